From an optimization exercise on the open Yosys and OpenROAD flow, aimed at small area; shortcuts taken in it are not production practice.
Where RTL was checked, it was by simulation tests only, not by an equivalence proof against the original.
Order is by start time. A run may have started before the one above it ended, and the first run may already hold edits.
Some runs may be left out. An edit can pass the tests and still lose a function that they never use.
For runs 1, 10 and 11, only the layout was checked, not whether the RTL still works.
The clock cells of runs 8 to 21 come from the design's own scripts or RTL, not from TritonCTS.
The clock input has no modelled driver; a real chip could not lean on it and would need a root buffer or a full tree.
Power is estimated from default activity; no workload was simulated.

==> design.v <==
module Reloj200Hz
(
input clk,
input rst,
output reg salida,
output tick
);
parameter SIZE = 25;
parameter duty = 25'd6;
reg [SIZE-1:0] count;
assign tick = (count == duty) & ~salida;
always@ (posedge clk) begin
	if (rst) begin
		salida <= 0;
		count <= 0;
	end
	else if(count == duty) begin
		count <= 0;
		salida <= ~salida;
	end
	else begin
		count <= count + 1;
	end
end
endmodule
module Reloj50Hz
(
input clk,
input rst,
output reg salida,
output tick
);
parameter SIZE = 25;
parameter duty = 25'd25;
reg [SIZE-1:0] count;
assign tick = (count == duty) & ~salida;
always@ (posedge clk) begin
	if (rst) begin
		salida <= 0;
		count <= 0;
	end
	else if(count == duty) begin
		count <= 0;
		salida <= ~salida;
	end
	else begin
		count <= count + 1;
	end
end
endmodule
module Reloj5Hz
(
input clk,
input rst,
output reg salida,
output tick
);
parameter SIZE = 25;
parameter duty = 25'd250;
reg [SIZE-1:0] count;
assign tick = (count == duty) & ~salida;
always@ (posedge clk) begin
	if (rst) begin
		salida <= 0;
		count <= 0;
	end
	else if(count == duty) begin
		count <= 0;
		salida <= ~salida;
	end
	else begin
		count <= count + 1;
	end
end
endmodule
module DIG_D_FF_1bit
#(
    parameter Default = 0
)
(
   input D,
   input C,
   input en,
   input rst,
   output Q,
   output \~Q
);
    reg state;
    assign Q = state;
    assign \~Q = ~state;
    always @ (posedge C) begin
        if (rst)
            state <= Default;
        else if (en)
            state <= D;
    end
endmodule
module Prototipo_UWU (
  input X,
  input R,
  input en,
  input rst,
  output S0,
  output S1,
  output S2,
  output S3
);
  wire s4;
  wire s5;
  wire s6;
  wire s7;
  assign s4 = ((~ X & s5) | (X & ~ s5 & s7) | (s5 & ~ s7));
  assign s6 = ((~ X & s7) | (X & ~ s7));
  assign S0 = (X & ~ s5 & ~ s7);
  assign S1 = (X & ~ s5 & s7);
  assign S2 = (X & s5 & ~ s7);
  assign S3 = (X & s5 & s7);
  DIG_D_FF_1bit #(
    .Default(0)
  )
  DIG_D_FF_1bit_i0 (
    .D( s4 ),
    .C( R ),
    .en( en ),
    .rst( rst ),
    .Q( s5 )
  );
  DIG_D_FF_1bit #(
    .Default(0)
  )
  DIG_D_FF_1bit_i1 (
    .D( s6 ),
    .C( R ),
    .en( en ),
    .rst( rst ),
    .Q( s7 )
  );
endmodule
module ContadorTiempo
( 
input clk,
input en,
input rst,
input setTime,
input [SIZE-1:0] setSeg,
input [SIZE-1:0] setMin, 
output reg [SIZE-1:0] countSeg,
output reg [SIZE-1:0] countMin,
input clk2,
output [3:0] SalidaMotor,
input sensor
);
parameter SIZE = 6;
reg control ;
reg [2:0] estados;
reg [9:0] count;
Prototipo_UWU protounu(control,clk2,en,rst,SalidaMotor[0],SalidaMotor[1],SalidaMotor[2],SalidaMotor[3]);
always@ (posedge clk) begin
	if (rst) begin
		control <= 0;
		count <= 412;
		countSeg <= 0;
		countMin <= 0;
		estados <= 1;
	end
	else if (en)
	case(estados)
	0: 
	begin	
			count<=count+1;
			if(setTime==1'b1)begin
				estados<=2;
				count<=0;
			end
			else begin
			if(countSeg==0 && countMin==0)begin
				count<=0;
				estados<=1;
			end 
			else begin
				if(countSeg==0 & count==50)begin
					count<=0;
					countSeg<=6'd59;
					countMin<=countMin-1;
				end
				else begin
					if(count==50)begin
					countSeg<=countSeg-1;
					count<=0;
					end
				end
		end 
		end
	end
	1: begin	
			if(sensor==1)begin
			control<=0;
			count<=count;
			end
			else begin 
			count<=count+1;
			control<=1;
			if (count==512)begin
				control<=0;
				count<=0;
				countSeg<=setSeg;
				countMin<=setMin;
				estados<=0;
			end
			end
		end
	2:begin
			if(setTime==1'b0)begin
				estados<=0;
			end
			countSeg<=setSeg;
			countMin<=setMin;
	  end
	endcase
end
endmodule
module pulsadores (
    input clk,
    input en,
    input rst,
    input sw1,
    input sw2,
    input sw3,
    input setTime,
    output reg [5:0] setSeg,
    output reg [5:0] setMin,
    output reg op
  );
always@(posedge clk)	
begin
	if (rst) begin
		setSeg <= 6'd30;
		setMin <= 0;
		op <= 0;
	end
	else if (en) begin
	if (sw3==1'b1)begin
		op<=~op;
	end
	if (setTime==1)begin
		if(op==0)begin
			if(sw1==1'b1)begin
				if(setSeg==6'd59)begin
					setSeg<=0;
				end
				else begin
					setSeg<=setSeg+1;
				end
			end 
			else begin
			if(sw2==1'b1)begin
				if(setSeg==6'd0)begin
					setSeg<=6'd59;
				end
				else begin
					setSeg<=setSeg-1;
				end
				end
			end
		end begin
		if(op==1)begin
			if(sw1==1'b1)begin
				if(setMin==6'd59)begin
					setMin<=0;
				end
				else begin
					setMin<=setMin+1;
				end
			end 
			else begin
			if(sw2==1'b1)begin
				if(setMin==6'd0)begin
					setMin<=6'd59;
				end
				else begin
					setMin<=setMin-1;
				end
				end
			end
			end
		end
	end
	end
	end
endmodule
module pulsador (
    input clk,
    input en,
    input rst,
    input sw,
    output reg salida
  );
reg[2:0] count;
always@(posedge clk)
begin 
	if (rst) begin
		count <= 0;
		salida <= 0;
	end
	else if (en) begin
		if(sw==1'b1)begin
			count<=count+1;
		end
		else begin
			count<=0;
		end
		if(count==3'd5)begin
			salida<=~salida;
			count<=0;
		end
	end
end
endmodule
module blink (
	input clk,
	input en,
	input rst,
	input setTime,
    input [5:0] Segundos,
	input [5:0] Minutos,
	input [5:0] SegundosPulsa,
	input [5:0] MinutosPulsa,
	output reg [5:0] SalidaSelectorMin,
	output reg [5:0] SalidaSelectorSeg
  );
always@(posedge clk)
begin 
	if (rst) begin
		SalidaSelectorMin <= 0;
		SalidaSelectorSeg <= 0;
	end
	else if (en) begin
		if(setTime==1'b1)begin
			SalidaSelectorMin<=MinutosPulsa;
			SalidaSelectorSeg<=SegundosPulsa;
		end
		else begin
			SalidaSelectorMin<=Minutos;
			SalidaSelectorSeg<=Segundos;
		end
	end
end
endmodule
module selector (
input clk,
input en,
input rst,
input [5:0] Segundos,
input [5:0] Minutos,
output reg [5:0] SalidaSelector,
output reg SenalDecontrol,
output reg Led1,
output reg Led2,
output reg Led3,
output reg Led4,
output reg punto
);
reg [2:0] count;
always@ (posedge clk) begin
	if (rst) begin
		SalidaSelector <= 0;
		SenalDecontrol <= 0;
		punto <= 1;
		Led1 <= 0;
		Led2 <= 0;
		Led3 <= 0;
		Led4 <= 0;
		count <= 0;
	end
	else if (en)
	case (count)
	0:
	begin
		SalidaSelector <= Segundos;
		SenalDecontrol<=1;
		punto<=1;
		Led4 <=0;
		Led1 <=1;
		count <=1;
	end
	1:
	begin
		SenalDecontrol<=0;
		Led1 <=0;
		Led2 <=1;
		count <=2;
	end
	2:
	begin
		SalidaSelector <= Minutos;
		SenalDecontrol<=0;
		Led2 <=0;
		Led3 <=1;
		count <=3;
	end
	3:
	begin
		SenalDecontrol<=1;
		punto<=0;
		Led3 <=0;
		Led4 <=1;
		count <=0;
	end
	endcase
end
endmodule
module BinarioBCD (
  input S5,
  input S4,
  input S3,
  input S2,
  input S1,
  input S0,
  output D3,
  output D2,
  output D1,
  output D0,
  output U3,
  output U2,
  output U1,
  output U0
);
  wire s6;
  wire s7;
  wire s8;
  wire s9;
  wire s10;
  assign D3 = 1'b0;
  assign D2 = ((S3 & S5) | (S4 & S5));
  assign s6 = ~ S5;
  assign s8 = ~ S4;
  assign s7 = ~ S3;
  assign s9 = ~ S2;
  assign s10 = ~ S1;
  assign D1 = ((S2 & S4 & s6) | (S3 & S4 & s6) | (s7 & s8 & S5));
  assign D0 = ((S1 & s9 & s7 & S4) | (S1 & S2 & S3 & S4) | (S1 & S3 & s8 & s6) | (S2 & S3 & s8 & s6) | (s9 & s7 & S4 & s6) | (S2 & s7 & S5) | (s7 & s8 & S5) | (S3 & S4 & S5));
  assign U3 = ((s10 & s9 & S3 & s8 & s6) | (S1 & s9 & s7 & S4 & s6) | (S1 & S2 & s7 & s8 & S5) | (s10 & s9 & s7 & S4 & S5) | (s10 & S2 & S3 & S4) | (S1 & S3 & S4 & S5));
  assign U2 = ((S1 & s9 & s7 & s8 & S5) | (S1 & S2 & S3 & s8) | (s10 & s9 & S3 & S4) | (s10 & s9 & S4 & s6) | (s10 & S2 & s8 & S5) | (S1 & S2 & S4 & S5) | (S2 & s7 & s8 & s6) | (s9 & S3 & S4 & s6));
  assign U1 = ((s10 & S2 & S3 & s8 & s6) | (s10 & s9 & s7 & S4 & s6) | (S1 & s9 & S3 & S4 & s6) | (S1 & S2 & s7 & s6) | (s10 & S2 & s7 & S5) | (S1 & s7 & s8 & s6) | (s10 & s7 & s8 & S5) | (S1 & S3 & s8 & S5) | (s10 & S3 & S4 & S5));
  assign U0 = S0;
endmodule
module mux8a4 (
  input A0,
  input A1,
  input A2,
  input A3,
  input B0,
  input B1,
  input B2,
  input B3,
  input control,
  output A,
  output B,
  output C,
  output D
);
assign A=((A3 & ~(control))|(B3 & control));
assign B=((A2 & ~(control))|(B2 & control));
assign C=((A1 & ~(control))|(B1 & control));
assign D=((A0 & ~(control))|(B0 & control));
endmodule
module bcd7seg (
  input A,
  input B,
  input C,
  input D,
  output Y,
  output X,
  output W,
  output V,
  output U,
  output T,
  output S,
  output N
);
  wire s0;
  wire s1;
  wire s2;
  assign s0 = ~ B;
  assign s2 = ~ C;
  assign s1 = ~ D;
  assign Y = ~(A | (s0 & s1) | (B & D) | C);
  assign X = ~(s0 | (s2 & s1) | (C & D));
  assign W = ~(B | s2 | D);
  assign V = ~(A | (s0 & s1) | (s0 & C) | (B & s2 & D) | (C & s1));
  assign U = ~((s0 & s1) | (C & s1));
  assign T = ~(A | (B & s2) | (B & s1) | (s2 & s1));
  assign S = ~(A | (s0 & C) | (B & s2) | (C & s1));
  assign N= 1;
endmodule
module top 
( 
    input  clk, 
    input rst,
    input sw1,
    input sw2,
    input sw3,
    input sensor,
    output [6:0] salidaSieteSeg,
    output [4:0] Leds,
    output [3:0] SalidaMotor
  );
parameter SIZE=6;
wire [3:0] Led;
wire [SIZE-1:0] salidaSeg;
wire [SIZE-1:0] salidaMin;
wire [SIZE-1:0] setSeg;
wire [SIZE-1:0] setMin;
wire [SIZE-1:0] salidaSelec;
wire [SIZE-1:0] salidaSegBlink;
wire [SIZE-1:0] salidaMinBlink;
wire op;
wire control;
wire setTime;
wire NewReloj200;
wire NewReloj50; 
wire NewReloj5; 
wire tick200;
wire tick50;
wire tick5;
wire [3:0] Decenas;
wire [3:0] Unidades;
wire [3:0] SalidaMux;
wire punto7seg;
Reloj200Hz clk200z(clk,rst,NewReloj200,tick200);
Reloj5Hz clk5z(clk,rst,NewReloj5,tick5); 
Reloj50Hz clk50z(clk,rst,NewReloj50,tick50);
pulsadores pulsa(clk,tick5,rst,~sw1,~sw2,~sw3,setTime,setSeg,setMin,op);
pulsador set(clk,tick5,rst,~sw3,setTime);
ContadorTiempo   contauwu(clk,tick50,rst,setTime,setSeg,setMin,salidaSeg,salidaMin,clk,SalidaMotor,sensor);
blink unu(clk,tick200,rst,setTime,salidaSeg,salidaMin,setSeg,setMin,salidaMinBlink,salidaSegBlink);
selector Selectouwu(clk,tick200,rst,salidaSegBlink,salidaMinBlink,salidaSelec,control,Led[0],Led[1],Led[2],Led[3],Leds[4]);
BinarioBCD binaBCD (salidaSelec[5],salidaSelec[4],salidaSelec[3],salidaSelec[2],salidaSelec[1],salidaSelec[0],Decenas[3],Decenas[2],Decenas[1],Decenas[0],Unidades[3],Unidades[2],Unidades[1],Unidades[0]);
mux8a4 mux (Decenas[0],Decenas[1],Decenas[2],Decenas[3],Unidades[0],Unidades[1],Unidades[2],Unidades[3],control,SalidaMux[3],SalidaMux[2],SalidaMux[1],SalidaMux[0]);
bcd7seg SieteSeg(SalidaMux[3],SalidaMux[2],SalidaMux[1],SalidaMux[0],salidaSieteSeg[6],salidaSieteSeg[5],salidaSieteSeg[4],salidaSieteSeg[3],salidaSieteSeg[2],salidaSieteSeg[1],salidaSieteSeg[0],punto7seg);
assign Leds[0] = Led[0]&~(setTime&~op)||Led[0]&NewReloj5&(setTime&~op);
assign Leds[1] = Led[1]&~(setTime&~op)||Led[1]&NewReloj5&(setTime&~op);
assign Leds[2] = Led[2]&~(setTime&op)||Led[2]&NewReloj5&(setTime&op);
assign Leds[3] = Led[3]&~(setTime&op)||Led[3]&NewReloj5&(setTime&op);
endmodule
==> run.sh <==
#!/bin/bash
# synth_recipe.tcl (not shown) runs the flow's synth.tcl, then flattens the netlist and writes it again
# the make line also repeats each setting of config.mk as NAME=value (left out here)
make -C /OpenROAD-flow-scripts/flow DESIGN_CONFIG=/design/flow/config.mk WORK_HOME=/design/flow/orfs CLKGATE_MAP_FILE= SYNTH_SCRIPT=/design/flow/synth_recipe.tcl finish
==> config.mk <==
export PLATFORM = sky130hd
export DESIGN_NAME = top
export DESIGN_NICKNAME = top
export VERILOG_FILES = /design/flow/design.v
export SDC_FILE = /design/flow/constraint.sdc
export NUM_CORES = 4
export LEC_CHECK = 0
export CAP_MARGIN = 20
export CORE_MARGIN = 2
export CORE_UTILIZATION = 40
export SLEW_MARGIN = 20
==> constraint.sdc <==
create_clock -name core_clock -period 10.0 [get_ports {clk}]
set_input_delay 2.0000 -clock core_clock [delete_from_list [all_inputs] [get_ports {clk}]]
set_output_delay 2.0000 -clock core_clock [all_outputs]
set_load 0.01 [all_outputs]
==> impl_metrics.ini, run 1 <==
[run_status]
status = no timing/DRC/antenna violations

[floorplan]
design.core.area_mm2 = 0.01953
die_x_um = 145.2
fp.dieArea_mm2 = 0.02109
rows = 51
initial_core_util_pct = 40.85
ios = 22
die_h_um = 145.2

[routing]
drtIter0Drc = 374
num_vias = 6495
wl_per_cell_um = 13.29
ant_nets = 0
drc_errors = 0
viasPerCell = 5.263
drt-pass1-iter-count = 5
wirelength_um = 16400

[power]
power_frac_seq_pct = 45.5
p_int_w = 0.001036
power_w = 0.001315
peakVddDrop_mv = 0.1070
p_per_area_mw_per_mm2 = 147.5
p_sw_w = 0.0002789
pwr-share-comb_pct = 2.3
power.clock.fraction_pct = 52.2
netSwitchingFraction_pct = 21.22
power_leakage_nw = 3.163

[clocking]
cts_max_level = 4
cts_buffers = 17
clk_pin_slew_ns = 0.06
cts_tree = yes
clk_path_buf_depth = 2
clock-sinks = 148
ctsResizeCount = 0
clock_latency_ns = 0.43
root_buffer = clkbuf_16
post-cts-setup-buffers = 0
postCtsHoldBufs = 0

[layout]
register_area_mm2 = 0.002963
area_growth_pct = 11.72
nets = 991
stdcell_count = 1234
antenna-diode-count = 0
drive_gt1_share_pct = 5.882
finish.utilization_pct = 45.64
fin_area_mm2 = 0.008911
multiInputGateArea_mm2 = 0.004613
fillers = 1950

[global_routing]
grt_max_degree = 71
antenna_found_initial = 0
overflow = 0
first_global_vias = 5836
track_usage_pct = 15.86
grt_pass1_wl_um = 28150

[sta]
timing.final.hold_violations = 0
finalClockSkew_ns = 0.01015
tns_ns = 0
layout_min_cycle_time_ns = 5.133
period_share_pct = 51.33
rsz0062_at_grt = no
setup_viol = 0
slew_headroom_pct = 31.79
fmax_mhz = 194.8
finalMaxSlewViolations = 0
tightest_slew_ns = 1.022

[critical_path]
regToRegSetupSlack_ns = 6.94
r2r_end = pulsa.setSeg[5]$_SDFFE_PP0P_
reg2reg_depth = 4
crit_path_end_kind = output pin
worstPathArrival_ns = 3.13
crit_type = flop to output pin
cp.required_ns = 8.00
path_max_fanout = 13
start_kind = flop
crit-reg2reg-launch = set.salida$_SDFFE_PP0P_

[synthesis]
synth_top_area_share_pct = 37.15
synth-seq-area-share_pct = 37.15
synth_nets = 1007
synthArstFlopShare_pct = 0
ys.warnings.count = 9
ys_types = 76
synth_edf_count = 0
synth.area.top_cells = dfxtp_1, nor2_1, xor2_1
yosysTopAreaCell = dfxtp_1
synth-main-ff-cell = dfxtp_1
netlist_area_mm2 = 0.007976
syn_inst = 973
synth-seq-cells = 148
synth_area_per_cell_um2 = 8.198

[placed_design]
numPortBuffers = 21
placed_cells = 1203
placed_area_mm2 = 0.008278
hpwl_um = 11190
place_congestion = 0.8380

[min_path]
hold_path.class = flop to flop
min_to = clk5z.count[0]$_SDFF_PP0_
whs_path_depth = 1
hold_start = clk5z.count[0]$_SDFF_PP0_

[flow_run]
drv_cap = 0
-- final cells by class --
cell class	instances	share of cell area, %
clock buffers	20	5.125
clock inverters	11	1.980
inverters	32	1.348
multi-input cells	731	51.77
flip-flops and latches	148	33.25
well taps	265	3.721
repair buffers	27	2.808
-- worst max-delay path: stages (launching register included) --
cell and delay, ns:
dfxtp_1 0.54, or4b_2 0.61, o221ai_1 0.09, a221oi_1 0.11, a21o_1 0.24, or3_1 0.40
a21oi_1 0.16, clkdlybuf4s50_1 0.55
-- cell usage in the layout, fill, tap and decap left out, drive strengths merged, types with 5 or more instances in the layout --
master / synthesis / routed
nor3b: 5 / 5
ha: 28 / 28
nor4: 19 / 19
a211oi: 24 / 24
or4b: 5 / 5
clkinv: 1 / 6
and4: 6 / 6
inv: 31 / 32
nand4: 24 / 24
nor3: 14 / 14
a21oi: 51 / 51
nor2b: 15 / 15
dfxtp: 148 / 148
a22oi: 6 / 6
clkbuf: 44 / 20
nand3b: 6 / 6
and2: 16 / 16
or3: 14 / 14
xnor2: 25 / 25
a311oi: 5 / 5
a211o: 6 / 6
nand2b: 5 / 5
xor2: 52 / 52
nand3: 32 / 32
buf: 18 / 7
and3: 22 / 22
clkdlybuf4s50: 0 / 20
mux2: 5 / 5
or2: 5 / 5
mux2i: 22 / 22
nand2: 76 / 76
o21ai: 49 / 49
nor2: 140 / 140
-- state kept, by name, indices dropped and copies added (netlist names), 2 cells and up --
register / cells
Selectouwu.SalidaSelector: 6
contauwu.estados: 2
unu.SalidaSelectorSeg: 6
pulsa.setSeg: 6
unu.SalidaSelectorMin: 6
pulsa.setMin: 6
clk200z.count: 25
set.count: 3
contauwu.count: 10
clk50z.count: 25
contauwu.countSeg: 6
Selectouwu.count: 2
clk5z.count: 25
contauwu.countMin: 6
-- Yosys cell counts (4+ instances only) --
cell and number:
a211o_1 6, a211oi_1 24, a21oi_1 51, a22oi_1 6, a311oi_1 5, a32oi_1 4, and2_1 15, and3_1 22
and4_1 6, buf_2 4, buf_4 13, clkbuf_1 44, dfxtp_1 148, ha_1 28, inv_1 31, mux2_2 5
mux2i_1 22, nand2_1 76, nand2b_1 5, nand3_1 32, nand3b_1 6, nand4_1 24, nor2_1 140, nor2b_1 15
nor3_1 12, nor3b_1 5, nor4_1 19, o21ai_0 43, o21ai_1 6, or3_1 14, xnor2_1 25, xor2_1 52
-- metal layers --
metal / share of wire, % / vias to the layer above / GRT usage (%)
li1: - / 3394 / -
met1: 48 / 2995 / 20.25
met2: 47 / 87 / 26.35
met3: 2.8 / 19 / 3.239
met4: 1.5 / 0 / 6.078
met5: 0 / - / 0
-- power groups by stage --
stage,sequential (W),clock (W),combinational (W)
final,0.000598,0.000686,0.0000301
after global placement,0.000611,0,0.0000305
after floorplan,0.000610,0,0.0000222
after detailed placement,0.000611,0,0.0000304
after CTS,0.000598,0.000706,0.0000306
after global routing,0.000599,0.000728,0.0000342
-- logic make-up after synthesis --
kind of cell               share of synthesized area, %
AOI/OAI and AO/OA                                 15.07
muxes                                             3.467
DFF                                               37.15
xor gates and xnor gates                          8.455
adders and majority gates                         4.392
and+or+nand+nor                                   26.37
buffers and inverters                             5.098
-- metrics by stage --
stage	worst slack [ns]	hold WS, ns
2_1_floorplan	6.010	0.4256
3_3_place_gp	5.296	0.4401
3_5_place_dp	5.265	0.4555
4_1_cts	4.856	0.4693
5_1_grt	4.697	0.4799
6_report	4.867	0.4609
-- worst max path at each step --
stage / from / endpoint / slack [ns] / cells past startpoint
after global placement: sw1 / pulsa.setSeg[5]$_SDFFE_PP0P_ / 5.30 / 5
after floorplan: Selectouwu.SalidaSelector[1]$_SDFFE_PP0P_ / salidaSieteSeg[0] / 6.01 / 7
final: Selectouwu.SenalDecontrol$_SDFFE_PP0P_ / salidaSieteSeg[0] / 4.87 / 7
after CTS: Selectouwu.SenalDecontrol$_SDFFE_PP0P_ / salidaSieteSeg[0] / 4.86 / 7
after global routing: Selectouwu.SenalDecontrol$_SDFFE_PP0P_ / salidaSieteSeg[0] / 4.70 / 7
after detailed placement: sw1 / pulsa.setSeg[5]$_SDFFE_PP0P_ / 5.26 / 5
==> run 2, diff against run 1 <==
==> design.v (replaced) <==
module top (
    input  clk,
    input  rst,
    input  sw1,
    input  sw2,
    input  sw3,
    input  sensor,
    output [6:0] salidaSieteSeg,
    output [4:0] Leds,
    output [3:0] SalidaMotor
  );
reg [1:0] m4;
reg [2:0] m7;
reg [3:0] m13;
reg [7:0] m251;
reg s5;
wire e7   = m7[1] & m7[0];
wire e13  = ~m13[3] & ~m13[1] & ~m13[0];
wire e251 = ~m251[7] & ~m251[6] & ~m251[4] & m251[3] & ~m251[2] & ~m251[1] & m251[0];
wire tick200 = e7 & ~m4[0];
wire tick50  = e13 & ~m4[1] & m4[0];
wire tick5   = e251 & ~s5;
always @(posedge clk) begin
  if (rst) begin
    m4 <= 2'd0; m7 <= 3'd6; m13 <= 4'd1; m251 <= 8'd18; s5 <= 1'b0;
  end else begin
    m4   <= {m4[1] ^ m4[0], ~m4[0]};
    m7   <= {m7[1:0], ~(m7[2] ^ m7[0])};
    m13  <= {m13[2:0], ~(m13[3] ^ (~m13[0] & m13[1]))};
    m251 <= {m251[6:0], m251[7] ^ m251[2] ^ (~m251[0] & ~m251[3])};
    if (e251) s5 <= ~s5;
  end
end
wire p1 = ~sw1, p2 = ~sw2, p3 = ~sw3;
reg [2:0] pc;          
reg setTime, op;
reg [5:0] setSeg, setMin;
wire [5:0] selSet = op ? setMin : setSeg;
reg  [5:0] adjSet;
always @(*) begin
  if (p1) adjSet = (selSet == 6'd59) ? 6'd0 : selSet + 1'b1;
  else    adjSet = (selSet == 6'd0) ? 6'd59 : selSet - 1'b1;
end
wire adj = setTime & (p1 | p2);
always @(posedge clk) begin
  if (rst) begin
    pc <= 0; setTime <= 0; op <= 0; setSeg <= 6'd30; setMin <= 0;
  end else if (tick5) begin
    pc <= p3 ? {pc[1:0], ~pc[2]} : 3'b000;
    if (pc[2] & ~pc[1]) setTime <= ~setTime;
    if (p3) op <= ~op;
    if (adj & ~op) setSeg <= adjSet;
    if (adj & op)  setMin <= adjSet;
  end
end
reg [1:0] st;
reg [9:0] cnt;
reg [5:0] cSeg, cMin;
reg [1:0] ph;           
wire zero = (cSeg == 0) & (cMin == 0);
wire sec  = cnt[5] & cnt[0];                                             
wire full = cnt[9] & cnt[7] & cnt[6] & cnt[4] & ~cnt[3] & ~cnt[2] & cnt[0];  
wire [9:0] cntInc = {cnt[8:0], cnt[9] ^ cnt[0]};
localparam [9:0] CLR = 10'd34, INIT = 10'd814;    
always @(posedge clk) begin
  if (rst) begin
    st <= 2'b01; cnt <= INIT; cSeg <= 0; cMin <= 0; ph <= 0;
  end else if (tick50) begin
    if (st == 2'b11) ph <= {ph[0], ~ph[1]};
    if (st == 2'b10) begin
      if (~setTime) st <= 2'b00;
      cSeg <= setSeg; cMin <= setMin;
    end else if (st[0]) begin
      if (sensor) st <= 2'b01;
      else if (full) begin
        cnt <= CLR; cSeg <= setSeg; cMin <= setMin; st <= 2'b00;
      end else begin
        st <= 2'b11; cnt <= cntInc;
      end
    end else begin
      if (setTime) begin st <= 2'b10; cnt <= CLR; end
      else if (zero) begin st <= 2'b01; cnt <= CLR; end
      else if (sec) begin
        cnt <= CLR;
        if (cSeg == 0) begin cSeg <= 6'd59; cMin <= cMin - 1'b1; end
        else cSeg <= cSeg - 1'b1;
      end else cnt <= cntInc;
    end
  end
end
wire run = st[1] & st[0];
assign SalidaMotor[0] = run & ~ph[1] & ~ph[0];
assign SalidaMotor[1] = run & ~ph[1] &  ph[0];
assign SalidaMotor[2] = run &  ph[1] &  ph[0];
assign SalidaMotor[3] = run &  ph[1] & ~ph[0];
reg [1:0] sc; reg started;
reg [5:0] P;       
reg [3:0] dig;     
wire [5:0] vSeg = setTime ? setSeg : cSeg;
wire [5:0] vMin = setTime ? setMin : cMin;
wire [2:0] tens = (P >= 50) ? 3'd5 : (P >= 40) ? 3'd4 : (P >= 30) ? 3'd3 :
                  (P >= 20) ? 3'd2 : (P >= 10) ? 3'd1 : 3'd0;
wire [5:0] unit6 = P - tens * 4'd10;
always @(posedge clk) begin
  if (rst) begin
    sc <= 0; started <= 0; P <= 0; dig <= 0;
  end else if (tick200) begin
    sc <= {sc[0], ~sc[1]};
    started <= 1;
    if (sc[1] ^ sc[0]) P <= sc[1] ? vSeg : vMin;
    dig <= sc[0] ? {1'b0, tens} : unit6[3:0];
  end
end
wire L1 = ~sc[1] & sc[0];
wire L2 = sc[1] & sc[0];
wire L3 = sc[1] & ~sc[0];
wire L4 = ~sc[1] & ~sc[0] & started;
wire bS = setTime & ~op & ~s5;
wire bM = setTime & op & ~s5;
assign Leds[0] = L1 & ~bS;
assign Leds[1] = L2 & ~bS;
assign Leds[2] = L3 & ~bM;
assign Leds[3] = L4 & ~bM;
assign Leds[4] = ~L4;
wire A = dig[3], B = dig[2], C = dig[1], D = dig[0];
assign salidaSieteSeg[6] = ~(A | (~B & ~D) | (B & D) | C);
assign salidaSieteSeg[5] = ~(~B | (~C & ~D) | (C & D));
assign salidaSieteSeg[4] = ~(B | ~C | D);
assign salidaSieteSeg[3] = ~(A | (~B & ~D) | (~B & C) | (B & ~C & D) | (C & ~D));
assign salidaSieteSeg[2] = ~((~B & ~D) | (C & ~D));
assign salidaSieteSeg[1] = ~(A | (B & ~C) | (B & ~D) | (~C & ~D));
assign salidaSieteSeg[0] = ~(A | (~B & C) | (B & ~C) | (C & ~D));
endmodule
==> run 2 against run 1 <==
Effect of this change:
- total power shrank 54%
- clock skew shrank 0.0045 ns
- synthesized cell count shrank 47%
- combinational power grew 5%
- design area shrank 47%
- critical path depth shrank 4
- setup slack gained 0.86 ns
- clock power shrank 62%
- still clean on timing, DRC and antenna
- largest cell class unchanged
- sequential power shrank 49%
- flip-flop and latch count shrank 74
==> impl_metrics.ini, run 2 <==
[floorplan]
die_h_um = 107.2
design.core.area_mm2 = 0.01032
fp.dieArea_mm2 = 0.01148
ios = 22
initial_core_util_pct = 41.23
die_x_um = 107.2
rows = 37

[sta]
fmax_mhz = 234.2
tightest_slew_ns = 0.9056
tns_ns = 0
finalClockSkew_ns = 0.005648
slew_headroom_pct = 39.40
fin_ws_ns = 5.730
finalMaxSlewViolations = 0
period_share_pct = 42.70
setup_viol = 0
timing.final.hold_violations = 0
layout_min_cycle_time_ns = 4.270
rsz0062_at_grt = no

[synthesis]
synth_nets = 536
synth_top_area_share_pct = 34.80
synth_most_common_cell = dfxtp_1
synth-seq-cells = 74
synth-seq-area-share_pct = 34.80
ys.warnings.count = 1
ys_top_cells_by_count = dfxtp_1, nor2_1, nand2_1
yosysTopAreaCell = dfxtp_1
synth_area_per_cell_um2 = 8.202
synth.area.top_cells = dfxtp_1, nor2_1, a21oi_1
synth_edf_count = 0
synthArstFlopShare_pct = 0
netlist_area_mm2 = 0.004257
ys_types = 73
synth-main-ff-cell = dfxtp_1
syn_inst = 519

[routing]
drt-pass1-iter-count = 5
drc_errors = 0
viasPerCell = 5.690
ant_nets = 0
wirelength_um = 9951
wl_per_cell_um = 14.99
drtIter0Drc = 315
num_vias = 3778

[critical_path]
regToRegSetupSlack_ns = 7.31
r2r_end = setSeg[1]$_SDFFE_PP1P_
cp_cell_sequence = nand3b_1 > and2_1 > clkdlybuf4s50_1
crit_type = flop to output pin
path_max_fanout = 27
reg2reg_depth = 8
critPathSlowestCell = dfxtp_1
cp.required_ns = 8.00
start_kind = flop
worstPathArrival_ns = 2.27
crit_path_max_incr_delay_ns = 0.89
crit-reg2reg-launch = op$_SDFFE_PP0P_
crit_path_end_kind = output pin

[global_routing]
grt_pass1_wl_um = 16740
first_global_vias = 3441
grt_max_degree = 68
overflow = 0
track_usage_pct = 18.19
antenna_found_initial = 0

[layout]
final_common_cell = dfxtp_1
largest_register = cnt
area_growth_pct = 10.88
antenna-diode-count = 0
multiInputGateArea_mm2 = 0.002561
fillers = 1018
final_cell_mix = dfxtp_1, nor2_1, nand2_1
drive_gt1_share_pct = 8.523
finish.utilization_pct = 45.72
register_area_mm2 = 0.001481
stdcell_count = 664
largest_registers = cnt (10), m251 (8)
nets = 540
largest_reg_flops = 10

[min_path]
hold_start = m251[5]$_SDFF_PP0_
hold_path.class = flop to flop
whs_path_depth = 1
min_to = m251[6]$_SDFF_PP0_

[placed_design]
numPortBuffers = 21
hpwl_um = 6968
place_congestion = 0.8428
placed_cells = 648
post-place-ws_ns = 5.922

[clocking]
cts_max_level = 3
cts_tree = yes
clock_latency_ns = 0.36
clk_pin_slew_ns = 0.08
postCtsHoldBufs = 0
clock-sinks = 74
clk_path_buf_depth = 2
cts_buffers = 9
root_buffer = clkbuf_8
post-cts-setup-buffers = 0
ctsResizeCount = 0

[run_status]
status = no timing/DRC/antenna violations

[power]
p_per_area_mw_per_mm2 = 126.8
peakVddDrop_mv = 0.06606
power_leakage_nw = 1.659

[flow_run]
drv_cap = 0
==> run 2: cell count changes after synthesis, moves of 22 or more <==
cell,before,now
clkbuf_1,44,16
dfxtp_1,148,74
nand2_1,76,45
nor2_1,140,63
o21ai_0,43,21
xor2_1,52,5
==> run 2: critical path, delay by kind of cell, from the launching register on <==
| kind | cells | cell delay [ns] |
|---|---|---|
| flip-flops | 1 | 0.89 |
| AND/OR/NAND/NOR | 2 | 0.55 |
| buffers and inverters | 1 | 0.47 |
==> run 2: per-stage QoR <==
| stage | cell area (um2) | hold slack (ns) | total power (W) |
|---|---|---|---|
| 4_1_cts | 4720 | 0.4558 | 0.0006047 |
| 6_report | 4720 | 0.4537 | 0.0005987 |
| 3_3_place_gp | 4501 | 0.4236 | 0.0003441 |
| 3_5_place_dp | 4501 | 0.4357 | 0.0003449 |
| 5_1_grt | 4720 | 0.4622 | 0.0006230 |
| 2_1_floorplan | 4257 | 0.4138 | 0.0003339 |
==> run 2: worst max-delay path by stage <==
stage / from / to / slack (ns) / cells after the start
finish: op$_SDFFE_PP0P_ / Leds[2] / 5.73 / 3
detailed placement: sw1 / setMin[5]$_SDFFE_PP0P_ / 5.92 / 6
floorplan: sc[1]$_SDFFE_PP0P_ / Leds[3] / 6.84 / 5
global route: op$_SDFFE_PP0P_ / Leds[2] / 5.53 / 3
global placement: sw1 / setMin[5]$_SDFFE_PP0P_ / 5.98 / 6
CTS: op$_SDFFE_PP0P_ / Leds[2] / 5.71 / 3
==> run 2: kinds of logic after synthesis <==
family                   count (synthesis)  synth area share, %
adder cells (fa/ha/maj)                 11                3.410
flip-flops                              74                34.80
AO/OA/AOI/OAI                          137                21.72
buffers and inverters                   49                5.026
XOR/XNOR                                10                2.058
multiplexers                            20                6.673
AND/OR/NAND/NOR                        218                26.31
==> run 2: layout make-up <==
cell class / count / share of cell area, %
repair buffers: 22 / 4.507
multi-input cells: 396 / 54.27
clock buffers: 10 / 2.704
inverters: 20 / 1.591
well taps: 136 / 3.606
flip-flops and latches: 74 / 31.39
clock inverters: 6 / 1.935
==> run 2: power breakdown <==
part / switching, W / total [W] / internal [W]
clock network: 0.000120 / 0.000261 / 0.000141
logic: 0.0000177 / 0.0000315 / 0.0000138
registers: 0.00000524 / 0.000306 / 0.000301
==> run 2: layer usage <==
metal,vias up,GRT usage [%],part of all wire (%)
li1,1892,-,-
met1,1771,24.62,48
met4,0,7.328,2.6
met3,21,3.891,4.3
met2,94,28.12,45
met5,-,0,0
==> run 3, diff against run 2 <==
==> flow/run.sh (new file) <==
#!/bin/bash
# Own layout flow: the standard ORFS flow with three changes:
#  - synthesis maps logic with an area-oriented ABC script (flow/abc_area.script),
#    registers are mapped by the unchanged standard steps;
#  - input/output ports get the smallest buffer cell;
#  - clock tree synthesis inserts no dummy load cells.
set -euo pipefail
W=$PWD
mkdir -p scripts_area
for f in "$FLOW_HOME"/scripts/*; do ln -sf "$f" scripts_area/; done
rm -f scripts_area/abc_area.script
cp flow/abc_area.script scripts_area/abc_area.script
SCRIPTS_DIR=$W/scripts_area bash standard.sh synth > synth.log 2>&1
export BUFFER_PORTS_ARGS="-buffer_cell sky130_fd_sc_hd__buf_1"
export CTS_ARGS="-sink_clustering_enable -repair_clock_nets -dont_use_dummy_load"
[ -f flow/knobs.sh ] && source flow/knobs.sh
bash standard.sh > layout.log 2>&1
==> flow/abc_area.script (new file) <==
strash
&get -n
&deepsyn -T 30
&put
dch -f
amap -m
==> standard.sh (new file) <==
#!/bin/bash
# synth_recipe.tcl (not shown) runs the flow's synth.tcl, then flattens the netlist and writes it again
# the make line also repeats each setting of config.mk as NAME=value (left out here)
make -C /OpenROAD-flow-scripts/flow DESIGN_CONFIG=/design/flow/config.mk WORK_HOME=/design/flow/orfs CLKGATE_MAP_FILE= SYNTH_SCRIPT=/design/flow/synth_recipe.tcl "${@:-finish}"
--- a/config.mk
+++ b/config.mk
@@ -6,4 +6,5 @@
 export NUM_CORES = 4
 export LEC_CHECK = 0
+export ABC_AREA = 1
 export CAP_MARGIN = 20
 export CORE_MARGIN = 2
removed: run.sh
==> run 3 against run 2 <==
Effect of this change:
- flip-flop and latch count is the same
- still clean on timing, DRC and antenna
- design area down 20%
- die area decreased by 19%
- area after synthesis fell by 20%
- clock-buffer cell count shrank 1
- global-route usage shrank 0.30 points
- sequential share of layout area up 8.0 points
- via count decreased by 18%
- core utilization fell by 0.14 points
- synthesized cell count down 16%
- hold slack got worse by 0.030 ns
==> impl_metrics.ini, run 3 <==
[min_path]
hold_path.class = flop to flop

[sta]
fmax_mhz = 261.5
slew_headroom_pct = 51.64
tns_ns = 0
tightest_slew_ns = 0.7178
period_share_pct = 38.23
rsz0062_at_grt = no
finalClockSkew_ns = 0.02720
fin_ws_ns = 6.177
setup_viol = 0
whs_ns = 0.4234
layout_min_cycle_time_ns = 3.823
finalMaxSlewViolations = 0
timing.final.hold_violations = 0

[global_routing]
grt_use_met1_pct = 24.86
track_usage_pct = 17.89
first_global_vias = 2712
met2_usage_pct = 27.37
gr-usage-met3_pct = 2.327
grt_pass1_wl_um = 12740
overflow = 0
antenna_found_initial = 0
busiest_layer = met2
grt_max_degree = 31

[synthesis]
syn_inst = 438
netlist_area_mm2 = 0.003422
muxShareOfSynthArea_pct = 0.2925
ys_types = 37
synth.area.top_cells = dfxtp_1, clkinv_1, nor2_1
synth_area_per_cell_um2 = 7.813
synth_top_area_share_pct = 43.29
synth_compound_area_share_pct = 23.62
synth_edf_count = 0
synth_nets = 455
synth_most_common_cell = clkinv_1
synth-seq-area-share_pct = 43.29
ys_top_cells_by_count = clkinv_1, dfxtp_1, nor2_1
synth_top_family_by_area = compound AO/OA/AOI/OAI gates
yosysTopAreaCell = dfxtp_1
synth_xor_area_share_pct = 0
synth-seq-cells = 74
synth-simple-area-share_pct = 19.23
synthArstFlopShare_pct = 0
ys.warnings.count = 1
synth-main-ff-cell = dfxtp_1
synthAdderAreaFrac_pct = 4.241

[placed_design]
post-place-ws_ns = 5.967
place_congestion = 0.9098
hpwl_um = 5907
placed_cells = 565
numPortBuffers = 21

[clocking]
cts_tree = yes
clock-sinks = 74
cts_buffers = 9
clk_path_buf_depth = 2
clk_pin_slew_ns = 0.08
cts_max_level = 3
clock_latency_ns = 0.35
root_buffer = clkbuf_8
postCtsHoldBufs = 0
ctsResizeCount = 0
post-cts-setup-buffers = 0

[critical_path]
crit_type = flop to output pin
regToRegSetupSlack_ns = 6.70
crit-reg2reg-launch = cMin[0]$_SDFFE_PP0P_
cp.required_ns = 8.00
start_kind = flop
cp-endpoint = Leds[3]
crit_path_end_kind = output pin
crit_start = setTime$_SDFFE_PP0P_
worstPathArrival_ns = 1.82
reg2reg_depth = 14
r2r_end = cMin[1]$_SDFFE_PP0P_
path_max_fanout = 6

[floorplan]
design.core.area_mm2 = 0.008258
ios = 22
rows = 33
die_x_um = 96.50
fp.dieArea_mm2 = 0.009311
die_h_um = 96.50
initial_core_util_pct = 41.44

[layout]
area_growth_pct = 9.982
stdcell_count = 574
nets = 488
drive_gt1_share_pct = 2.132
register_area_mm2 = 0.001481
largest_registers = cnt (10), m251 (8)
largest_reg_flops = 10
fillers = 855
final_cell_mix = clkinv_1, dfxtp_1, nor2_1
final_common_cell = clkinv_1
antenna-diode-count = 0
multiInputGateArea_mm2 = 0.001622
finish.utilization_pct = 45.58
largest_register = cnt

[routing]
wl_per_cell_um = 13.52
ant_nets = 0
drc_errors = 0
viasPerCell = 5.423
drtIter0Drc = 200
wirelength_um = 7763
drt-pass1-iter-count = 5
num_vias = 3113

[power]
netSwitchingFraction_pct = 22.59
pwr-share-comb_pct = 4.7
p_per_area_mw_per_mm2 = 133.5
power_leakage_nw = 1.329
peakVddDrop_mv = 0.05713
p_int_w = 0.0003890
power_frac_seq_pct = 60.5
p_sw_w = 0.0001135
power.clock.fraction_pct = 34.8

[flow_run]
drv_cap = 0

[run_status]
status = no timing/DRC/antenna violations
-- run 3: power by group through the flow --
stage / Sequential, W / Combinational, W / Clock (W)
2_1_floorplan: 0.000310 / 0.0000165 / 0
3_3_place_gp: 0.000310 / 0.0000235 / 0
3_5_place_dp: 0.000311 / 0.0000238 / 0
4_1_cts: 0.000304 / 0.0000239 / 0.000180
5_1_grt: 0.000305 / 0.0000273 / 0.000191
6_report: 0.000304 / 0.0000238 / 0.000175
-- run 3: cell families after synthesis --
family                     Yosys count
AOI/OAI and AO/OA                  119
and+or+nand+nor                    148
buffers and inverters               85
adders and majority gates           11
muxes                                1
DFF                                 74
-- run 3: worst min-delay path by stage --
stage | to | depth (start not counted) | start | slack, ns
final | m251[2]$_SDFF_PP0_ | 2 | m251[1]$_SDFF_PP1_ | 0.42
after global routing | m251[7]$_SDFF_PP0_ | 2 | m251[6]$_SDFF_PP0_ | 0.45
after CTS | m251[2]$_SDFF_PP0_ | 2 | m251[1]$_SDFF_PP1_ | 0.43
after detailed placement | m251[2]$_SDFF_PP0_ | 2 | m251[1]$_SDFF_PP1_ | 0.41
after global placement | m251[2]$_SDFF_PP0_ | 2 | m251[1]$_SDFF_PP1_ | 0.41
after floorplan | m251[2]$_SDFF_PP0_ | 2 | m251[1]$_SDFF_PP1_ | 0.40
-- run 3: metrics by stage --
stage               instance area [um2]   power, W
floorplan                          3422  0.0003263
global placement                   3640  0.0003339
detailed placement                 3640  0.0003343
CTS                                3764  0.0005079
global route                       3764  0.0005230
finish                             3764  0.0005025
-- run 3: final cells by class --
cell class	instances	share of cell area (%)
flip-flops and latches	74	39.36
clock buffers	9	3.291
inverters	85	8.477
well taps	105	3.491
multi-input cells	279	43.09
repair buffers	22	2.294
-- run 3: critical path, stage by stage (launching register included) --
cell and delay (ns):
dfxtp_1 0.48, clkinv_1 0.22, or2_0 0.38, nor2_1 0.21
nor2_1 0.07, buf_1 0.12
-- run 3: routing by layer --
metal / vias up / wire, um
met5: - / 0
met4: 0 / 119
met3: 9 / 291
met2: 74 / 3375
met1: 1424 / 3977
li1: 1606 / -
==> run 4, diff against run 3 <==
--- a/design.v
+++ b/design.v
@@ -64,15 +64,24 @@
 localparam [9:0] CLR = 10'd34, INIT = 10'd814;    
 always @(posedge clk) begin
+  if (tick50) begin
+    if (st != 2'b00) begin
+      cSeg <= setSeg; cMin <= setMin;
+    end else if (~setTime & ~zero & sec) begin
+      if (cSeg == 0) begin cSeg <= 6'd59; cMin <= cMin - 1'b1; end
+      else cSeg <= cSeg - 1'b1;
+    end
+  end
+end
+always @(posedge clk) begin
   if (rst) begin
-    st <= 2'b01; cnt <= INIT; cSeg <= 0; cMin <= 0; ph <= 0;
+    st <= 2'b01; cnt <= INIT; ph <= 0;
   end else if (tick50) begin
     if (st == 2'b11) ph <= {ph[0], ~ph[1]};
     if (st == 2'b10) begin
       if (~setTime) st <= 2'b00;
-      cSeg <= setSeg; cMin <= setMin;
     end else if (st[0]) begin
       if (sensor) st <= 2'b01;
       else if (full) begin
-        cnt <= CLR; cSeg <= setSeg; cMin <= setMin; st <= 2'b00;
+        cnt <= CLR; st <= 2'b00;
       end else begin
         st <= 2'b11; cnt <= cntInc;
@@ -81,9 +90,6 @@
       if (setTime) begin st <= 2'b10; cnt <= CLR; end
       else if (zero) begin st <= 2'b01; cnt <= CLR; end
-      else if (sec) begin
-        cnt <= CLR;
-        if (cSeg == 0) begin cSeg <= 6'd59; cMin <= cMin - 1'b1; end
-        else cSeg <= cSeg - 1'b1;
-      end else cnt <= cntInc;
+      else if (sec) cnt <= CLR;
+      else cnt <= cntInc;
     end
   end
@@ -108,5 +114,5 @@
     sc <= {sc[0], ~sc[1]};
     started <= 1;
-    if (sc[1] ^ sc[0]) P <= sc[1] ? vSeg : vMin;
+    if (sc[1] ^ sc[0]) P <= (st[0] & ~setTime) ? 6'd0 : sc[1] ? vSeg : vMin;
     dig <= sc[0] ? {1'b0, tens} : unit6[3:0];
   end
==> run 4 against run 3 <==
Effect of this change:
- die area rose by 0.95%
- total power increased by 0.56%
- core utilization rose by 0.18 points
- design area up 0.90%
- hold slack better by 0.0039 ns
- combinational power down 14%
- synthesized cell count fell by 5.0%
- critical path type unchanged
- still clean
- sequential power grew 2%
- via count shrank 3.4%
- largest cell class is now registers
==> impl_metrics.ini, run 4 <==
[run_status]
status = no timing/DRC/antenna violations

[clocking]
clk_pin_slew_ns = 0.08
ctsResizeCount = 0
post-cts-setup-buffers = 0
cts_max_level = 3
root_buffer = clkbuf_8
cts_buffers = 9
cts_tree = yes
clock-sinks = 74
clk_path_buf_depth = 2
postCtsHoldBufs = 0
clock_latency_ns = 0.33

[global_routing]
antenna_found_initial = 0
first_global_vias = 2805
grt_pass1_wl_um = 13210
grt_max_degree = 31
overflow = 0
track_usage_pct = 16.99

[routing]
drt-pass1-iter-count = 4
ant_nets = 0
viasPerCell = 5.449
wl_per_cell_um = 13.89
wirelength_um = 7670
num_vias = 3008
drtIter0Drc = 187
drc_errors = 0

[layout]
largest_register = cnt
stdcell_count = 552
area_growth_pct = 9.884
final_cell_mix = clkinv_1, dfxtp_1, nor2_1
antenna-diode-count = 0
fillers = 818
nets = 467
largest_registers = cnt (10), m251 (8)
largest_reg_flops = 10
drive_gt1_share_pct = 2.237
fin_area_mm2 = 0.003797
final_common_cell = clkinv_1

[critical_path]
cp.required_ns = 8.00
crit_type = flop to output pin
critPathSlowestCell = dfxtp_1
crit_path_end_kind = output pin
crit_path_max_incr_delay_ns = 0.50
regToRegSetupSlack_ns = 6.82
path_max_fanout = 9
start_kind = flop
reg2reg_depth = 8
worstPathArrival_ns = 1.86
cp_cell_sequence = clkinv_1 > or2_0 > nor2_1 > nor2b_1 > buf_1

[floorplan]
fp.dieArea_mm2 = 0.009399
rows = 33
design.core.area_mm2 = 0.008299
die_x_um = 96.95
initial_core_util_pct = 41.64
die_h_um = 96.95
ios = 22

[synthesis]
ys_top_cells_by_count = clkinv_1, dfxtp_1, nor2_1
synth_edf_count = 12
ys_types = 38
synth-seq-cells = 74
synth-main-ff-cell = dfxtp_1
synthArstFlopShare_pct = 0
syn_inst = 416
netlist_area_mm2 = 0.003456
synth_most_common_cell = clkinv_1
synth.area.top_cells = dfxtp_1, edfxtp_1, clkinv_1
synth-seq-area-share_pct = 46.34
synth_nets = 434
synth_area_per_cell_um2 = 8.307
yosysTopAreaCell = dfxtp_1
ys.warnings.count = 1
synth_top_area_share_pct = 35.92

[power]
p_per_area_mw_per_mm2 = 133.1
power_leakage_nw = 1.311
peakVddDrop_mv = 0.07484

[sta]
slew_headroom_pct = 53.53
rsz0062_at_grt = no
whs_ns = 0.4273
fmax_mhz = 258.9
period_share_pct = 38.63
finalMaxSlewViolations = 0
timing.final.hold_violations = 0
setup_viol = 0
layout_min_cycle_time_ns = 3.863
tightest_slew_ns = 0.6907
finalClockSkew_ns = 0.02210
tns_ns = 0

[placed_design]
numPortBuffers = 21
hpwl_um = 5793
place_congestion = 0.8428
placed_cells = 543
placed_area_mm2 = 0.003674

[min_path]
hold_path.class = flop to flop
whs_path_depth = 2

[flow_run]
drv_cap = 0
[run 4: changes by cell type in the layout (fill, tap and decap cells not counted), moves of 4 or more]
| cell | change |
|---|---|
| clkinv_1 | -13 |
| dfxtp_1 | -12 |
| edfxtp_1 | +12 |
| o221ai_1 | -9 |
| nand2_1 | -8 |
| o22ai_1 | +8 |
| nor2_1 | -7 |
| o21a_1 | +4 |
[run 4: logic make-up (layout without fill, tap and decap cells)]
logic type               count (synthesis)  in the layout  share of synthesized area (%)
AO/OA/AOI/OAI                          126            126                          24.11
adder cells (fa/ha/maj)                 12             12                          4.562
buffers and inverters                   72            103                          7.820
flip-flops                              74             74                          46.34
AND/OR/NAND/NOR                        132            132                          17.16
[run 4: cell type report]
class                           count  area, um2  share of cell area (%)
Sequential cell                    74       1602                   42.17
Multi-Input combinational cell    270       1584                   41.71
Timing Repair Buffer               22      86.33                   2.273
Tap cell                          105      131.4                   3.460
Inverter                           72      270.3                   7.117
Clock buffer                        9      123.9                   3.262
[run 4: report_power, final]
group | switching (W) | leakage [nW] | total [W] | internal [W]
logic | 0.0000133 | 0.639 | 0.0000205 | 0.00000723
clock network | 0.0000937 | 0.0647 | 0.000174 | 0.0000805
registers | 0.00000324 | 0.608 | 0.000311 | 0.000307
total | 0.000110 | 1.31 | 0.000505 | 0.000395
[run 4: per-stage QoR]
stage	power, W	utilization, %	worst slack, ns
global placement	0.0003374	44.26	6.135
floorplan	0.0003301	-	6.506
detailed placement	0.0003379	44.26	6.075
finish	0.0005053	45.76	6.137
global route	0.0005251	45.76	5.937
CTS	0.0005096	45.76	6.099
[run 4: final timing paths]
path	from	endpoint
min reg2reg	m251[4]$_SDFF_PP1_	m251[5]$_SDFF_PP0_
min	m251[4]$_SDFF_PP1_	m251[5]$_SDFF_PP0_
max	setTime$_SDFFE_PP0P_	Leds[2]
max reg2reg	st[0]$_SDFFE_PP1P_	cnt[7]$_SDFFE_PP0P_
[run 4: layer usage]
layer | vias up | routed length (um) | global-route usage (%)
met2 | 71 | 3383 | 27.08
met4 | 0 | 69 | 5.092
met5 | - | 0 | 0
met1 | 1379 | 3860 | 23.59
li1 | 1552 | - | -
met3 | 6 | 356 | 3.035
[run 4: critical path, delay by kind of cell, from the launching register on]
family                 cells  cell delay [ns]
buffers and inverters      2             0.39
and+or+nand+nor            3             0.64
DFF                        1             0.50
==> run 5, diff against run 4 <==
==> flow/knobs.sh (new file) <==
export CTS_ARGS="-sink_clustering_enable -sink_clustering_size 80 -sink_clustering_max_diameter 300 -repair_clock_nets -dont_use_dummy_load -buf_list sky130_fd_sc_hd__clkbuf_16"
==> run 5 against run 4 <==
Effect of this change:
- still clean on timing, DRC and antenna
- total power rose by 17%
- sequential share of layout area fell by 1.1 points
- area after synthesis stayed put
- via count increased by 1.7%
- core utilization up 1.2 points
- setup slack worse by 0.034 ns
- clock skew shrank 0.0082 ns
- cell count stayed put
- flip-flop and latch count stayed put
- non-clock buffer count stayed put
- critical path type unchanged
==> impl_metrics.ini, run 5 <==
[synthesis]
synth.area.top_cells = dfxtp_1, edfxtp_1, clkinv_1
ys.warnings.count = 1
synth-main-ff-cell = dfxtp_1
netlist_area_mm2 = 0.003456
synth-seq-cells = 74
synth_top_area_share_pct = 35.92
synth_edf_count = 12
synth_most_common_cell = clkinv_1
yosysTopAreaCell = dfxtp_1
synthArstFlopShare_pct = 0
synth-seq-area-share_pct = 46.34
ys_types = 38
syn_inst = 416
synth_area_per_cell_um2 = 8.307
ys_top_cells_by_count = clkinv_1, dfxtp_1, nor2_1
synth_nets = 434

[clocking]
clk_pin_slew_ns = 0.06
post-cts-setup-buffers = 0
cts_tree = yes
clock-sinks = 74
ctsResizeCount = 0
postCtsHoldBufs = 0
cts_buffers = 9
clock_latency_ns = 0.33
clk_path_buf_depth = 2
root_buffer = clkbuf_16
cts_max_level = 3

[layout]
finish.utilization_pct = 46.98
antenna-diode-count = 0
final_cell_mix = clkinv_1, dfxtp_1, nor2_1
area_growth_pct = 12.82
largest_register = cnt
largest_reg_flops = 10
final_common_cell = clkinv_1
nets = 467
largest_registers = cnt (10), m251 (8)
drive_gt1_share_pct = 2.237

[placed_design]
post-place-ws_ns = 6.075
place_congestion = 0.8428
numPortBuffers = 21
hpwl_um = 5793

[flow_run]
drv_cap = 0

[sta]
period_share_pct = 38.97
slew_headroom_pct = 53.99
whs_ns = 0.4225
finalClockSkew_ns = 0.01393
timing.final.hold_violations = 0
fmax_mhz = 256.6
tightest_slew_ns = 0.6838
fin_ws_ns = 6.103
setup_viol = 0
rsz0062_at_grt = no
finalMaxSlewViolations = 0
tns_ns = 0
layout_min_cycle_time_ns = 3.897

[run_status]
status = no timing/DRC/antenna violations

[critical_path]
critPathTopFamily = simple AND/OR/NAND/NOR gates
crit_path_end_kind = output pin
cp_cell_sequence = clkinv_1 > or2_0 > nor2_1 > nor2b_1 > buf_1
critPathSlowestCell = dfxtp_1
worst-path-buf-inv = 2
crit_type = flop to output pin
crit_path_max_incr_delay_ns = 0.50
path_max_fanout = 9
cp.required_ns = 8.00
start_kind = flop
worstPathArrival_ns = 1.90

[global_routing]
antenna_found_initial = 0
grt_max_degree = 31
track_usage_pct = 16.99
overflow = 0
first_global_vias = 2804
grt_pass1_wl_um = 13160

[routing]
viasPerCell = 5.543
ant_nets = 0
num_vias = 3060
wl_per_cell_um = 13.93
drc_errors = 0
wirelength_um = 7692
drtIter0Drc = 156
drt-pass1-iter-count = 4

[power]
power_w = 0.0005921
peakVddDrop_mv = 0.09537
p_per_area_mw_per_mm2 = 151.9
power_leakage_nw = 1.358

[floorplan]
die_x_um = 96.95
initial_core_util_pct = 41.64
ios = 22
die_h_um = 96.95
rows = 33
design.core.area_mm2 = 0.008299
fp.dieArea_mm2 = 0.009399

[min_path]
hold_path.class = flop to flop
## run 5: cell count changes in the layout (fill, tap and decap cells not counted)
cell	previous run	this run
clkbuf_16	0	9
clkbuf_8	9	0
## run 5: power breakdown
group	leakage (nW)	internal (W)	switching [W]
Combinational	0.639	0.00000723	0.0000131
Sequential	0.608	0.000308	0.00000323
Clock	0.111	0.000157	0.000103
Total	1.36	0.000473	0.000119
## run 5: per-stage QoR
step	cells	cell area, um2
after floorplan	416	3456
after CTS	552	3899
after detailed placement	543	3674
final	552	3899
after global routing	552	3899
after global placement	543	3674
## run 5: final timing paths
| path | startpoint | end | depth (start not counted) | slack (ns) |
|---|---|---|---|---|
| worst max-delay path | setTime$_SDFFE_PP0P_ | Leds[2] | 5 | 6.10 |
| worst min-delay path | m251[4]$_SDFF_PP1_ | m251[5]$_SDFF_PP0_ | 2 | 0.42 |
| worst max register to register | st[0]$_SDFFE_PP1P_ | cnt[7]$_SDFFE_PP0P_ | 8 | 6.77 |
| worst min register to register | m251[4]$_SDFF_PP1_ | m251[5]$_SDFF_PP0_ | 2 | 0.42 |
## run 5: tightest hold or removal path: stages (launching register included)
cell,delay (ns)
dfxtp_1,0.30
clkinv_1,0.05
nor2_1,0.04
## run 5: cell families (layout without fill, tap and decap cells)
group | Yosys count | in the layout | synth area share (%)
simple gates | 132 | 132 | 17.16
buf+inv | 72 | 103 | 7.820
fa+ha+maj | 12 | 12 | 4.562
flops | 74 | 74 | 46.34
compound gates | 126 | 126 | 24.11
## run 5: layout make-up
type / count / area, um2
multi-input combinational: 270 / 1584
sequential: 74 / 1602
clock buffer: 9 / 225.2
inverter: 72 / 270.3
tap: 105 / 131.4
fill: 798 / 4400
timing repair buffer: 22 / 86.33
## run 5: metal layers
| metal | wire length [um] | vias up | GRT usage [%] |
|---|---|---|---|
| li1 | - | 1558 | - |
| met1 | 3815 | 1418 | 23.45 |
| met2 | 3447 | 75 | 27.08 |
| met3 | 321 | 9 | 2.601 |
| met4 | 108 | 0 | 6.067 |
| met5 | 0 | - | 0 |
==> run 6, diff against run 5 <==
==> flow/run.sh (replaced) <==
#!/bin/bash
# Own layout flow: the standard ORFS flow (standard.sh) with these changes:
#  - synthesis maps logic with an area-oriented ABC script (flow/abc_area.script);
#    registers are mapped by the unchanged standard steps;
#  - input/output ports get the smallest buffer cell;
#  - the clock is distributed by one clock buffer (flow/cts.tcl) instead of a tree.
# Each step's full log is in orfs/logs/; make's output is in synth.log and layout.log.
set -euo pipefail
W=$PWD
mkdir -p scripts_own
for f in "$FLOW_HOME"/scripts/*; do ln -sf "$f" scripts_own/; done
rm -f scripts_own/abc_area.script scripts_own/cts.tcl
cp flow/abc_area.script scripts_own/abc_area.script
cp flow/cts.tcl scripts_own/cts.tcl
export SCRIPTS_DIR=$W/scripts_own
export BUFFER_PORTS_ARGS="-buffer_cell sky130_fd_sc_hd__buf_1"
export CLOCK_BUFFER_CELL=sky130_fd_sc_hd__clkbuf_16
[ -f flow/knobs.sh ] && source flow/knobs.sh
bash standard.sh synth > synth.log 2>&1
bash standard.sh > layout.log 2>&1
==> flow/cts.tcl (new file) <==
# Clock distribution for this small design: one clock buffer, placed at the
# centre of the registers, drives every register clock pin (replaces the
# clock tree that TritonCTS would build). The rest follows ORFS's cts.tcl.
utl::set_metrics_stage "cts__{}"
source $::env(SCRIPTS_DIR)/load.tcl
erase_non_stage_variables cts
load_design 3_place.odb 3_place.sdc

set block [ord::get_db_block]
set clk_port [lindex [get_ports -quiet clk] 0]
set net [$block findNet clk]
set sx 0.0
set sy 0.0
set n 0
foreach it [$net getITerms] {
  set bb [[$it getInst] getBBox]
  set sx [expr { $sx + ([$bb xMin] + [$bb xMax]) / 2.0 }]
  set sy [expr { $sy + ([$bb yMin] + [$bb yMax]) / 2.0 }]
  incr n
}
set dbu [$block getDbUnitsPerMicron]
set cx [expr { $sx / $n / $dbu }]
set cy [expr { $sy / $n / $dbu }]
puts "clock sinks: $n, buffer at ($cx, $cy)"
log_cmd insert_buffer -buffer_cell $::env(CLOCK_BUFFER_CELL) -net clk \
  -location [list $cx $cy] -buffer_name clkbuf_0_clk -net_name clknet_0_clk
[$block findNet clknet_0_clk] setSigType CLOCK

set_propagated_clock [all_clocks]
set_dont_use $::env(DONT_USE_CELLS)
estimate_parasitics -placement

set_placement_padding -global \
  -left $::env(CELL_PAD_IN_SITES_DETAIL_PLACEMENT) \
  -right $::env(CELL_PAD_IN_SITES_DETAIL_PLACEMENT)
detailed_placement
estimate_parasitics -placement

repair_timing_helper
detailed_placement
check_placement -verbose

report_metrics 4 "cts final"
orfs_write_db $::env(RESULTS_DIR)/4_1_cts.odb
orfs_write_sdc $::env(RESULTS_DIR)/4_cts.sdc
==> flow/knobs.sh (replaced) <==
export CLOCK_BUFFER_CELL=sky130_fd_sc_hd__clkbuf_8
==> run 6 against run 5 <==
Effect of this change:
- the run now fails in clock tree synthesis (4_1_cts)
- synthesized cell count unchanged
- area after synthesis unchanged
==> impl_metrics.ini, run 6 <==
[floorplan]
initial_core_util_pct = 41.64
die_h_um = 96.95
die_x_um = 96.95
ios = 22
rows = 33

[placed_design]
numPortBuffers = 21
hpwl_um = 5793
post-place-ws_ns = 6.075
place_congestion = 0.8428

[run_status]
firstError = Error: cts.tcl, 27 invalid command name "NULL"
status = stopped before the end
lastStage = clock tree synthesis (4_1_cts)

[synthesis]
synthArstFlopShare_pct = 0
netlist_area_mm2 = 0.003456
ys.warnings.count = 1
synth.area.top_cells = dfxtp_1, edfxtp_1, clkinv_1
yosysTopAreaCell = dfxtp_1
ys_top_cells_by_count = clkinv_1, dfxtp_1, nor2_1
syn_inst = 416
synth_top_area_share_pct = 35.92
synth_area_per_cell_um2 = 8.307
synth_edf_count = 12
ys_types = 38
synth-seq-area-share_pct = 46.34
synth-main-ff-cell = dfxtp_1
synth_nets = 434
synth-seq-cells = 74
synth_most_common_cell = clkinv_1
## run 6: how the worst max path moves through the flow
stage                                         to  slack [ns]  cells after the start
after floorplan           setMin[5]$_SDFFE_PP0P_        6.51                      8
after global placement    setMin[5]$_SDFFE_PP0P_        6.13                      9
after detailed placement  setMin[5]$_SDFFE_PP0P_        6.08                      9
## run 6: stage by stage
step                hold slack, ns  instance area [um2]  instances  total power, W  util, %
floorplan                   0.4007                 3456        416       0.0003301        -
detailed placement          0.4152                 3674        543       0.0003379    44.26
global placement            0.4127                 3674        543       0.0003374    44.26
## run 6: logic make-up after synthesis
| family | synth area share (%) |
|---|---|
| and+or+nand+nor | 17.16 |
| AOI/OAI and AO/OA | 24.11 |
| DFF | 46.34 |
| buffers and inverters | 7.820 |
| adders and majority gates | 4.562 |
## run 6: power groups by stage
| stage | clock network, W | logic [W] | registers [W] |
|---|---|---|---|
| floorplan | 0 | 0.0000135 | 0.000317 |
| global placement | 0 | 0.0000202 | 0.000317 |
| detailed placement | 0 | 0.0000205 | 0.000317 |
==> run 7, diff against run 6 <==
removed: flow/knobs.sh
==> run 7 against run 6 <==
Effect of this change:
- the flow again stops in clock tree synthesis (4_1_cts)
- synthesized cell count did not move
- area after synthesis did not move
==> impl_metrics.ini, run 7 <==
[synthesis]
netlist_area_mm2 = 0.003456
ys_types = 38
synth-simple-area-share_pct = 17.16
synth_top_family_by_area = compound AO/OA/AOI/OAI gates
syn_inst = 416
yosysTopAreaCell = dfxtp_1
synth-seq-area-share_pct = 46.34
synth-main-ff-cell = dfxtp_1
ys_top_cells_by_count = clkinv_1, dfxtp_1, nor2_1
synthArstFlopShare_pct = 0
synth_nets = 434
muxShareOfSynthArea_pct = 0
ys.warnings.count = 1
synth_edf_count = 12
synth_xor_area_share_pct = 0
synth_compound_area_share_pct = 24.11
synth_top_area_share_pct = 35.92
synth_area_per_cell_um2 = 8.307
synth-seq-cells = 74
synthAdderAreaFrac_pct = 4.562
synth.area.top_cells = dfxtp_1, edfxtp_1, clkinv_1
synth_most_common_cell = clkinv_1

[floorplan]
rows = 33
die_x_um = 96.95
die_h_um = 96.95
initial_core_util_pct = 41.64
ios = 22

[placed_design]
place_congestion = 0.8428
post-place-ws_ns = 6.075
hpwl_um = 5793
placed_area_mm2 = 0.003674
numPortBuffers = 21

[run_status]
lastStage = clock tree synthesis (4_1_cts)
status = stopped before the end
firstError = Error: cts.tcl, 27 invalid command name "NULL"
[run 7: cell counts after synthesis]
Identical to the previous run, type by type.
[run 7: worst max-delay path by stage]
stage,to,slack (ns),cells after the start
2_1_floorplan,setMin[5]$_SDFFE_PP0P_,6.51,8
3_3_place_gp,setMin[5]$_SDFFE_PP0P_,6.13,9
3_5_place_dp,setMin[5]$_SDFFE_PP0P_,6.08,9
[run 7: kinds of logic after synthesis]
kind of cell,Yosys count
AO/OA/AOI/OAI,126
buffers and inverters,72
flip-flops,74
adder cells (fa/ha/maj),12
AND/OR/NAND/NOR,132
[run 7: through the flow]
step | utilization [%] | cells
after floorplan | - | 416
after global placement | 44.26 | 543
after detailed placement | 44.26 | 543
[run 7: power groups by stage]
stage / Combinational [W] / Clock (W) / Sequential (W)
after floorplan: 0.0000135 / 0 / 0.000317
after detailed placement: 0.0000205 / 0 / 0.000317
after global placement: 0.0000202 / 0 / 0.000317
==> run 8, diff against run 7 <==
--- a/flow/run.sh
+++ b/flow/run.sh
@@ -4,5 +4,6 @@
 #    registers are mapped by the unchanged standard steps;
 #  - input/output ports get the smallest buffer cell;
-#  - the clock is distributed by one clock buffer (flow/cts.tcl) instead of a tree.
+#  - the clock is distributed by four buffers fed by the clock port (flow/cts.tcl)
+#    instead of a TritonCTS tree.
 # Each step's full log is in orfs/logs/; make's output is in synth.log and layout.log.
 set -euo pipefail
@@ -15,5 +16,5 @@
 export SCRIPTS_DIR=$W/scripts_own
 export BUFFER_PORTS_ARGS="-buffer_cell sky130_fd_sc_hd__buf_1"
-export CLOCK_BUFFER_CELL=sky130_fd_sc_hd__clkbuf_16
+export CLOCK_BUFFER_CELL=sky130_fd_sc_hd__buf_12
 [ -f flow/knobs.sh ] && source flow/knobs.sh
 bash standard.sh synth > synth.log 2>&1
==> flow/cts.tcl (replaced) <==
# Clock distribution for this small design, in place of the TritonCTS tree:
# the registers are split into four balanced groups by position (halves by x,
# then halves by y) and each group gets one clock buffer at its centre, driven
# straight from the clock port (four loads on the port). The rest of the step
# follows ORFS's cts.tcl (placement legalisation, timing repair, outputs).
utl::set_metrics_stage "cts__{}"
source $::env(SCRIPTS_DIR)/load.tcl
erase_non_stage_variables cts
load_design 3_place.odb 3_place.sdc

set block [ord::get_db_block]
set dbu [$block getDbUnitsPerMicron]
set sinks {}
foreach pin [get_pins -of_objects [get_nets clk]] {
  set bb [[[sta::sta_to_db_pin $pin] getInst] getBBox]
  lappend sinks [list $pin \
    [expr { ([$bb xMin] + [$bb xMax]) / 2.0 / $dbu }] \
    [expr { ([$bb yMin] + [$bb yMax]) / 2.0 / $dbu }]]
}
set byx [lsort -real -index 1 $sinks]
set h [expr { [llength $byx] / 2 }]
set groups {}
foreach half [list [lrange $byx 0 [expr { $h - 1 }]] [lrange $byx $h end]] {
  set byy [lsort -real -index 2 $half]
  set q [expr { [llength $byy] / 2 }]
  lappend groups [lrange $byy 0 [expr { $q - 1 }]] [lrange $byy $q end]
}
set k 0
foreach g $groups {
  set sx 0.0
  set sy 0.0
  set pins {}
  foreach s $g {
    lappend pins [lindex $s 0]
    set sx [expr { $sx + [lindex $s 1] }]
    set sy [expr { $sy + [lindex $s 2] }]
  }
  set n [llength $g]
  set loc [list [expr { $sx / $n }] [expr { $sy / $n }]]
  puts "clock group $k: $n registers, buffer at $loc"
  log_cmd insert_buffer -buffer_cell $::env(CLOCK_BUFFER_CELL) -net clk -load_pins $pins \
    -location $loc -buffer_name clkbuf_$k -net_name clknet_$k
  incr k
}
foreach it [[$block findNet clk] getITerms] {
  [[[$it getInst] findITerm X] getNet] setSigType CLOCK
}

set_propagated_clock [all_clocks]
set_dont_use $::env(DONT_USE_CELLS)
estimate_parasitics -placement

set_placement_padding -global \
  -left $::env(CELL_PAD_IN_SITES_DETAIL_PLACEMENT) \
  -right $::env(CELL_PAD_IN_SITES_DETAIL_PLACEMENT)
detailed_placement
estimate_parasitics -placement

repair_timing_helper
detailed_placement
check_placement -verbose

report_metrics 4 "cts final"
orfs_write_db $::env(RESULTS_DIR)/4_1_cts.odb
orfs_write_sdc $::env(RESULTS_DIR)/4_cts.sdc
==> run 8 against run 7 <==
Effect of this change:
- area after synthesis is the same
- the run now finishes clean
- synthesized cell count is the same
==> impl_metrics.ini, run 8 <==
[layout]
antenna-diode-count = 0
drive_gt1_share_pct = 1.131
area_growth_pct = 8.617
fin_area_mm2 = 0.003754
final_common_cell = clkinv_1
final_cell_mix = clkinv_1, dfxtp_1, nor2_1
largest_reg_flops = 10
finish.utilization_pct = 45.23
nets = 462
stdcell_count = 547
largest_registers = cnt (10), m251 (8)
largest_register = cnt

[critical_path]
crit_type = input pin to flop
crit_path_end_kind = flop
worstPathArrival_ns = 3.88
cp.required_ns = 10.06
start_kind = input pin
path_max_fanout = 9

[floorplan]
fp.dieArea_mm2 = 0.009399
rows = 33
die_x_um = 96.95
design.core.area_mm2 = 0.008299
initial_core_util_pct = 41.64
ios = 22
die_h_um = 96.95

[placed_design]
place_congestion = 0.8428
placed_area_mm2 = 0.003674
placed_cells = 543
numPortBuffers = 21
hpwl_um = 5793

[synthesis]
synth-main-ff-cell = dfxtp_1
synthArstFlopShare_pct = 0
synth_edf_count = 12
ys.warnings.count = 1
ys_top_cells_by_count = clkinv_1, dfxtp_1, nor2_1
synth_top_area_share_pct = 35.92
synth-seq-cells = 74
synth_nets = 434
synth-seq-area-share_pct = 46.34
ys_types = 38
yosysTopAreaCell = dfxtp_1
netlist_area_mm2 = 0.003456
synth_area_per_cell_um2 = 8.307
syn_inst = 416
synth_most_common_cell = clkinv_1
synth.area.top_cells = dfxtp_1, edfxtp_1, clkinv_1

[sta]
tns_ns = 0
finalMaxSlewViolations = 0
finalClockSkew_ns = 0.01102
slew_headroom_pct = 52.95
fmax_mhz = 261.4
setup_viol = 0
rsz0062_at_grt = no
layout_min_cycle_time_ns = 3.826
period_share_pct = 38.26
tightest_slew_ns = 0.7032
timing.final.hold_violations = 0

[global_routing]
first_global_vias = 2772
grt_max_degree = 31
track_usage_pct = 16.05
antenna_found_initial = 0
overflow = 0
grt_pass1_wl_um = 13080

[power]
peakVddDrop_mv = 0.1053
p_per_area_mw_per_mm2 = 126.0
power_leakage_nw = 1.284

[routing]
drc_errors = 0
drtIter0Drc = 112
drt-pass1-iter-count = 5
viasPerCell = 5.492
wl_per_cell_um = 13.95
ant_nets = 0
wirelength_um = 7629
num_vias = 3004

[clocking]
ctsResizeCount = 0
clk_pin_slew_ns = 0.08
post-cts-setup-buffers = 0
postCtsHoldBufs = 0
clock_latency_ns = 0.12

[min_path]
hold_path.class = flop to flop

[flow_run]
drv_cap = 0

[run_status]
status = no timing/DRC/antenna violations
## run 8: kinds of logic after synthesis
family / count (synthesis) / synth area share, %
simple gates: 132 / 17.16
buf+inv: 72 / 7.820
fa+ha+maj: 12 / 4.562
flops: 74 / 46.34
compound gates: 126 / 24.11
## run 8: power by group
part	leakage (nW)	switching, W	internal, W
registers	0.608	0.00000321	0.000308
clock network	0.0376	0.0000767	0.0000650
logic	0.639	0.0000132	0.00000723
## run 8: final timing paths
check	from	endpoint	slack [ns]	cells past startpoint
worst min register to register	m251[4]$_SDFF_PP1_	m251[5]$_SDFF_PP0_	0.43	2
worst max-delay path	sw1	setMin[5]$_SDFFE_PP0P_	6.17	9
worst min-delay path	m251[4]$_SDFF_PP1_	m251[5]$_SDFF_PP0_	0.43	2
worst max register to register	st[0]$_SDFFE_PP1P_	cnt[7]$_SDFFE_PP0P_	6.77	8
## run 8: layer usage
metal | up-vias | global-route usage, % | part of all wire [%] | wire (um)
met5 | - | 0 | 0 | 0
met4 | 0 | 1.408 | 0.97 | 74
met3 | 5 | 1.373 | 5.1 | 390
met2 | 64 | 27.19 | 44 | 3346
met1 | 1390 | 23.27 | 50 | 3818
li1 | 1545 | - | - | -
## run 8: cell type report
cell class | instances | area (um2)
timing repair buffer | 22 | 86.33
fill | 818 | 4546
tap | 105 | 131.4
inverter | 72 | 270.3
sequential | 74 | 1602
clock buffer | 4 | 80.08
multi-input combinational | 270 | 1584
## run 8: worst max-delay path, stage by stage
cell	delay [ns]
buf_1	0.16
or2_0	0.27
nand2b_1	0.16
nor4_1	0.54
nand2b_1	0.21
a21oi_1	0.08
nor3_1	0.27
nor2_1	0.08
a21oi_1	0.10
## run 8: per-stage QoR
step,hold slack (ns),power (W),setup slack [ns]
6_report,0.4252,0.0004730,6.174
5_1_grt,0.4481,0.0004891,5.980
4_1_cts,0.4262,0.0004748,6.213
3_5_place_dp,0.4152,0.0003379,6.075
3_3_place_gp,0.4127,0.0003374,6.135
2_1_floorplan,0.4007,0.0003301,6.506
==> run 9, diff against run 8 <==
==> flow/knobs.sh (new file) <==
export CLOCK_BUFFER_CELL=sky130_fd_sc_hd__buf_8
==> run 9 against run 8 <==
Effect of this change:
- via count is 0.70% lower
- combinational power about the same
- highest routed layer unchanged
- critical path type unchanged
- die area did not move
- sequential power barely moved
- global-route usage stayed put
- largest power group unchanged
- clock-buffer cell count unchanged
- register-to-register slack improved by 0.04 ns
==> impl_metrics.ini, run 9 <==
[synthesis]
yosysTopAreaCell = dfxtp_1
synthArstFlopShare_pct = 0
synth-simple-area-share_pct = 17.16
synth_top_area_share_pct = 35.92
synth_area_per_cell_um2 = 8.307
synth-seq-cells = 74
synth_edf_count = 12
syn_inst = 416
synth.area.top_cells = dfxtp_1, edfxtp_1, clkinv_1
ys_types = 38
synth_top_family_by_area = compound AO/OA/AOI/OAI gates
synth_nets = 434
synth-seq-area-share_pct = 46.34
synth_compound_area_share_pct = 24.11
ys.warnings.count = 1
synth_xor_area_share_pct = 0
muxShareOfSynthArea_pct = 0
synth-main-ff-cell = dfxtp_1
synthAdderAreaFrac_pct = 4.562
ys_top_cells_by_count = clkinv_1, dfxtp_1, nor2_1
netlist_area_mm2 = 0.003456
synth_most_common_cell = clkinv_1

[placed_design]
place_congestion = 0.8428
numPortBuffers = 21
hpwl_um = 5793
placed_cells = 543
placed_area_mm2 = 0.003674

[layout]
fin_area_mm2 = 0.003734
multiInputGateArea_mm2 = 0.001584
largest_registers = cnt (10), m251 (8)
drive_gt1_share_pct = 1.131
register_area_mm2 = 0.001602
nets = 462
area_growth_pct = 8.038
largest_register = cnt
final_cell_mix = clkinv_1, dfxtp_1, nor2_1
largest_reg_flops = 10
finish.utilization_pct = 44.99
stdcell_count = 547
antenna-diode-count = 0
fillers = 823
final_common_cell = clkinv_1

[routing]
ant_nets = 0
drtIter0Drc = 118
top_layer = met4
wl_per_cell_um = 13.85
drt-pass1-iter-count = 4
wl_met1_um = 3801
num_vias = 2983
dr_wl_met3_um = 355
drc_errors = 0
viasPerCell = 5.453
wirelength_um = 7577
wl_met2_um = 3353

[critical_path]
crit_type = input pin to flop
regToRegSetupSlack_ns = 6.81
crit_path_end_kind = flop
path_max_fanout = 9
crit-reg2reg-launch = st[0]$_SDFFE_PP1P_
cp.required_ns = 10.07
cp-endpoint = setMin[5]$_SDFFE_PP0P_
start_kind = input pin
r2r_end = cnt[7]$_SDFFE_PP0P_
worstPathArrival_ns = 3.89
crit_start = sw1
reg2reg_depth = 8

[floorplan]
initial_core_util_pct = 41.64
ios = 22
die_h_um = 96.95
rows = 33
die_x_um = 96.95
design.core.area_mm2 = 0.008299
fp.dieArea_mm2 = 0.009399

[power]
peakVddDrop_mv = 0.06675
power_leakage_nw = 1.276
p_per_area_mw_per_mm2 = 121.5

[global_routing]
grt_pass1_wl_um = 13080
track_usage_pct = 16.05
overflow = 0
first_global_vias = 2771
grt_max_degree = 31
antenna_found_initial = 0

[sta]
whs_ns = 0.4270
tightest_slew_ns = 0.6942
rsz0062_at_grt = no
fmax_mhz = 262.2
setup_viol = 0
period_share_pct = 38.14
slew_headroom_pct = 53.29
tns_ns = 0
finalMaxSlewViolations = 0
timing.final.hold_violations = 0
layout_min_cycle_time_ns = 3.814
finalClockSkew_ns = 0.01394

[flow_run]
drv_cap = 0

[clocking]
clock_latency_ns = 0.14
clk_pin_slew_ns = 0.10
post-cts-setup-buffers = 0
postCtsHoldBufs = 0
ctsResizeCount = 0

[run_status]
status = no timing/DRC/antenna violations

[min_path]
hold_path.class = flop to flop
-- run 9: cell counts after synthesis --
Identical to the previous run, type by type.
-- run 9: stage by stage --
| step | setup slack (ns) | total power, W |
|---|---|---|
| floorplan | 6.506 | 0.0003301 |
| global placement | 6.135 | 0.0003374 |
| detailed placement | 6.075 | 0.0003379 |
| CTS | 6.230 | 0.0004553 |
| global route | 6.000 | 0.0004699 |
| finish | 6.186 | 0.0004535 |
-- run 9: critical path, cell delays in order --
cell      delay [ns]
buf_1           0.16
or2_0           0.27
nand2b_1        0.16
nor4_1          0.54
nand2b_1        0.21
a21oi_1         0.08
nor3_1          0.28
nor2_1          0.08
a21oi_1         0.10
-- run 9: kinds of logic after synthesis --
group | Yosys count
buf+inv | 72
flops | 74
compound gates | 126
fa+ha+maj | 12
simple gates | 132
-- run 9: how the worst min path moves through the flow --
stage                                     to                from  cells after the start  slack [ns]
final                     m251[5]$_SDFF_PP0_  m251[4]$_SDFF_PP1_                      2        0.43
after global routing      m251[5]$_SDFF_PP0_  m251[4]$_SDFF_PP1_                      2        0.45
after CTS                 m251[5]$_SDFF_PP0_  m251[4]$_SDFF_PP1_                      2        0.43
after detailed placement  m251[5]$_SDFF_PP0_  m251[4]$_SDFF_PP1_                      2        0.42
after global placement    m251[5]$_SDFF_PP0_  m251[4]$_SDFF_PP1_                      2        0.41
after floorplan           m251[5]$_SDFF_PP0_  m251[4]$_SDFF_PP1_                      2        0.40
-- run 9: layout make-up --
cell class                      instances  area share [%]
Tap cell                              105           3.519
Sequential cell                        74           42.90
Timing Repair Buffer                   22           2.312
Multi-Input combinational cell        270           42.43
Inverter                               72           7.239
Clock buffer                            4           1.609
-- run 9: routing by layer --
| metal | up-vias | track usage [%] |
|---|---|---|
| met1 | 1370 | 23.27 |
| met2 | 68 | 27.19 |
| met3 | 4 | 1.373 |
| li1 | 1541 | - |
| met5 | - | 0 |
| met4 | 0 | 1.408 |
-- run 9: where the power goes --
group / internal (W) / switching, W / total [W]
sequential: 0.000307 / 0.00000321 / 0.000310
combinational: 0.00000723 / 0.0000131 / 0.0000203
clock: 0.0000459 / 0.0000767 / 0.000123
total: 0.000360 / 0.0000930 / 0.000453
==> run 10, diff against run 9 <==
--- a/design.v
+++ b/design.v
@@ -64,11 +64,9 @@
 localparam [9:0] CLR = 10'd34, INIT = 10'd814;    
 always @(posedge clk) begin
-  if (tick50) begin
-    if (st != 2'b00) begin
-      cSeg <= setSeg; cMin <= setMin;
-    end else if (~setTime & ~zero & sec) begin
-      if (cSeg == 0) begin cSeg <= 6'd59; cMin <= cMin - 1'b1; end
-      else cSeg <= cSeg - 1'b1;
-    end
+  if (setTime | (tick50 & (st != 2'b00))) begin
+    cSeg <= setSeg; cMin <= setMin;
+  end else if (tick50 & ~zero & sec) begin
+    if (cSeg == 0) begin cSeg <= 6'd59; cMin <= cMin - 1'b1; end
+    else cSeg <= cSeg - 1'b1;
   end
 end
@@ -103,6 +101,4 @@
 reg [5:0] P;       
 reg [3:0] dig;     
-wire [5:0] vSeg = setTime ? setSeg : cSeg;
-wire [5:0] vMin = setTime ? setMin : cMin;
 wire [2:0] tens = (P >= 50) ? 3'd5 : (P >= 40) ? 3'd4 : (P >= 30) ? 3'd3 :
                   (P >= 20) ? 3'd2 : (P >= 10) ? 3'd1 : 3'd0;
@@ -114,5 +110,5 @@
     sc <= {sc[0], ~sc[1]};
     started <= 1;
-    if (sc[1] ^ sc[0]) P <= (st[0] & ~setTime) ? 6'd0 : sc[1] ? vSeg : vMin;
+    if (sc[1] ^ sc[0]) P <= (st[0] & ~setTime) ? 6'd0 : sc[1] ? cSeg : cMin;
     dig <= sc[0] ? {1'b0, tens} : unit6[3:0];
   end
--- a/flow/run.sh
+++ b/flow/run.sh
@@ -16,5 +16,5 @@
 export SCRIPTS_DIR=$W/scripts_own
 export BUFFER_PORTS_ARGS="-buffer_cell sky130_fd_sc_hd__buf_1"
-export CLOCK_BUFFER_CELL=sky130_fd_sc_hd__buf_12
+export CLOCK_BUFFER_CELL=sky130_fd_sc_hd__buf_8
 [ -f flow/knobs.sh ] && source flow/knobs.sh
 bash standard.sh synth > synth.log 2>&1
--- a/config.mk
+++ b/config.mk
@@ -9,4 +9,4 @@
 export CAP_MARGIN = 20
 export CORE_MARGIN = 2
-export CORE_UTILIZATION = 40
+export CORE_UTILIZATION = 65
 export SLEW_MARGIN = 20
removed: flow/knobs.sh
==> run 10 against run 9 <==
Effect of this change:
- design area fell by 2.0%
- area after synthesis shrank 1.1%
- core utilization grew 27 points
- setup slack lost 0.40 ns
- still clean
- first-iteration DRC count rose by 34%
- synthesized cell count rose by 0.48%
- clock skew decreased by 0.0046 ns
- clock-buffer cell count unchanged
- hold slack worse by 0.0021 ns
- clock power shrank 7%
- register-to-register slack better by 0.07 ns
- highest routed layer unchanged
- combinational power is 12% higher
- critical endpoint unchanged
==> impl_metrics.ini, run 10 <==
[run_status]
status = no timing/DRC/antenna violations

[clocking]
clock_latency_ns = 0.13
postCtsHoldBufs = 0
ctsResizeCount = 0
post-cts-setup-buffers = 0
clk_pin_slew_ns = 0.09

[layout]
final_common_cell = clkinv_1
largest_register = cnt
largest_registers = cnt (10), m251 (8)
drive_gt1_share_pct = 1.348
area_growth_pct = 7.064
antenna-diode-count = 0
final_cell_mix = clkinv_1, nor2_1, dfxtp_1
nets = 465
largest_reg_flops = 10
stdcell_count = 515

[sta]
rsz0062_at_grt = no
layout_min_cycle_time_ns = 4.211
slew_headroom_pct = 43.00
finalMaxSlewViolations = 0
setup_viol = 0
timing.final.hold_violations = 0
finalClockSkew_ns = 0.009370
tns_ns = 0
period_share_pct = 42.11
tightest_slew_ns = 0.8431
fmax_mhz = 237.5

[critical_path]
crit_path_end_kind = flop
path_max_fanout = 6
reg2reg_depth = 11
regToRegSetupSlack_ns = 6.88
start_kind = input pin
cp_cell_sequence = buf_1 > clkinv_1 > or3_1 > nor4b_1 > nor4_1 > nor3_1 > nor2_1 > a21oi_1
crit_path_max_incr_delay_ns = 0.76
crit-reg2reg-launch = cMin[0]$_DFFE_PP_
critPathSlowestCell = nor4b_1
cp.required_ns = 10.06
crit_type = input pin to flop
worstPathArrival_ns = 4.27
r2r_end = cnt[0]$_SDFFE_PP0P_

[synthesis]
synth-seq-cells = 74
netlist_area_mm2 = 0.003418
synth_area_per_cell_um2 = 8.178
synthArstFlopShare_pct = 0
synth_edf_count = 12
synth_most_common_cell = clkinv_1
ys_types = 36
synth-seq-area-share_pct = 46.85
syn_inst = 418
synth.area.top_cells = dfxtp_1, edfxtp_1, clkinv_1
ys_top_cells_by_count = clkinv_1, nor2_1, dfxtp_1
yosysTopAreaCell = dfxtp_1
ys.warnings.count = 1
synth_top_area_share_pct = 36.31
synth-main-ff-cell = dfxtp_1
synth_nets = 436

[min_path]
whs_path_depth = 2
hold_start = m251[6]$_SDFF_PP0_
hold_path.class = flop to flop
min_to = m251[7]$_SDFF_PP0_

[routing]
num_vias = 2889
drt-pass1-iter-count = 4
wirelength_um = 6850
drtIter0Drc = 158
viasPerCell = 5.610
wl_per_cell_um = 13.30
drc_errors = 0
ant_nets = 0

[floorplan]
rows = 26
die_h_um = 76.52
fp.dieArea_mm2 = 0.005855
ios = 22
initial_core_util_pct = 66.93
design.core.area_mm2 = 0.005107
die_x_um = 76.52

[global_routing]
overflow = 0
antenna_found_initial = 0
first_global_vias = 2727
grt_max_degree = 29
track_usage_pct = 23.70
grt_pass1_wl_um = 11950

[power]
p_per_area_mw_per_mm2 = 122.8
peakVddDrop_mv = 0.1409
power_leakage_nw = 1.271

[placed_design]
hpwl_um = 5317
place_congestion = 1.012
placed_cells = 511
numPortBuffers = 21

[flow_run]
drv_cap = 0
[run 10: layer usage]
layer  up-vias  share of wire, %  GRT usage, %
met1      1302                47         32.16
met4         0               1.7         3.455
met3        11               4.2         1.185
met5         -                 0             0
met2        58                47         42.92
li1       1518                 -             -
[run 10: cell type report]
cell class | count | area [um2]
Clock buffer | 4 | 60.06
Fill cell | 449 | 1448
Inverter | 85 | 319.1
Multi-Input combinational cell | 259 | 1498
Sequential cell | 74 | 1602
Tap cell | 70 | 87.58
Timing Repair Buffer | 23 | 93.84
[run 10: how the worst max path moves through the flow]
stage	slack, ns	depth (start not counted)	to	start
floorplan	6.23	7	setMin[5]$_SDFFE_PP0P_	sw1
global placement	5.70	8	setMin[5]$_SDFFE_PP0P_	sw1
detailed placement	5.67	8	setMin[5]$_SDFFE_PP0P_	sw1
CTS	5.80	8	setMin[5]$_SDFFE_PP0P_	sw1
global route	5.57	8	setMin[5]$_SDFFE_PP0P_	sw1
finish	5.79	8	setMin[5]$_SDFFE_PP0P_	sw1
[run 10: where the power goes]
| group | switching, W | leakage (nW) | internal [W] |
|---|---|---|---|
| Combinational | 0.0000149 | 0.629 | 0.00000790 |
| Sequential | 0.00000347 | 0.613 | 0.000308 |
| Clock | 0.0000691 | 0.0297 | 0.0000459 |
[run 10: cell families after synthesis]
| logic type | count (synthesis) | synth area share (%) |
|---|---|---|
| simple gates | 145 | 18.85 |
| compound gates | 102 | 20.35 |
| buf+inv | 85 | 9.334 |
| flops | 74 | 46.85 |
| fa+ha+maj | 12 | 4.612 |
[run 10: critical path, delay by kind of cell]
kind / cells / cell delay (ns)
buffers and inverters: 2 / 0.40
AND/OR/NAND/NOR: 5 / 1.77
AO/OA/AOI/OAI: 1 / 0.10
[run 10: stage by stage]
stage	util (%)	setup WS, ns	area (um2)	power [W]	hold WS (ns)
floorplan	-	6.227	3418	0.0003331	0.4007
global placement	70.48	5.702	3600	0.0003403	0.4129
detailed placement	70.48	5.666	3600	0.0003410	0.4168
CTS	71.66	5.796	3660	0.0004525	0.4307
global route	71.66	5.565	3660	0.0004670	0.4578
finish	71.66	5.789	3660	0.0004494	0.4249
==> run 11, diff against run 10 <==
--- a/config.mk
+++ b/config.mk
@@ -9,4 +9,4 @@
 export CAP_MARGIN = 20
 export CORE_MARGIN = 2
-export CORE_UTILIZATION = 65
+export CORE_UTILIZATION = 40
 export SLEW_MARGIN = 20
==> run 11 against run 10 <==
Effect of this change:
- register-to-register slack gained 0.02 ns
- routed wire length up 3.0%
- largest power group unchanged
- hold slack gained 0.0036 ns
- sequential share of layout area is 0.52 points lower
- flip-flop and latch count unchanged
- first-iteration DRC count shrank 17%
- combinational power barely moved
- die area increased by 59%
- sequential power is essentially flat
- total power is 1.2% higher
- critical endpoint unchanged
- global-route usage shrank 8.0 points
==> impl_metrics.ini, run 11 <==
[sta]
layout_min_cycle_time_ns = 4.183
period_share_pct = 41.83
timing.final.hold_violations = 0
fin_ws_ns = 5.817
slew_headroom_pct = 46.99
finalMaxSlewViolations = 0
finalClockSkew_ns = 0.007661
tightest_slew_ns = 0.7841
tns_ns = 0
rsz0062_at_grt = no
whs_ns = 0.4285
fmax_mhz = 239.1
setup_viol = 0

[synthesis]
synth_most_common_cell = clkinv_1
synth_area_per_cell_um2 = 8.178
synth_top_area_share_pct = 36.31
ys_top_cells_by_count = clkinv_1, nor2_1, dfxtp_1
synth-seq-cells = 74
synth_edf_count = 12
synth.area.top_cells = dfxtp_1, edfxtp_1, clkinv_1
synth-main-ff-cell = dfxtp_1
syn_inst = 418
synthArstFlopShare_pct = 0
netlist_area_mm2 = 0.003418
yosysTopAreaCell = dfxtp_1
synth-seq-area-share_pct = 46.85
synth_nets = 436
ys.warnings.count = 1
ys_types = 36

[floorplan]
ios = 22
fp.dieArea_mm2 = 0.009301
die_x_um = 96.44
initial_core_util_pct = 41.39
die_h_um = 96.44
rows = 33
design.core.area_mm2 = 0.008258

[routing]
num_vias = 2894
drt-pass1-iter-count = 4
ant_nets = 0
wl_per_cell_um = 12.83
drc_errors = 0
wirelength_um = 7058
drtIter0Drc = 131
viasPerCell = 5.262

[layout]
largest_register = cnt
largest_reg_flops = 10
register_area_mm2 = 0.001602
largest_registers = cnt (10), m251 (8)
drive_gt1_share_pct = 1.348
nets = 465
antenna-diode-count = 0
area_growth_pct = 8.345
fillers = 829
final_common_cell = clkinv_1
final_cell_mix = clkinv_1, nor2_1, dfxtp_1
multiInputGateArea_mm2 = 0.001498

[flow_run]
drv_cap = 0

[min_path]
whs_path_depth = 2
hold_start = m251[6]$_SDFF_PP0_
min_to = m251[7]$_SDFF_PP0_
hold_path.class = flop to flop

[global_routing]
antenna_found_initial = 0
grt_pass1_wl_um = 11940
track_usage_pct = 15.70
overflow = 0
first_global_vias = 2544
grt_max_degree = 29

[power]
p_per_area_mw_per_mm2 = 122.8
power_leakage_nw = 1.271
power_w = 0.0004546
peakVddDrop_mv = 0.06673

[critical_path]
cp.required_ns = 10.06
crit_type = input pin to flop
start_kind = input pin
crit_path_end_kind = flop
path_max_fanout = 6
regToRegSetupSlack_ns = 6.90
crit-reg2reg-launch = m13[0]$_SDFF_PP1_
r2r_end = cnt[0]$_SDFFE_PP0P_
reg2reg_depth = 9
worstPathArrival_ns = 4.25

[clocking]
clock_latency_ns = 0.13
postCtsHoldBufs = 0
post-cts-setup-buffers = 0
ctsResizeCount = 0
clk_pin_slew_ns = 0.09

[run_status]
status = no timing/DRC/antenna violations

[placed_design]
numPortBuffers = 21
post-place-ws_ns = 5.636
hpwl_um = 5507
place_congestion = 0.8135
==> run 11: cell counts after synthesis <==
Identical to the previous run, type by type.
==> run 11: worst max-delay path: stages <==
cell	delay [ns]
buf_1	0.21
clkinv_1	0.21
or3_1	0.42
nor4b_1	0.72
nor4_1	0.21
nor3_1	0.29
nor2_1	0.08
a21oi_1	0.11
==> run 11: power breakdown <==
| group | total (W) | internal (W) | switching [W] |
|---|---|---|---|
| sequential | 0.000312 | 0.000308 | 0.00000347 |
| clock | 0.000120 | 0.0000459 | 0.0000740 |
| combinational | 0.0000231 | 0.00000788 | 0.0000153 |
| total | 0.000455 | 0.000362 | 0.0000928 |
==> run 11: cells by family after synthesis <==
family,synth area share [%]
simple gates,18.85
buf+inv,9.334
flops,46.85
fa+ha+maj,4.612
compound gates,20.35
==> run 11: final cells by class <==
class / instances / share of cell area (%)
timing repair buffer: 23 / 2.534
multi-input combinational: 259 / 40.44
tap: 105 / 3.547
sequential: 74 / 43.24
inverter: 85 / 8.615
clock buffer: 4 / 1.622
==> run 11: worst max-delay path by stage <==
stage / startpoint / endpoint / slack [ns] / cells after the start
after CTS: sw1 / setMin[5]$_SDFFE_PP0P_ / 5.78 / 8
after global placement: sw1 / setMin[5]$_SDFFE_PP0P_ / 5.67 / 8
final: sw1 / setMin[5]$_SDFFE_PP0P_ / 5.82 / 8
after floorplan: sw1 / setMin[5]$_SDFFE_PP0P_ / 6.23 / 7
after detailed placement: sw1 / setMin[5]$_SDFFE_PP0P_ / 5.64 / 8
after global routing: sw1 / setSeg[5]$_SDFFE_PP0P_ / 5.50 / 8
==> run 11: metal layers <==
layer  up-vias  share of wire (%)  GRT usage, %
li1       1527                  -             -
met2        43                 46         26.68
met1      1320                 49         22.97
met5         -                  0             0
met4         0               0.71        0.9390
met3         4                3.8         1.164
==> run 11: stage by stage <==
| stage | utilization, % | instance area, um2 | cells |
|---|---|---|---|
| 2_1_floorplan | - | 3418 | 418 |
| 3_3_place_gp | 44.12 | 3643 | 546 |
| 3_5_place_dp | 44.12 | 3643 | 546 |
| 4_1_cts | 44.85 | 3704 | 550 |
| 5_1_grt | 44.85 | 3704 | 550 |
| 6_report | 44.85 | 3704 | 550 |
==> run 12, diff against run 11 <==
--- a/design.v
+++ b/design.v
@@ -36,10 +36,11 @@
 reg setTime, op;
 reg [5:0] setSeg, setMin;
-wire [5:0] selSet = op ? setMin : setSeg;
-reg  [5:0] adjSet;
-always @(*) begin
-  if (p1) adjSet = (selSet == 6'd59) ? 6'd0 : selSet + 1'b1;
-  else    adjSet = (selSet == 6'd0) ? 6'd59 : selSet - 1'b1;
-end
+reg [5:0] cSeg, cMin;   
+wire segZ = (cSeg == 0);
+wire selMin = setTime ? op : segZ;
+wire [5:0] adjIn = selMin ? cMin : cSeg;
+wire up = setTime & p1;
+wire [5:0] adjSet = up ? ((adjIn == 6'd59) ? 6'd0 : adjIn + 1'b1)
+                       : ((adjIn == 6'd0) ? 6'd59 : adjIn - 1'b1);
 wire adj = setTime & (p1 | p2);
 always @(posedge clk) begin
@@ -56,7 +57,6 @@
 reg [1:0] st;
 reg [9:0] cnt;
-reg [5:0] cSeg, cMin;
 reg [1:0] ph;           
-wire zero = (cSeg == 0) & (cMin == 0);
+wire zero = segZ & (cMin == 0);
 wire sec  = cnt[5] & cnt[0];                                             
 wire full = cnt[9] & cnt[7] & cnt[6] & cnt[4] & ~cnt[3] & ~cnt[2] & cnt[0];  
@@ -67,6 +67,6 @@
     cSeg <= setSeg; cMin <= setMin;
   end else if (tick50 & ~zero & sec) begin
-    if (cSeg == 0) begin cSeg <= 6'd59; cMin <= cMin - 1'b1; end
-    else cSeg <= cSeg - 1'b1;
+    if (segZ) begin cSeg <= 6'd59; cMin <= adjSet; end
+    else cSeg <= adjSet;
   end
 end
--- a/config.mk
+++ b/config.mk
@@ -9,4 +9,4 @@
 export CAP_MARGIN = 20
 export CORE_MARGIN = 2
-export CORE_UTILIZATION = 40
+export CORE_UTILIZATION = 65
 export SLEW_MARGIN = 20
==> run 12 against run 11 <==
Effect of this change:
- still clean on timing, DRC and antenna
- sequential share of layout area grew 4.3 points
- total power shrank 1.5%
- first-iteration DRC count grew 16%
- core utilization grew 27 points
- cell count shrank 18%
- setup slack gained 0.16 ns
- hold slack gained 0.0021 ns
- clock-buffer cell count is the same
- clock skew is essentially flat
- sequential power is essentially flat
- critical path depth grew 9
- flip-flop and latch count is the same
- largest power group unchanged
- highest routed layer unchanged
==> impl_metrics.ini, run 12 <==
[routing]
viasPerCell = 5.731
wl_per_cell_um = 13.15
wirelength_um = 5958
drt-pass1-iter-count = 5
drc_errors = 0
drtIter0Drc = 152
num_vias = 2596
ant_nets = 0

[layout]
nets = 414
largest_register = cnt
final_common_cell = dfxtp_1
largest_registers = cnt (10), m251 (8)
antenna-diode-count = 0
largest_reg_flops = 10
drive_gt1_share_pct = 1.504
register_area_mm2 = 0.001602
fillers = 379
final_cell_mix = dfxtp_1, nor2_1, clkinv_1
multiInputGateArea_mm2 = 0.001328
finish.utilization_pct = 71.87
stdcell_count = 453
area_growth_pct = 7.029

[global_routing]
first_global_vias = 2212
track_usage_pct = 22.50
met2_usage_pct = 38.19
gr-usage-met3_pct = 1.097
grt_pass1_wl_um = 9977
grt_use_met1_pct = 32.89
grt_max_degree = 27
antenna_found_initial = 0
overflow = 0
busiest_layer = met2

[floorplan]
initial_core_util_pct = 67.15
ios = 22
fp.dieArea_mm2 = 0.005420
design.core.area_mm2 = 0.004692
rows = 25
die_h_um = 73.62
die_x_um = 73.62

[synthesis]
synth_area_per_cell_um2 = 8.469
ys_types = 33
synthArstFlopShare_pct = 0
synth.area.top_cells = dfxtp_1, edfxtp_1, nor2_1
yosysTopAreaCell = dfxtp_1
ys_top_cells_by_count = dfxtp_1, nor2_1, clkinv_1
synth_top_area_share_pct = 39.40
netlist_area_mm2 = 0.003151
synth-main-ff-cell = dfxtp_1
synth-seq-area-share_pct = 50.83
synth_edf_count = 12
synth-seq-cells = 74
synth_nets = 385
synth_most_common_cell = dfxtp_1
ys.warnings.count = 1
syn_inst = 372

[sta]
finalClockSkew_ns = 0.008104
timing.final.hold_violations = 0
period_share_pct = 40.26
whs_ns = 0.4306
setup_viol = 0
finalMaxSlewViolations = 0
rsz0062_at_grt = no
fmax_mhz = 248.4
slew_headroom_pct = 48.07
tns_ns = 0
layout_min_cycle_time_ns = 4.026
tightest_slew_ns = 0.7765

[power]
peakVddDrop_mv = 0.1310
power_leakage_nw = 1.198
p_per_area_mw_per_mm2 = 132.9

[critical_path]
worstPathArrival_ns = 3.88
cp.required_ns = 9.86
crit_path_end_kind = flop
crit_type = flop to flop
path_max_fanout = 7
regToRegSetupSlack_ns = 5.97
start_kind = flop

[clocking]
ctsResizeCount = 0
clock_latency_ns = 0.13
clk_pin_slew_ns = 0.09
postCtsHoldBufs = 0
post-cts-setup-buffers = 0

[placed_design]
numPortBuffers = 21
hpwl_um = 4551
place_congestion = 0.8459
placed_cells = 449

[flow_run]
drv_cap = 0

[run_status]
status = no timing/DRC/antenna violations

[min_path]
hold_path.class = flop to flop
## run 12: changes by cell type after synthesis, sizes merged, moves of 6 or more
cell | before | now
o21ai | 11 | 20
nor3 | 18 | 10
o221ai | 13 | 7
a22oi | 2 | 11
clkinv | 85 | 59
## run 12: worst paths after layout
check	from	to	cells past startpoint
hold reg to reg	m251[4]$_SDFF_PP1_	m251[5]$_SDFF_PP0_	2
setup / recovery	cSeg[2]$_DFFE_PP_	cSeg[5]$_DFFE_PP_	17
hold / removal	m251[4]$_SDFF_PP1_	m251[5]$_SDFF_PP0_	2
setup reg to reg	cSeg[2]$_DFFE_PP_	cSeg[5]$_DFFE_PP_	17
## run 12: through the flow
step                      total power, W  instance area [um2]  setup WS [ns]
after floorplan                0.0003323                 3151          6.332
after global placement         0.0003388                 3312          6.088
after detailed placement       0.0003397                 3312          5.953
after CTS                      0.0004509                 3372          6.034
after global routing           0.0004668                 3372          5.561
final                          0.0004480                 3372          5.974
## run 12: cell type report
class / count / share of cell area, %
multi-input combinational: 239 / 39.37
sequential: 74 / 47.50
inverter: 59 / 6.568
timing repair buffer: 23 / 2.783
tap: 54 / 2.004
clock buffer: 4 / 1.781
## run 12: logic make-up (layout without fill, tap and decap cells)
kind of cell	after synthesis	in the layout	share of synthesized area, %
DFF	74	74	50.83
buffers and inverters	59	86	7.029
and+or+nand+nor	128	128	17.79
AOI/OAI and AO/OA	104	104	21.33
adders and majority gates	7	7	3.018
## run 12: report_power, final
part	internal, W	total [W]	switching [W]	leakage [nW]
clock	0.0000459	0.000115	0.0000690	0.0297
combinational	0.00000760	0.0000214	0.0000138	0.555
sequential	0.000308	0.000312	0.00000365	0.613
total	0.000362	0.000448	0.0000865	1.20
## run 12: critical path, cell delays in order, from the launching register on
cell and delay, ns:
edfxtp_1 0.43, or4_1 0.53, nor3_1 0.39, o22ai_1 0.27
clkinv_1 0.17, o22ai_1 0.14, nor2_1 0.21, o21ai_0 0.14
o21ai_0 0.28, o21ai_0 0.17, nand2_1 0.10, o21ai_0 0.11
nor2_1 0.15, nor2_1 0.05, a21oi_1 0.17, nor2_1 0.06
a21oi_1 0.27, a22oi_1 0.12
## run 12: layer usage
layer	wire length (um)	vias up
met3	279	8
li1	-	1367
met1	2801	1165
met5	0	-
met4	92	0
met2	2784	56
==> run 13, diff against run 12 <==
--- a/flow/run.sh
+++ b/flow/run.sh
@@ -1,6 +1,7 @@
 #!/bin/bash
 # Own layout flow: the standard ORFS flow (standard.sh) with these changes:
-#  - synthesis maps logic with an area-oriented ABC script (flow/abc_area.script);
-#    registers are mapped by the unchanged standard steps;
+#  - synthesis maps logic with an area-oriented ABC script (flow/abc_area.script)
+#    and leaves adders to ABC (no half/full adder cells); registers are mapped by
+#    the unchanged standard steps;
 #  - input/output ports get the smallest buffer cell;
 #  - the clock is distributed by four buffers fed by the clock port (flow/cts.tcl)
@@ -15,4 +16,5 @@
 cp flow/cts.tcl scripts_own/cts.tcl
 export SCRIPTS_DIR=$W/scripts_own
+export ADDER_MAP_FILE=
 export BUFFER_PORTS_ARGS="-buffer_cell sky130_fd_sc_hd__buf_1"
 export CLOCK_BUFFER_CELL=sky130_fd_sc_hd__buf_8
==> run 13 against run 12 <==
Effect of this change:
- global-route usage rose by 0.62 points
- critical path depth fell by 7
- still clean
- combinational power fell by 7%
- maximum frequency rose by 0.34%
- core utilization rose by 0.080 points
- highest routed layer unchanged
- sequential share of layout area fell by 0.053 points
- via count rose by 0.39%
==> impl_metrics.ini, run 13 <==
[flow_run]
drv_cap = 0

[critical_path]
cp_cell_sequence = buf_1 > or4_1 > nor2_1 > o22ai_1 > nor2_1 > nor2_1 > clkinv_1 > a21oi_1 > o21ai_0 > a21oi_1
critPathSlowestCell = or4_1
crit_path_end_kind = flop
critPathTopFamily = simple AND/OR/NAND/NOR gates
regToRegSetupSlack_ns = 6.21
crit-reg2reg-launch = cSeg[0]$_DFFE_PP_
r2r_end = cMin[5]$_DFFE_PP_
path_max_fanout = 4
worstPathArrival_ns = 3.88
start_kind = input pin
reg2reg_depth = 16
crit_type = input pin to flop
cp.required_ns = 9.87
crit_path_max_incr_delay_ns = 0.54
worst-path-buf-inv = 2
cpMostUsedCell = nor2_1

[synthesis]
synth_top_area_share_pct = 39.44
synth-main-ff-cell = dfxtp_1
netlist_area_mm2 = 0.003147
syn_inst = 377
synth_nets = 383
synth.area.top_cells = dfxtp_1, edfxtp_1, clkinv_1
ys.warnings.count = 1
synthArstFlopShare_pct = 0
synth-seq-cells = 74
ys_types = 32
synth-seq-area-share_pct = 50.89
synth_most_common_cell = clkinv_1
synth_area_per_cell_um2 = 8.347
synth_edf_count = 12
yosysTopAreaCell = dfxtp_1
ys_top_cells_by_count = clkinv_1, dfxtp_1, nor2_1

[global_routing]
track_usage_pct = 23.13
overflow = 0
grt_use_met1_pct = 33.69
first_global_vias = 2343
gr-usage-met3_pct = 1.097
grt_pass1_wl_um = 10230
met2_usage_pct = 38.59
busiest_layer = met2
antenna_found_initial = 0
grt_max_degree = 27

[clocking]
clk_pin_slew_ns = 0.09
postCtsHoldBufs = 0
ctsResizeCount = 0
clock_latency_ns = 0.13
post-cts-setup-buffers = 0

[run_status]
status = no timing/DRC/antenna violations

[layout]
largest_registers = cnt (10), m251 (8)
nets = 413
area_growth_pct = 7.276
largest_reg_flops = 10
final_cell_mix = clkinv_1, dfxtp_1, nor2_1
final_common_cell = clkinv_1
fillers = 384
finish.utilization_pct = 71.95
drive_gt1_share_pct = 1.728
largest_register = cnt
antenna-diode-count = 0

[power]
power_w = 0.0004468
power_leakage_nw = 1.138
peakVddDrop_mv = 0.1410
p_per_area_mw_per_mm2 = 132.4

[sta]
slew_headroom_pct = 47.32
tns_ns = 0
rsz0062_at_grt = no
tightest_slew_ns = 0.7830
finalMaxSlewViolations = 0
setup_viol = 0
fmax_mhz = 249.2
timing.final.hold_violations = 0
layout_min_cycle_time_ns = 4.012
finalClockSkew_ns = 0.01403
period_share_pct = 40.12

[min_path]
hold_path.class = flop to flop
whs_path_depth = 2
hold_start = m251[1]$_SDFF_PP1_
min_to = m251[2]$_SDFF_PP0_

[floorplan]
design.core.area_mm2 = 0.004692
fp.dieArea_mm2 = 0.005414
ios = 22
die_h_um = 73.58
die_x_um = 73.58
rows = 25
initial_core_util_pct = 67.07

[routing]
drt-pass1-iter-count = 4
wirelength_um = 6148
drc_errors = 0
wl_per_cell_um = 13.39
drtIter0Drc = 138
num_vias = 2606
viasPerCell = 5.678
ant_nets = 0

[placed_design]
hpwl_um = 4751
numPortBuffers = 21
place_congestion = 0.8382
==> run 13: final cells by class <==
class                           instances  area, um2  share of cell area (%)
Clock buffer                            4      60.06                   1.779
Sequential cell                        74       1602                   47.44
Inverter                               69      259.0                   7.672
Timing Repair Buffer                   24      101.3                   3.002
Multi-Input combinational cell        234       1286                   38.10
Tap cell                               54      67.56                   2.001
==> run 13: power by group <==
| group | internal, W | switching, W | total, W | leakage, nW |
|---|---|---|---|---|
| clock | 0.0000459 | 0.0000703 | 0.000116 | 0.0297 |
| sequential | 0.000308 | 0.00000312 | 0.000311 | 0.613 |
| combinational | 0.00000706 | 0.0000129 | 0.0000200 | 0.496 |
==> run 13: worst min-delay path: cells and delay by family (launching register included) <==
family,cells,cell delay (ns)
and+or+nand+nor,1,0.04
buffers and inverters,1,0.05
DFF,1,0.31
==> run 13: cell families (layout without fill, tap and decap cells) <==
logic type,after synthesis,count (layout),synth area share (%)
compound gates,109,109,22.59
buf+inv,69,97,8.231
flops,74,74,50.89
mux,1,1,0.3578
simple gates,124,124,17.93
==> run 13: how the worst max path moves through the flow <==
stage / startpoint / slack [ns] / depth (start not counted) / end
detailed placement: sw1 / 5.85 / 10 / cSeg[4]$_DFFE_PP_
global route: sw1 / 5.66 / 10 / cMin[3]$_DFFE_PP_
global placement: sw1 / 5.93 / 10 / cSeg[4]$_DFFE_PP_
CTS: sw1 / 6.01 / 10 / cSeg[3]$_DFFE_PP_
finish: sw1 / 5.99 / 10 / cSeg[4]$_DFFE_PP_
floorplan: sw1 / 6.18 / 9 / cMin[3]$_DFFE_PP_
==> run 13: stage by stage <==
stage                     cell area [um2]  hold slack, ns  worst slack (ns)  std cells
after floorplan                      3147          0.4006             6.175        377
after global routing                 3376          0.4533             5.659        459
final                                3376          0.4229             5.988        459
after global placement               3316          0.4107             5.932        455
after CTS                            3376          0.4276             6.011        459
after detailed placement             3316          0.4127             5.852        455
==> run 13: per-layer routing <==
layer / part of all wire [%] / vias up
met2: 45 / 51
met4: 2.2 / 0
met3: 3.3 / 9
met1: 50 / 1147
met5: 0 / -
li1: - / 1399
==> run 14, diff against run 13 <==
--- a/config.mk
+++ b/config.mk
@@ -10,3 +10,4 @@
 export CORE_MARGIN = 2
 export CORE_UTILIZATION = 65
+export GPL_TIMING_DRIVEN = 0
 export SLEW_MARGIN = 20
==> run 14 against run 13 <==
Effect of this change:
- cell count increased by 0.44%
- register-to-register slack got worse by 0.11 ns
- non-clock buffer count fell by 2
- global-route usage fell by 0.43 points
- setup slack got worse by 0.24 ns
- routed wire length barely moved
- flip-flop and latch count stayed put
- die area decreased by 0.53%
- critical path depth grew 2
- clock skew increased by 0.0018 ns
- critical path type unchanged
==> impl_metrics.ini, run 14 <==
[run_status]
status = no timing/DRC/antenna violations

[floorplan]
ios = 22
die_x_um = 73.39
fp.dieArea_mm2 = 0.005385
initial_core_util_pct = 66.69
rows = 25
die_h_um = 73.39
design.core.area_mm2 = 0.004692

[synthesis]
synthArstFlopShare_pct = 0
synth-seq-area-share_pct = 51.18
synth_edf_count = 12
ys_types = 31
synth-main-ff-cell = dfxtp_1
synth_top_area_share_pct = 39.66
synth_area_per_cell_um2 = 8.213
synthAdderAreaFrac_pct = 0
synth_most_common_cell = clkinv_1
synth_xor_area_share_pct = 0
synth_nets = 387
ys.warnings.count = 1
syn_inst = 381
synth.area.top_cells = dfxtp_1, edfxtp_1, clkinv_1
netlist_area_mm2 = 0.003129
yosysTopAreaCell = dfxtp_1
synth_compound_area_share_pct = 22.07
synth_top_family_by_area = compound AO/OA/AOI/OAI gates
muxShareOfSynthArea_pct = 0
ys_top_cells_by_count = clkinv_1, dfxtp_1, nor2_1
synth-simple-area-share_pct = 18.47
synth-seq-cells = 74

[placed_design]
hpwl_um = 4686
place_congestion = 0.8763
numPortBuffers = 21
placed_area_mm2 = 0.003283

[routing]
drc_errors = 0
viasPerCell = 5.805
wl_per_cell_um = 13.33
ant_nets = 0
drt-pass1-iter-count = 4
num_vias = 2676
drtIter0Drc = 97
wirelength_um = 6144

[global_routing]
grt_max_degree = 28
first_global_vias = 2302
antenna_found_initial = 0
grt_pass1_wl_um = 10070
overflow = 0
track_usage_pct = 22.69

[flow_run]
drv_cap = 0

[layout]
final_common_cell = clkinv_1
largest_register = cnt
antenna-diode-count = 0
fillers = 387
register_area_mm2 = 0.001602
largest_registers = cnt (10), m251 (8)
multiInputGateArea_mm2 = 0.001276
largest_reg_flops = 10
nets = 415
drive_gt1_share_pct = 1.474
area_growth_pct = 7.197
fin_area_mm2 = 0.003354
final_cell_mix = clkinv_1, dfxtp_1, nor2_1

[sta]
tightest_slew_ns = 1.037
finalClockSkew_ns = 0.01583
slew_headroom_pct = 30.85
setup_viol = 0
tns_ns = 0
period_share_pct = 42.54
finalMaxSlewViolations = 0
fmax_mhz = 235.1
rsz0062_at_grt = no
timing.final.hold_violations = 0
layout_min_cycle_time_ns = 4.254

[power]
p_per_area_mw_per_mm2 = 133.0
power_leakage_nw = 1.119
peakVddDrop_mv = 0.1304

[critical_path]
crit_type = input pin to flop
reg2reg_depth = 16
worst-path-buf-inv = 2
worstSetupPathDepth = 12
cpMostUsedCell = nor2_1
worstPathArrival_ns = 4.10
path_max_fanout = 5
cp.required_ns = 9.84
critPathSlowestCell = a21oi_1
critPathTopFamily = compound AO/OA/AOI/OAI gates
start_kind = input pin
cp_cell_sequence = buf_1 > o21ai_0 > or2_0 > nor2b_1 > o22ai_1 > nor2_1 > nor2_1 > clkinv_1 > a21oi_1 > nor2_1 > a21oi_1 > o22ai_1
crit_path_end_kind = flop
crit_path_max_incr_delay_ns = 0.36

[clocking]
postCtsHoldBufs = 0
clk_pin_slew_ns = 0.10
ctsResizeCount = 0
clock_latency_ns = 0.13
post-cts-setup-buffers = 0

[min_path]
whs_path_depth = 2
hold_path.class = flop to flop
[run 14: cell type report]
| type | count | share of cell area [%] |
|---|---|---|
| Sequential cell | 74 | 47.74 |
| Multi-Input combinational cell | 238 | 38.05 |
| Inverter | 69 | 7.721 |
| Timing Repair Buffer | 22 | 2.686 |
| Tap cell | 54 | 2.014 |
| Clock buffer | 4 | 1.790 |
[run 14: routing by layer]
metal / vias to the layer above / track usage, % / routed length (um)
li1: 1401 / - / -
met1: 1211 / 31.16 / 2822
met2: 59 / 40.94 / 2974
met3: 5 / 1.235 / 284
met4: 0 / 2.626 / 62
met5: - / 0 / 0
[run 14: worst paths after layout]
check	start	endpoint	slack (ns)
hold / removal	m251[6]$_SDFF_PP0_	m251[7]$_SDFF_PP0_	0.42
setup / recovery	sw1	cMin[4]$_DFFE_PP_	5.75
setup reg to reg	cSeg[0]$_DFFE_PP_	cMin[4]$_DFFE_PP_	6.10
hold reg to reg	m251[6]$_SDFF_PP0_	m251[7]$_SDFF_PP0_	0.42
[run 14: logic make-up (layout without fill, tap and decap cells)]
family,Yosys count,count (layout)
flip-flops,74,74
buffers and inverters,69,95
AND/OR/NAND/NOR,130,130
AO/OA/AOI/OAI,108,108
[run 14: worst register-to-register path, stage by stage, from the launching register on]
cell	delay [ns]
edfxtp_1	0.48
nor2_1	0.10
nand2_1	0.11
clkinv_1	0.09
o22ai_1	0.35
clkinv_1	0.28
o21ai_0	0.48
or4_1	0.23
nor2_1	0.07
o22ai_1	0.22
nor2_1	0.11
nor2_1	0.22
clkinv_1	0.10
a21oi_1	0.22
nor2_1	0.06
a21oi_1	0.36
o22ai_1	0.15
[run 14: through the flow]
stage	utilization [%]	std cells	hold WS, ns	total power, W	setup WS, ns
finish	71.49	461	0.4242	0.0004462	5.746
global route	71.49	461	0.4467	0.0004611	5.463
CTS	71.25	460	0.4279	0.0004471	5.767
detailed placement	69.97	456	0.4142	0.0003363	5.626
global placement	69.81	456	0.4068	0.0003354	5.709
floorplan	-	381	0.4006	0.0003298	6.180
[run 14: report_power, final]
group	leakage [nW]	switching, W	total [W]	internal, W
logic	0.476	0.0000125	0.0000193	0.00000683
clock network	0.0297	0.0000703	0.000116	0.0000459
registers	0.613	0.00000313	0.000311	0.000308
total	1.12	0.0000859	0.000446	0.000360
==> run 15, diff against run 14 <==
--- a/design.v
+++ b/design.v
@@ -64,5 +64,6 @@
 localparam [9:0] CLR = 10'd34, INIT = 10'd814;    
 always @(posedge clk) begin
-  if (setTime | (tick50 & (st != 2'b00))) begin
+  if (rst) begin cSeg <= 0; cMin <= 0; end
+  else if (setTime | (tick50 & (st != 2'b00))) begin
     cSeg <= setSeg; cMin <= setMin;
   end else if (tick50 & ~zero & sec) begin
==> run 15 against run 14 <==
Effect of this change:
- critical path depth fell by 4
- highest routed layer unchanged
- sequential power fell by 2%
- cell count rose by 3.7%
==> impl_metrics.ini, run 15 <==
[sta]
timing.final.hold_violations = 0
tightest_slew_ns = 0.8191
slew_headroom_pct = 44.89
tns_ns = 0
whs_ns = 0.4319
fin_ws_ns = 5.943
setup_viol = 0
period_share_pct = 40.57
fmax_mhz = 246.5
layout_min_cycle_time_ns = 4.057
finalClockSkew_ns = 0.003142
finalMaxSlewViolations = 0
rsz0062_at_grt = no

[placed_design]
placed_area_mm2 = 0.003268
hpwl_um = 4851
numPortBuffers = 21
post-place-ws_ns = 5.544
place_congestion = 0.8740

[floorplan]
fp.dieArea_mm2 = 0.005373
design.core.area_mm2 = 0.004692
ios = 22
initial_core_util_pct = 66.53
die_x_um = 73.30
die_h_um = 73.30
rows = 25

[layout]
area_growth_pct = 6.974
largest_reg_flops = 10
final_cell_mix = dfxtp_1, clkinv_1, nor2_1
nets = 432
antenna-diode-count = 0
fillers = 391
largest_register = cnt
finish.utilization_pct = 71.17
drive_gt1_share_pct = 1.179
fin_area_mm2 = 0.003339
largest_registers = cnt (10), m251 (8)

[synthesis]
synth-seq-area-share_pct = 47.45
synth.area.top_cells = dfxtp_1, clkinv_1, nor2_1
synth_area_per_cell_um2 = 7.844
ys.warnings.count = 1
yosysTopAreaCell = dfxtp_1
synthArstFlopShare_pct = 0
ys_top_cells_by_count = clkinv_1, dfxtp_1, nor2_1
synth-main-ff-cell = dfxtp_1
syn_inst = 398
synth_top_area_share_pct = 47.45
netlist_area_mm2 = 0.003122
synth_edf_count = 0
ys_types = 29
synth_nets = 404
synth-seq-cells = 74

[power]
peakVddDrop_mv = 0.1366
p_per_area_mw_per_mm2 = 137.4
power_leakage_nw = 1.168

[clocking]
ctsResizeCount = 0
postCtsHoldBufs = 0
post-cts-setup-buffers = 0
clk_pin_slew_ns = 0.10
clock_latency_ns = 0.13

[routing]
wirelength_um = 6501
drt-pass1-iter-count = 4
drtIter0Drc = 141
num_vias = 2806
viasPerCell = 5.870
drc_errors = 0
wl_per_cell_um = 13.60
ant_nets = 0

[critical_path]
crit_path_end_kind = flop
start_kind = input pin
worst-path-buf-inv = 2
critPathSlowestCell = a211oi_1
worstSetupPathDepth = 8
crit-reg2reg-launch = cSeg[0]$_SDFFE_PP0P_
crit_path_max_incr_delay_ns = 0.59
path_max_fanout = 14
crit_type = input pin to flop
crit_start = rst
reg2reg_depth = 15
worstPathArrival_ns = 4.12
cpMostUsedCell = nor2_1
critPathTopFamily = compound AO/OA/AOI/OAI gates
cp.required_ns = 10.06
cp_cell_sequence = buf_1 > nor2_1 > nand3_1 > nor2_1 > clkinv_1 > a211oi_1 > a22oi_1 > o21ai_0

[global_routing]
grt_pass1_wl_um = 10510
track_usage_pct = 23.67
first_global_vias = 2401
grt_max_degree = 27
overflow = 0
antenna_found_initial = 0

[min_path]
whs_path_depth = 2
hold_path.class = flop to flop
hold_start = m251[4]$_SDFF_PP1_

[run_status]
status = no timing/DRC/antenna violations

[flow_run]
drv_cap = 0
[run 15: cell count changes after synthesis, moves of 3 or more]
cell / before / now
a21oi_1: 23 / 15
clkinv_1: 69 / 74
dfxtp_1: 62 / 74
edfxtp_1: 12 / 0
nand3_1: 5 / 8
nor3_1: 8 / 12
o21ai_0: 20 / 31
o221ai_1: 10 / 15
or3_1: 3 / 0
[run 15: layout make-up]
type	count	area (um2)	share of cell area [%]
tap	54	67.56	2.023
sequential	74	1481	44.36
multi-input combinational	250	1363	40.80
inverter	74	277.8	8.318
timing repair buffer	22	90.09	2.698
clock buffer	4	60.06	1.798
[run 15: routing by layer]
metal | global-route usage, % | share of wire, % | vias up
met5 | 0 | 0 | -
met4 | 3.030 | 0.75 | 0
met3 | 1.509 | 4.1 | 6
met2 | 40.94 | 46 | 63
met1 | 33.68 | 49 | 1281
li1 | - | - | 1456
[run 15: where the power goes]
group	internal (W)	switching, W
registers	0.000301	0.00000352
clock network	0.0000459	0.0000717
logic	0.0000117	0.0000256
[run 15: metrics by stage]
stage,cells,power [W]
2_1_floorplan,398,0.0003364
3_3_place_gp,473,0.0003458
3_5_place_dp,473,0.0003468
4_1_cts,477,0.0004602
5_1_grt,478,0.0004766
6_report,478,0.0004589
[run 15: cell families after synthesis]
family	Yosys count	share of synthesized area, %
AO/OA/AOI/OAI	120	25.25
flip-flops	74	47.45
buffers and inverters	74	8.898
AND/OR/NAND/NOR	130	18.40
[run 15: final timing paths]
path	endpoint	slack, ns
setup / recovery	P[4]$_SDFFE_PP0P_	5.94
hold / removal	m251[5]$_SDFF_PP0_	0.43
setup reg to reg	cSeg[4]$_SDFFE_PP0P_	6.44
hold reg to reg	m251[5]$_SDFF_PP0_	0.43
[run 15: worst register-to-register path: cells and delay by family (launching register included)]
family	cells	cell delay (ns)
AOI/OAI and AO/OA	7	1.71
and+or+nand+nor	5	0.84
buffers and inverters	3	0.50
DFF	1	0.39
==> run 16, diff against run 15 <==
==> flow/run.sh (replaced) <==
#!/bin/bash
# Own layout flow: the standard ORFS flow (standard.sh) with these changes:
#  - synthesis maps logic with an area-oriented ABC script (flow/abc_area.script)
#    and leaves adders to ABC (no half/full adder cells); registers are mapped by
#    the unchanged standard steps. The ABC script's random search runs with four
#    seeds (four synthesis runs in orfs_s*/) and the layout uses the seed whose
#    netlist has the smallest cell area;
#  - input/output ports get the smallest buffer cell;
#  - the clock is distributed by four buffers fed by the clock port (flow/cts.tcl)
#    instead of a TritonCTS tree.
# Each step's full log is in orfs/logs/ (and orfs_s*/logs/ for the seed runs);
# make's output is in synth_s*.log, synth.log and layout.log.
set -euo pipefail
W=$PWD
export ADDER_MAP_FILE=
export BUFFER_PORTS_ARGS="-buffer_cell sky130_fd_sc_hd__buf_1"
export CLOCK_BUFFER_CELL=sky130_fd_sc_hd__buf_8
[ -f flow/knobs.sh ] && source flow/knobs.sh
SEEDS="0 1 2 3"

make_scripts() {
  local d=$W/scripts_s$1
  mkdir -p "$d"
  for f in "$FLOW_HOME"/scripts/*; do ln -sf "$f" "$d"/; done
  rm -f "$d"/abc_area.script "$d"/cts.tcl
  sed "s/@SEED@/$1/" flow/abc_area.script > "$d"/abc_area.script
  cp flow/cts.tcl "$d"/cts.tcl
}

for s in $SEEDS; do
  make_scripts $s
  sed "s#WORK_HOME=$W/orfs #WORK_HOME=$W/orfs_s$s #" standard.sh > standard_s$s.sh
  grep -q "WORK_HOME=$W/orfs_s$s " standard_s$s.sh
  (SCRIPTS_DIR=$W/scripts_s$s bash standard_s$s.sh synth > synth_s$s.log 2>&1 || true) &
done
wait

best=0
bestA=
for s in $SEEDS; do
  f=orfs_s$s/reports/$FLOW_PLATFORM/top/base/synth_stat.txt
  [ -f "$f" ] || continue
  a=$(awk '/Chip area/ {print $NF}' "$f")
  echo "seed $s: synthesized cell area $a"
  if [ -z "$bestA" ] || awk -v a="$a" -v b="$bestA" 'BEGIN { exit !(a < b) }'; then
    best=$s
    bestA=$a
  fi
done
echo "using seed $best"
export SCRIPTS_DIR=$W/scripts_s$best
bash standard.sh synth > synth.log 2>&1
bash standard.sh > layout.log 2>&1
==> flow/abc_area.script (replaced) <==
strash
&get -n
&deepsyn -J 300 -T 300 -S @SEED@
&put
dch -f
amap -m
==> run 16 against run 15 <==
Effect of this change:
- still clean
- synthesized cell count unchanged
- setup slack is the same
- clock-buffer cell count unchanged
- area after synthesis unchanged
- sequential share of layout area did not move
- global-route usage unchanged
- critical endpoint unchanged
- largest cell class unchanged
- highest routed layer unchanged
==> impl_metrics.ini, run 16 <==
[run_status]
status = no timing/DRC/antenna violations

[sta]
finalMaxSlewViolations = 0
timing.final.hold_violations = 0
layout_min_cycle_time_ns = 4.057
tns_ns = 0
period_share_pct = 40.57
finalClockSkew_ns = 0.003142
rsz0062_at_grt = no
slew_headroom_pct = 44.89
fin_ws_ns = 5.943
tightest_slew_ns = 0.8191
fmax_mhz = 246.5
setup_viol = 0

[placed_design]
place_congestion = 0.8740
hpwl_um = 4851
post-place-ws_ns = 5.544
numPortBuffers = 21

[global_routing]
grt_pass1_wl_um = 10510
grt_max_degree = 27
busiest_layer = met2
met2_usage_pct = 40.94
gr-usage-met3_pct = 1.509
overflow = 0
grt_use_met1_pct = 33.68
first_global_vias = 2401
antenna_found_initial = 0
track_usage_pct = 23.67

[floorplan]
die_x_um = 73.30
ios = 22
design.core.area_mm2 = 0.004692
rows = 25
die_h_um = 73.30
initial_core_util_pct = 66.53
fp.dieArea_mm2 = 0.005373

[power]
peakVddDrop_mv = 0.1366
p_per_area_mw_per_mm2 = 137.4
power_leakage_nw = 1.168

[layout]
nets = 432
largest_reg_flops = 10
drive_gt1_share_pct = 1.179
finish.utilization_pct = 71.17
area_growth_pct = 6.974
largest_registers = cnt (10), m251 (8)
final_cell_mix = dfxtp_1, clkinv_1, nor2_1
largest_register = cnt
antenna-diode-count = 0

[min_path]
hold_start = m251[4]$_SDFF_PP1_
whs_path_depth = 2
hold_path.class = flop to flop
min_to = m251[5]$_SDFF_PP0_

[synthesis]
synth_compound_area_share_pct = 25.25
netlist_area_mm2 = 0.003122
ys_types = 29
synth_top_area_share_pct = 47.45
synth_xor_area_share_pct = 0
ys.warnings.count = 1
synth-main-ff-cell = dfxtp_1
syn_inst = 398
synth.area.top_cells = dfxtp_1, clkinv_1, nor2_1
muxShareOfSynthArea_pct = 0
synth_area_per_cell_um2 = 7.844
synth-seq-area-share_pct = 47.45
synth_edf_count = 0
ys_top_cells_by_count = clkinv_1, dfxtp_1, nor2_1
synth-seq-cells = 74
synthAdderAreaFrac_pct = 0
synth_nets = 404
yosysTopAreaCell = dfxtp_1
synth_top_family_by_area = compound AO/OA/AOI/OAI gates
synth-simple-area-share_pct = 18.40
synthArstFlopShare_pct = 0

[routing]
wirelength_um = 6501
drt-pass1-iter-count = 4
wl_per_cell_um = 13.60
drc_errors = 0
drtIter0Drc = 141
num_vias = 2806
ant_nets = 0
viasPerCell = 5.870

[clocking]
clock_latency_ns = 0.13
post-cts-setup-buffers = 0
ctsResizeCount = 0
clk_pin_slew_ns = 0.10
postCtsHoldBufs = 0

[critical_path]
crit-reg2reg-launch = cSeg[0]$_SDFFE_PP0P_
path_max_fanout = 14
reg2reg_depth = 15
cp.required_ns = 10.06
start_kind = input pin
crit_type = input pin to flop
regToRegSetupSlack_ns = 6.44
worstPathArrival_ns = 4.12
r2r_end = cSeg[4]$_SDFFE_PP0P_
crit_path_end_kind = flop

[flow_run]
drv_cap = 0
run 16: worst max-delay path by stage:
stage	from	depth (start not counted)	end
after detailed placement	rst	4	cMin[3]$_SDFFE_PP0P_
after floorplan	sw1	13	cSeg[2]$_SDFFE_PP0P_
final	rst	8	P[4]$_SDFFE_PP0P_
after global placement	rst	4	cMin[3]$_SDFFE_PP0P_
after global routing	rst	8	P[5]$_SDFFE_PP0P_
after CTS	rst	4	cMin[3]$_SDFFE_PP0P_
run 16: worst max-delay path, stage by stage:
cell and delay, ns:
buf_1 0.27, nor2_1 0.22, nand3_1 0.25, nor2_1 0.33, clkinv_1 0.18, a211oi_1 0.59
a22oi_1 0.15, o21ai_0 0.10
run 16: where the power goes:
part           total (W)  switching [W]  internal [W]
logic          0.0000372      0.0000256     0.0000117
clock network   0.000118      0.0000717     0.0000459
registers       0.000304     0.00000352      0.000301
total           0.000459       0.000101      0.000358
run 16: layout make-up:
cell class                 instances  area, um2
sequential                        74       1481
multi-input combinational        250       1363
fill                             391       1353
inverter                          74      277.8
timing repair buffer              22      90.09
tap                               54      67.56
clock buffer                       4      60.06
run 16: metal layers:
| layer | share of wire (%) | vias to the layer above | routed length (um) |
|---|---|---|---|
| met5 | 0 | - | 0 |
| met4 | 0.75 | 0 | 49 |
| met3 | 4.1 | 6 | 264 |
| met2 | 46 | 63 | 2972 |
| met1 | 49 | 1281 | 3215 |
| li1 | - | 1456 | - |
run 16: cells by family (layout without fill, tap and decap cells):
logic type             Yosys count  in the layout
AO/OA/AOI/OAI                  120            120
buffers and inverters           74            100
flip-flops                      74             74
AND/OR/NAND/NOR                130            130
run 16: metrics by stage:
step	cells	power (W)	hold WS, ns	cell area (um2)
2_1_floorplan	398	0.0003364	0.4004	3122
3_3_place_gp	473	0.0003458	0.4156	3268
3_5_place_dp	473	0.0003468	0.4155	3268
4_1_cts	477	0.0004602	0.4331	3328
5_1_grt	478	0.0004766	0.4416	3339
6_report	478	0.0004589	0.4319	3339
==> run 17, diff against run 16 <==
==> flow/run.sh (replaced) <==
#!/bin/bash
# Own layout flow: the standard ORFS flow (standard.sh) with these changes:
#  - synthesis maps logic with an area-oriented ABC script (flow/abc_area.script)
#    and leaves adders to ABC (no half/full adder cells); registers are mapped by
#    the unchanged standard steps. Synthesis runs once for each line of
#    flow/portfolio.txt (random seed of the ABC search, ABC mapping command; runs
#    in orfs_s*/, four at a time) and the layout uses the setting whose netlist
#    has the smallest cell area;
#  - input/output ports get the smallest buffer cell;
#  - the clock is distributed by four buffers fed by the clock port (flow/cts.tcl)
#    instead of a TritonCTS tree.
# Each step's full log is in orfs/logs/ (and orfs_s*/logs/ for the seed runs);
# make's output is in synth_s*.log, synth.log and layout.log.
set -euo pipefail
W=$PWD
export ADDER_MAP_FILE=
export BUFFER_PORTS_ARGS="-buffer_cell sky130_fd_sc_hd__buf_1"
export CLOCK_BUFFER_CELL=sky130_fd_sc_hd__buf_8
[ -f flow/knobs.sh ] && source flow/knobs.sh

make_scripts() {
  local d=$W/scripts_s$1
  mkdir -p "$d"
  for f in "$FLOW_HOME"/scripts/*; do ln -sf "$f" "$d"/; done
  rm -f "$d"/abc_area.script "$d"/cts.tcl
  sed -e "s/@SEED@/$2/" -e "s/@MAP@/$3/" flow/abc_area.script > "$d"/abc_area.script
  cp flow/cts.tcl "$d"/cts.tcl
}

N=0
while read -r seed map; do
  [ -n "$seed" ] || continue
  make_scripts $N "$seed" "$map"
  sed "s#WORK_HOME=$W/orfs #WORK_HOME=$W/orfs_s$N #" standard.sh > standard_s$N.sh
  grep -q "WORK_HOME=$W/orfs_s$N " standard_s$N.sh
  (SCRIPTS_DIR=$W/scripts_s$N bash standard_s$N.sh synth > synth_s$N.log 2>&1 || true) &
  N=$((N + 1))
  if [ $((N % 4)) -eq 0 ]; then wait; fi
done < flow/portfolio.txt
wait

best=0
bestA=
for ((s = 0; s < N; s++)); do
  f=orfs_s$s/reports/$FLOW_PLATFORM/top/base/synth_stat.txt
  [ -f "$f" ] || continue
  a=$(awk '/Chip area/ {print $NF}' "$f")
  echo "setting $s ($(sed -n "$((s + 1))p" flow/portfolio.txt)): synthesized cell area $a"
  if [ -z "$bestA" ] || awk -v a="$a" -v b="$bestA" 'BEGIN { exit !(a < b) }'; then
    best=$s
    bestA=$a
  fi
done
echo "using setting $best"
export SCRIPTS_DIR=$W/scripts_s$best
bash standard.sh synth > synth.log 2>&1
bash standard.sh > layout.log 2>&1
==> flow/abc_area.script (replaced) <==
strash
&get -n
&deepsyn -J 300 -T 300 -S @SEED@
&put
dch -f
@MAP@
==> flow/portfolio.txt (new file) <==
0 amap -m
1 amap -m
2 amap -m
3 amap -m
0 amap -m -A 10 -F 3
1 amap -m -A 10 -F 3
2 amap -m -A 10 -F 3
3 amap -m -A 10 -F 3
==> run 17 against run 16 <==
Effect of this change:
- still clean
- clock-buffer cell count unchanged
- synthesized cell count down 4.3%
- routed wire length decreased by 1.1%
- global-route usage grew 0.55 points
- combinational power increased by 23%
- critical path depth increased by 4
- sequential share of layout area up 0.25 points
- critical endpoint is now cMin[4]$_SDFFE_PP0P_
==> impl_metrics.ini, run 17 <==
[run_status]
status = no timing/DRC/antenna violations

[clocking]
clock_latency_ns = 0.13
ctsResizeCount = 0
post-cts-setup-buffers = 0
postCtsHoldBufs = 0
clk_pin_slew_ns = 0.09

[sta]
finalMaxSlewViolations = 0
layout_min_cycle_time_ns = 4.249
period_share_pct = 42.49
setup_viol = 0
timing.final.hold_violations = 0
tns_ns = 0
rsz0062_at_grt = no
whs_ns = 0.4320
finalClockSkew_ns = 0.008976
tightest_slew_ns = 0.7908
slew_headroom_pct = 46.79
fmax_mhz = 235.3

[power]
peakVddDrop_mv = 0.1276
p_sw_w = 0.0001059
power_frac_seq_pct = 65.4
p_int_w = 0.0003607
power.clock.fraction_pct = 24.9
pwr-share-comb_pct = 9.8
p_per_area_mw_per_mm2 = 140.5
netSwitchingFraction_pct = 22.70
power_leakage_nw = 1.097

[synthesis]
synth-main-ff-cell = dfxtp_1
syn_inst = 381
synth_most_common_cell = clkinv_1
ys_top_cells_by_count = clkinv_1, dfxtp_1, nor2_1
synth_area_per_cell_um2 = 8.171
synth-seq-area-share_pct = 47.59
synth_edf_count = 0
ys.warnings.count = 1
synthArstFlopShare_pct = 0
synth_top_area_share_pct = 47.59
synth.area.top_cells = dfxtp_1, clkinv_1, nor2_1
synth-seq-cells = 74
netlist_area_mm2 = 0.003113
ys_types = 37
yosysTopAreaCell = dfxtp_1
synth_nets = 387

[layout]
area_growth_pct = 6.672
final_cell_mix = clkinv_1, dfxtp_1, nor2_1
fillers = 382
drive_gt1_share_pct = 1.232
fin_area_mm2 = 0.003321
largest_reg_flops = 10
largest_registers = cnt (10), m251 (8)
nets = 414
largest_register = cnt
final_common_cell = clkinv_1
antenna-diode-count = 0
multiInputGateArea_mm2 = 0.001350
register_area_mm2 = 0.001481

[min_path]
whs_path_depth = 2
min_to = m251[5]$_SDFF_PP0_
hold_start = m251[4]$_SDFF_PP1_
hold_path.class = flop to flop

[placed_design]
placed_area_mm2 = 0.003261
numPortBuffers = 21
place_congestion = 0.9267
hpwl_um = 4901

[critical_path]
cp.required_ns = 10.01
regToRegSetupSlack_ns = 6.12
crit_type = input pin to flop
worst-path-buf-inv = 4
cpMostUsedCell = clkinv_1
crit_path_end_kind = flop
reg2reg_depth = 17
critPathTopFamily = simple AND/OR/NAND/NOR gates
worstPathArrival_ns = 4.26
r2r_end = cMin[4]$_SDFFE_PP0P_
path_max_fanout = 4
crit-reg2reg-launch = cSeg[0]$_SDFFE_PP0P_
crit_path_max_incr_delay_ns = 0.44
cp_cell_sequence = buf_1 > or2_0 > nor2_1 > clkinv_1 > or4_1 > o21ai_0 > a22o_1 > nor2_1 > a21oi_1 > clkinv_1 > a222oi_1 > clkinv_1
start_kind = input pin
critPathSlowestCell = or4_1

[routing]
ant_nets = 0
drtIter0Drc = 314
wl_per_cell_um = 13.97
num_vias = 2773
drt-pass1-iter-count = 4
wirelength_um = 6427
drc_errors = 0
viasPerCell = 6.028

[flow_run]
drv_cap = 0

[floorplan]
design.core.area_mm2 = 0.004661
fp.dieArea_mm2 = 0.005359
die_x_um = 73.21
die_h_um = 73.21
ios = 22
initial_core_util_pct = 66.79
rows = 25

[global_routing]
grt_max_degree = 31
antenna_found_initial = 0
grt_pass1_wl_um = 10670
track_usage_pct = 24.22
overflow = 0
first_global_vias = 2443
==> run 17: worst min-delay path, stage by stage, from the launching register on <==
cell and delay, ns:
dfxtp_1 0.31, clkinv_1 0.05, nor2_1 0.04
==> run 17: layer usage <==
layer / vias up / global-route usage (%) / share of wire (%) / wire length, um
li1: 1423 / - / - / -
met1: 1260 / 33.22 / 47 / 3004
met2: 76 / 42.84 / 47 / 3038
met3: 14 / 0.9669 / 3.9 / 251
met4: 0 / 4.321 / 2.1 / 133
met5: - / 0 / 0 / 0
==> run 17: worst max-delay path by stage <==
stage,start,end,slack [ns],cells past startpoint
2_1_floorplan,sw1,cMin[4]$_SDFFE_PP0P_,6.03,11
3_3_place_gp,rst,P[2]$_SDFFE_PP0P_,5.24,6
3_5_place_dp,sw1,cMin[4]$_SDFFE_PP0P_,5.62,12
4_1_cts,sw1,cMin[4]$_SDFFE_PP0P_,5.76,12
5_1_grt,sw1,cMin[4]$_SDFFE_PP0P_,5.50,12
6_report,sw1,cMin[4]$_SDFFE_PP0P_,5.75,12
==> run 17: power by group through the flow <==
stage	combinational (W)	clock, W	sequential, W
after floorplan	0.0000330	0	0.000311
after CTS	0.0000454	0.000119	0.000305
after global placement	0.0000440	0	0.000312
after detailed placement	0.0000453	0	0.000312
after global routing	0.0000506	0.000129	0.000306
final	0.0000456	0.000116	0.000305
==> run 17: logic make-up after synthesis <==
family,share of synthesized area [%]
AO/OA/AOI/OAI,25.97
buffers and inverters,9.043
flip-flops,47.59
multiplexers,0.3216
AND/OR/NAND/NOR,17.08
==> run 17: metrics by stage <==
step | power, W | worst slack (ns) | instances | util, %
floorplan | 0.0003437 | 6.029 | 381 | -
global placement | 0.0003555 | 5.243 | 456 | 69.93
detailed placement | 0.0003571 | 5.619 | 456 | 69.96
CTS | 0.0004697 | 5.757 | 460 | 71.25
global route | 0.0004856 | 5.500 | 460 | 71.25
finish | 0.0004666 | 5.751 | 460 | 71.25
==> run 17: final cells by class <==
cell class,instances,area share (%)
clock buffers,4,1.809
inverters,75,8.478
multi-input cells,232,40.66
flip-flops and latches,74,44.61
well taps,54,2.035
repair buffers,21,2.411
==> run 18, diff against run 17 <==
--- a/flow/run.sh
+++ b/flow/run.sh
@@ -34,5 +34,5 @@
   sed "s#WORK_HOME=$W/orfs #WORK_HOME=$W/orfs_s$N #" standard.sh > standard_s$N.sh
   grep -q "WORK_HOME=$W/orfs_s$N " standard_s$N.sh
-  (SCRIPTS_DIR=$W/scripts_s$N bash standard_s$N.sh synth > synth_s$N.log 2>&1 || true) &
+  (SCRIPTS_DIR=$W/scripts_s$N bash standard_s$N.sh synth < /dev/null > synth_s$N.log 2>&1 || true) &
   N=$((N + 1))
   if [ $((N % 4)) -eq 0 ]; then wait; fi
==> run 18 against run 17 <==
Effect of this change:
- clock skew unchanged
- area after synthesis is the same
- total power unchanged
- highest routed layer unchanged
==> impl_metrics.ini, run 18 <==
[clocking]
post-cts-setup-buffers = 0
clk_pin_slew_ns = 0.09
clock_latency_ns = 0.13
ctsResizeCount = 0
postCtsHoldBufs = 0

[floorplan]
rows = 25
fp.dieArea_mm2 = 0.005359
initial_core_util_pct = 66.79
ios = 22
die_h_um = 73.21
design.core.area_mm2 = 0.004661
die_x_um = 73.21

[synthesis]
synth_area_per_cell_um2 = 8.171
synth-main-ff-cell = dfxtp_1
synthArstFlopShare_pct = 0
yosysTopAreaCell = dfxtp_1
synth_most_common_cell = clkinv_1
ys.warnings.count = 1
synth-seq-cells = 74
ys_types = 37
synth_edf_count = 0
netlist_area_mm2 = 0.003113
synth-seq-area-share_pct = 47.59
syn_inst = 381
synth.area.top_cells = dfxtp_1, clkinv_1, nor2_1
ys_top_cells_by_count = clkinv_1, dfxtp_1, nor2_1
synth_nets = 387
synth_top_area_share_pct = 47.59

[min_path]
hold_path.class = flop to flop
whs_path_depth = 2
min_to = m251[5]$_SDFF_PP0_
hold_start = m251[4]$_SDFF_PP1_

[global_routing]
busiest_layer = met2
met2_usage_pct = 42.84
grt_use_met1_pct = 33.22
grt_pass1_wl_um = 10670
grt_max_degree = 31
overflow = 0
first_global_vias = 2443
gr-usage-met3_pct = 0.9669
track_usage_pct = 24.22
antenna_found_initial = 0

[routing]
drtIter0Drc = 314
viasPerCell = 6.028
drt-pass1-iter-count = 4
wl_per_cell_um = 13.97
num_vias = 2773
wirelength_um = 6427
ant_nets = 0
drc_errors = 0

[sta]
finalMaxSlewViolations = 0
tightest_slew_ns = 0.7908
period_share_pct = 42.49
setup_viol = 0
fmax_mhz = 235.3
rsz0062_at_grt = no
slew_headroom_pct = 46.79
layout_min_cycle_time_ns = 4.249
fin_ws_ns = 5.751
timing.final.hold_violations = 0
finalClockSkew_ns = 0.008976
tns_ns = 0

[critical_path]
regToRegSetupSlack_ns = 6.12
crit_path_end_kind = flop
crit_type = input pin to flop
reg2reg_depth = 17
start_kind = input pin
worstPathArrival_ns = 4.26
crit-reg2reg-launch = cSeg[0]$_SDFFE_PP0P_
cp.required_ns = 10.01
crit_start = sw1
path_max_fanout = 4
r2r_end = cMin[4]$_SDFFE_PP0P_

[layout]
final_cell_mix = clkinv_1, dfxtp_1, nor2_1
nets = 414
drive_gt1_share_pct = 1.232
antenna-diode-count = 0
stdcell_count = 460
area_growth_pct = 6.672
largest_registers = cnt (10), m251 (8)
final_common_cell = clkinv_1
fillers = 382
largest_register = cnt
largest_reg_flops = 10

[placed_design]
numPortBuffers = 21
hpwl_um = 4901
post-place-ws_ns = 5.619
placed_cells = 456
place_congestion = 0.9267

[run_status]
status = no timing/DRC/antenna violations

[power]
peakVddDrop_mv = 0.1276
power_leakage_nw = 1.097
p_per_area_mw_per_mm2 = 140.5

[flow_run]
drv_cap = 0
## run 18: cell counts in the layout (fill, tap and decap cells not counted)
Identical to the previous run, type by type.
## run 18: critical path, cell delays in order
cell and delay [ns]:
buf_1 0.09, or2_0 0.26, nor2_1 0.17, clkinv_1 0.14, or4_1 0.44, o21ai_0 0.16, a22o_1 0.20, nor2_1 0.04
a21oi_1 0.20, clkinv_1 0.16, a222oi_1 0.29, clkinv_1 0.11
## run 18: how the worst max path moves through the flow
stage | endpoint | cells past startpoint
after CTS | cMin[4]$_SDFFE_PP0P_ | 12
final | cMin[4]$_SDFFE_PP0P_ | 12
after detailed placement | cMin[4]$_SDFFE_PP0P_ | 12
after global routing | cMin[4]$_SDFFE_PP0P_ | 12
after global placement | P[2]$_SDFFE_PP0P_ | 6
after floorplan | cMin[4]$_SDFFE_PP0P_ | 11
## run 18: layer usage
| metal | routed length, um | up-vias |
|---|---|---|
| li1 | - | 1423 |
| met1 | 3004 | 1260 |
| met2 | 3038 | 76 |
| met3 | 251 | 14 |
| met4 | 133 | 0 |
| met5 | 0 | - |
## run 18: cell families (layout without fill, tap and decap cells)
logic type	Yosys count	count (layout)	synth area share [%]
compound gates	117	117	25.97
buf+inv	75	100	9.043
mux	1	1	0.3216
simple gates	114	114	17.08
flops	74	74	47.59
## run 18: final cells by class
type | count | area (um2) | area share [%]
clock buffers | 4 | 60.06 | 1.809
repair buffers | 21 | 80.08 | 2.411
well taps | 54 | 67.56 | 2.035
multi-input cells | 232 | 1350 | 40.66
flip-flops and latches | 74 | 1481 | 44.61
inverters | 75 | 281.5 | 8.478
## run 18: power breakdown
part | internal, W | switching, W | leakage (nW)
clock | 0.0000459 | 0.0000700 | 0.0297
sequential | 0.000301 | 0.00000395 | 0.601
combinational | 0.0000137 | 0.0000319 | 0.466
## run 18: through the flow
| stage | hold slack, ns | total power, W | utilization (%) | area (um2) |
|---|---|---|---|---|
| floorplan | 0.4006 | 0.0003437 | - | 3113 |
| global placement | 0.4146 | 0.0003555 | 69.93 | 3259 |
| detailed placement | 0.4196 | 0.0003571 | 69.96 | 3261 |
| global route | 0.4522 | 0.0004856 | 71.25 | 3321 |
| finish | 0.4320 | 0.0004666 | 71.25 | 3321 |
| CTS | 0.4336 | 0.0004697 | 71.25 | 3321 |
==> run 19, diff against run 18 <==
==> flow/knobs.sh (new file) <==
export CLOCK_BUFFER_CELL=sky130_fd_sc_hd__buf_6
==> flow/portfolio.txt (replaced) <==
0 amap -m
--- a/config.mk
+++ b/config.mk
@@ -9,5 +9,5 @@
 export CAP_MARGIN = 20
 export CORE_MARGIN = 2
-export CORE_UTILIZATION = 65
+export CORE_UTILIZATION = 80
 export GPL_TIMING_DRIVEN = 0
 export SLEW_MARGIN = 20
==> run 19 against run 18 <==
Effect of this change:
- non-clock buffer count unchanged
- still clean on timing, DRC and antenna
- first-iteration DRC count down 27%
- setup slack worse by 0.077 ns
- design area down 0.45%
- total power down 4.4%
- sequential share of layout area up 0.20 points
- cell count up 2.4%
- routed wire length up 10%
- clock-buffer cell count unchanged
- hold slack better by 0.0046 ns
- die area down 18%
- clock power down about 10%
==> impl_metrics.ini, run 19 <==
[run_status]
status = no timing/DRC/antenna violations

[placed_design]
place_congestion = 0.9553
hpwl_um = 5379
numPortBuffers = 21
placed_area_mm2 = 0.003261

[critical_path]
crit_path_max_incr_delay_ns = 0.61
cp.required_ns = 10.08
start_kind = input pin
worstPathArrival_ns = 4.40
critPathSlowestCell = a211oi_1
crit_path_end_kind = flop
regToRegSetupSlack_ns = 6.19
cpMostUsedCell = nor2_1
cp_cell_sequence = buf_1 > nor2_1 > nand3_1 > nor2_1 > clkinv_1 > a211oi_1 > a22oi_1 > o21ai_0
worst-path-buf-inv = 2
path_max_fanout = 26
crit_type = input pin to flop
critPathTopFamily = compound AO/OA/AOI/OAI gates

[layout]
final_cell_mix = dfxtp_1, clkinv_1, nor2_1
drive_gt1_share_pct = 0.9456
largest_reg_flops = 10
area_growth_pct = 5.892
largest_registers = cnt (10), m251 (8)
fin_area_mm2 = 0.003306
largest_register = cnt
antenna-diode-count = 0
fillers = 184
nets = 431

[sta]
layout_min_cycle_time_ns = 4.326
finalClockSkew_ns = 0.008702
rsz0062_at_grt = no
finalMaxSlewViolations = 0
timing.final.hold_violations = 0
setup_viol = 0
tightest_slew_ns = 1.068
tns_ns = 0
period_share_pct = 43.26
slew_headroom_pct = 28.81
fmax_mhz = 231.2

[synthesis]
synth-main-ff-cell = dfxtp_1
ys_top_cells_by_count = clkinv_1, dfxtp_1, nor2_1
synth_top_area_share_pct = 47.45
netlist_area_mm2 = 0.003122
synth_nets = 404
syn_inst = 398
ys_types = 29
synth.area.top_cells = dfxtp_1, clkinv_1, nor2_1
synth-seq-cells = 74
yosysTopAreaCell = dfxtp_1
synth_edf_count = 0
synthArstFlopShare_pct = 0
ys.warnings.count = 1
synth_area_per_cell_um2 = 7.844
synth-seq-area-share_pct = 47.45

[global_routing]
track_usage_pct = 32.84
antenna_found_initial = 0
grt_max_degree = 27
first_global_vias = 2729
overflow = 0
grt_pass1_wl_um = 11570

[min_path]
hold_path.class = flop to flop

[routing]
drt-pass1-iter-count = 6
num_vias = 2938
ant_nets = 0
drtIter0Drc = 230
wirelength_um = 7075
viasPerCell = 6.238
drc_errors = 0
wl_per_cell_um = 15.02

[floorplan]
rows = 22
fp.dieArea_mm2 = 0.004418
die_h_um = 66.47
ios = 22
initial_core_util_pct = 84.01
die_x_um = 66.47
design.core.area_mm2 = 0.003716

[clocking]
clk_pin_slew_ns = 0.12
postCtsHoldBufs = 0
clock_latency_ns = 0.14
post-cts-setup-buffers = 0
ctsResizeCount = 0

[flow_run]
drv_cap = 0

[power]
p_per_area_mw_per_mm2 = 135.0
power_leakage_nw = 1.156
peakVddDrop_mv = 0.1261
run 19: tightest hold or removal path: cells and delay by family (launching register included):
family	cells	cell delay [ns]
AND/OR/NAND/NOR	1	0.04
flip-flops	1	0.32
buffers and inverters	1	0.05
run 19: cell type report:
| type | instances | area, um2 | area share [%] |
|---|---|---|---|
| clock buffer | 4 | 45.04 | 1.363 |
| inverter | 74 | 277.8 | 8.403 |
| multi-input combinational | 250 | 1363 | 41.22 |
| sequential | 74 | 1481 | 44.81 |
| tap | 48 | 60.06 | 1.817 |
| timing repair buffer | 21 | 78.83 | 2.385 |
run 19: routing by layer:
layer,vias up,global-route usage (%),wire length (um)
met3,19,2.027,407
met5,-,0,0
met4,0,8.929,123
met2,123,63.75,3598
met1,1341,38.56,2946
li1,1455,-,-
run 19: where the power goes:
group | switching (W) | internal, W
clock network | 0.0000711 | 0.0000325
logic | 0.0000269 | 0.0000113
registers | 0.00000395 | 0.000300
run 19: stage by stage:
stage	hold slack, ns	setup WS (ns)	utilization (%)	std cells	total power (W)
floorplan	0.4004	6.418	-	398	0.0003364
global placement	0.4143	5.684	87.74	467	0.0003449
detailed placement	0.4216	5.557	87.74	467	0.0003480
CTS	0.4394	5.712	88.96	471	0.0004440
global route	0.4627	5.422	88.96	471	0.0004608
finish	0.4365	5.674	88.96	471	0.0004463
run 19: path summary, 6_finish.rpt:
path | from | to | depth (start not counted)
worst max-delay path | rst | P[3]$_SDFFE_PP0P_ | 8
worst min-delay path | m251[4]$_SDFF_PP1_ | m251[5]$_SDFF_PP0_ | 2
worst max register to register | cSeg[0]$_SDFFE_PP0P_ | setSeg[5]$_SDFFE_PP0P_ | 14
worst min register to register | m251[4]$_SDFF_PP1_ | m251[5]$_SDFF_PP0_ | 2
run 19: kinds of logic after synthesis:
kind of cell | share of synthesized area, %
flip-flops | 47.45
buffers and inverters | 8.898
AND/OR/NAND/NOR | 18.40
AO/OA/AOI/OAI | 25.25
==> run 20, diff against run 19 <==
==> flow/portfolio.txt (replaced) <==
0 amap -m
1 amap -m
2 amap -m
3 amap -m
4 amap -m
5 amap -m
6 amap -m
7 amap -m
0 amap -m -A 10 -F 3
1 amap -m -A 10 -F 3
2 amap -m -A 10 -F 3
3 amap -m -A 10 -F 3
4 amap -m -A 10 -F 3
5 amap -m -A 10 -F 3
6 amap -m -A 10 -F 3
7 amap -m -A 10 -F 3
--- a/config.mk
+++ b/config.mk
@@ -9,5 +9,5 @@
 export CAP_MARGIN = 20
 export CORE_MARGIN = 2
-export CORE_UTILIZATION = 80
+export CORE_UTILIZATION = 65
 export GPL_TIMING_DRIVEN = 0
 export SLEW_MARGIN = 20
removed: flow/knobs.sh
==> run 20 against run 19 <==
Effect of this change:
- still clean on timing, DRC and antenna
- clock power up 13%
- global-route usage is 6.7 points lower
- clock skew decreased by 0.00086 ns
- die area is 21% higher
- critical path depth rose by 4
- sequential power about the same
- largest cell class unchanged
==> impl_metrics.ini, run 20 <==
[floorplan]
design.core.area_mm2 = 0.004661
rows = 25
fp.dieArea_mm2 = 0.005333
ios = 22
initial_core_util_pct = 66.44
die_h_um = 73.03
die_x_um = 73.03

[sta]
finalMaxSlewViolations = 0
setup_viol = 0
finalClockSkew_ns = 0.007839
tightest_slew_ns = 0.9779
layout_min_cycle_time_ns = 5.001
tns_ns = 0
fmax_mhz = 200.0
period_share_pct = 50.01
fin_ws_ns = 4.999
rsz0062_at_grt = no
timing.final.hold_violations = 0
slew_headroom_pct = 34.12

[placed_design]
hpwl_um = 4949
post-place-ws_ns = 5.110
numPortBuffers = 21
place_congestion = 0.8625

[power]
peakVddDrop_mv = 0.1261
p_per_area_mw_per_mm2 = 141.4
power_leakage_nw = 1.099
power_w = 0.0004674

[min_path]
hold_path.class = flop to flop

[layout]
drive_gt1_share_pct = 1.222
antenna-diode-count = 0
largest_reg_flops = 10
nets = 417
area_growth_pct = 6.707
final_cell_mix = dfxtp_1, clkinv_1, nor2_1
largest_registers = cnt (10), m251 (8)
largest_register = cnt

[routing]
num_vias = 2832
viasPerCell = 6.117
wl_per_cell_um = 14.36
drtIter0Drc = 211
drc_errors = 0
wirelength_um = 6648
ant_nets = 0
drt-pass1-iter-count = 5

[critical_path]
start_kind = flop
crit-reg2reg-launch = m4[0]$_SDFF_PP0_
crit_path_max_incr_delay_ns = 0.85
crit_path_end_kind = flop
cp-endpoint = cnt[6]$_SDFFE_PP0P_
crit_type = flop to flop
cp_cell_sequence = clkinv_1 > nor4_1 > clkinv_1 > o21ai_0 > clkinv_1 > o21ai_0 > o21ai_0 > nor2_1 > nor3_1 > o21ai_0 > or2_0 > o22ai_1
cpMostUsedCell = o21ai_0
crit_start = m4[0]$_SDFF_PP0_
regToRegSetupSlack_ns = 5.00
worst-path-buf-inv = 3
path_max_fanout = 11
reg2reg_depth = 12
r2r_end = cnt[6]$_SDFFE_PP0P_
worstPathArrival_ns = 5.01
cp.required_ns = 10.01
critPathSlowestCell = o21ai_0
critPathTopFamily = compound AO/OA/AOI/OAI gates
worstSetupPathDepth = 12

[global_routing]
antenna_found_initial = 0
first_global_vias = 2590
track_usage_pct = 26.11
overflow = 0
grt_pass1_wl_um = 11530
grt_max_degree = 40

[synthesis]
ys.warnings.count = 1
netlist_area_mm2 = 0.003097
ys_top_cells_by_count = clkinv_1, dfxtp_1, nor2_1
syn_inst = 384
synth_area_per_cell_um2 = 8.064
synth_top_area_share_pct = 47.84
synthArstFlopShare_pct = 0
synth-seq-area-share_pct = 47.84
ys_types = 32
yosysTopAreaCell = dfxtp_1
synth-main-ff-cell = dfxtp_1
synth_edf_count = 0
synth-seq-cells = 74
synth.area.top_cells = dfxtp_1, clkinv_1, nor2_1
synth_nets = 390

[clocking]
postCtsHoldBufs = 0
clk_pin_slew_ns = 0.10
clock_latency_ns = 0.13
post-cts-setup-buffers = 0
ctsResizeCount = 0

[flow_run]
drv_cap = 0

[run_status]
status = no timing/DRC/antenna violations
==> run 20: cell families after synthesis <==
logic type	Yosys count	share of synthesized area, %
AOI/OAI and AO/OA	119	26.14
xor gates and xnor gates	1	0.2829
and+or+nand+nor	116	16.77
buffers and inverters	74	8.970
DFF	74	47.84
==> run 20: how the worst min path moves through the flow <==
stage / start / endpoint / slack [ns] / cells past startpoint
after global routing: m251[4]$_SDFF_PP1_ / m251[5]$_SDFF_PP0_ / 0.44 / 2
after detailed placement: m251[4]$_SDFF_PP1_ / m251[5]$_SDFF_PP0_ / 0.41 / 2
after CTS: m251[6]$_SDFF_PP0_ / m251[7]$_SDFF_PP0_ / 0.43 / 2
after floorplan: m251[1]$_SDFF_PP1_ / m251[2]$_SDFF_PP0_ / 0.40 / 2
final: m251[6]$_SDFF_PP0_ / m251[7]$_SDFF_PP0_ / 0.43 / 2
after global placement: m251[6]$_SDFF_PP0_ / m251[7]$_SDFF_PP0_ / 0.41 / 2
==> run 20: per-stage QoR <==
step	hold slack (ns)	std cells	utilization (%)	instance area [um2]
5_1_grt	0.4422	463	70.90	3304
4_1_cts	0.4306	463	70.90	3304
3_5_place_dp	0.4146	459	69.61	3244
2_1_floorplan	0.4006	384	-	3097
6_report	0.4279	463	70.90	3304
3_3_place_gp	0.4067	459	69.58	3243
==> run 20: per-layer routing <==
metal / GRT usage, % / part of all wire (%) / vias up
met5: 0 / 0 / -
met4: 4.938 / 1.9 / 0
met3: 1.381 / 4.6 / 11
met2: 46.45 / 47 / 80
met1: 35.26 / 47 / 1310
li1: - / - / 1431
==> run 20: final cells by class <==
| class | count | area, um2 |
|---|---|---|
| multi-input combinational | 236 | 1338 |
| timing repair buffer | 21 | 80.08 |
| sequential | 74 | 1481 |
| inverter | 74 | 277.8 |
| clock buffer | 4 | 60.06 |
| tap | 54 | 67.56 |
| fill | 378 | 1356 |
==> run 20: power by group <==
group / switching [W] / internal (W)
registers: 0.00000395 / 0.000301
logic: 0.0000314 / 0.0000136
clock network: 0.0000714 / 0.0000459
==> run 20: worst min-delay path, cell delays in order (launching register included) <==
cell,delay [ns]
dfxtp_1,0.31
clkinv_1,0.05
nor2_1,0.04
==> run 21, diff against run 20 <==
==> flow/abc_area.script (replaced) <==
strash
&get -n
&deepsyn -J 600 -T 600 -S @SEED@
&put
dch -f
@MAP@
==> run 21 against run 20 <==
Effect of this change:
- synthesized cell count is the same
- register-to-register slack is essentially flat
- flip-flop and latch count is the same
- design area is the same
- non-clock buffer count is the same
- area after synthesis is the same
- clock skew is the same
- die area is the same
- clock-buffer cell count is the same
- total power is the same
- via count is the same
- largest power group unchanged
==> impl_metrics.ini, run 21 <==
[placed_design]
hpwl_um = 4949
placed_cells = 459
placed_area_mm2 = 0.003244
place_congestion = 0.8625
numPortBuffers = 21

[sta]
finalMaxSlewViolations = 0
tightest_slew_ns = 0.9779
setup_viol = 0
timing.final.hold_violations = 0
slew_headroom_pct = 34.12
fmax_mhz = 200.0
finalClockSkew_ns = 0.007839
layout_min_cycle_time_ns = 5.001
period_share_pct = 50.01
tns_ns = 0
rsz0062_at_grt = no

[synthesis]
synth-simple-area-share_pct = 16.77
synthAdderAreaFrac_pct = 0
synth-main-ff-cell = dfxtp_1
muxShareOfSynthArea_pct = 0
yosysTopAreaCell = dfxtp_1
syn_inst = 384
synthArstFlopShare_pct = 0
synth.area.top_cells = dfxtp_1, clkinv_1, nor2_1
synth_compound_area_share_pct = 26.14
ys_types = 32
synth-seq-cells = 74
synth_top_family_by_area = compound AO/OA/AOI/OAI gates
synth_edf_count = 0
synth_area_per_cell_um2 = 8.064
netlist_area_mm2 = 0.003097
synth_nets = 390
synth_xor_area_share_pct = 0.2828
synth_top_area_share_pct = 47.84
synth-seq-area-share_pct = 47.84
ys_top_cells_by_count = clkinv_1, dfxtp_1, nor2_1
ys.warnings.count = 1

[power]
p_per_area_mw_per_mm2 = 141.4
power_w = 0.0004674
p_int_w = 0.0003606
pwr-share-comb_pct = 9.6
power.clock.fraction_pct = 25.1
power_leakage_nw = 1.099
p_sw_w = 0.0001067
peakVddDrop_mv = 0.1261
power_frac_seq_pct = 65.3
netSwitchingFraction_pct = 22.84

[layout]
fillers = 378
final_cell_mix = dfxtp_1, clkinv_1, nor2_1
largest_reg_flops = 10
drive_gt1_share_pct = 1.222
largest_registers = cnt (10), m251 (8)
finish.utilization_pct = 70.90
nets = 417
fin_area_mm2 = 0.003304
antenna-diode-count = 0
stdcell_count = 463
largest_register = cnt
multiInputGateArea_mm2 = 0.001338
register_area_mm2 = 0.001481
area_growth_pct = 6.707

[flow_run]
drv_cap = 0

[floorplan]
fp.dieArea_mm2 = 0.005333
die_h_um = 73.03
die_x_um = 73.03
rows = 25
design.core.area_mm2 = 0.004661
initial_core_util_pct = 66.44
ios = 22

[min_path]
whs_path_depth = 2
hold_path.class = flop to flop

[run_status]
status = no timing/DRC/antenna violations

[routing]
drtIter0Drc = 211
wl_per_cell_um = 14.36
num_vias = 2832
ant_nets = 0
drt-pass1-iter-count = 5
viasPerCell = 6.117
wirelength_um = 6648
drc_errors = 0

[clocking]
clk_pin_slew_ns = 0.10
ctsResizeCount = 0
clock_latency_ns = 0.13
postCtsHoldBufs = 0
post-cts-setup-buffers = 0

[critical_path]
crit_type = flop to flop
reg2reg_depth = 12
worstPathArrival_ns = 5.01
start_kind = flop
path_max_fanout = 11
cp.required_ns = 10.01
crit_path_end_kind = flop

[global_routing]
grt_pass1_wl_um = 11530
first_global_vias = 2590
antenna_found_initial = 0
grt_max_degree = 40
track_usage_pct = 26.11
overflow = 0
==> run 21: cell counts after synthesis <==
No cell type changed its count.
==> run 21: power by group through the flow <==
stage          clock [W]  sequential [W]  combinational (W)
2_1_floorplan          0        0.000311          0.0000325
3_3_place_gp           0        0.000312          0.0000432
3_5_place_dp           0        0.000312          0.0000443
4_1_cts         0.000120        0.000305          0.0000444
5_1_grt         0.000130        0.000306          0.0000514
6_report        0.000117        0.000305          0.0000450
==> run 21: path summary, 6_finish.rpt <==
path         slack, ns                from             endpoint
min               0.43  m251[6]$_SDFF_PP0_   m251[7]$_SDFF_PP0_
max reg2reg       5.00    m4[0]$_SDFF_PP0_  cnt[6]$_SDFFE_PP0P_
max               5.00    m4[0]$_SDFF_PP0_  cnt[6]$_SDFFE_PP0P_
min reg2reg       0.43  m251[6]$_SDFF_PP0_   m251[7]$_SDFF_PP0_
==> run 21: area by class of cell <==
class / instances / area share, %
repair buffers: 21 / 2.423
inverters: 74 / 8.406
well taps: 54 / 2.045
clock buffers: 4 / 1.817
flip-flops and latches: 74 / 44.83
multi-input cells: 236 / 40.48
==> run 21: metrics by stage <==
step | worst slack [ns] | hold slack, ns
after floorplan | 6.571 | 0.4006
after global placement | 4.487 | 0.4067
after detailed placement | 5.110 | 0.4146
after CTS | 5.083 | 0.4306
after global routing | 4.654 | 0.4422
final | 4.999 | 0.4279
==> run 21: cells by family after synthesis <==
family                 after synthesis
AND/OR/NAND/NOR                    116
flip-flops                          74
AO/OA/AOI/OAI                      119
buffers and inverters               74
XOR/XNOR                             1
==> run 21: worst max-delay path, cell delays in order, from the launching register on <==
cell and delay (ns):
dfxtp_1 0.35, clkinv_1 0.09, nor4_1 0.53, clkinv_1 0.33, o21ai_0 0.85, clkinv_1 0.60
o21ai_0 0.47, o21ai_0 0.40, nor2_1 0.47, nor3_1 0.16, o21ai_0 0.26, or2_0 0.27
o22ai_1 0.11
==> run 21: metal layers <==
metal	global-route usage, %	up-vias	share of wire (%)
li1	-	1431	-
met1	35.26	1310	47
met2	46.45	80	47
met3	1.381	11	4.6
met4	4.938	0	1.9
met5	0	-	0

[separate check: timing with driven ports]
How much do the figures lean on ideal ports? The routed layouts below were timed once more, with nothing changed but the port constraints.
Step 1, drivers: a clkbuf_16 drives clk and a buf_2 each remaining input, both assumed.
Step 2, shift: input delay + t, output delay - t, t = (earliest + latest rising clock arrival at the registers) / 2. This alone moves slack from input paths to output paths.
Slacks: no drivers / after step 1 / after step 2; pairs: no drivers / after step 1.
run	shift t [ns]	slack for setup (ns)	hold WS [ns]	latest minus earliest clock arrival (ns)	worst register clock-pin slew, ns
run 1	0.466	4.867 / 4.822 / 5.238	0.461 / 0.461 / 0.461	0.011 / 0.011	0.06 / 0.06
run 2	0.393	5.730 / 5.695 / 5.907	0.454 / 0.454 / 0.454	0.006 / 0.006	0.08 / 0.08
run 3	0.364	6.177 / 6.145 / 5.935	0.423 / 0.423 / 0.423	0.027 / 0.027	0.08 / 0.08
run 4	0.357	6.137 / 6.103 / 6.024	0.427 / 0.427 / 0.427	0.022 / 0.023	0.08 / 0.08
run 5	0.353	6.103 / 6.068 / 6.038	0.422 / 0.422 / 0.422	0.014 / 0.014	0.06 / 0.06
run 8	0.200	6.174 / 6.207 / 6.038	0.425 / 0.425 / 0.425	0.011 / 0.011	0.08 / 0.08
run 9	0.202	6.186 / 6.196 / 6.036	0.427 / 0.427 / 0.427	0.014 / 0.014	0.11 / 0.11
run 10	0.199	5.789 / 5.841 / 5.642	0.425 / 0.425 / 0.425	0.012 / 0.012	0.10 / 0.10
run 11	0.201	5.817 / 5.869 / 5.668	0.428 / 0.429 / 0.429	0.010 / 0.010	0.10 / 0.10
run 12	0.195	5.974 / 5.974 / 5.955	0.431 / 0.431 / 0.431	0.009 / 0.008	0.10 / 0.10
run 13	0.198	5.988 / 6.043 / 5.845	0.423 / 0.423 / 0.423	0.017 / 0.017	0.10 / 0.10
run 14	0.195	5.746 / 5.796 / 5.601	0.424 / 0.424 / 0.424	0.016 / 0.016	0.11 / 0.11
run 15	0.195	5.943 / 5.991 / 5.796	0.432 / 0.432 / 0.432	0.003 / 0.003	0.10 / 0.10
run 16	0.195	5.943 / 5.991 / 5.796	0.432 / 0.432 / 0.432	0.003 / 0.003	0.10 / 0.10
run 17	0.196	5.751 / 5.804 / 5.608	0.432 / 0.432 / 0.432	0.009 / 0.009	0.10 / 0.10
run 18	0.196	5.751 / 5.804 / 5.608	0.432 / 0.432 / 0.432	0.009 / 0.009	0.10 / 0.10
run 19	0.197	5.674 / 5.714 / 5.517	0.437 / 0.437 / 0.437	0.009 / 0.008	0.12 / 0.12
run 20	0.199	4.999 / 4.999 / 4.999	0.428 / 0.428 / 0.428	0.008 / 0.008	0.10 / 0.10
run 21	0.199	4.999 / 4.999 / 4.999	0.428 / 0.428 / 0.428	0.008 / 0.008	0.10 / 0.10
After both steps setup and hold are still met in every run listed. The setup slack of run 3, which loses most, moves by -0.032 ns with the drivers and by -0.242 ns with both steps.
